This is an optimization exercise on Yosys and OpenROAD, whose aim is small area, a short achievable clock period and few clock cycles, not a production implementation. At most, simulation tests tie the RTL to the original design; equivalence was not proved. Order is by start time. A run may have started before the one above it ended, and the first run may already hold edits. The series may have gaps, and a smaller design here may also do less where the tests do not look. Function not checked in runs 1 to 8, 15 and 19: the RTL went through the layout flow alone. Power figures rest on the tool's default switching activity, not on a simulated workload.

--- run.sh ---
#!/bin/bash
# synth_recipe.tcl (not shown) runs the flow's synth.tcl, then flattens the netlist and writes it again
# the make line also repeats each setting of config.mk as NAME=value (left out here)
make -C /OpenROAD-flow-scripts/flow DESIGN_CONFIG=/design/flow/config.mk WORK_HOME=/design/flow/orfs CLKGATE_MAP_FILE= SYNTH_SCRIPT=/design/flow/synth_recipe.tcl finish
--- config.mk ---
export PLATFORM = sky130hd
export DESIGN_NAME = fullyconnect_4
export DESIGN_NICKNAME = fullyconnect_4
export VERILOG_FILES = /design/flow/design.v
export SDC_FILE = /design/flow/constraint.sdc
export NUM_CORES = 4
export LEC_CHECK = 0
export CAP_MARGIN = 20
export CORE_MARGIN = 2
export CORE_UTILIZATION = 40
export PLACE_DENSITY = 0.6
export SLEW_MARGIN = 20
--- constraint.sdc ---
create_clock -name core_clock -period 10.0 [get_ports {Clk}]
set_input_delay 2.0000 -clock core_clock [delete_from_list [all_inputs] [get_ports {Clk}]]
set_output_delay 2.0000 -clock core_clock [all_outputs]
set_load 0.01 [all_outputs]
--- design.v ---
module Mult #(
	Bitwidth = 32
)(
    input signed [31:0] a, b,
    output signed [31:0] c
);
	 logic signed [63:0] ab;  
	 assign ab = a * b;
	 assign c = ab[55:24];
endmodule
module fullyconnect_4(
	input logic 				  Clk, Reset, start,
	input logic signed [31:0] curdata,
	input logic signed [31:0] curweight,
	input logic signed [31:0] curbias,
	output logic 		 [13:0] data_addr,
	output logic 		 [13:0] weight_addr,
	output logic 		 [9:0]  bias_addr,
	output logic 		 [13:0] temp_addr,
	output logic signed[31:0] temp_data,
	output logic     			  temp_wren,
	output logic 				  ready
);
	logic signed [31:0] data;  
	logic signed [31:0] weight;
	logic signed [31:0] bias;
	logic signed [31:0] result;
	logic signed [31:0] accumulator;
	logic 		 [13:0] data_base_addr;
	integer counter_step, counter_neuron;
	Mult kernel(.a(data), .b(weight), .c(result));  
	assign data_addr = counter_step;
	assign weight_addr = counter_neuron * 60 + counter_step;
	assign temp_addr = counter_neuron;
	assign temp_data = accumulator;  
	enum logic [4:0] {IDLE, CHECK_NEURON, LOAD_BIAS, LOAD, CHECK_STEP, 
							ACCUMULATE, RELU, SAVE_RESULT, DONE} state;
	always_ff@(posedge Clk)
	begin
		if(Reset)begin
			state 			<= IDLE;
			accumulator    <= 0;
			bias_addr 		<= 0;
			counter_step 	<= 0;
			counter_neuron <= 0;
		end else begin
			case(state)
				IDLE:
					if(start)
						state <= CHECK_NEURON;
				CHECK_NEURON:
					if(counter_neuron == 48)  
						state <= DONE;
					else begin
						state <= LOAD_BIAS;
					end
				LOAD_BIAS:begin
					bias 			<= curbias;
					bias_addr 	<= bias_addr + 1;
					state 		<= CHECK_STEP;
				end
				CHECK_STEP:
					if(counter_step == 60)begin
						counter_step <= 0;
						accumulator  <= accumulator + bias;  
						state 		 <= RELU;
					end else
						state <= LOAD;
				LOAD:begin
					state 			<= ACCUMULATE;
					counter_step 	<= counter_step + 1;
					data 				<= curdata;
					weight 			<= curweight;
				end
				ACCUMULATE:begin
					accumulator 	<= accumulator + result;
					state 			<= CHECK_STEP;
				end
				RELU:begin
					if(accumulator < 0)
						accumulator <= 0;
					state <= SAVE_RESULT;
				end
				SAVE_RESULT:begin
					accumulator 	<= 0;  
					counter_neuron <= counter_neuron + 1;
					state 			<= CHECK_NEURON;
				end
				DONE:begin
					counter_neuron <= 0;  
					bias_addr <= 0;  
					state <= IDLE;
				end
			endcase
		end
	end
	always_comb
	begin
		temp_wren = 1'b0;
		ready = 1'b0;
		case(state)
			SAVE_RESULT:
				temp_wren = 1'b1;
			DONE:
				ready = 1'b1;
			default:;
		endcase
	end
endmodule
==> results of run 1 <==
==> cells by family (layout without fill, tap and decap cells) <==
kind of cell	after synthesis	in the layout
AO/OA/AOI/OAI	354	354
buffers and inverters	1221	1443
adder cells (fa/ha/maj)	1239	1239
flip-flops	206	206
multiplexers	3	3
XOR/XNOR	148	148
AND/OR/NAND/NOR	1484	1484
==> placed cells by master (no fill, tap or decap), types with 10 or more instances in the layout <==
cell,synthesis,routed
a22oi_1,14,14
dfxtp_1,110,110
buf_4,30,184
clkbuf_16,0,35
ha_4,0,13
ha_1,239,222
inv_1,955,951
or3_1,19,19
nor4_1,17,15
buf_12,0,50
edfxtp_1,96,96
nand2_1,584,581
and2_1,499,496
a21o_1,43,43
nor2_1,154,153
o21ai_0,77,60
nor3_1,31,30
nand4_1,31,31
o21ai_1,2,13
a21oi_2,0,13
clkdlybuf4s50_1,0,183
nand3_1,44,43
a21oi_1,110,97
o21bai_1,11,10
nor2b_1,22,22
xor2_1,65,64
xnor2_1,83,81
fa_2,0,14
fa_1,1000,986
and3_1,21,21
nand2b_1,23,23
o21a_1,17,16
==> cell type report <==
type,count,area share
sequential,206,0.101
inverter,956,0.0712
clock buffer,33,0.0147
multi-input combinational,3228,0.685
clock inverter,21,0.00456
timing repair buffer,433,0.0887
tap,1414,0.0351
==> flip-flops by register name (all words and copies together) (netlist names) <==
| name | flops |
|---|---|
| accumulator | 32 |
| bias | 32 |
| counter_neuron | 32 |
| counter_step | 32 |
| data | 32 |
| weight | 32 |
| bias_addr | 10 |
| state | 4 |
==> metal layers <==
layer	routed length, um	vias up
met1	50300	16400
met3	5860	144
met5	12	-
met2	60800	732
met4	3250	2
li1	-	14300
==> per-stage QoR <==
step                hold slack (ns)  setup TNS, ns  utilization
floorplan                     0.465              0            -
global placement              0.475        -0.0749        0.446
detailed placement            0.487         -0.142        0.446
CTS                           0.496              0        0.455
global route                  0.542         -0.140        0.464
finish                        0.500              0        0.464
==> power groups by stage <==
stage	clock [mW]	sequential, mW	combinational [mW]
after floorplan	0	0.915	6.07
after global placement	0	0.919	9.73
after detailed placement	0	0.919	9.73
after CTS	1.14	0.901	9.91
after global routing	1.17	0.902	11.8
final	1.10	0.901	10.6
==> what timing repair did <==
item / CTS / global route
gates cloned: 0 / 6
endpoints found under the setup margin: 5 / 17
buffers inserted: 1 / 32
pin swaps: 4 / 91
gates resized for setup: 10 / 116
==> final timing paths <==
kind	slack, ns	start	end
min reg2reg	0.50	counter_neuron[15]	counter_neuron[15]
max reg2reg	0.27	data[15]	accumulator[31]
max	0.27	data[15]	accumulator[31]
min	0.50	counter_neuron[15]	counter_neuron[15]
==> critical path: cells and delay by family (launching register included) <==
kind | cells | cell delay (ns)
adders and majority gates | 10 | 4.73
AOI/OAI and AO/OA | 12 | 2.61
buffers and inverters | 7 | 0.77
and+or+nand+nor | 6 | 0.71
DFF | 1 | 0.43
xor gates and xnor gates | 1 | 0.29
==> results.json, run 1 <==
{
  "powerDensity_nw_per_um2": 250,
  "coreArea_um2": 109000,
  "p_sw_mw": 6.40,
  "pwr-share-comb": 0.841,
  "grt_use_met2": 0.383,
  "intPower_mw": 6.24,
  "clockRootBuffer": "clkbuf_16",
  "io_buffers": 184,
  "critPathMostFrequentCell": "fa_1",
  "finalSetupViolCount": 0,
  "rows": 121,
  "n_fill_cell": 10400,
  "rsz0062_at_grt": "true",
  "setup.worst_path.class": "register to register",
  "p_clk_frac": 0.087,
  "grt_util_met1": 0.289,
  "max_freq_mhz": 103,
  "clk_latency_ns": 0.65,
  "gp_congestion": 0.865,
  "diodes": 0,
  "wl_mm": 120,
  "slew_viol_final": 0,
  "hpwl_mm": 98.3,
  "max-slew-margin-rel": 0.326,
  "multiInputGateArea_um2": 34500,
  "grt_pass1_vias": 34000,
  "synth_commonest_cells": "fa_1, inv_1, nand2_1, and2_1, ha_1",
  "synth_xor_area_frac": 0.0296,
  "hold_viol": 0,
  "initial_core_util": 0.403,
  "ys.flop_type": "dfxtp_1",
  "io_pins": 185,
  "netlist_area_um2": 43800,
  "skew_ns": 0.0566,
  "synth.top_cell.area_share": 0.457,
  "fin_crit_sh": 0.973,
  "post-place-ws_ns": -0.142,
  "synth-compound-area-share": 0.0515,
  "drtIter0Drc": 1676,
  "antenna_found_initial": 5,
  "numCtsBuffers": 29,
  "synth_top_family_by_area": "adder cells",
  "holdPathStages": 2,
  "die-area_um2": 112000,
  "syn_avg_cell_area_um2": 9.41,
  "yosysSeqAreaShare": 0.116,
  "finalCriticalPeriod_ns": 9.73,
  "fin_cells": 6291,
  "holdBufCountCts": 0,
  "tightest_slew_ns": 1.01,
  "power_frac_seq": 0.071,
  "ys_types": 71,
  "sw_frac_of_total": 0.506,
  "dp_cells": 6198,
  "max_cap_viol_count": 0,
  "reg2regPathDepth": 36,
  "async_flop_share": 0,
  "grtUsageTotal": 0.218,
  "die_w_um": 335,
  "gr-usage-met3": 0.0269,
  "postRouteAntennaNets": 0,
  "top_usage_layer": "met2",
  "required_ns": 10.49,
  "synth_edf_count": 96,
  "viasPerCell": 5.02,
  "dpl_cell_area_um2": 48500,
  "synth_most_common_cell": "fa_1",
  "grt_max_degree": 65,
  "muxShareOfSynthArea": 0.000685,
  "p_leak_nw": 23.6,
  "fin_nets": 6192,
  "cts_buffer_depth": 3,
  "synth-simple-area-share": 0.170,
  "post-route-drc-count": 0,
  "dr_total_vias": 31600,
  "drt-wirelength-per-cell_um": 19.1,
  "start_kind": "register",
  "path_clk_slew_ns": 0.07,
  "syn_inst": 4655,
  "grt-ovfl-total": 0,
  "yosys-top-cells-area": "fa_1, inv_1, and2_1",
  "vdd_drop_max_uv": 513,
  "synth-warning-count": 1,
  "fin_area_um2": 50400,
  "dr.pass1.iters": 8,
  "cts_sinks": 206,
  "crit_slowest_cell": "fa_1",
  "status": "finished clean",
  "fin_ws_ns": 0.274,
  "cts_tree": "yes",
  "yosysTopAreaCell": "fa_1",
  "seqCellArea_um2": 5080,
  "cts_max_level": 1,
  "fin_total_pwr_mw": 12.6,
  "worst_setup_path_end_kind": "register",
  "hp-class": "register to register",
  "path_max_fanout": 6,
  "cpPeakStageDelay_ns": 0.60,
  "final_layout_size_suffix_gt1_frac": 0.0812,
  "grt_pass1_wl_mm": 191,
  "yosys_register_bits": 206,
  "synth-adder-area-share": 0.525,
  "die_y_um": 335,
  "critical_path_arrival_ns": 10.21,
  "syn2layout_area_growth_pct": 15.1
}
==> run 2: too many edits to list; what changed since run 1 <==
design.v: 109 -> 3140 lines; modules unchanged: 0
  Mult: edited, 10 -> 2489 lines, shown in part
  fullyconnect_4: edited, 99 -> 651 lines, not shown
==> module Mult, changes in run 2, first 84 of 2498 lines <==
@@ -1,10 +1,2489 @@
-module Mult #(
-	Bitwidth = 32
-)(
-    input signed [31:0] a, b,
-    output signed [31:0] c
+module Mult (
+    input  logic [31:0] d,
+    input  logic [31:0] w,
+    output logic [214:0] rows
 );
-	 logic signed [63:0] ab;  
-	 assign ab = a * b;
-	 assign c = ab[55:24];
+    logic [15:0] one, two, neg;
+    logic [32:0] wx;
+    assign wx = {w, 1'b0};
+    always_comb begin
+        for (int i = 0; i < 16; i++) begin
+            one[i] = wx[2*i+1] ^ wx[2*i];
+            two[i] = (wx[2*i+2] & ~wx[2*i+1] & ~wx[2*i]) | (~wx[2*i+2] & wx[2*i+1] & wx[2*i]);
+            neg[i] = wx[2*i+2] & ~(wx[2*i+1] & wx[2*i]);
+        end
+    end
+    logic pp0_0;
+    logic pp0_1;
+    logic pp0_2;
+    logic pp0_3;
+    logic pp0_4;
+    logic pp0_5;
+    logic pp0_6;
+    logic pp0_7;
+    logic pp0_8;
+    logic pp0_9;
+    logic pp0_10;
+    logic pp0_11;
+    logic pp0_12;
+    logic pp0_13;
+    logic pp0_14;
+    logic pp0_15;
+    logic pp0_16;
+    logic pp0_17;
+    logic pp0_18;
+    logic pp0_19;
+    logic pp0_20;
+    logic pp0_21;
+    logic pp0_22;
+    logic pp0_23;
+    logic pp0_24;
+    logic pp0_25;
+    logic pp0_26;
+    logic pp0_27;
+    logic pp0_28;
+    logic pp0_29;
+    logic pp0_30;
+    logic pp0_31;
+    logic pp0_32;
+    logic pp1_0;
+    logic pp1_1;
+    logic pp1_2;
+    logic pp1_3;
+    logic pp1_4;
+    logic pp1_5;
+    logic pp1_6;
+    logic pp1_7;
+    logic pp1_8;
+    logic pp1_9;
+    logic pp1_10;
+    logic pp1_11;
+    logic pp1_12;
+    logic pp1_13;
+    logic pp1_14;
+    logic pp1_15;
+    logic pp1_16;
+    logic pp1_17;
+    logic pp1_18;
+    logic pp1_19;
+    logic pp1_20;
+    logic pp1_21;
+    logic pp1_22;
+    logic pp1_23;
+    logic pp1_24;
+    logic pp1_25;
+    logic pp1_26;
==> run 2 against run 1 <==
Against the previous run:
- final cell count fell by 26%
- area after synthesis fell by 23%
- maximum frequency rose by 99%
- core utilization fell by 1.0 points
- highest routed layer unchanged
- global-route usage rose by 3.9 points
- non-clock buffer count fell by 208
- first-iteration DRC count rose by 78%
- flip-flop and latch count rose by 178
- via count fell by 19%
==> results.json, run 2 <==
{
  "yosysSeqAreaShare": 0.227,
  "fin_ws_ns": 5.10,
  "gp_congestion": 0.874,
  "fin_area_um2": 38000,
  "clockRootBuffer": "clkbuf_16",
  "grt_max_degree": 65,
  "synth_top_family_by_area": "adder cells",
  "synth-adder-area-share": 0.308,
  "dr.pass1.iters": 6,
  "synth-compound-area-share": 0.150,
  "finalSetupViolCount": 0,
  "cts_buffer_depth": 3,
  "start_kind": "register",
  "top_usage_layer": "met2",
  "cts_tree": "yes",
  "worst_setup_path_end_kind": "register",
  "fin_crit_sh": 0.490,
  "synth_commonest_cells": "inv_1, a22oi_1, fa_1, dfxtp_1, xnor2_1",
  "hp-start": "l0",
  "multiInputGateArea_um2": 22900,
  "final_common_cell": "inv_1",
  "rsz0062_at_grt": "false",
  "die-area_um2": 86900,
  "slew_viol_final": 0,
  "max_cap_viol_count": 0,
  "gr-usage-met3": 0.0779,
  "seqCellArea_um2": 7710,
  "r2r-start": "f1",
  "final_layout_size_suffix_gt1_frac": 0.0681,
  "hp-class": "register to register",
  "finalSetupTns_ns": 0,
  "diodes": 0,
  "yosys-top-cells-area": "fa_1, dfxtp_1, a22oi_1",
  "hold_viol": 0,
  "viasPerCell": 5.47,
  "required_ns": 10.51,
  "rows": 106,
  "initial_core_util": 0.404,
  "synth_edf_count": 0,
  "fin_nets": 4168,
  "io_buffers": 161,
  "numCtsBuffers": 47,
  "io_pins": 185,
  "path_clk_slew_ns": 0.06,
  "grt_use_met2": 0.376,
  "path_max_fanout": 32,
  "reg2regPathDepth": 14,
  "dr_total_vias": 25600,
  "wl_mm": 112,
  "grtUsageTotal": 0.257,
  "finalCriticalPeriod_ns": 4.90,
  "grt-ovfl-total": 0,
  "max_freq_mhz": 204,
  "async_flop_share": 0,
  "muxShareOfSynthArea": 0.0109,
  "dpl_cell_area_um2": 36400,
  "yosysTopAreaCell": "fa_1",
  "largest_reg_flops": 215,
  "coreArea_um2": 83700,
  "syn2layout_area_growth_pct": 12.2,
  "drtIter0Drc": 2987,
  "tightest_slew_ns": 1.15,
  "die_w_um": 295,
  "drt-wirelength-per-cell_um": 24.0,
  "synth_xor_area_frac": 0.148,
  "syn_avg_cell_area_um2": 9.61,
  "final_cell_mix": "inv_1, a22oi_1, fa_1",
  "skew_ns": 0.0356,
  "ys_types": 65,
  "holdPathStages": 0,
  "clk_latency_ns": 0.63,
  "post-place-ws_ns": 5.09,
  "ys.flop_type": "dfxtp_1",
  "postRouteAntennaNets": 0,
  "synth_most_common_cell": "inv_1",
  "cts_max_level": 2,
  "synth.top_cell.area_share": 0.263,
  "n_fill_cell": 7941,
  "cts_sinks": 384,
  "grt_util_met1": 0.359,
  "post-cts-setup-buffer-count": 0,
  "setup.worst_path.class": "register to register",
  "status": "finished clean",
  "holdBufCountCts": 0,
  "syn_inst": 3522,
  "netlist_area_um2": 33800,
  "die_y_um": 295,
  "regMostFlops": "r1",
  "antenna_found_initial": 1,
  "critical_path_arrival_ns": 5.41,
  "post-route-drc-count": 0,
  "synth-simple-area-share": 0.0521,
  "crit_start": "f1",
  "cts_resized": 0,
  "grt_pass1_vias": 26100,
  "max-slew-margin-rel": 0.232,
  "hpwl_mm": 72.8,
  "synth-warning-count": 2,
  "yosys_register_bits": 384,
  "grt_pass1_wl_mm": 167
}
[run 2: layer usage]
layer	wire length, um	up-vias
met5	10	-
met4	3950	2
met2	46700	1604
met1	47700	12500
met3	14000	306
li1	-	11200
[run 2: path summary, 6_finish.rpt]
path	to	slack, ns
max	acc[29]	5.10
min	l1	0.33
min reg2reg	l1	0.33
max reg2reg	acc[29]	5.10
[run 2: cells by family after synthesis]
family | after synthesis
mux | 34
simple gates | 352
buf+inv | 913
fa+ha+maj | 566
other cells | 1
compound gates | 702
xor+xnor | 570
flops | 384
[run 2: critical path, stage by stage, from the launching register on]
cell and delay (ns):
dfxtp_2 0.96, mux2i_1 0.32, fa_1 0.46, fa_1 0.48, inv_1 0.04, ha_1 0.36
a21oi_1 0.15, o21ai_1 0.11, a2111oi_2 0.39, nand3_2 0.16, a21oi_4 0.28, o22ai_1 0.15
o41ai_2 0.53, o31ai_1 0.16, xor2_1 0.16
[run 2: metrics by stage]
step           instances   util  hold slack (ns)
3_3_place_gp        4588  0.434            0.310
2_1_floorplan       3544      -            0.310
5_1_grt             4673  0.454            0.329
6_report            4673  0.454            0.325
4_1_cts             4673  0.454            0.327
3_5_place_dp        4588  0.434            0.313
[run 2: cell type report]
type / instances / area share
Tap cell: 1134 / 0.0374
Clock inverter: 27 / 0.00946
Sequential cell: 384 / 0.203
Multi-Input combinational cell: 2247 / 0.603
Clock buffer: 58 / 0.0331
Inverter: 598 / 0.0591
Timing Repair Buffer: 225 / 0.0551
Power of run 2 is left out: the tool's default activity adds up to more than one toggle a clock period on the data nets, which glitch-free logic cannot reach.
==> inputs of run 3 (changes only) <==
--- a/config.mk
+++ b/config.mk
@@ -7,2 +7,3 @@
 export LEC_CHECK = 0
+export ABC_CLOCK_PERIOD_IN_PS = 3000
 export CAP_MARGIN = 20
==> run 3 against run 2 <==
Against the previous run:
- still clean on timing, DRC and antenna
- worst setup slack did not move
- clock skew did not move
- hold slack did not move
- cell area stayed put
- area after synthesis did not move
- non-clock buffer count unchanged
- global-route usage unchanged
- wire length stayed put
- maximum frequency stayed put
- synthesized cell count stayed put
- count of clock-buffer cells in the layout stayed put
- critical endpoint unchanged
- highest routed layer unchanged
==> results.json, run 3 <==
{
  "status": "finished clean",
  "yosysTopAreaCell": "fa_1",
  "synth_most_common_cell": "inv_1",
  "post-cts-setup-buffer-count": 0,
  "start_kind": "register",
  "fin_nets": 4168,
  "die-area_um2": 86900,
  "cts_max_level": 2,
  "final_common_cell": "inv_1",
  "finalSetupViolCount": 0,
  "drtIter0Drc": 2987,
  "numCtsBuffers": 47,
  "drt-wirelength-per-cell_um": 24.0,
  "postRouteAntennaNets": 0,
  "yosysSeqAreaShare": 0.227,
  "finalSetupTns_ns": 0,
  "final_layout_size_suffix_gt1_frac": 0.0681,
  "die_y_um": 295,
  "io_buffers": 161,
  "synth-warning-count": 2,
  "crit_slowest_cell": "dfxtp_2",
  "regMostFlops": "r1",
  "coreArea_um2": 83700,
  "final_cell_mix": "inv_1, a22oi_1, fa_1",
  "clockRootBuffer": "clkbuf_16",
  "cts_sinks": 384,
  "diodes": 0,
  "holdBufCountCts": 0,
  "finalCriticalPeriod_ns": 4.90,
  "clk_latency_ns": 0.63,
  "fin_area_um2": 38000,
  "grtUsageTotal": 0.257,
  "dp_cells": 4588,
  "yosys_register_bits": 384,
  "dr.pass1.iters": 6,
  "ys.flop_type": "dfxtp_1",
  "wl_mm": 112,
  "critPathMostFrequentCell": "fa_1",
  "yosys-top-cells-area": "fa_1, dfxtp_1, a22oi_1",
  "antenna_found_initial": 1,
  "ys_types": 65,
  "cts_tree": "yes",
  "synth_edf_count": 0,
  "hold_viol": 0,
  "max_freq_mhz": 204,
  "netlist_area_um2": 33800,
  "worst_setup_path_end_kind": "register",
  "rows": 106,
  "hpwl_mm": 72.8,
  "tightest_slew_ns": 1.15,
  "max-slew-margin-rel": 0.232,
  "viasPerCell": 5.47,
  "gp_congestion": 0.874,
  "cpPeakStageDelay_ns": 0.96,
  "grt_pass1_vias": 26100,
  "grt_pass1_wl_mm": 167,
  "async_flop_share": 0,
  "max_cap_viol_count": 0,
  "dr_total_vias": 25600,
  "dpl_cell_area_um2": 36400,
  "slew_viol_final": 0,
  "synth_commonest_cells": "inv_1, a22oi_1, fa_1, dfxtp_1, xnor2_1",
  "grt-ovfl-total": 0,
  "critical_path_arrival_ns": 5.41,
  "syn_avg_cell_area_um2": 9.61,
  "fin_crit_sh": 0.490,
  "required_ns": 10.51,
  "setup.worst_path.class": "register to register",
  "io_pins": 185,
  "die_w_um": 295,
  "cts_buffer_depth": 3,
  "largest_reg_flops": 215,
  "path_max_fanout": 32,
  "initial_core_util": 0.404,
  "grt_max_degree": 65,
  "hp-class": "register to register",
  "synth.top_cell.area_share": 0.263,
  "fin_cells": 4673,
  "post-route-drc-count": 0,
  "cts_resized": 0,
  "skew_ns": 0.0356,
  "path_cells": "mux2i_1 -> fa_1 -> fa_1 -> inv_1 -> ha_1 -> a21oi_1 -> o21ai_1 -> a2111oi_2 -> nand3_2 -> a21oi_4 -> o22ai_1 -> o41ai_2 -> o31ai_1 -> xor2_1",
  "syn_inst": 3522,
  "syn2layout_area_growth_pct": 12.2,
  "rsz0062_at_grt": "false",
  "path_clk_slew_ns": 0.06
}
[run 3: cell counts in the layout (fill, tap and decap cells not counted)]
No cell type changed its count.
[run 3: critical path, delay by kind of cell, from the launching register on]
family | cells | cell delay [ns]
AO/OA/AOI/OAI | 7 | 1.77
XOR/XNOR | 1 | 0.16
adder cells (fa/ha/maj) | 3 | 1.30
buffers and inverters | 1 | 0.04
flip-flops | 1 | 0.96
multiplexers | 1 | 0.32
AND/OR/NAND/NOR | 1 | 0.16
[run 3: cell families after synthesis]
kind of cell	synth area share
multiplexers	0.0109
other	0.000111
AND/OR/NAND/NOR	0.0521
buffers and inverters	0.104
AO/OA/AOI/OAI	0.150
adder cells (fa/ha/maj)	0.308
flip-flops	0.227
XOR/XNOR	0.148
[run 3: worst paths after layout]
check	end	start	slack, ns	cells after the start
setup / recovery	acc[29]	f1	5.10	14
setup reg to reg	acc[29]	f1	5.10	14
hold reg to reg	l1	l0	0.33	0
hold / removal	l1	l0	0.33	0
[run 3: layer usage]
| layer | global-route usage | part of all wire |
|---|---|---|
| met5 | 0 | 0.000089 |
| met1 | 0.359 | 0.42 |
| met3 | 0.0779 | 0.12 |
| met2 | 0.376 | 0.42 |
| met4 | 0.0872 | 0.035 |
[run 3: final cells by class]
cell class	count	area, um^2
well taps	1134	1420
multi-input cells	2247	22900
repair buffers	225	2090
clock buffers	58	1260
fillers	7941	45700
clock inverters	27	359
flip-flops and latches	384	7710
inverters	598	2240
[run 3: stage by stage]
| step | setup WS (ns) | utilization | hold slack (ns) |
|---|---|---|---|
| global placement | 5.18 | 0.434 | 0.310 |
| finish | 5.10 | 0.454 | 0.325 |
| CTS | 5.09 | 0.454 | 0.327 |
| floorplan | 5.68 | - | 0.310 |
| global route | 4.88 | 0.454 | 0.329 |
| detailed placement | 5.09 | 0.434 | 0.313 |
Power of run 3 is left out for the same reason.
## Run 4: large edit since run 3, in outline
design.v: 3140 -> 3277 lines; modules unchanged: 0
  Mult: edited, 2489 -> 2571 lines, shown in part
  fullyconnect_4: edited, 651 -> 706 lines, not shown
==> module Mult as of run 4, first 100 of 2571 lines <==
module Mult (
    input  logic [31:0] d,
    input  logic [15:0] e_one, e_two, e_neg,
    output logic [152:0] rows
);
    logic pp0_0;
    logic pp0_1;
    logic pp0_2;
    logic pp0_3;
    logic pp0_4;
    logic pp0_5;
    logic pp0_6;
    logic pp0_7;
    logic pp0_8;
    logic pp0_9;
    logic pp0_10;
    logic pp0_11;
    logic pp0_12;
    logic pp0_13;
    logic pp0_14;
    logic pp0_15;
    logic pp0_16;
    logic pp0_17;
    logic pp0_18;
    logic pp0_19;
    logic pp0_20;
    logic pp0_21;
    logic pp0_22;
    logic pp0_23;
    logic pp0_24;
    logic pp0_25;
    logic pp0_26;
    logic pp0_27;
    logic pp0_28;
    logic pp0_29;
    logic pp0_30;
    logic pp0_31;
    logic pp0_32;
    logic pp1_0;
    logic pp1_1;
    logic pp1_2;
    logic pp1_3;
    logic pp1_4;
    logic pp1_5;
    logic pp1_6;
    logic pp1_7;
    logic pp1_8;
    logic pp1_9;
    logic pp1_10;
    logic pp1_11;
    logic pp1_12;
    logic pp1_13;
    logic pp1_14;
    logic pp1_15;
    logic pp1_16;
    logic pp1_17;
    logic pp1_18;
    logic pp1_19;
    logic pp1_20;
    logic pp1_21;
    logic pp1_22;
    logic pp1_23;
    logic pp1_24;
    logic pp1_25;
    logic pp1_26;
    logic pp1_27;
    logic pp1_28;
    logic pp1_29;
    logic pp1_30;
    logic pp1_31;
    logic pp1_32;
    logic pp2_0;
    logic pp2_1;
    logic pp2_2;
    logic pp2_3;
    logic pp2_4;
    logic pp2_5;
    logic pp2_6;
    logic pp2_7;
    logic pp2_8;
    logic pp2_9;
    logic pp2_10;
    logic pp2_11;
    logic pp2_12;
    logic pp2_13;
    logic pp2_14;
    logic pp2_15;
    logic pp2_16;
    logic pp2_17;
    logic pp2_18;
    logic pp2_19;
    logic pp2_20;
    logic pp2_21;
    logic pp2_22;
    logic pp2_23;
    logic pp2_24;
    logic pp2_25;
    logic pp2_26;
    logic pp2_27;
    logic pp2_28;
--- a/config.mk
+++ b/config.mk
@@ -7,3 +7,2 @@
 export LEC_CHECK = 0
-export ABC_CLOCK_PERIOD_IN_PS = 3000
 export CAP_MARGIN = 20
==> run 4 against run 3 <==
Against the previous run:
- die area fell by 0.35%
- non-clock buffer count fell by 26
- clock skew fell by 0.0016 ns
- global-route usage fell by 1.9 points
- sequential share of layout area rose by 1.4 points
- register-to-register slack improved by 1.0 ns
- highest routed layer is now met4
==> results.json, run 4 <==
{
  "postRouteAntennaNets": 0,
  "rsz0062_at_grt": "false",
  "hpwl_mm": 65.5,
  "coreArea_um2": 83600,
  "crit_slowest_cell": "dfxtp_1",
  "final_layout_size_suffix_gt1_frac": 0.0677,
  "die-area_um2": 86600,
  "critPathMostFrequentCell": "fa_1",
  "grt-ovfl-total": 0,
  "ys.flop_type": "dfxtp_1",
  "numCtsBuffers": 50,
  "syn2layout_area_growth_pct": 11.7,
  "fin_crit_sh": 0.388,
  "initial_core_util": 0.403,
  "dpl_cell_area_um2": 35900,
  "tightest_slew_ns": 1.11,
  "critical_path_arrival_ns": 4.36,
  "finalCriticalPeriod_ns": 3.88,
  "wl_met3_mm": 11.2,
  "holdBufCountCts": 0,
  "syn_avg_cell_area_um2": 10.1,
  "finalSetupTns_ns": 0,
  "grt_max_degree": 67,
  "die_w_um": 294,
  "yosysTopAreaCell": "fa_1",
  "ys_types": 70,
  "fin_area_um2": 37700,
  "synth_edf_count": 0,
  "path_max_fanout": 23,
  "finalSetupViolCount": 0,
  "critPathTopFamily": "adder cells",
  "fin_nets": 3993,
  "dr_total_vias": 24200,
  "async_flop_share": 0,
  "cpPeakStageDelay_ns": 0.85,
  "cts_buffer_depth": 3,
  "cts_sinks": 404,
  "grt_pass1_wl_mm": 157,
  "post-route-drc-count": 0,
  "viasPerCell": 5.49,
  "grt_pass1_vias": 25300,
  "start_kind": "register",
  "max_freq_mhz": 258,
  "io_buffers": 161,
  "cts_resized": 0,
  "drt-wirelength-per-cell_um": 23.1,
  "powerDensity_nw_per_um2": 317,
  "required_ns": 10.48,
  "syn_inst": 3333,
  "clk_latency_ns": 0.63,
  "cts_tree": "yes",
  "worst_setup_path_end_kind": "register",
  "hold_viol": 0,
  "p_leak_nw": 16.0,
  "skew_ns": 0.0339,
  "yosys_register_bits": 404,
  "cts_max_level": 2,
  "netlist_area_um2": 33700,
  "met1Wirelength_mm": 42.6,
  "max-slew-margin-rel": 0.259,
  "setup.worst_path.class": "register to register",
  "die_y_um": 294,
  "n_fill_cell": 7944,
  "crit_buf_inv": 2,
  "yosys-top-cells-area": "fa_1, dfxtp_1, a22oi_1",
  "wl_mm": 102,
  "io_pins": 185,
  "max_cap_viol_count": 0,
  "slew_viol_final": 0,
  "grtUsageTotal": 0.238,
  "final_common_cell": "a22oi_1",
  "yosysSeqAreaShare": 0.240,
  "synth_commonest_cells": "a22oi_1, fa_1, inv_1, dfxtp_1, xnor2_1",
  "gp_congestion": 0.840,
  "dr.pass1.iters": 6,
  "status": "finished clean",
  "vdd_drop_max_uv": 166,
  "drtIter0Drc": 2502,
  "post-cts-setup-buffer-count": 0,
  "synth_most_common_cell": "a22oi_1",
  "clockRootBuffer": "clkbuf_16",
  "rows": 106,
  "path_clk_slew_ns": 0.06,
  "fin_total_pwr_mw": 12.0,
  "synth-warning-count": 1,
  "hp-class": "register to register",
  "antenna_found_initial": 1,
  "synth.top_cell.area_share": 0.283,
  "diodes": 0,
  "highest_layer": "met4",
  "regMostFlops": "r1",
  "largest_reg_flops": 153,
  "met2_length_mm": 44.7,
  "final_cell_mix": "a22oi_1, fa_1, inv_1",
  "path_cells": "inv_2 -> xnor2_1 -> fa_1 -> fa_1 -> inv_1 -> fa_1 -> fa_1"
}
run 4: cell type report:
class,count,area (um^2),area share
clock inverter,26,385,0.0102
sequential,404,8160,0.217
tap,1080,1350,0.0359
inverter,462,1730,0.0461
clock buffer,66,1400,0.0372
timing repair buffer,199,1900,0.0504
multi-input combinational,2181,22700,0.604
run 4: kinds of logic after synthesis:
group / synth area share
AO/OA/AOI/OAI: 0.139
adder cells (fa/ha/maj): 0.327
flip-flops: 0.240
buffers and inverters: 0.0887
AND/OR/NAND/NOR: 0.0471
multiplexers: 0.0108
XOR/XNOR: 0.147
other: 0.000111
run 4: metrics by stage:
step,util,worst slack [ns],hold WS (ns),instances
6_report,0.451,6.12,0.328,4418
5_1_grt,0.451,6.00,0.330,4418
4_1_cts,0.451,6.18,0.330,4418
3_5_place_dp,0.429,6.20,0.312,4326
3_3_place_gp,0.429,6.28,0.313,4326
2_1_floorplan,-,6.49,0.310,3355
run 4: metal layers:
layer / vias up / GRT usage
met4: 0 / 0.0803
met1: 12000 / 0.328
met2: 1393 / 0.362
li1: 10600 / -
met3: 261 / 0.0623
met5: - / 0
run 4: path summary, 6_finish.rpt:
kind / startpoint / end / slack, ns / cells after the start
hold reg to reg: f0 / f1 / 0.33 / 0
setup reg to reg: e_neg[11] / r1[61] / 6.12 / 7
hold / removal: f0 / f1 / 0.33 / 0
setup / recovery: e_neg[11] / r1[61] / 6.12 / 7
run 4: report_power, final:
| group | switching, mW | total, mW | internal [mW] | leakage (nW) |
|---|---|---|---|---|
| Combinational | 4.10 | 7.17 | 3.07 | 11.7 |
| Sequential | 0.448 | 2.82 | 2.37 | 3.39 |
| Clock | 0.763 | 1.96 | 1.20 | 0.888 |
| Total | 5.31 | 12.0 | 6.64 | 16.0 |
==> run 5: too many edits to list; what changed since run 4 <==
design.v: 3277 -> 3373 lines; modules unchanged: 0
  Mult: edited, 2571 -> 2699 lines, shown in part
  fullyconnect_4: edited, 706 -> 674 lines, not shown
==> module Mult, changes in run 5, first 81 of 1645 lines <==
@@ -3,3 +3,3 @@
     input  logic [15:0] e_one, e_two, e_neg,
-    output logic [152:0] rows
+    output logic [119:0] rows
 );
@@ -1287,2 +1287,66 @@
     logic c770;
+    logic s771;
+    logic c772;
+    logic s773;
+    logic c774;
+    logic s775;
+    logic c776;
+    logic s777;
+    logic c778;
+    logic s779;
+    logic c780;
+    logic s781;
+    logic c782;
+    logic s783;
+    logic c784;
+    logic s785;
+    logic c786;
+    logic s787;
+    logic c788;
+    logic s789;
+    logic c790;
+    logic s791;
+    logic c792;
+    logic s793;
+    logic c794;
+    logic s795;
+    logic c796;
+    logic s797;
+    logic c798;
+    logic s799;
+    logic c800;
+    logic s801;
+    logic c802;
+    logic s803;
+    logic c804;
+    logic s805;
+    logic c806;
+    logic s807;
+    logic c808;
+    logic s809;
+    logic c810;
+    logic s811;
+    logic c812;
+    logic s813;
+    logic c814;
+    logic s815;
+    logic c816;
+    logic s817;
+    logic c818;
+    logic s819;
+    logic c820;
+    logic s821;
+    logic c822;
+    logic s823;
+    logic c824;
+    logic s825;
+    logic c826;
+    logic s827;
+    logic c828;
+    logic s829;
+    logic c830;
+    logic s831;
+    logic c832;
+    logic s833;
+    logic c834;
     assign pp0_0 = (e_one[0] & d[0]) ^ e_neg[0];
@@ -1815,757 +1879,821 @@
     assign c16 = (pp2_2 & pp3_0) | (pp2_2 & c10) | (pp3_0 & c10);
-    assign s17 = pp0_7 ^ pp1_5 ^ pp2_3;
-    assign c18 = (pp0_7 & pp1_5) | (pp0_7 & pp2_3) | (pp1_5 & pp2_3);
-    assign s19 = pp3_1 ^ c14 ^ s17;
-    assign c20 = (pp3_1 & c14) | (pp3_1 & s17) | (c14 & s17);
-    assign s21 = e_neg[4] ^ pp0_8 ^ pp1_6;
-    assign c22 = (e_neg[4] & pp0_8) | (e_neg[4] & pp1_6) | (pp0_8 & pp1_6);
-    assign s23 = pp2_4 ^ pp3_2 ^ pp4_0;
==> run 5 against run 4 <==
Against the previous run:
- core utilization barely moved
- global-route usage shrank 0.079 points
- register-to-register slack worse by 0.92 ns
- total power down 0.47%
- first-iteration DRC count is 4.4% higher
- critical endpoint is now r1[77]
- final cell count shrank 0.91%
- critical path type unchanged
- hold slack gained 0.00052 ns
- worst setup slack lost 0.92 ns
- clock power down 9%
==> results.json, run 5 <==
{
  "status": "finished clean",
  "grt-ovfl-total": 0,
  "r2r-start": "e_neg[11]",
  "die_w_um": 292,
  "final_layout_size_suffix_gt1_frac": 0.0680,
  "synth_commonest_cells": "a22oi_1, fa_1, inv_1, dfxtp_1, xnor2_1",
  "ys.flop_type": "dfxtp_1",
  "ys_types": 57,
  "io_pins": 185,
  "die-area_um2": 85100,
  "finalSetupViolCount": 0,
  "final_cell_mix": "a22oi_1, fa_1, inv_1",
  "path_clk_slew_ns": 0.08,
  "drtIter0Drc": 2612,
  "dr.pass1.iters": 9,
  "cts_sinks": 371,
  "diodes": 0,
  "largest_reg_flops": 120,
  "initial_core_util": 0.404,
  "syn_avg_cell_area_um2": 10.0,
  "gp_congestion": 0.887,
  "holdBufCountCts": 0,
  "clockRootBuffer": "clkbuf_16",
  "final_common_cell": "a22oi_1",
  "seqCellArea_um2": 7500,
  "final_util": 0.450,
  "r2r_end": "r1[77]",
  "syn_inst": 3303,
  "finalSetupTns_ns": 0,
  "vdd_drop_max_uv": 152,
  "netlist_area_um2": 33100,
  "regMostFlops": "r1",
  "fin_crit_sh": 0.481,
  "required_ns": 10.50,
  "critical_path_arrival_ns": 5.31,
  "yosys-top-cells-area": "fa_1, dfxtp_1, a22oi_1",
  "cts_max_level": 2,
  "reg2regPathDepth": 11,
  "synth_edf_count": 0,
  "coreArea_um2": 82000,
  "n_fill_cell": 7915,
  "setup.worst_path.class": "register to register",
  "grtUsageTotal": 0.237,
  "p_leak_nw": 15.7,
  "antenna_found_initial": 1,
  "tightest_slew_ns": 1.22,
  "holdPathStages": 0,
  "post-cts-setup-buffer-count": 0,
  "yosysSeqAreaShare": 0.224,
  "regToRegSetupSlack_ns": 5.19,
  "hold_viol": 0,
  "clk_latency_ns": 0.61,
  "multiInputGateArea_um2": 22700,
  "fin_nets": 3990,
  "grt_max_degree": 66,
  "yosys_register_bits": 371,
  "die_y_um": 292,
  "cts_tree": "yes",
  "viasPerCell": 5.54,
  "slew_viol_final": 0,
  "hold_slack_ns": 0.329,
  "max-slew-margin-rel": 0.184,
  "start_kind": "register",
  "syn2layout_area_growth_pct": 11.6,
  "numCtsBuffers": 45,
  "dr_total_vias": 24300,
  "cts_resized": 0,
  "cts_buffer_depth": 3,
  "async_flop_share": 0,
  "wl_mm": 101,
  "rows": 105,
  "hp-class": "register to register",
  "drt-wirelength-per-cell_um": 23.0,
  "grt_pass1_vias": 25100,
  "max_freq_mhz": 208,
  "hpwl_mm": 63.8,
  "grt_pass1_wl_mm": 155,
  "yosysTopAreaCell": "fa_1",
  "finalCriticalPeriod_ns": 4.81,
  "holdPathEnd": "f1",
  "rsz0062_at_grt": "false",
  "path_max_fanout": 13,
  "max_cap_viol_count": 0,
  "hp-start": "f0",
  "postRouteAntennaNets": 0,
  "skew_ns": 0.0380,
  "worst_setup_path_end_kind": "register",
  "io_buffers": 161,
  "synth-warning-count": 1,
  "powerDensity_nw_per_um2": 322,
  "post-route-drc-count": 0,
  "synth_most_common_cell": "a22oi_1",
  "synth.top_cell.area_share": 0.289
}
==> run 5: changes by cell type after synthesis, moves of 9 or more <==
cell / previous run / this run
a21oi_1: 37 / 47
dfxtp_1: 404 / 371
ha_1: 119 / 142
mux2_2: 18 / 28
mux2i_1: 16 / 5
o21ai_0: 45 / 54
xnor2_1: 361 / 328
xor2_1: 204 / 236
==> run 5: how the worst max path moves through the flow <==
| stage | from | end | slack [ns] | cells after the start |
|---|---|---|---|---|
| 3_3_place_gp | e_neg[11] | r1[77] | 5.36 | 11 |
| 2_1_floorplan | e_neg[13] | r1[50] | 6.01 | 11 |
| 3_5_place_dp | e_neg[11] | r1[77] | 5.28 | 11 |
| 5_1_grt | e_neg[11] | r1[77] | 5.02 | 11 |
| 6_report | e_neg[11] | r1[77] | 5.19 | 11 |
| 4_1_cts | e_neg[11] | r1[77] | 5.27 | 11 |
==> run 5: per-stage QoR <==
step / std cells / cell area, um^2 / total power, mW / setup slack, ns
floorplan: 3325 / 33200 / 7.88 / 6.01
global placement: 4295 / 35300 / 9.99 / 5.36
detailed placement: 4295 / 35300 / 10.2 / 5.28
CTS: 4378 / 36900 / 12.0 / 5.27
global route: 4378 / 36900 / 13.4 / 5.02
finish: 4378 / 36900 / 11.9 / 5.19
==> run 5: kinds of logic (layout without fill, tap and decap cells) <==
logic type      Yosys count  count (layout)  synth area share
fa+ha+maj               619             619             0.342
buf+inv                 775             758            0.0911
mux                      33              33            0.0110
compound gates          640             640             0.139
simple gates            300             300            0.0430
flops                   371             371             0.224
other cells               1              23          0.000113
xor+xnor                564             564             0.149
==> run 5: metal layers <==
metal | part of all wire | GRT usage
met5 | 0.00013 | 0
met3 | 0.12 | 0.0774
met1 | 0.41 | 0.322
met2 | 0.43 | 0.351
met4 | 0.040 | 0.0874
==> run 5: cell type report <==
cell class | count | area share
Multi-Input combinational cell | 2179 | 0.616
Tap cell | 1070 | 0.0363
Clock inverter | 21 | 0.00901
Clock buffer | 62 | 0.0352
Sequential cell | 371 | 0.203
Timing Repair Buffer | 207 | 0.0530
Inverter | 468 | 0.0476
==> run 5: critical path, cell delays in order, from the launching register on <==
cell      delay [ns]
dfxtp_1         0.82
clkinv_1        0.72
buf_4           0.46
xnor2_1         0.18
fa_1            0.51
inv_1           0.05
fa_1            0.41
inv_1           0.09
fa_1            0.42
fa_1            0.54
inv_1           0.05
fa_1            0.42
==> run 5: power by group <==
group / switching (mW) / leakage [nW] / total, mW / internal (mW)
clock: 0.688 / 0.799 / 1.78 / 1.10
combinational: 4.32 / 11.8 / 7.58 / 3.25
sequential: 0.349 / 3.11 / 2.53 / 2.18
total: 5.36 / 15.7 / 11.9 / 6.53
==> inputs of run 6 (changes only) <==
==> design.v: back to that of run 4 <==
==> flow/run.sh (new file) <==
#!/bin/bash
# Layout flow: the standard ORFS flow (standard.sh) with two changes:
#  - synthesis runs the standard script with yosys's early generic ABC pass
#    skipped (synth -noabc), so that extract_fa sees the adders as written;
#  - timing repair (floorplan, CTS, global route) aims for SETUP_MARGIN ns of
#    setup slack beyond the design's clock period.
# Every tool's output stays in ORFS's logs under orfs/logs; make's output is
# in standard.log.
set -euo pipefail
SETUP_MARGIN=6.5
NOABC=1
SYN=$PWD/synth_recipe.tcl
if [[ $NOABC == 1 ]]; then
  sed 's/yosys synth -nofsm -noshare /yosys synth -nofsm -noshare -noabc /' synth_recipe.tcl > synth_recipe_noabc.tcl
  grep -q -- '-noabc' synth_recipe_noabc.tcl
  SYN=$PWD/synth_recipe_noabc.tcl
fi
bash standard.sh SYNTH_SCRIPT=$SYN SETUP_SLACK_MARGIN=$SETUP_MARGIN finish > standard.log 2>&1
==> standard.sh (new file) <==
#!/bin/bash
# synth_recipe.tcl (not shown) runs the flow's synth.tcl, then flattens the netlist and writes it again
# the make line also repeats each setting of config.mk as NAME=value (left out here)
make -C /OpenROAD-flow-scripts/flow DESIGN_CONFIG=/design/flow/config.mk WORK_HOME=/design/flow/orfs CLKGATE_MAP_FILE= SYNTH_SCRIPT=/design/flow/synth_recipe.tcl "${@:-finish}"
removed: run.sh
==> run 6 against run 5 <==
Against the previous run:
- still clean
- worst setup slack better by 1.4 ns
- synthesized cell count is 12% lower
- sequential share of layout area is 2.3 points higher
- combinational power is 6.6% lower
- via count is 4.6% lower
- wire length is 1.3% lower
- critical path depth is 10 lower
- die area is 2.7% lower
- first-iteration DRC count is 11% lower
- clock skew is 0.017 ns lower
- global-route usage is 0.25 points higher
- non-clock buffer count is 18 higher
- largest cell class unchanged
- largest power group unchanged
==> results.json, run 6 <==
{
  "drtIter0Drc": 2333,
  "finalSetupTns_ns": 0,
  "async_flop_share": 0,
  "initial_core_util": 0.402,
  "die_y_um": 288,
  "finalCriticalPeriod_ns": 3.44,
  "path_max_fanout": 1,
  "final_cell_mix": "xnor2_1, a22oi_1, fa_1",
  "cts_tree": "yes",
  "wl_mm": 99.4,
  "diodes": 0,
  "final_layout_size_suffix_gt1_frac": 0.0887,
  "p_leak_nw": 13.9,
  "viasPerCell": 5.80,
  "hpwl_mm": 63.7,
  "sw_frac_of_total": 0.425,
  "grt_pass1_vias": 25000,
  "finalSetupViolCount": 0,
  "tightest_slew_ns": 0.914,
  "post-cts-setup-buffer-count": 0,
  "cpPeakStageDelay_ns": 0.53,
  "cts_max_level": 2,
  "regMostFlops": "r1",
  "slew_viol_final": 0,
  "fin_crit_sh": 0.344,
  "io_buffers": 161,
  "yosysTopAreaCell": "fa_1",
  "syn_avg_cell_area_um2": 11.1,
  "critPathTopFamily": "buffers and inverters",
  "max_cap_viol_count": 0,
  "path_cells": "clkdlybuf4s50_1",
  "largest_reg_flops": 153,
  "numCtsBuffers": 48,
  "dr_total_vias": 23100,
  "synth_edf_count": 0,
  "cts_buffer_depth": 3,
  "netlist_area_um2": 32200,
  "vdd_drop_max_uv": 160,
  "hold_viol": 0,
  "fin_total_pwr_mw": 11.7,
  "synth.top_cell.area_share": 0.297,
  "worst_setup_path_end_kind": "output port",
  "ys_types": 65,
  "p_sw_mw": 4.96,
  "gp_congestion": 0.872,
  "syn2layout_area_growth_pct": 12.5,
  "io_pins": 185,
  "cts_sinks": 404,
  "n_fill_cell": 7389,
  "max_freq_mhz": 291,
  "fin_nets": 3592,
  "p_clk_frac": 0.161,
  "status": "finished clean",
  "post-route-drc-count": 0,
  "final_common_cell": "xnor2_1",
  "intPower_mw": 6.71,
  "critical_path_arrival_ns": 1.44,
  "coreArea_um2": 80000,
  "crit_buf_inv": 1,
  "synth_most_common_cell": "xnor2_1",
  "grtUsageTotal": 0.240,
  "powerDensity_nw_per_um2": 322,
  "die_w_um": 288,
  "crit_slowest_cell": "clkdlybuf4s50_1",
  "die-area_um2": 82700,
  "syn_inst": 2909,
  "pwr-share-comb": 0.607,
  "clk_latency_ns": 0.60,
  "grt_pass1_wl_mm": 152,
  "yosys-top-cells-area": "fa_1, dfxtp_1, xnor2_1",
  "dr.pass1.iters": 6,
  "ys.flop_type": "dfxtp_1",
  "power_frac_seq": 0.232,
  "yosys_register_bits": 404,
  "clockRootBuffer": "clkbuf_16",
  "grt-ovfl-total": 0,
  "synth-warning-count": 1,
  "grt_max_degree": 66,
  "start_kind": "register",
  "required_ns": 8.00,
  "setup.worst_path.class": "register to output port",
  "skew_ns": 0.0209,
  "rows": 104,
  "antenna_found_initial": 2,
  "max-slew-margin-rel": 0.386,
  "synth_commonest_cells": "xnor2_1, a22oi_1, fa_1, dfxtp_1, clkbuf_1",
  "rsz0062_at_grt": "false",
  "postRouteAntennaNets": 0,
  "yosysSeqAreaShare": 0.251,
  "path_clk_slew_ns": 0.06,
  "hp-class": "register to register",
  "drt-wirelength-per-cell_um": 24.9
}
-- run 6: cell count changes after synthesis, sizes merged, moves of 11 or more --
cell / delta
xnor2: +163
inv: -404
buf: +11
nor2b: +19
ha: -20
xor2: -159
dfxtp: +33
-- run 6: worst paths after layout --
check	startpoint	endpoint	slack [ns]	cells after the start
hold reg to reg	l0	l1	0.33	0
setup reg to reg	e_neg[4]	r1[81]	6.57	6
hold / removal	l0	l1	0.33	0
setup / recovery	tdata[8]	temp_data[8]	6.56	1
-- run 6: worst register-to-register path: stages, from the launching register on --
cell and delay, ns:
dfxtp_2 0.31, buf_4 0.59, xnor2_1 0.24, fa_1 0.53
fa_1 0.61, fa_1 0.55, fa_1 0.48
-- run 6: area by class of cell --
type | instances | area, um^2 | share of cell area
clock buffers | 62 | 1370 | 0.0377
clock inverters | 25 | 362 | 0.00999
inverters | 61 | 229 | 0.00632
multi-input cells | 2153 | 22700 | 0.626
flip-flops and latches | 404 | 8180 | 0.226
well taps | 1060 | 1330 | 0.0366
repair buffers | 225 | 2080 | 0.0575
-- run 6: repair_timing --
item                       CTS  global route
gates resized for setup     74            15
pin swaps                    0             0
hold buffers                 0             0
setup endpoints to repair   95            13
-- run 6: power groups by stage --
stage	Sequential, mW	Clock [mW]	Combinational, mW
after floorplan	2.62	0	5.07
after global placement	2.73	0	6.88
after detailed placement	2.74	0	7.16
after CTS	2.71	1.94	7.19
after global routing	2.76	2.00	8.09
final	2.70	1.88	7.08
-- run 6: cells by family after synthesis --
logic type,after synthesis,share of synthesized area
compound gates,630,0.142
xor+xnor,568,0.155
fa+ha+maj,600,0.345
buf+inv,374,0.0473
flops,404,0.251
mux,34,0.0118
other cells,1,0.000117
simple gates,298,0.0472
-- run 6: metal layers --
metal | share of wire | routed length, um | vias up | global-route usage
met5 | 0.00026 | 26 | - | 0
met1 | 0.41 | 40300 | 11600 | 0.315
met3 | 0.10 | 10400 | 334 | 0.0572
li1 | - | - | 9781 | -
met2 | 0.45 | 44600 | 1435 | 0.378
met4 | 0.042 | 4180 | 4 | 0.0984
-- run 6: through the flow --
| stage | util | hold WS (ns) | setup slack [ns] | cells | area [um^2] |
|---|---|---|---|---|---|
| after floorplan | - | 0.310 | 6.52 | 2931 | 32300 |
| after global placement | 0.430 | 0.316 | 6.34 | 3903 | 34400 |
| after detailed placement | 0.430 | 0.316 | 6.27 | 3903 | 34400 |
| after CTS | 0.452 | 0.331 | 6.39 | 3990 | 36200 |
| after global routing | 0.453 | 0.339 | 6.50 | 3990 | 36200 |
| final | 0.453 | 0.326 | 6.56 | 3990 | 36200 |
==> inputs of run 7 (changes only) <==
--- a/flow/run.sh
+++ b/flow/run.sh
@@ -9,3 +9,3 @@
 set -euo pipefail
-SETUP_MARGIN=6.5
+SETUP_MARGIN=0
 NOABC=1
==> run 7 against run 6 <==
Against the previous run:
- cell area shrank 0.49%
- wire length grew 0.65%
- critical endpoint is now r1[81]
- flip-flop and latch count is the same
- via count grew 0.38%
- critical path type is now register to register
- critical path depth grew 5
- count of clock-buffer cells in the layout grew 1
- clock power shrank 5%
- non-clock buffer count grew 1
- core utilization shrank 0.22 points
- largest cell class unchanged
==> results.json, run 7 <==
{
  "cts_resized": 0,
  "synth_most_common_cell": "xnor2_1",
  "crit_start": "d[9]",
  "final_util": 0.450,
  "antenna_found_initial": 1,
  "regMostFlops": "r1",
  "p_clk_frac": 0.154,
  "fin_ws_ns": 6.24,
  "syn_inst": 2909,
  "path_cells": "a22oi_1 -> xnor2_1 -> fa_1 -> fa_1 -> fa_1 -> fa_1",
  "required_ns": 10.45,
  "synth_edf_count": 0,
  "n_fill_cell": 7410,
  "finalSetupViolCount": 0,
  "drtIter0Drc": 2394,
  "sw_frac_of_total": 0.428,
  "powerDensity_nw_per_um2": 323,
  "ys_types": 65,
  "pwr-share-comb": 0.614,
  "max_freq_mhz": 266,
  "cpPeakStageDelay_ns": 1.10,
  "synth-warning-count": 1,
  "drt-wirelength-per-cell_um": 25.1,
  "max_cap_viol_count": 0,
  "hold_viol": 0,
  "yosysTopAreaCell": "fa_1",
  "rows": 104,
  "power_frac_seq": 0.232,
  "syn2layout_area_growth_pct": 12.0,
  "viasPerCell": 5.82,
  "clockRootBuffer": "clkbuf_16",
  "vdd_drop_max_uv": 172,
  "grt-ovfl-total": 0,
  "cts_buffer_depth": 3,
  "max-slew-margin-rel": 0.219,
  "hp-start": "f0",
  "dpl_cell_area_um2": 34400,
  "skew_ns": 0.0526,
  "fin_total_pwr_mw": 11.6,
  "holdBufCountCts": 0,
  "start_kind": "register",
  "syn_avg_cell_area_um2": 11.1,
  "rsz0062_at_grt": "false",
  "io_pins": 185,
  "clk_latency_ns": 0.63,
  "synth_commonest_cells": "xnor2_1, a22oi_1, fa_1, dfxtp_1, clkbuf_1",
  "fin_nets": 3593,
  "dr_total_vias": 23200,
  "crit_slowest_cell": "dfxtp_2",
  "io_buffers": 161,
  "synth.top_cell.area_share": 0.297,
  "r2r-start": "d[9]",
  "post-cts-setup-buffer-count": 0,
  "tightest_slew_ns": 1.17,
  "setup.worst_path.class": "register to register",
  "grtUsageTotal": 0.243,
  "dr.pass1.iters": 6,
  "path_clk_slew_ns": 0.07,
  "worst_setup_path_end_kind": "register",
  "yosys_register_bits": 404,
  "ys.flop_type": "dfxtp_1",
  "grt_max_degree": 66,
  "die_w_um": 288,
  "slew_viol_final": 0,
  "cts_sinks": 404,
  "yosysSeqAreaShare": 0.251,
  "critPathMostFrequentCell": "fa_1",
  "postRouteAntennaNets": 0,
  "final_common_cell": "xnor2_1",
  "finalSetupTns_ns": 0,
  "grt_pass1_vias": 25100,
  "coreArea_um2": 80000,
  "die-area_um2": 82700,
  "dp_cells": 3904,
  "fin_cells": 3992,
  "fin_area_um2": 36000,
  "path_max_fanout": 32,
  "hpwl_mm": 63.7,
  "p_leak_nw": 13.6,
  "finalCriticalPeriod_ns": 3.76,
  "initial_core_util": 0.402,
  "die_y_um": 288,
  "status": "finished clean",
  "critical_path_arrival_ns": 4.21,
  "hp-class": "register to register",
  "cts_max_level": 2,
  "final_cell_mix": "xnor2_1, a22oi_1, fa_1",
  "hold_slack_ns": 0.330,
  "final_layout_size_suffix_gt1_frac": 0.0839,
  "yosys-top-cells-area": "fa_1, dfxtp_1, xnor2_1",
  "async_flop_share": 0,
  "largest_reg_flops": 153,
  "numCtsBuffers": 48,
  "wl_mm": 100,
  "grt_pass1_wl_mm": 154,
  "fin_crit_sh": 0.376,
  "netlist_area_um2": 32200,
  "diodes": 0,
  "cts_tree": "yes",
  "post-place-ws_ns": 6.31,
  "post-route-drc-count": 0,
  "p_sw_mw": 4.98,
  "intPower_mw": 6.65,
  "gp_congestion": 0.875
}
[run 7: cell counts after synthesis]
Identical to the previous run, type by type.
[run 7: worst paths after layout]
| kind | slack [ns] | end | depth (start not counted) |
|---|---|---|---|
| max | 6.24 | r1[81] | 6 |
| min | 0.33 | f1 | 0 |
| max reg2reg | 6.24 | r1[81] | 6 |
| min reg2reg | 0.33 | f1 | 0 |
[run 7: cells by family after synthesis]
kind of cell               Yosys count  synth area share
DFF                                404             0.251
AOI/OAI and AO/OA                  630             0.142
other                                1          0.000117
xor gates and xnor gates           568             0.155
muxes                               34            0.0118
and+or+nand+nor                    298            0.0472
buffers and inverters              374            0.0473
adders and majority gates          600             0.345
[run 7: worst max-delay path, delay by kind of cell, from the launching register on]
kind / cells / cell delay, ns
adders and majority gates: 4 / 2.07
DFF: 1 / 1.10
xor gates and xnor gates: 1 / 0.22
AOI/OAI and AO/OA: 1 / 0.19
[run 7: cell type report]
| class | count | area [um^2] | area share |
|---|---|---|---|
| multi-input cells | 2153 | 22700 | 0.629 |
| flip-flops and latches | 404 | 8130 | 0.225 |
| repair buffers | 226 | 2100 | 0.0583 |
| clock buffers | 63 | 1330 | 0.0369 |
| well taps | 1060 | 1330 | 0.0368 |
| clock inverters | 25 | 277 | 0.00767 |
| inverters | 61 | 229 | 0.00635 |
[run 7: layer usage]
layer,GRT usage,up-vias,share of wire,wire length [um]
met5,0,-,0.00012,12
met4,0.105,2,0.041,4140
met3,0.0544,310,0.099,9910
met2,0.381,1409,0.45,45200
met1,0.323,11700,0.41,40800
li1,-,9777,-,-
[run 7: power groups by stage]
| stage | registers [mW] | clock network, mW | logic, mW |
|---|---|---|---|
| floorplan | 2.62 | 0 | 5.07 |
| global placement | 2.73 | 0 | 6.91 |
| detailed placement | 2.74 | 0 | 7.18 |
| CTS | 2.71 | 1.85 | 7.24 |
| global route | 2.76 | 1.91 | 8.18 |
| finish | 2.70 | 1.79 | 7.14 |
==> inputs of run 8 (changes only) <==
--- a/design.v
+++ b/design.v
@@ -2592,3 +2592,3 @@
 	assign bias_addr   = {4'd0, neuron};
-	assign go = running | start;
+	assign go = running;
 	assign step_last  = (step == 6'd59);
@@ -2613,2 +2613,4 @@
 			end
+		end else if (start) begin
+			running <= 1'b1;
 		end
--- a/flow/run.sh
+++ b/flow/run.sh
@@ -9,3 +9,3 @@
 set -euo pipefail
-SETUP_MARGIN=0
+SETUP_MARGIN=7.0
 NOABC=1
==> run 8 against run 7 <==
Against the previous run:
- critical path type unchanged
- sequential power barely moved
- hold slack got worse by 0.0016 ns
- first-iteration DRC count rose by 62%
- via count rose by 14%
- still clean
==> results.json, run 8 <==
{
  "status": "finished clean",
  "io_pins": 185,
  "grt_pass1_wl_mm": 185,
  "n_fill_cell": 6626,
  "wl_mm": 133,
  "grt_max_degree": 66,
  "yosys-top-cells-area": "fa_1, dfxtp_1, xnor2_1",
  "viasPerCell": 6.24,
  "cpPeakStageDelay_ns": 0.58,
  "crit_buf_inv": 1,
  "numCtsBuffers": 50,
  "final_common_cell": "xnor2_1",
  "cts_sinks": 404,
  "ys.flop_type": "dfxtp_1",
  "regMostFlops": "r1",
  "rows": 104,
  "grt_pass1_vias": 27500,
  "yosysTopAreaCell": "fa_1",
  "die_w_um": 288,
  "io_buffers": 161,
  "cts_max_level": 2,
  "p_sw_mw": 5.51,
  "post-route-drc-count": 0,
  "dr.pass1.iters": 9,
  "final_cell_mix": "xnor2_1, fa_1, a22oi_1",
  "fin_nets": 3838,
  "start_kind": "register",
  "syn2layout_area_growth_pct": 32.2,
  "holdBufCountCts": 0,
  "fin_crit_sh": 0.311,
  "hp-class": "register to register",
  "antenna_found_initial": 2,
  "crit_slowest_cell": "fa_1",
  "drtIter0Drc": 3874,
  "power_frac_seq": 0.211,
  "final_util": 0.533,
  "cts_tree": "yes",
  "highest_layer": "met5",
  "synth_commonest_cells": "xnor2_1, a22oi_1, fa_1, dfxtp_1, clkbuf_1",
  "cts_buffer_depth": 3,
  "met2_length_mm": 54.6,
  "gp_congestion": 0.870,
  "largest_reg_flops": 153,
  "critPathMostFrequentCell": "fa_1",
  "clk_latency_ns": 0.63,
  "path_cells": "buf_12 -> a22oi_2 -> xnor2_2 -> fa_1 -> fa_1 -> fa_1 -> fa_1",
  "dr_total_vias": 26500,
  "synth.top_cell.area_share": 0.296,
  "p_leak_nw": 16.5,
  "ys_types": 54,
  "sw_frac_of_total": 0.427,
  "p_clk_frac": 0.159,
  "required_ns": 10.50,
  "rsz0062_at_grt": "true",
  "skew_ns": 0.0392,
  "async_flop_share": 0,
  "drt-wirelength-per-cell_um": 31.3,
  "powerDensity_nw_per_um2": 301,
  "grtUsageTotal": 0.305,
  "finalSetupTns_ns": 0,
  "postRouteAntennaNets": 0,
  "worst_setup_path_end_kind": "register",
  "syn_avg_cell_area_um2": 11.1,
  "yosysSeqAreaShare": 0.250,
  "wl_met3_mm": 20.6,
  "pwr-share-comb": 0.630,
  "max-slew-margin-rel": 0.426,
  "initial_core_util": 0.403,
  "intPower_mw": 7.38,
  "final_layout_size_suffix_gt1_frac": 0.305,
  "grt-ovfl-total": 0,
  "syn_inst": 2923,
  "max_cap_viol_count": 0,
  "hpwl_mm": 64.7,
  "finalSetupViolCount": 0,
  "synth_edf_count": 0,
  "die_y_um": 288,
  "synth-warning-count": 1,
  "yosys_register_bits": 404,
  "slew_viol_final": 0,
  "coreArea_um2": 80300,
  "critical_path_arrival_ns": 3.61,
  "hold_viol": 0,
  "clockRootBuffer": "clkbuf_16",
  "tightest_slew_ns": 0.856,
  "critPathTopFamily": "adder cells",
  "finalCriticalPeriod_ns": 3.11,
  "max_freq_mhz": 322,
  "vdd_drop_max_uv": 183,
  "path_clk_slew_ns": 0.06,
  "netlist_area_um2": 32400,
  "synth_most_common_cell": "xnor2_1",
  "path_max_fanout": 8,
  "die-area_um2": 83200,
  "setup.worst_path.class": "register to register",
  "met1Wirelength_mm": 46.2
}
## run 8: per-stage QoR
step | instances | power (mW) | hold WS, ns | setup WS, ns | area (um^2)
floorplan | 2945 | 7.73 | 0.310 | 6.96 | 32800
global placement | 3914 | 9.78 | 0.314 | 6.35 | 34600
detailed placement | 3914 | 10.0 | 0.317 | 6.30 | 34600
CTS | 4179 | 12.6 | 0.332 | 6.88 | 41000
global route | 4241 | 14.0 | 0.349 | 6.87 | 42800
finish | 4244 | 12.9 | 0.328 | 6.89 | 42800
## run 8: power groups by stage
stage                     logic, mW  clock network [mW]  registers [mW]
after floorplan                5.11                   0            2.62
after global placement         7.01                   0            2.76
after detailed placement       7.25                   0            2.77
after CTS                      7.79                2.08            2.71
after global routing           9.03                2.16            2.78
final                          8.12                2.05            2.73
## run 8: area by class of cell
type | instances | area [um^2] | share of cell area
Sequential cell | 404 | 8420 | 0.197
Tap cell | 1060 | 1330 | 0.0310
Clock inverter | 33 | 518 | 0.0121
Multi-Input combinational cell | 2167 | 24200 | 0.567
Clock buffer | 60 | 1370 | 0.0320
Inverter | 58 | 218 | 0.00509
Antenna cell | 4 | 10.0 | 0.000234
Timing Repair Buffer | 458 | 6690 | 0.156
## run 8: kinds of logic after synthesis
group | after synthesis | share of synthesized area
other cells | 1 | 0.000116
simple gates | 289 | 0.0486
flops | 404 | 0.250
fa+ha+maj | 600 | 0.343
compound gates | 648 | 0.145
buf+inv | 375 | 0.0474
mux | 35 | 0.0120
xor+xnor | 571 | 0.154
## run 8: repair_timing
item,CTS,global route
resized for setup,769,262
setup endpoints to repair,228,180
buffers inserted,123,47
pin swaps,112,174
cloned,49,14
## run 8: final timing paths
kind | from | to | cells past startpoint | slack (ns)
setup reg to reg | d[17] | r1[33] | 7 | 6.89
hold reg to reg | l0 | l1 | 0 | 0.33
hold / removal | l0 | l1 | 0 | 0.33
setup / recovery | d[17] | r1[33] | 7 | 6.89
## run 8: worst register-to-register path: cells and delay by family (launching register included)
kind / cells / cell delay [ns]
flops: 1 / 0.46
compound gates: 1 / 0.14
buf+inv: 1 / 0.23
xor+xnor: 1 / 0.17
fa+ha+maj: 4 / 1.97
## run 8: per-layer routing
metal | up-vias | track usage
met5 | - | 0.00966
met4 | 8 | 0.197
met3 | 831 | 0.127
met2 | 2323 | 0.446
met1 | 13000 | 0.370
li1 | 10400 | -
==> run 9: too many edits to list; what changed since run 8 <==
design.v: 3279 -> 3287 lines; modules unchanged: 0
  Mult: edited, 2571 -> 2391 lines, shown in part
  fullyconnect_4: edited, 708 -> 896 lines, not shown
==> module Mult as of run 9, first 100 of 2391 lines <==
module Mult (
    input  logic [31:0] d,
    input  logic [15:0] e_one, e_two, e_neg,
    output logic [197:0] rows
);
    logic pp0_0;
    logic pp0_1;
    logic pp0_2;
    logic pp0_3;
    logic pp0_4;
    logic pp0_5;
    logic pp0_6;
    logic pp0_7;
    logic pp0_8;
    logic pp0_9;
    logic pp0_10;
    logic pp0_11;
    logic pp0_12;
    logic pp0_13;
    logic pp0_14;
    logic pp0_15;
    logic pp0_16;
    logic pp0_17;
    logic pp0_18;
    logic pp0_19;
    logic pp0_20;
    logic pp0_21;
    logic pp0_22;
    logic pp0_23;
    logic pp0_24;
    logic pp0_25;
    logic pp0_26;
    logic pp0_27;
    logic pp0_28;
    logic pp0_29;
    logic pp0_30;
    logic pp0_31;
    logic pp0_32;
    logic pp1_0;
    logic pp1_1;
    logic pp1_2;
    logic pp1_3;
    logic pp1_4;
    logic pp1_5;
    logic pp1_6;
    logic pp1_7;
    logic pp1_8;
    logic pp1_9;
    logic pp1_10;
    logic pp1_11;
    logic pp1_12;
    logic pp1_13;
    logic pp1_14;
    logic pp1_15;
    logic pp1_16;
    logic pp1_17;
    logic pp1_18;
    logic pp1_19;
    logic pp1_20;
    logic pp1_21;
    logic pp1_22;
    logic pp1_23;
    logic pp1_24;
    logic pp1_25;
    logic pp1_26;
    logic pp1_27;
    logic pp1_28;
    logic pp1_29;
    logic pp1_30;
    logic pp1_31;
    logic pp1_32;
    logic pp2_0;
    logic pp2_1;
    logic pp2_2;
    logic pp2_3;
    logic pp2_4;
    logic pp2_5;
    logic pp2_6;
    logic pp2_7;
    logic pp2_8;
    logic pp2_9;
    logic pp2_10;
    logic pp2_11;
    logic pp2_12;
    logic pp2_13;
    logic pp2_14;
    logic pp2_15;
    logic pp2_16;
    logic pp2_17;
    logic pp2_18;
    logic pp2_19;
    logic pp2_20;
    logic pp2_21;
    logic pp2_22;
    logic pp2_23;
    logic pp2_24;
    logic pp2_25;
    logic pp2_26;
    logic pp2_27;
    logic pp2_28;
==> run 9 against run 8 <==
Against the previous run:
- still clean on timing, DRC and antenna
- clock skew fell by 0.025 ns
- wire length fell by 19%
- sequential power rose by 15%
- first-iteration DRC count fell by 32%
- global-route usage fell by 5.7 points
- non-clock buffer count fell by 207
- register-to-register slack improved by 0.13 ns
- critical path depth fell by 6
- worst setup slack improved by 0.027 ns
- cell area fell by 11%
- synthesized cell count rose by 3.3%
==> results.json, run 9 <==
{
  "fin_area_um2": 37900,
  "coreArea_um2": 82400,
  "path_clk_slew_ns": 0.06,
  "ys_types": 60,
  "rsz0062_at_grt": "true",
  "final_layout_size_suffix_gt1_frac": 0.127,
  "cts_buffer_depth": 3,
  "grtUsageTotal": 0.248,
  "dpl_cell_area_um2": 35500,
  "syn2layout_area_growth_pct": 13.7,
  "netlist_area_um2": 33400,
  "hold_viol": 0,
  "crit_buf_inv": 1,
  "largest_reg_flops": 198,
  "ys.flop_type": "dfxtp_1",
  "critPathTopFamily": "flip-flops",
  "crit_slowest_cell": "dfxtp_4",
  "yosys_register_bits": 449,
  "path_max_fanout": 2,
  "met1Wirelength_mm": 44.0,
  "holdBufCountCts": 0,
  "grt_pass1_wl_mm": 163,
  "wl_met3_mm": 12.9,
  "status": "finished clean",
  "antenna_found_initial": 2,
  "initial_core_util": 0.405,
  "diodes": 0,
  "numCtsBuffers": 52,
  "die_w_um": 293,
  "highest_layer": "met5",
  "yosys-top-cells-area": "fa_1, dfxtp_1, xnor2_1",
  "vdd_drop_max_uv": 189,
  "required_ns": 8.00,
  "syn_avg_cell_area_um2": 11.1,
  "holdPathStages": 0,
  "start_kind": "register",
  "synth_edf_count": 0,
  "die_y_um": 293,
  "final_cell_mix": "xnor2_1, a22oi_1, fa_1",
  "skew_ns": 0.0143,
  "synth.top_cell.area_share": 0.286,
  "hp-class": "register to register",
  "setup.worst_path.class": "register to output port",
  "fin_nets": 3728,
  "sw_frac_of_total": 0.431,
  "power_frac_seq": 0.239,
  "drt-wirelength-per-cell_um": 26.1,
  "drtIter0Drc": 2616,
  "regMostFlops": "r1",
  "tightest_slew_ns": 0.821,
  "p_leak_nw": 14.6,
  "async_flop_share": 0,
  "met2_length_mm": 45.8,
  "slew_viol_final": 0,
  "yosysTopAreaCell": "fa_1",
  "powerDensity_nw_per_um2": 346,
  "grt-ovfl-total": 0,
  "p_clk_frac": 0.154,
  "yosysSeqAreaShare": 0.269,
  "final_common_cell": "xnor2_1",
  "p_sw_mw": 5.65,
  "cpPeakStageDelay_ns": 0.36,
  "rows": 105,
  "cp.depth": 1,
  "finalSetupTns_ns": 0,
  "intPower_mw": 7.47,
  "synth_commonest_cells": "xnor2_1, a22oi_1, fa_1, dfxtp_1, clkbuf_1",
  "cts_tree": "yes",
  "max_freq_mhz": 325,
  "path_cells": "buf_6",
  "max-slew-margin-rel": 0.448,
  "dr.pass1.iters": 7,
  "reg2regPathDepth": 5,
  "gp_congestion": 0.863,
  "die-area_um2": 85800,
  "syn_inst": 3020,
  "worst_setup_path_end_kind": "output port",
  "pwr-share-comb": 0.607,
  "io_pins": 185,
  "cts_max_level": 2,
  "grt_pass1_vias": 26800,
  "synth_most_common_cell": "xnor2_1",
  "grt_max_degree": 66,
  "wl_mm": 108,
  "viasPerCell": 5.90,
  "io_buffers": 161,
  "finalSetupViolCount": 0,
  "fin_crit_sh": 0.308,
  "critical_path_arrival_ns": 1.08,
  "post-route-drc-count": 0,
  "dr_total_vias": 24400,
  "max_cap_viol_count": 0,
  "cts_sinks": 449,
  "postRouteAntennaNets": 0,
  "clockRootBuffer": "clkbuf_16",
  "hpwl_mm": 67.8,
  "clk_latency_ns": 0.61,
  "finalCriticalPeriod_ns": 3.08,
  "synth-warning-count": 1
}
## run 9: cell count changes after synthesis, moves of 9 or more
cell / previous run / this run
nor3_1: 4 / 32
buf_2: 0 / 14
nor2_1: 56 / 76
nand3_1: 12 / 22
nor3_2: 26 / 1
dfxtp_1: 404 / 449
o21ai_0: 42 / 51
## run 9: power by group through the flow
stage | clock network [mW] | logic (mW) | registers, mW
6_report | 2.02 | 7.97 | 3.13
5_1_grt | 2.14 | 9.04 | 3.20
4_1_cts | 2.08 | 7.94 | 3.13
3_5_place_dp | 0 | 7.91 | 3.16
3_3_place_gp | 0 | 7.73 | 3.14
2_1_floorplan | 0 | 5.42 | 2.95
## run 9: cell type report
| class | count | area [um^2] |
|---|---|---|
| Clock inverter | 29 | 379 |
| Timing Repair Buffer | 251 | 2340 |
| Inverter | 61 | 229 |
| Tap cell | 1070 | 1340 |
| Multi-Input combinational cell | 2211 | 23000 |
| Sequential cell | 449 | 9230 |
| Fill cell | 7435 | 44400 |
| Clock buffer | 66 | 1460 |
## run 9: kinds of logic (layout without fill, tap and decap cells)
logic type	after synthesis	after routing	share of synthesized area
compound gates	654	654	0.140
xor+xnor	560	560	0.147
fa+ha+maj	603	603	0.333
buf+inv	382	407	0.0465
flops	449	449	0.269
mux	36	36	0.0120
other cells	1	23	0.000112
simple gates	335	335	0.0515
## run 9: layer usage
layer,up-vias,global-route usage
met3,363,0.0834
met5,-,0
met4,4,0.113
met2,1660,0.371
li1,10200,-
met1,12200,0.326
## run 9: final timing paths
check | start | to | slack, ns
hold reg to reg | f0 | f1 | 0.33
setup / recovery | waddr[3] | weight_addr[3] | 6.92
hold / removal | f0 | f1 | 0.33
setup reg to reg | e_neg[11] | r1[70] | 7.02
## run 9: worst register-to-register path, cell delays in order, from the launching register on
cell     delay, ns
dfxtp_2       0.31
buf_4         0.62
xnor2_1       0.29
fa_1          0.56
fa_1          0.52
fa_1          0.54
## run 9: what timing repair did
item / CTS / global route
pin swaps: 0 / 1
resized for setup: 392 / 30
endpoints found under the setup margin: 181 / 97
setup buffers: 29 / 11
## run 9: through the flow
| stage | hold slack, ns | setup WS, ns | utilization | cells | power, mW |
|---|---|---|---|---|---|
| after floorplan | 0.310 | 7.01 | - | 3042 | 8.37 |
| after global placement | 0.312 | 6.50 | 0.431 | 4002 | 10.9 |
| after detailed placement | 0.324 | 6.42 | 0.431 | 4002 | 11.1 |
| after CTS | 0.338 | 6.88 | 0.458 | 4126 | 13.1 |
| after global routing | 0.339 | 6.89 | 0.461 | 4137 | 14.4 |
| final | 0.334 | 6.92 | 0.461 | 4137 | 13.1 |
Testbench counts for the RTL of run 9, summed over its fixed seeds: cycles 69,240.
==> inputs of run 10 (changes only) <==
==> flow/run.sh (replaced) <==
#!/bin/bash
# Layout flow: the standard ORFS flow (standard.sh) with these changes:
#  - synthesis runs the standard script with yosys's early generic ABC pass
#    skipped (synth -noabc), so that extract_fa sees the adders as written;
#  - timing repair (floorplan, CTS, global route) aims for SETUP_MARGIN ns of
#    setup slack beyond the design's clock period;
#  - every port still gets a buffer, but a plain buffer cell (PORT_BUF) rather
#    than the delay cell buffer_ports picks by default; repair may upsize it.
# Every tool's output stays in ORFS's logs under orfs/logs; make's output is
# in standard.log.
set -euo pipefail
SETUP_MARGIN=7.0
PORT_BUF=sky130_fd_sc_hd__buf_1
sed 's/yosys synth -nofsm -noshare /yosys synth -nofsm -noshare -noabc /' synth_recipe.tcl > synth_recipe_noabc.tcl
grep -q -- '-noabc' synth_recipe_noabc.tcl
bash standard.sh SYNTH_SCRIPT=$PWD/synth_recipe_noabc.tcl SETUP_SLACK_MARGIN=$SETUP_MARGIN \
  "BUFFER_PORTS_ARGS=-buffer_cell $PORT_BUF" finish > standard.log 2>&1
==> run 10 against run 9 <==
Against the previous run:
- still clean
- core utilization shrank 0.80 points
- flip-flop and latch count stayed put
- count of clock-buffer cells in the layout grew 5
- final cell count rose by 0.22%
- die area is the same
- clock skew is 0.014 ns higher
- worst setup slack worse by 0.0048 ns
- global-route usage decreased by 1.1 points
- sequential share of layout area rose by 0.32 points
- combinational power down 2.6%
- area after synthesis unchanged
==> results.json, run 10 <==
{
  "io_buffers": 161,
  "skew_ns": 0.0281,
  "synth-warning-count": 1,
  "slew_viol_final": 0,
  "clockRootBuffer": "clkbuf_16",
  "hold_slack_ns": 0.330,
  "pwr-share-comb": 0.600,
  "regMostFlops": "r1",
  "crit_buf_inv": 1,
  "highest_layer": "met5",
  "powerDensity_nw_per_um2": 347,
  "cts_sinks": 449,
  "wl_mm": 101,
  "yosys_register_bits": 449,
  "grt_pass1_vias": 24900,
  "antenna_found_initial": 3,
  "multiInputGateArea_um2": 23000,
  "fin_cells": 4146,
  "setup.worst_path.class": "register to output port",
  "synth_commonest_cells": "xnor2_1, a22oi_1, fa_1, dfxtp_1, clkbuf_1",
  "met1Wirelength_mm": 43.0,
  "syn2layout_area_growth_pct": 11.7,
  "grt_pass1_wl_mm": 156,
  "netlist_area_um2": 33400,
  "holdBufCountCts": 0,
  "grt-ovfl-total": 0,
  "io_pins": 185,
  "finalSetupViolCount": 0,
  "grt_max_degree": 66,
  "syn_inst": 3020,
  "max-slew-margin-rel": 0.449,
  "synth.top_cell.area_share": 0.286,
  "met2_length_mm": 43.7,
  "cts_max_level": 2,
  "yosys-top-cells-area": "fa_1, dfxtp_1, xnor2_1",
  "max_cap_viol_count": 0,
  "numCtsBuffers": 54,
  "async_flop_share": 0,
  "initial_core_util": 0.405,
  "postRouteAntennaNets": 0,
  "tightest_slew_ns": 0.827,
  "critical_path_arrival_ns": 1.08,
  "die_y_um": 293,
  "required_ns": 8.00,
  "ys.flop_type": "dfxtp_1",
  "die-area_um2": 85800,
  "grtUsageTotal": 0.237,
  "dr.pass1.iters": 6,
  "vdd_drop_max_uv": 207,
  "intPower_mw": 7.37,
  "sw_frac_of_total": 0.430,
  "start_kind": "register",
  "syn_avg_cell_area_um2": 11.1,
  "n_fill_cell": 7589,
  "p_leak_nw": 14.3,
  "hold_viol": 0,
  "power_frac_seq": 0.241,
  "p_clk_frac": 0.159,
  "final_cell_mix": "xnor2_1, a22oi_1, fa_1",
  "die_w_um": 293,
  "max_freq_mhz": 324,
  "fin_nets": 3732,
  "cts_tree": "yes",
  "seqCellArea_um2": 9190,
  "path_clk_slew_ns": 0.06,
  "cpPeakStageDelay_ns": 0.35,
  "synth_edf_count": 0,
  "synth_most_common_cell": "xnor2_1",
  "path_cells": "buf_6",
  "fin_crit_sh": 0.308,
  "rsz0062_at_grt": "true",
  "finalCriticalPeriod_ns": 3.08,
  "final_common_cell": "xnor2_1",
  "critPathTopFamily": "flip-flops",
  "yosysTopAreaCell": "fa_1",
  "crit_slowest_cell": "dfxtp_4",
  "clk_latency_ns": 0.62,
  "status": "finished clean",
  "dp_cells": 4007,
  "worst_setup_path_end_kind": "output port",
  "hpwl_mm": 64.8,
  "path_max_fanout": 2,
  "viasPerCell": 5.70,
  "gp_congestion": 0.887,
  "finalSetupTns_ns": 0,
  "largest_reg_flops": 198,
  "hp-class": "register to register",
  "wl_met3_mm": 11.1,
  "post-route-drc-count": 0,
  "rows": 105,
  "coreArea_um2": 82400,
  "yosysSeqAreaShare": 0.269,
  "drtIter0Drc": 2348,
  "final_layout_size_suffix_gt1_frac": 0.126,
  "final_util": 0.453,
  "drt-wirelength-per-cell_um": 24.4,
  "dr_total_vias": 23600,
  "p_sw_mw": 5.56,
  "ys_types": 60,
  "cts_buffer_depth": 3
}
-- run 10: per-stage QoR --
stage                     total power, mW  cell area [um^2]  setup WS (ns)
final                                12.9             37300           6.92
after global routing                 14.3             37300           6.89
after CTS                            13.0             37100           6.88
after detailed placement             10.8             34600           6.70
after global placement               10.7             34600           6.60
after floorplan                      8.37             33500           7.01
-- run 10: final cells by class --
class                      instances  share of cell area
multi-input combinational       2211               0.616
sequential                       449               0.247
timing repair buffer             253              0.0449
clock buffer                      71              0.0404
tap                             1070              0.0359
clock inverter                    30              0.0101
inverter                          61             0.00614
antenna                            1           0.0000671
-- run 10: per-layer routing --
metal | track usage | up-vias
li1 | - | 10300
met2 | 0.351 | 1382
met3 | 0.0648 | 247
met1 | 0.331 | 11700
met4 | 0.0863 | 4
met5 | 0 | -
-- run 10: kinds of logic after synthesis --
group,count (synthesis),share of synthesized area
mux,36,0.0120
simple gates,335,0.0515
buf+inv,382,0.0465
compound gates,654,0.140
fa+ha+maj,603,0.333
flops,449,0.269
xor+xnor,560,0.147
other cells,1,0.000112
-- run 10: power by group through the flow --
stage,logic (mW),clock network [mW],registers (mW)
floorplan,5.42,0,2.95
finish,7.76,2.06,3.11
global route,8.89,2.19,3.18
CTS,7.79,2.12,3.11
global placement,7.59,0,3.13
detailed placement,7.69,0,3.15
-- run 10: repair_timing --
action | in CTS | in global routing
resized for setup | 184 | 26
pin swaps | 0 | 1
setup endpoints to repair | 172 | 111
setup buffers | 29 | 8
-- run 10: final timing paths --
check                                 end  slack, ns     start  cells past startpoint
worst max-delay path            temp_wren       6.92       wr2                      1
worst min-delay path                   e1       0.33        e0                      0
worst max register to register    r1[159]       7.04  e_one[5]                      7
worst min register to register         e1       0.33        e0                      0
==> inputs of run 11 (changes only) <==
--- a/flow/run.sh
+++ b/flow/run.sh
@@ -7,3 +7,4 @@
 #  - every port still gets a buffer, but a plain buffer cell (PORT_BUF) rather
-#    than the delay cell buffer_ports picks by default; repair may upsize it.
+#    than the delay cell buffer_ports picks by default; repair may upsize it;
+#  - clock tree synthesis runs with ORFS's arguments plus CTS_EXTRA.
 # Every tool's output stays in ORFS's logs under orfs/logs; make's output is
@@ -13,2 +14,3 @@
 PORT_BUF=sky130_fd_sc_hd__buf_1
+CTS_EXTRA="-dont_use_dummy_load"
 sed 's/yosys synth -nofsm -noshare /yosys synth -nofsm -noshare -noabc /' synth_recipe.tcl > synth_recipe_noabc.tcl
@@ -16,2 +18,4 @@
 bash standard.sh SYNTH_SCRIPT=$PWD/synth_recipe_noabc.tcl SETUP_SLACK_MARGIN=$SETUP_MARGIN \
-  "BUFFER_PORTS_ARGS=-buffer_cell $PORT_BUF" finish > standard.log 2>&1
+  "BUFFER_PORTS_ARGS=-buffer_cell $PORT_BUF" \
+  "CTS_ARGS=-sink_clustering_enable -repair_clock_nets $CTS_EXTRA" \
+  finish > standard.log 2>&1
==> run 11 against run 10 <==
Against the previous run:
- die area stayed put
- flip-flop and latch count did not move
- still clean
- clock power decreased by about 20%
- wire length decreased by 0.23%
- sequential share of layout area up 0.35 points
- sequential power hardly changed
- hold slack worse by 0.00070 ns
- non-clock buffer count unchanged
- critical path type unchanged
- area after synthesis is the same
- critical path depth stayed put
- maximum frequency grew 0.67%
- largest cell class unchanged
==> results.json, run 11 <==
{
  "gp_congestion": 0.887,
  "cts_sinks": 449,
  "path_cells": "buf_6",
  "clk_latency_ns": 0.61,
  "yosysTopAreaCell": "fa_1",
  "rsz0062_at_grt": "true",
  "die_w_um": 293,
  "max_freq_mhz": 326,
  "cpPeakStageDelay_ns": 0.35,
  "grt_pass1_vias": 24900,
  "synth_commonest_cells": "xnor2_1, a22oi_1, fa_1, dfxtp_1, clkbuf_1",
  "syn_avg_cell_area_um2": 11.1,
  "antenna_found_initial": 3,
  "syn_inst": 3020,
  "fin_cells": 4099,
  "path_clk_slew_ns": 0.06,
  "numCtsBuffers": 54,
  "start_kind": "register",
  "skew_ns": 0.0459,
  "dp_cells": 4007,
  "fin_crit_sh": 0.306,
  "p_leak_nw": 14.0,
  "finalSetupTns_ns": 0,
  "critical_path_arrival_ns": 1.06,
  "crit_slowest_cell": "dfxtp_4",
  "netlist_area_um2": 33400,
  "post-route-drc-count": 0,
  "die_y_um": 293,
  "holdBufCountCts": 0,
  "cts_tree": "yes",
  "initial_core_util": 0.405,
  "drt-wirelength-per-cell_um": 24.7,
  "max_cap_viol_count": 0,
  "final_common_cell": "xnor2_1",
  "synth.top_cell.area_share": 0.286,
  "worst_setup_path_end_kind": "output port",
  "post-place-ws_ns": 6.70,
  "viasPerCell": 5.72,
  "synth_most_common_cell": "xnor2_1",
  "synth_edf_count": 0,
  "setup.worst_path.class": "register to output port",
  "grt-ovfl-total": 0,
  "final_cell_mix": "xnor2_1, a22oi_1, fa_1",
  "async_flop_share": 0,
  "critPathTopFamily": "flip-flops",
  "cts_max_level": 2,
  "synth-warning-count": 1,
  "path_max_fanout": 1,
  "die-area_um2": 85800,
  "ys_types": 60,
  "finalCriticalPeriod_ns": 3.06,
  "status": "finished clean",
  "final_layout_size_suffix_gt1_frac": 0.115,
  "yosysSeqAreaShare": 0.269,
  "regMostFlops": "r1",
  "hp-class": "register to register",
  "yosys_register_bits": 449,
  "syn2layout_area_growth_pct": 10.1,
  "hold_viol": 0,
  "required_ns": 8.00,
  "vdd_drop_max_uv": 204,
  "tightest_slew_ns": 0.826,
  "wl_mm": 101,
  "drtIter0Drc": 2411,
  "slew_viol_final": 0,
  "io_pins": 185,
  "postRouteAntennaNets": 0,
  "powerDensity_nw_per_um2": 341,
  "io_buffers": 161,
  "coreArea_um2": 82400,
  "cts_buffer_depth": 3,
  "grtUsageTotal": 0.237,
  "fin_nets": 3732,
  "n_fill_cell": 7631,
  "grt_pass1_wl_mm": 155,
  "hpwl_mm": 64.8,
  "dr_total_vias": 23400,
  "max-slew-margin-rel": 0.449,
  "grt_max_degree": 66,
  "fin_ws_ns": 6.94,
  "finalSetupViolCount": 0,
  "yosys-top-cells-area": "fa_1, dfxtp_1, xnor2_1",
  "clockRootBuffer": "clkbuf_16",
  "rows": 105,
  "dr.pass1.iters": 6,
  "crit_buf_inv": 1,
  "largest_reg_flops": 198,
  "ys.flop_type": "dfxtp_1"
}
## run 11: changes by cell type in the layout (fill, tap and decap cells not counted), sizes merged
| cell | previous run | this run |
|---|---|---|
| bufinv | 6 | 0 |
| clkbuf | 71 | 54 |
| clkinv | 11 | 0 |
| clkinvlp | 7 | 0 |
| inv | 67 | 61 |
## run 11: final timing paths
kind | startpoint | to | slack (ns) | cells past startpoint
min reg2reg | e0 | e1 | 0.33 | 0
max | tdata[11] | temp_data[11] | 6.94 | 1
min | e0 | e1 | 0.33 | 0
max reg2reg | e_neg[8] | r1[117] | 7.06 | 5
## run 11: logic make-up (layout without fill, tap and decap cells)
family	Yosys count	count (layout)	share of synthesized area
XOR/XNOR	560	560	0.147
flip-flops	449	449	0.269
buffers and inverters	382	368	0.0465
other	1	24	0.000112
AND/OR/NAND/NOR	335	335	0.0515
AO/OA/AOI/OAI	654	654	0.140
multiplexers	36	36	0.0120
adder cells (fa/ha/maj)	603	603	0.333
## run 11: what timing repair did
item / CTS / global route
resized for setup: 182 / 27
pin swaps: 0 / 1
buffers inserted: 29 / 8
setup endpoints to repair: 154 / 116
## run 11: routing by layer
| layer | GRT usage | wire length, um | vias up | part of all wire |
|---|---|---|---|---|
| li1 | - | - | 10200 | - |
| met2 | 0.351 | 43400 | 1342 | 0.43 |
| met3 | 0.0645 | 11000 | 253 | 0.11 |
| met5 | 0 | 30 | - | 0.00030 |
| met1 | 0.330 | 43300 | 11600 | 0.43 |
| met4 | 0.0847 | 3460 | 4 | 0.034 |
## run 11: per-stage QoR
stage / hold WS [ns] / util / instance area [um^2] / power [mW]
final: 0.329 / 0.446 / 36700 / 12.5
after global routing: 0.335 / 0.446 / 36700 / 13.8
after CTS: 0.332 / 0.444 / 36600 / 12.6
after detailed placement: 0.318 / 0.419 / 34600 / 10.8
after global placement: 0.310 / 0.419 / 34600 / 10.7
after floorplan: 0.310 / - / 33500 / 8.37
## run 11: final cells by class
class / instances / area, um^2 / share of cell area
diodes: 1 / 2.50 / 0.0000681
multi-input cells: 2211 / 23000 / 0.625
inverters: 61 / 229 / 0.00623
repair buffers: 253 / 1670 / 0.0455
well taps: 1070 / 1340 / 0.0364
flip-flops and latches: 449 / 9190 / 0.250
clock buffers: 54 / 1350 / 0.0368
## run 11: report_power, final
part           total, mW  internal, mW  switching (mW)
logic               7.78          3.50            4.28
registers           3.11          2.66           0.457
clock network       1.64         0.936           0.700
total               12.5          7.09            5.44
==> inputs of run 12 (changes only) <==
==> flow/run.sh (replaced) <==
#!/bin/bash
# Layout flow: the standard ORFS flow (standard.sh) with these changes:
#  - synthesis runs the standard script with yosys's early generic ABC pass
#    skipped (synth -noabc), so that extract_fa sees the adders as written;
#  - timing repair (floorplan, CTS, global route) aims for SETUP_MARGIN ns of
#    setup slack beyond the design's clock period;
#  - every port still gets a buffer, but a plain buffer cell (PORT_BUF) rather
#    than the delay cell buffer_ports picks by default; repair may upsize it.
# Every tool's output stays in ORFS's logs under orfs/logs; make's output is
# in standard.log.
set -euo pipefail
SETUP_MARGIN=7.3
PORT_BUF=sky130_fd_sc_hd__buf_1
sed 's/yosys synth -nofsm -noshare /yosys synth -nofsm -noshare -noabc /' synth_recipe.tcl > synth_recipe_noabc.tcl
grep -q -- '-noabc' synth_recipe_noabc.tcl
bash standard.sh SYNTH_SCRIPT=$PWD/synth_recipe_noabc.tcl SETUP_SLACK_MARGIN=$SETUP_MARGIN \
  "BUFFER_PORTS_ARGS=-buffer_cell $PORT_BUF" finish > standard.log 2>&1
==> run 12 against run 11 <==
Against the previous run:
- final cell count grew 4.7%
- global-route usage grew 2.9 points
- die area is the same
- core utilization grew 5.1 points
- register-to-register slack gained 0.17 ns
- critical path type unchanged
- largest power group unchanged
- critical endpoint is now ready
- largest cell class unchanged
==> results.json, run 12 <==
{
  "status": "finished clean",
  "hp-class": "register to register",
  "post-place-ws_ns": 6.74,
  "max_cap_viol_count": 0,
  "grtUsageTotal": 0.265,
  "syn_inst": 3020,
  "sw_frac_of_total": 0.426,
  "die_w_um": 293,
  "grt_pass1_wl_mm": 171,
  "finalSetupTns_ns": 0,
  "yosys_register_bits": 449,
  "synth_commonest_cells": "xnor2_1, a22oi_1, fa_1, dfxtp_1, clkbuf_1",
  "crit_slowest_cell": "dfxtp_4",
  "yosysSeqAreaShare": 0.269,
  "gp_congestion": 0.877,
  "postRouteAntennaNets": 0,
  "final_cell_mix": "xnor2_1, a22oi_1, fa_1",
  "n_fill_cell": 7227,
  "cts_buffer_depth": 3,
  "clk_latency_ns": 0.64,
  "crit_buf_inv": 1,
  "critPathTopFamily": "flip-flops",
  "vdd_drop_max_uv": 205,
  "hp-start": "f0",
  "p_sw_mw": 5.87,
  "drtIter0Drc": 3268,
  "wl_mm": 123,
  "synth_edf_count": 0,
  "syn_avg_cell_area_um2": 11.1,
  "io_buffers": 161,
  "finalCriticalPeriod_ns": 3.10,
  "coreArea_um2": 82400,
  "max-slew-margin-rel": 0.198,
  "max_freq_mhz": 323,
  "die_y_um": 293,
  "fin_crit_sh": 0.310,
  "fin_nets": 3882,
  "hold_viol": 0,
  "regMostFlops": "r1",
  "holdPathStages": 0,
  "r2r_end": "tdata[22]",
  "synth.top_cell.area_share": 0.286,
  "fin_area_um2": 41000,
  "skew_ns": 0.0282,
  "power_frac_seq": 0.225,
  "tightest_slew_ns": 1.20,
  "netlist_area_um2": 33400,
  "antenna_found_initial": 4,
  "cts_max_level": 2,
  "cts_sinks": 449,
  "worst_setup_path_end_kind": "output port",
  "io_pins": 185,
  "clockRootBuffer": "clkbuf_16",
  "grt_pass1_vias": 25900,
  "dr.pass1.iters": 10,
  "yosysTopAreaCell": "fa_1",
  "die-area_um2": 85800,
  "numCtsBuffers": 54,
  "syn2layout_area_growth_pct": 22.8,
  "p_clk_frac": 0.160,
  "p_leak_nw": 15.8,
  "path_cells": "buf_6",
  "finalSetupViolCount": 0,
  "fin_total_pwr_mw": 13.8,
  "drt-wirelength-per-cell_um": 28.6,
  "initial_core_util": 0.405,
  "r2r-start": "dc",
  "pwr-share-comb": 0.615,
  "synth-warning-count": 1,
  "final_layout_size_suffix_gt1_frac": 0.196,
  "regToRegSetupSlack_ns": 7.23,
  "final_common_cell": "xnor2_1",
  "async_flop_share": 0,
  "path_max_fanout": 4,
  "fin_ws_ns": 6.90,
  "powerDensity_nw_per_um2": 336,
  "viasPerCell": 6.05,
  "rows": 105,
  "intPower_mw": 7.90,
  "largest_reg_flops": 198,
  "start_kind": "register",
  "slew_viol_final": 0,
  "hold_slack_ns": 0.331,
  "rsz0062_at_grt": "true",
  "dr_total_vias": 26000,
  "diodes": 0,
  "ys_types": 60,
  "cts_tree": "yes",
  "hpwl_mm": 66.4,
  "required_ns": 8.00,
  "ys.flop_type": "dfxtp_1",
  "grt-ovfl-total": 0,
  "yosys-top-cells-area": "fa_1, dfxtp_1, xnor2_1",
  "holdPathEnd": "f1",
  "critical_path_arrival_ns": 1.10,
  "cpPeakStageDelay_ns": 0.36,
  "reg2regPathDepth": 10,
  "grt_max_degree": 35,
  "post-route-drc-count": 0,
  "path_clk_slew_ns": 0.06,
  "synth_most_common_cell": "xnor2_1",
  "setup.worst_path.class": "register to output port",
  "dpl_cell_area_um2": 34600
}
==> run 12: power by group through the flow <==
stage / logic (mW) / clock network, mW / registers (mW)
floorplan: 5.43 / 0 / 2.95
detailed placement: 7.52 / 0 / 3.16
finish: 8.46 / 2.20 / 3.10
CTS: 7.98 / 2.24 / 3.11
global route: 9.58 / 2.32 / 3.16
global placement: 7.34 / 0 / 3.16
==> run 12: how the worst max path moves through the flow <==
stage | depth (start not counted) | endpoint | slack (ns) | start
final | 1 | ready | 6.90 | rdy2
after global routing | 1 | temp_data[11] | 6.88 | tdata[11]
after CTS | 1 | temp_data[11] | 6.88 | tdata[11]
after detailed placement | 6 | r1[66] | 6.74 | d[16]
after global placement | 6 | r1[117] | 6.54 | e_two[1]
after floorplan | 7 | r1[95] | 7.30 | d[28]
==> run 12: cell families (layout without fill, tap and decap cells) <==
| family | after synthesis | count (layout) | synth area share |
|---|---|---|---|
| compound gates | 654 | 655 | 0.140 |
| fa+ha+maj | 603 | 603 | 0.333 |
| xor+xnor | 560 | 560 | 0.147 |
| flops | 449 | 449 | 0.269 |
| buf+inv | 382 | 562 | 0.0465 |
| simple gates | 335 | 335 | 0.0515 |
| mux | 36 | 36 | 0.0120 |
| other cells | 1 | 23 | 0.000112 |
==> run 12: timing repair <==
item | in CTS | in global routing
setup buffers | 79 | 78
pin swaps | 13 | 82
resized for setup | 327 | 190
endpoints found under the setup margin | 300 | 189
gates cloned | 4 | 23
hold buffers | 0 | 0
==> run 12: metrics by stage <==
step / cells / utilization
floorplan: 3042 / -
global placement: 4010 / 0.420
detailed placement: 4010 / 0.420
CTS: 4192 / 0.472
global route: 4293 / 0.498
finish: 4293 / 0.498
==> run 12: metal layers <==
metal	GRT usage	share of wire	vias up
li1	-	-	10600
met1	0.356	0.38	12700
met2	0.387	0.41	2114
met3	0.0942	0.14	581
met4	0.111	0.064	8
met5	0	0.00046	-
==> run 12: area by class of cell <==
type / count / area [um^2] / share of cell area
multi-input combinational: 2212 / 23400 / 0.570
sequential: 449 / 9260 / 0.226
timing repair buffer: 402 / 4800 / 0.117
clock buffer: 72 / 1550 / 0.0378
tap: 1070 / 1340 / 0.0327
clock inverter: 27 / 459 / 0.0112
inverter: 61 / 229 / 0.00559
==> inputs of run 13 (changes only) <==
--- a/flow/run.sh
+++ b/flow/run.sh
@@ -7,3 +7,4 @@
 #  - every port still gets a buffer, but a plain buffer cell (PORT_BUF) rather
-#    than the delay cell buffer_ports picks by default; repair may upsize it.
+#    than the delay cell buffer_ports picks by default; repair may upsize it;
+#  - clock tree synthesis runs with ORFS's arguments plus CTS_EXTRA.
 # Every tool's output stays in ORFS's logs under orfs/logs; make's output is
@@ -11,4 +12,5 @@
 set -euo pipefail
-SETUP_MARGIN=7.3
+SETUP_MARGIN=7.0
 PORT_BUF=sky130_fd_sc_hd__buf_1
+CTS_EXTRA="-dont_use_dummy_load -buf_list sky130_fd_sc_hd__clkbuf_8"
 sed 's/yosys synth -nofsm -noshare /yosys synth -nofsm -noshare -noabc /' synth_recipe.tcl > synth_recipe_noabc.tcl
@@ -16,2 +18,4 @@
 bash standard.sh SYNTH_SCRIPT=$PWD/synth_recipe_noabc.tcl SETUP_SLACK_MARGIN=$SETUP_MARGIN \
-  "BUFFER_PORTS_ARGS=-buffer_cell $PORT_BUF" finish > standard.log 2>&1
+  "BUFFER_PORTS_ARGS=-buffer_cell $PORT_BUF" \
+  "CTS_ARGS=-sink_clustering_enable -repair_clock_nets $CTS_EXTRA" \
+  finish > standard.log 2>&1
==> run 13 against run 12 <==
Against the previous run:
- still clean
- final cell count down 3.8%
- clock power down 36%
- critical path depth stayed put
- largest cell class unchanged
==> results.json, run 13 <==
{
  "regMostFlops": "r1",
  "clk_latency_ns": 0.68,
  "rows": 105,
  "reg2regPathDepth": 6,
  "max_cap_viol_count": 0,
  "fin_crit_sh": 0.314,
  "p_leak_nw": 14.0,
  "status": "finished clean",
  "synth.top_cell.area_share": 0.286,
  "gp_congestion": 0.887,
  "largest_reg_flops": 198,
  "yosysTopAreaCell": "fa_1",
  "final_cell_mix": "xnor2_1, a22oi_1, fa_1",
  "required_ns": 8.00,
  "critical_path_arrival_ns": 1.14,
  "post-route-drc-count": 0,
  "cpPeakStageDelay_ns": 0.35,
  "grtUsageTotal": 0.238,
  "finalCriticalPeriod_ns": 3.14,
  "powerDensity_nw_per_um2": 336,
  "postRouteAntennaNets": 0,
  "crit_slowest_cell": "dfxtp_4",
  "die_y_um": 293,
  "hpwl_mm": 64.8,
  "cts_sinks": 449,
  "start_kind": "register",
  "drt-wirelength-per-cell_um": 24.6,
  "fin_nets": 3759,
  "antenna_found_initial": 5,
  "synth_edf_count": 0,
  "die_w_um": 293,
  "max_freq_mhz": 319,
  "viasPerCell": 5.71,
  "path_clk_slew_ns": 0.06,
  "dr_total_vias": 23600,
  "hp-class": "register to register",
  "r2r_end": "r1[117]",
  "slew_viol_final": 0,
  "async_flop_share": 0,
  "rsz0062_at_grt": "true",
  "hp-start": "e0",
  "synth_most_common_cell": "xnor2_1",
  "regToRegSetupSlack_ns": 7.00,
  "ys_types": 60,
  "grt_pass1_wl_mm": 156,
  "cts_buffer_depth": 3,
  "dpl_cell_area_um2": 34600,
  "io_pins": 185,
  "grt_max_degree": 66,
  "yosys_register_bits": 449,
  "r2r-start": "d[18]",
  "grt-ovfl-total": 0,
  "final_layout_size_suffix_gt1_frac": 0.123,
  "path_cells": "buf_6",
  "crit_path_end": "weight_addr[2]",
  "synth_commonest_cells": "xnor2_1, a22oi_1, fa_1, dfxtp_1, clkbuf_1",
  "wl_mm": 101,
  "drtIter0Drc": 2493,
  "path_max_fanout": 2,
  "tightest_slew_ns": 0.815,
  "io_buffers": 161,
  "skew_ns": 0.0831,
  "dr.pass1.iters": 6,
  "synth-warning-count": 1,
  "setup.worst_path.class": "register to output port",
  "syn_inst": 3020,
  "numCtsBuffers": 80,
  "grt_pass1_vias": 25000,
  "yosys-top-cells-area": "fa_1, dfxtp_1, xnor2_1",
  "crit_start": "waddr[2]",
  "holdBufCountCts": 0,
  "cts_max_level": 3,
  "fin_total_pwr_mw": 12.3,
  "crit_buf_inv": 1,
  "max-slew-margin-rel": 0.456,
  "finalSetupTns_ns": 0,
  "ys.flop_type": "dfxtp_1",
  "initial_core_util": 0.405,
  "worst_setup_path_end_kind": "output port",
  "netlist_area_um2": 33400,
  "vdd_drop_max_uv": 218,
  "final_common_cell": "xnor2_1",
  "critPathTopFamily": "flip-flops",
  "yosysSeqAreaShare": 0.269,
  "cts_tree": "yes",
  "die-area_um2": 85800,
  "clockRootBuffer": "clkbuf_8",
  "coreArea_um2": 82400,
  "fin_area_um2": 36500,
  "syn2layout_area_growth_pct": 9.45,
  "syn_avg_cell_area_um2": 11.1,
  "hold_viol": 0,
  "cp.depth": 1,
  "finalSetupViolCount": 0
}
==> run 13: cell counts after synthesis <==
No cell type changed its count.
==> run 13: what timing repair did <==
action	CTS	global route
pin swaps	0	2
setup buffers	29	9
endpoints found under the setup margin	173	107
resized for setup	185	26
==> run 13: stage by stage <==
| stage | cells | util | setup WS (ns) | hold WS, ns |
|---|---|---|---|---|
| final | 4130 | 0.443 | 6.86 | 0.329 |
| after global routing | 4130 | 0.443 | 6.82 | 0.335 |
| after CTS | 4116 | 0.441 | 6.79 | 0.332 |
| after detailed placement | 4007 | 0.419 | 6.70 | 0.318 |
| after global placement | 4007 | 0.419 | 6.60 | 0.310 |
| after floorplan | 3042 | - | 7.01 | 0.310 |
==> run 13: cell type report <==
cell class                      count  area [um^2]
Fill cell                        7670        45800
Multi-Input combinational cell   2211        23000
Sequential cell                   449         9190
Timing Repair Buffer              254         1680
Tap cell                         1070         1340
Clock buffer                       80         1100
Inverter                           61          229
Antenna cell                        5         12.5
==> run 13: report_power, final <==
| group | internal (mW) | switching, mW |
|---|---|---|
| Combinational | 3.51 | 4.27 |
| Sequential | 2.66 | 0.456 |
| Clock | 0.701 | 0.702 |
| Total | 6.87 | 5.42 |
==> run 13: worst reg2reg max path, stage by stage (launching register included) <==
cell and delay [ns]:
dfxtp_1 0.50, buf_6 0.33, a22oi_1 0.16, xnor2_1 0.19, fa_1 0.46, fa_1 0.73
fa_1 0.46
==> run 13: logic make-up (layout without fill, tap and decap cells) <==
| family | after synthesis | in the layout | synth area share |
|---|---|---|---|
| other | 1 | 28 | 0.000112 |
| adder cells (fa/ha/maj) | 603 | 603 | 0.333 |
| AND/OR/NAND/NOR | 335 | 335 | 0.0515 |
| XOR/XNOR | 560 | 560 | 0.147 |
| multiplexers | 36 | 36 | 0.0120 |
| buffers and inverters | 382 | 395 | 0.0465 |
| AO/OA/AOI/OAI | 654 | 654 | 0.140 |
| flip-flops | 449 | 449 | 0.269 |
==> run 13: worst min-delay path by stage <==
stage                     endpoint  slack, ns  cells after the start
after detailed placement        e1       0.32                      0
final                           e1       0.33                      0
after CTS                       e1       0.33                      0
after floorplan                 e1       0.31                      0
after global placement          e1       0.31                      0
after global routing            e1       0.34                      0
==> run 13: per-layer routing <==
metal  up-vias  track usage  part of all wire
met5         -            0           0.00025
met4         4       0.0941             0.037
met3       283       0.0673              0.11
met2      1381        0.349              0.43
met1     11700        0.332              0.43
li1      10300            -                 -
==> inputs of run 14 (changes only) <==
--- a/flow/run.sh
+++ b/flow/run.sh
@@ -14,3 +14,3 @@
 PORT_BUF=sky130_fd_sc_hd__buf_1
-CTS_EXTRA="-dont_use_dummy_load -buf_list sky130_fd_sc_hd__clkbuf_8"
+CTS_EXTRA="-dont_use_dummy_load -buf_list {sky130_fd_sc_hd__clkbuf_4 sky130_fd_sc_hd__clkbuf_8} -sink_clustering_size 20"
 sed 's/yosys synth -nofsm -noshare /yosys synth -nofsm -noshare -noabc /' synth_recipe.tcl > synth_recipe_noabc.tcl
==> run 14 against run 13 <==
Against the previous run:
- still clean on timing, DRC and antenna
- register-to-register slack about the same
- critical path depth did not move
- via count up 0.25%
- die area did not move
- critical endpoint unchanged
- largest cell class unchanged
- largest power group unchanged
==> results.json, run 14 <==
{
  "coreArea_um2": 82400,
  "met2_length_mm": 43.2,
  "path_cells": "buf_6",
  "yosys-top-cells-area": "fa_1, dfxtp_1, xnor2_1",
  "gp_congestion": 0.887,
  "grt_max_degree": 66,
  "die_y_um": 293,
  "max_cap_viol_count": 0,
  "rows": 105,
  "ys_types": 60,
  "yosys_register_bits": 449,
  "n_fill_cell": 7672,
  "met1Wirelength_mm": 43.1,
  "hold_slack_ns": 0.329,
  "required_ns": 8.00,
  "dr_total_vias": 23600,
  "synth_most_common_cell": "xnor2_1",
  "hp-start": "e0",
  "hpwl_mm": 64.8,
  "netlist_area_um2": 33400,
  "syn2layout_area_growth_pct": 9.45,
  "holdPathStages": 0,
  "yosysSeqAreaShare": 0.269,
  "largest_reg_flops": 198,
  "numCtsBuffers": 80,
  "io_buffers": 161,
  "vdd_drop_max_uv": 217,
  "clk_latency_ns": 0.68,
  "finalSetupTns_ns": 0,
  "p_leak_nw": 14.0,
  "max_freq_mhz": 318,
  "cts_sinks": 449,
  "status": "finished clean",
  "synth_commonest_cells": "xnor2_1, a22oi_1, fa_1, dfxtp_1, clkbuf_1",
  "fin_crit_sh": 0.315,
  "drtIter0Drc": 2486,
  "yosysTopAreaCell": "fa_1",
  "crit_buf_inv": 1,
  "regToRegSetupSlack_ns": 7.01,
  "critPathTopFamily": "flip-flops",
  "holdPathEnd": "e1",
  "skew_ns": 0.0853,
  "final_layout_size_suffix_gt1_frac": 0.123,
  "finalCriticalPeriod_ns": 3.15,
  "synth_edf_count": 0,
  "highest_layer": "met5",
  "dr.pass1.iters": 7,
  "critical_path_arrival_ns": 1.15,
  "synth.top_cell.area_share": 0.286,
  "path_clk_slew_ns": 0.06,
  "finalSetupViolCount": 0,
  "viasPerCell": 5.72,
  "cts_max_level": 3,
  "ys.flop_type": "dfxtp_1",
  "die_w_um": 293,
  "regMostFlops": "r1",
  "die-area_um2": 85800,
  "cts_buffer_depth": 3,
  "grt_pass1_vias": 25000,
  "drt-wirelength-per-cell_um": 24.6,
  "final_cell_mix": "xnor2_1, a22oi_1, fa_1",
  "worst_setup_path_end_kind": "output port",
  "tightest_slew_ns": 0.817,
  "syn_inst": 3020,
  "path_max_fanout": 2,
  "start_kind": "register",
  "reg2regPathDepth": 5,
  "final_common_cell": "xnor2_1",
  "syn_avg_cell_area_um2": 11.1,
  "synth-warning-count": 1,
  "hold_viol": 0,
  "initial_core_util": 0.405,
  "wl_mm": 102,
  "post-route-drc-count": 0,
  "crit_slowest_cell": "dfxtp_4",
  "grt_pass1_wl_mm": 156,
  "slew_viol_final": 0,
  "wl_met3_mm": 11.1,
  "async_flop_share": 0,
  "cp.depth": 1,
  "powerDensity_nw_per_um2": 337,
  "cts_tree": "yes",
  "r2r-start": "e_one[8]",
  "holdBufCountCts": 0,
  "setup.worst_path.class": "register to output port",
  "clockRootBuffer": "clkbuf_8",
  "rsz0062_at_grt": "true",
  "dpl_cell_area_um2": 34600,
  "max-slew-margin-rel": 0.455,
  "fin_nets": 3759,
  "grt-ovfl-total": 0,
  "postRouteAntennaNets": 0,
  "final_util": 0.443,
  "grtUsageTotal": 0.238,
  "cpPeakStageDelay_ns": 0.35,
  "antenna_found_initial": 5,
  "fin_area_um2": 36500,
  "io_pins": 185,
  "hp-class": "register to register",
  "r2r_end": "r1[117]"
}
run 14: what timing repair did:
action,in CTS,in global routing
buffers inserted,29,9
gates cloned,0,0
gates resized for setup,184,27
pin swaps,0,2
endpoints found under the setup margin,173,107
run 14: worst max-delay path by stage:
stage | slack [ns] | to | startpoint
finish | 6.85 | weight_addr[2] | waddr[2]
global placement | 6.60 | r1[117] | e_two[1]
floorplan | 7.01 | r1[74] | e_neg[13]
global route | 6.81 | weight_addr[0] | waddr[0]
detailed placement | 6.70 | waddr[9] | Reset
CTS | 6.79 | temp_data[30] | tdata[30]
run 14: cell families after synthesis:
kind of cell / share of synthesized area
DFF: 0.269
adders and majority gates: 0.333
and+or+nand+nor: 0.0515
other: 0.000112
AOI/OAI and AO/OA: 0.140
xor gates and xnor gates: 0.147
muxes: 0.0120
buffers and inverters: 0.0465
run 14: area by class of cell:
| type | instances | area, um^2 | area share |
|---|---|---|---|
| timing repair buffer | 254 | 1680 | 0.0460 |
| sequential | 449 | 9190 | 0.252 |
| antenna | 5 | 12.5 | 0.000343 |
| inverter | 61 | 229 | 0.00627 |
| multi-input combinational | 2211 | 23000 | 0.629 |
| clock buffer | 80 | 1100 | 0.0301 |
| tap | 1070 | 1340 | 0.0367 |
run 14: report_power, final:
| part | internal, mW | switching [mW] |
|---|---|---|
| logic | 3.51 | 4.27 |
| registers | 2.66 | 0.456 |
| clock network | 0.701 | 0.703 |
run 14: through the flow:
step,instances,total power [mW],setup WS (ns)
final,4130,12.3,6.85
after global routing,4130,13.6,6.81
after CTS,4116,12.3,6.79
after detailed placement,4007,10.8,6.70
after global placement,4007,10.7,6.60
after floorplan,3042,8.37,7.01
run 14: per-layer routing:
layer  global-route usage  up-vias
met5                    0        -
met4               0.0942        4
met3               0.0674      314
met2                0.349     1395
met1                0.332    11700
li1                     -    10200
## Run 15: large edit since run 14, in outline
design.v: 3287 -> 3239 lines; modules unchanged: 0
  Mult: edited, 2391 -> 2447 lines, shown in part
  fullyconnect_4: edited, 896 -> 792 lines, not shown
==> module Mult, changes in run 15, first 56 of 1392 lines <==
@@ -3,3 +3,3 @@
     input  logic [15:0] e_one, e_two, e_neg,
-    output logic [197:0] rows
+    output logic [170:0] rows
 );
@@ -1197,2 +1197,30 @@
     logic c680;
+    logic s681;
+    logic c682;
+    logic s683;
+    logic c684;
+    logic s685;
+    logic c686;
+    logic s687;
+    logic c688;
+    logic s689;
+    logic c690;
+    logic s691;
+    logic c692;
+    logic s693;
+    logic c694;
+    logic s695;
+    logic c696;
+    logic s697;
+    logic c698;
+    logic s699;
+    logic c700;
+    logic s701;
+    logic c702;
+    logic s703;
+    logic c704;
+    logic s705;
+    logic c706;
+    logic s707;
+    logic c708;
     assign pp0_0 = (e_one[0] & d[0]) ^ e_neg[0];
@@ -1719,438 +1747,438 @@
     assign c10 = (pp0_5 & pp1_3) | (pp0_5 & pp2_1) | (pp1_3 & pp2_1);
-    assign s11 = e_neg[3] ^ pp0_6 ^ pp1_4;
-    assign c12 = (e_neg[3] & pp0_6) | (e_neg[3] & pp1_4) | (pp0_6 & pp1_4);
-    assign s13 = pp2_2 ^ pp3_0 ^ c10;
-    assign c14 = (pp2_2 & pp3_0) | (pp2_2 & c10) | (pp3_0 & c10);
-    assign s15 = pp0_7 ^ pp1_5 ^ pp2_3;
-    assign c16 = (pp0_7 & pp1_5) | (pp0_7 & pp2_3) | (pp1_5 & pp2_3);
-    assign s17 = pp3_1 ^ c12 ^ s15;
-    assign c18 = (pp3_1 & c12) | (pp3_1 & s15) | (c12 & s15);
-    assign s19 = e_neg[4] ^ pp0_8 ^ pp1_6;
-    assign c20 = (e_neg[4] & pp0_8) | (e_neg[4] & pp1_6) | (pp0_8 & pp1_6);
-    assign s21 = pp2_4 ^ pp3_2 ^ pp4_0;
-    assign c22 = (pp2_4 & pp3_2) | (pp2_4 & pp4_0) | (pp3_2 & pp4_0);
-    assign s23 = c16 ^ s19 ^ s21;
-    assign c24 = (c16 & s19) | (c16 & s21) | (s19 & s21);
-    assign s25 = pp0_9 ^ pp1_7 ^ pp2_5;
-    assign c26 = (pp0_9 & pp1_7) | (pp0_9 & pp2_5) | (pp1_7 & pp2_5);
-    assign s27 = pp3_3 ^ pp4_1 ^ c20;
-    assign c28 = (pp3_3 & pp4_1) | (pp3_3 & c20) | (pp4_1 & c20);
--- a/flow/run.sh
+++ b/flow/run.sh
@@ -14,3 +14,3 @@
 PORT_BUF=sky130_fd_sc_hd__buf_1
-CTS_EXTRA="-dont_use_dummy_load -buf_list {sky130_fd_sc_hd__clkbuf_4 sky130_fd_sc_hd__clkbuf_8} -sink_clustering_size 20"
+CTS_EXTRA="-dont_use_dummy_load"
 sed 's/yosys synth -nofsm -noshare /yosys synth -nofsm -noshare -noabc /' synth_recipe.tcl > synth_recipe_noabc.tcl
==> run 15 against run 14 <==
Against the previous run:
- first-iteration DRC count is 45% higher
- cell area increased by 6.3%
- clock skew is 0.045 ns lower
- total power shrank 3.3%
==> results.json, run 15 <==
{
  "ys_types": 53,
  "grt_pass1_vias": 25700,
  "die_w_um": 288,
  "status": "finished clean",
  "async_flop_share": 0,
  "die_y_um": 288,
  "regMostFlops": "r1",
  "fin_nets": 3726,
  "finalSetupViolCount": 0,
  "path_max_fanout": 16,
  "skew_ns": 0.0399,
  "p_leak_nw": 14.8,
  "finalCriticalPeriod_ns": 3.06,
  "grtUsageTotal": 0.255,
  "n_fill_cell": 7116,
  "critical_path_arrival_ns": 3.54,
  "syn_inst": 2894,
  "cpPeakStageDelay_ns": 0.63,
  "final_layout_size_suffix_gt1_frac": 0.193,
  "regToRegSetupSlack_ns": 6.94,
  "io_buffers": 161,
  "r2r-start": "d[20]",
  "grt-ovfl-total": 0,
  "die-area_um2": 82900,
  "hold_slack_ns": 0.327,
  "vdd_drop_max_uv": 193,
  "clk_latency_ns": 0.61,
  "antenna_found_initial": 3,
  "path_clk_slew_ns": 0.06,
  "multiInputGateArea_um2": 22800,
  "slew_viol_final": 0,
  "reg2regPathDepth": 7,
  "drt-wirelength-per-cell_um": 29.1,
  "syn_avg_cell_area_um2": 11.1,
  "largest_reg_flops": 171,
  "cts_buffer_depth": 3,
  "max_freq_mhz": 327,
  "worst_setup_path_end_kind": "register",
  "synth.top_cell.area_share": 0.297,
  "cts_max_level": 2,
  "clockRootBuffer": "clkbuf_16",
  "critPathMostFrequentCell": "fa_1",
  "diodes": 0,
  "r2r_end": "r1[125]",
  "wl_mm": 119,
  "required_ns": 10.48,
  "fin_cells": 4095,
  "gp_congestion": 0.862,
  "coreArea_um2": 80200,
  "seqCellArea_um2": 8730,
  "drtIter0Drc": 3604,
  "initial_core_util": 0.402,
  "netlist_area_um2": 32200,
  "setup.worst_path.class": "register to register",
  "io_pins": 185,
  "fin_crit_sh": 0.306,
  "rows": 104,
  "synth_most_common_cell": "xnor2_1",
  "hold_viol": 0,
  "holdPathStages": 0,
  "yosysSeqAreaShare": 0.262,
  "syn2layout_area_growth_pct": 20.5,
  "postRouteAntennaNets": 0,
  "grt_max_degree": 65,
  "grt_pass1_wl_mm": 159,
  "post-route-drc-count": 0,
  "powerDensity_nw_per_um2": 306,
  "start_kind": "register",
  "dr_total_vias": 25200,
  "final_cell_mix": "xnor2_1, a22oi_1, fa_1",
  "ys.flop_type": "dfxtp_1",
  "yosys-top-cells-area": "fa_1, dfxtp_1, xnor2_1",
  "max_cap_viol_count": 0,
  "synth_edf_count": 0,
  "dr.pass1.iters": 10,
  "final_common_cell": "xnor2_1",
  "hp-start": "l0",
  "viasPerCell": 6.14,
  "numCtsBuffers": 51,
  "cts_sinks": 422,
  "cts_tree": "yes",
  "rsz0062_at_grt": "true",
  "yosys_register_bits": 422,
  "hpwl_mm": 64.6,
  "yosysTopAreaCell": "fa_1",
  "max-slew-margin-rel": 0.302,
  "dp_cells": 3894,
  "tightest_slew_ns": 1.04,
  "synth-warning-count": 1,
  "finalSetupTns_ns": 0,
  "crit_slowest_cell": "fa_2",
  "hp-class": "register to register",
  "path_cells": "buf_12 -> a22oi_1 -> xnor2_1 -> fa_1 -> fa_1 -> fa_2 -> fa_1",
  "holdPathEnd": "l1",
  "synth_commonest_cells": "xnor2_1, a22oi_1, fa_1, dfxtp_1, clkbuf_1",
  "holdBufCountCts": 0
}
## run 15: changes by cell type in the layout (fill, tap and decap cells not counted), moves of 27 or more
cell       change
fa_1          -39
a22oi_2       +41
buf_12        +76
a22oi_1       -42
nor3_1        -27
clkbuf_16     +86
inv_1         -29
fa_2          +40
dfxtp_1       -56
clkbuf_8      -77
## run 15: report_power, final
group	switching (mW)	total [mW]	internal, mW
clock	0.669	1.55	0.885
sequential	0.351	2.82	2.47
combinational	4.10	7.52	3.42
## run 15: area by class of cell
type	count	share of cell area
Timing Repair Buffer	385	0.117
Multi-Input combinational cell	2145	0.588
Inverter	32	0.00309
Tap cell	1060	0.0341
Sequential cell	422	0.225
Clock buffer	51	0.0329
## run 15: what timing repair did
item                                    4_1_cts  5_1_grt
pin swaps                                     7       53
gates cloned                                  7       35
gates resized for setup                     365      215
endpoints found under the setup margin      198      125
buffers inserted                             69       39
## run 15: kinds of logic after synthesis
family / share of synthesized area
compound gates: 0.141
fa+ha+maj: 0.340
xor+xnor: 0.155
flops: 0.262
buf+inv: 0.0440
simple gates: 0.0454
mux: 0.0121
other cells: 0.000116
## run 15: how the worst max path moves through the flow
stage,startpoint,endpoint,slack [ns],depth (start not counted)
after floorplan,e_neg[13],r1[74],6.98,8
after global placement,d[29],r1[170],6.36,9
after detailed placement,d[29],r1[170],6.41,9
after CTS,e_one[13],r1[170],6.89,10
after global routing,d[11],r1[70],6.90,8
final,d[20],r1[125],6.94,7
## run 15: worst max-delay path, delay by kind of cell (launching register included)
family / cells / cell delay [ns]
DFF: 1 / 0.44
buffers and inverters: 1 / 0.23
adders and majority gates: 4 / 1.99
AOI/OAI and AO/OA: 1 / 0.10
xor gates and xnor gates: 1 / 0.17
## run 15: metal layers
metal / wire length [um] / track usage
met1: 43400 / 0.328
met2: 49100 / 0.383
met3: 18300 / 0.0888
met4: 8040 / 0.118
met5: 76 / 0
## run 15: stage by stage
| step | utilization | worst slack [ns] | cell area (um^2) | power, mW |
|---|---|---|---|---|
| floorplan | - | 6.98 | 32400 | 7.62 |
| global placement | 0.418 | 6.36 | 33500 | 9.66 |
| detailed placement | 0.418 | 6.41 | 33500 | 9.89 |
| CTS | 0.461 | 6.89 | 36900 | 11.7 |
| global route | 0.485 | 6.90 | 38800 | 13.0 |
| finish | 0.485 | 6.94 | 38800 | 11.9 |
==> inputs of run 16 (changes only) <==
==> design.v: back to that of run 9 <==
--- a/flow/run.sh
+++ b/flow/run.sh
@@ -14,2 +14,3 @@
 PORT_BUF=sky130_fd_sc_hd__buf_1
+PLACE_DENSITY=0.75
 CTS_EXTRA="-dont_use_dummy_load"
@@ -20,2 +21,2 @@
   "CTS_ARGS=-sink_clustering_enable -repair_clock_nets $CTS_EXTRA" \
-  finish > standard.log 2>&1
+  PLACE_DENSITY=$PLACE_DENSITY finish > standard.log 2>&1
==> run 16 against run 15 <==
Against the previous run:
- flip-flop and latch count rose by 27
- area after synthesis rose by 3.5%
- global-route usage fell by 2.0 points
- die area rose by 3.5%
- sequential share of layout area rose by 2.4 points
- combinational power rose by 3.6%
- largest cell class unchanged
- sequential power rose by 9.9%
==> results.json, run 16 <==
{
  "fin_cells": 4113,
  "synth_xor_area_frac": 0.147,
  "critPathTopFamily": "flip-flops",
  "cts_max_level": 2,
  "muxShareOfSynthArea": 0.0120,
  "synth-simple-area-share": 0.0515,
  "postRouteAntennaNets": 0,
  "syn_inst": 3020,
  "regMostFlops": "r1",
  "grt-ovfl-total": 0,
  "antenna_found_initial": 18,
  "coreArea_um2": 82400,
  "synth-compound-area-share": 0.140,
  "powerDensity_nw_per_um2": 338,
  "fin_ws_ns": 6.92,
  "post-route-drc-count": 0,
  "start_kind": "register",
  "holdBufCountCts": 0,
  "synth.top_cell.area_share": 0.286,
  "finalSetupTns_ns": 0,
  "path_max_fanout": 1,
  "post-place-ws_ns": 6.72,
  "gp_congestion": 0.910,
  "required_ns": 8.00,
  "slew_viol_final": 0,
  "status": "finished clean",
  "die_w_um": 293,
  "fin_crit_sh": 0.308,
  "crit_slowest_cell": "dfxtp_2",
  "rsz0062_at_grt": "true",
  "synth_top_family_by_area": "adder cells",
  "wl_met3_mm": 14.8,
  "ys_types": 60,
  "drtIter0Drc": 2973,
  "finalSetupViolCount": 0,
  "max-slew-margin-rel": 0.253,
  "skew_ns": 0.0973,
  "syn_avg_cell_area_um2": 11.1,
  "clk_latency_ns": 0.63,
  "die_y_um": 293,
  "n_fill_cell": 7429,
  "finalCriticalPeriod_ns": 3.08,
  "fin_nets": 3745,
  "io_buffers": 161,
  "cts_sinks": 449,
  "die-area_um2": 85800,
  "dr.pass1.iters": 9,
  "yosys-top-cells-area": "fa_1, dfxtp_1, xnor2_1",
  "synth_edf_count": 0,
  "hp-class": "register to register",
  "synth_commonest_cells": "xnor2_1, a22oi_1, fa_1, dfxtp_1, clkbuf_1",
  "met1Wirelength_mm": 38.4,
  "tightest_slew_ns": 1.12,
  "yosysTopAreaCell": "fa_1",
  "grt_pass1_vias": 25700,
  "fin_total_pwr_mw": 12.5,
  "final_layout_size_suffix_gt1_frac": 0.121,
  "grt_max_degree": 66,
  "highest_layer": "met5",
  "initial_core_util": 0.405,
  "cts_tree": "yes",
  "async_flop_share": 0,
  "numCtsBuffers": 51,
  "max_freq_mhz": 324,
  "final_util": 0.448,
  "final_common_cell": "xnor2_1",
  "cpPeakStageDelay_ns": 0.35,
  "path_cells": "buf_6",
  "largest_reg_flops": 198,
  "yosys_register_bits": 449,
  "grt_pass1_wl_mm": 156,
  "synth-warning-count": 1,
  "path_clk_slew_ns": 0.06,
  "vdd_drop_max_uv": 222,
  "cts_buffer_depth": 3,
  "dr_total_vias": 24700,
  "io_pins": 185,
  "critical_path_arrival_ns": 1.08,
  "drt-wirelength-per-cell_um": 24.8,
  "syn2layout_area_growth_pct": 10.6,
  "ys.flop_type": "dfxtp_1",
  "crit_buf_inv": 1,
  "yosysSeqAreaShare": 0.269,
  "worst_setup_path_end_kind": "output port",
  "wl_mm": 102,
  "hold_viol": 0,
  "viasPerCell": 6.00,
  "max_cap_viol_count": 0,
  "synth_most_common_cell": "xnor2_1",
  "synth-adder-area-share": 0.333,
  "setup.worst_path.class": "register to output port",
  "met2_length_mm": 43.4,
  "hpwl_mm": 64.4,
  "clockRootBuffer": "clkbuf_16",
  "grtUsageTotal": 0.235,
  "rows": 105,
  "p_leak_nw": 14.1,
  "netlist_area_um2": 33400,
  "final_cell_mix": "xnor2_1, a22oi_1, fa_1",
  "dp_cells": 4020
}
## run 16: final timing paths
kind              startpoint            end  slack, ns  depth (start not counted)
hold reg to reg           e0             e1       0.33                          0
setup / recovery   tdata[20]  temp_data[20]       6.92                          1
hold / removal            e0             e1       0.33                          0
setup reg to reg       d[13]         r1[64]       7.02                          6
## run 16: metrics by stage
stage	hold WS [ns]	cell area, um^2
2_1_floorplan	0.310	33500
3_3_place_gp	0.312	34600
3_5_place_dp	0.315	34600
4_1_cts	0.329	36700
5_1_grt	0.331	36900
6_report	0.328	36900
## run 16: cell type report
class                           count  area [um^2]  share of cell area
Inverter                           61          229             0.00620
Antenna cell                        2         5.00            0.000136
Tap cell                         1070         1340              0.0363
Timing Repair Buffer              268         1910              0.0518
Multi-Input combinational cell   2212        23000               0.623
Sequential cell                   449         9170               0.248
Clock buffer                       51         1280              0.0346
## run 16: report_power, final
group	internal, mW	switching (mW)
registers	2.66	0.441
clock network	0.886	0.713
logic	3.52	4.27
total	7.07	5.43
## run 16: logic make-up (layout without fill, tap and decap cells)
group	Yosys count	in the layout
AO/OA/AOI/OAI	654	655
XOR/XNOR	560	560
adder cells (fa/ha/maj)	603	603
buffers and inverters	382	380
flip-flops	449	449
multiplexers	36	36
other	1	25
AND/OR/NAND/NOR	335	335
## run 16: layer usage
layer / up-vias / track usage
met1: 12000 / 0.297
li1: 10200 / -
met5: - / 0.00567
met4: 34 / 0.0991
met3: 546 / 0.0974
met2: 1916 / 0.352
## run 16: what timing repair did
| item | 4_1_cts | 5_1_grt |
|---|---|---|
| setup endpoints to repair | 120 | 114 |
| gates resized for setup | 205 | 31 |
| hold endpoints to repair | 0 | 0 |
| setup buffers | 30 | 9 |
| pin swaps | 1 | 1 |
| gates cloned | 1 | 0 |
## run 16: worst register-to-register path, stage by stage, from the launching register on
cell,delay (ns)
dfxtp_1,0.31
buf_4,0.44
a22oi_1,0.22
xnor2_1,0.19
fa_1,0.54
fa_1,0.52
fa_1,0.54
Testbench counts for the RTL of run 16, summed over its fixed seeds: cycles 69,240.
==> inputs of run 17 (changes only) <==
--- a/flow/run.sh
+++ b/flow/run.sh
@@ -14,4 +14,3 @@
 PORT_BUF=sky130_fd_sc_hd__buf_1
-PLACE_DENSITY=0.75
-CTS_EXTRA="-dont_use_dummy_load"
+CTS_EXTRA="-dont_use_dummy_load -sink_clustering_size 28 -sink_clustering_max_diameter 120"
 sed 's/yosys synth -nofsm -noshare /yosys synth -nofsm -noshare -noabc /' synth_recipe.tcl > synth_recipe_noabc.tcl
@@ -21,2 +20,2 @@
   "CTS_ARGS=-sink_clustering_enable -repair_clock_nets $CTS_EXTRA" \
-  PLACE_DENSITY=$PLACE_DENSITY finish > standard.log 2>&1
+  finish > standard.log 2>&1
==> run 17 against run 16 <==
Against the previous run:
- count of clock-buffer cells in the layout shrank 28
- still clean
- maximum frequency increased by 0.60%
- critical path depth unchanged
- wire length fell by 2.2%
- hold slack worse by 0.029 ns
- critical path type unchanged
- die area unchanged
- clock skew fell by 0.044 ns
- first-iteration DRC count shrank 22%
- cell area down 2.6%
==> results.json, run 17 <==
{
  "status": "finished clean",
  "initial_core_util": 0.405,
  "cpPeakStageDelay_ns": 0.37,
  "yosysTopAreaCell": "fa_1",
  "io_pins": 185,
  "synth_most_common_cell": "xnor2_1",
  "reg2regPathDepth": 6,
  "yosys-top-cells-area": "fa_1, dfxtp_1, xnor2_1",
  "fin_crit_sh": 0.307,
  "numCtsBuffers": 23,
  "crit_buf_inv": 1,
  "grt_max_degree": 66,
  "gp_congestion": 0.887,
  "cts_buffer_depth": 3,
  "viasPerCell": 5.71,
  "max_freq_mhz": 326,
  "fin_area_um2": 35900,
  "final_cell_mix": "xnor2_1, a22oi_1, fa_1",
  "ys.flop_type": "dfxtp_1",
  "post-route-drc-count": 0,
  "synth.top_cell.area_share": 0.286,
  "synth_commonest_cells": "xnor2_1, a22oi_1, fa_1, dfxtp_1, clkbuf_1",
  "rsz0062_at_grt": "true",
  "wl_mm": 99.9,
  "hp-class": "register to register",
  "max-slew-margin-rel": 0.450,
  "crit_slowest_cell": "dfxtp_4",
  "cts_tree": "yes",
  "die_w_um": 293,
  "worst_setup_path_end_kind": "output port",
  "regMostFlops": "r1",
  "grt-ovfl-total": 0,
  "clockRootBuffer": "clkbuf_16",
  "io_buffers": 161,
  "start_kind": "register",
  "synth_edf_count": 0,
  "drt-wirelength-per-cell_um": 24.6,
  "r2r-start": "d[15]",
  "rows": 105,
  "cts_sinks": 449,
  "finalCriticalPeriod_ns": 3.07,
  "syn2layout_area_growth_pct": 7.70,
  "diodes": 0,
  "die_y_um": 293,
  "synth-warning-count": 1,
  "path_cells": "buf_6",
  "drtIter0Drc": 2328,
  "holdBufCountCts": 0,
  "critPathTopFamily": "flip-flops",
  "path_clk_slew_ns": 0.10,
  "antenna_found_initial": 2,
  "yosysSeqAreaShare": 0.269,
  "largest_reg_flops": 198,
  "grt_pass1_wl_mm": 154,
  "grt_pass1_vias": 24500,
  "postRouteAntennaNets": 0,
  "dr.pass1.iters": 6,
  "skew_ns": 0.0530,
  "yosys_register_bits": 449,
  "dpl_cell_area_um2": 34600,
  "finalSetupTns_ns": 0,
  "fin_nets": 3696,
  "cts_max_level": 1,
  "powerDensity_nw_per_um2": 331,
  "p_leak_nw": 13.6,
  "grtUsageTotal": 0.234,
  "final_common_cell": "xnor2_1",
  "hold_viol": 0,
  "finalSetupViolCount": 0,
  "ys_types": 60,
  "syn_inst": 3020,
  "clk_latency_ns": 0.59,
  "die-area_um2": 85800,
  "coreArea_um2": 82400,
  "regToRegSetupSlack_ns": 7.07,
  "required_ns": 8.00,
  "critical_path_arrival_ns": 1.06,
  "crit_path_end": "temp_wren",
  "hpwl_mm": 64.8,
  "netlist_area_um2": 33400,
  "r2r_end": "r1[174]",
  "tightest_slew_ns": 0.825,
  "setup.worst_path.class": "register to output port",
  "dr_total_vias": 23200,
  "slew_viol_final": 0,
  "crit_start": "wr2",
  "final_layout_size_suffix_gt1_frac": 0.104,
  "max_cap_viol_count": 0,
  "syn_avg_cell_area_um2": 11.1,
  "vdd_drop_max_uv": 205,
  "path_max_fanout": 2,
  "async_flop_share": 0,
  "cp.depth": 1
}
run 17: cell counts after synthesis:
No cell type changed its count.
run 17: worst min path at each step:
stage / startpoint / endpoint / slack [ns] / cells after the start
after global routing: l0 / l1 / 0.31 / 0
after detailed placement: e0 / e1 / 0.32 / 0
after CTS: l0 / l1 / 0.31 / 0
final: l0 / l1 / 0.30 / 0
after global placement: e0 / e1 / 0.31 / 0
after floorplan: e0 / e1 / 0.31 / 0
run 17: timing repair:
action                     CTS  global route
resized for setup          184            26
cloned                       0             0
pin swaps                    0             2
setup endpoints to repair  171           101
setup buffers               29             3
run 17: area by class of cell:
type	count	area, um^2
inverters	61	229
well taps	1070	1340
fillers	7702	46400
multi-input cells	2211	23000
repair buffers	248	1630
flip-flops and latches	449	9190
clock buffers	23	576
run 17: power by group:
part           internal [mW]  switching, mW
logic                   3.50           4.29
clock network          0.411          0.586
registers               2.65          0.456
run 17: kinds of logic (layout without fill, tap and decap cells):
| group | after synthesis | in the layout | share of synthesized area |
|---|---|---|---|
| other | 1 | 23 | 0.000112 |
| buffers and inverters | 382 | 332 | 0.0465 |
| muxes | 36 | 36 | 0.0120 |
| and+or+nand+nor | 335 | 335 | 0.0515 |
| xor gates and xnor gates | 560 | 560 | 0.147 |
| AOI/OAI and AO/OA | 654 | 654 | 0.140 |
| adders and majority gates | 603 | 603 | 0.333 |
| DFF | 449 | 449 | 0.269 |
run 17: metrics by stage:
stage                     cells  hold slack [ns]  power (mW)  setup slack, ns  utilization
after floorplan            3042            0.310        8.37             7.01            -
after global placement     4007            0.310        10.7             6.60        0.419
after detailed placement   4007            0.318        10.8             6.70        0.419
after CTS                  4059            0.306        11.9             6.89        0.435
after global routing       4062            0.311        13.2             6.89        0.436
final                      4062            0.299        11.9             6.94        0.436
run 17: routing by layer:
layer | global-route usage | vias to the layer above | part of all wire
li1 | - | 10100 | -
met1 | 0.330 | 11600 | 0.43
met2 | 0.351 | 1290 | 0.43
met3 | 0.0586 | 217 | 0.10
met4 | 0.0725 | 4 | 0.033
met5 | 0 | - | 0.00026
==> inputs of run 18 (changes only) <==
--- a/flow/run.sh
+++ b/flow/run.sh
@@ -14,3 +14,3 @@
 PORT_BUF=sky130_fd_sc_hd__buf_1
-CTS_EXTRA="-dont_use_dummy_load -sink_clustering_size 28 -sink_clustering_max_diameter 120"
+CTS_EXTRA="-dont_use_dummy_load -sink_clustering_size 24 -sink_clustering_max_diameter 100"
 sed 's/yosys synth -nofsm -noshare /yosys synth -nofsm -noshare -noabc /' synth_recipe.tcl > synth_recipe_noabc.tcl
==> run 18 against run 17 <==
Against the previous run:
- worst setup slack better by 0.0036 ns
- sequential power barely moved
- non-clock buffer count is 3 higher
- via count is 0.40% higher
- combinational power about the same
- critical path depth unchanged
- register-to-register slack better by 0.02 ns
- clock power is 6% higher
- sequential share of layout area fell by 0.069 points
- maximum frequency rose by 0.12%
- critical path type unchanged
- highest routed layer unchanged
==> results.json, run 18 <==
{
  "worst_setup_path_end_kind": "output port",
  "gp_congestion": 0.887,
  "synth_top_family_by_area": "adder cells",
  "start_kind": "register",
  "post-route-drc-count": 0,
  "path_cells": "buf_6",
  "synth.top_cell.area_share": 0.286,
  "synth_edf_count": 0,
  "critPathTopFamily": "flip-flops",
  "grtUsageTotal": 0.234,
  "coreArea_um2": 82400,
  "syn_avg_cell_area_um2": 11.1,
  "synth_xor_area_frac": 0.147,
  "fin_area_um2": 36000,
  "cts_sinks": 449,
  "diodes": 0,
  "clk_latency_ns": 0.62,
  "syn_inst": 3020,
  "slew_viol_final": 0,
  "synth-warning-count": 1,
  "cts_buffer_depth": 3,
  "rows": 105,
  "fin_crit_sh": 0.306,
  "clockRootBuffer": "clkbuf_16",
  "yosys-top-cells-area": "fa_1, dfxtp_1, xnor2_1",
  "critical_path_arrival_ns": 1.06,
  "postRouteAntennaNets": 0,
  "status": "finished clean",
  "hold_slack_ns": 0.335,
  "required_ns": 8.00,
  "tightest_slew_ns": 0.829,
  "die_y_um": 293,
  "final_layout_size_suffix_gt1_frac": 0.106,
  "finalSetupTns_ns": 0,
  "path_max_fanout": 2,
  "holdBufCountCts": 0,
  "synth-adder-area-share": 0.333,
  "max_freq_mhz": 327,
  "crit_slowest_cell": "dfxtp_4",
  "yosys_register_bits": 449,
  "regMostFlops": "r1",
  "synth-compound-area-share": 0.140,
  "drtIter0Drc": 2428,
  "setup.worst_path.class": "register to output port",
  "cpPeakStageDelay_ns": 0.36,
  "wl_mm": 101,
  "max-slew-margin-rel": 0.447,
  "grt_pass1_vias": 24600,
  "ys_types": 60,
  "max_cap_viol_count": 0,
  "cts_max_level": 1,
  "final_util": 0.438,
  "syn2layout_area_growth_pct": 8.00,
  "path_clk_slew_ns": 0.09,
  "hp-class": "register to register",
  "grt_pass1_wl_mm": 154,
  "skew_ns": 0.0684,
  "rsz0062_at_grt": "true",
  "crit_buf_inv": 1,
  "yosysSeqAreaShare": 0.269,
  "drt-wirelength-per-cell_um": 24.7,
  "io_pins": 185,
  "dr_total_vias": 23300,
  "grt-ovfl-total": 0,
  "grt_max_degree": 66,
  "numCtsBuffers": 26,
  "largest_reg_flops": 198,
  "finalSetupViolCount": 0,
  "antenna_found_initial": 2,
  "synth-simple-area-share": 0.0515,
  "vdd_drop_max_uv": 205,
  "ys.flop_type": "dfxtp_1",
  "async_flop_share": 0,
  "hpwl_mm": 64.8,
  "viasPerCell": 5.73,
  "final_cell_mix": "xnor2_1, a22oi_1, fa_1",
  "finalCriticalPeriod_ns": 3.06,
  "hold_viol": 0,
  "p_leak_nw": 13.7,
  "dr.pass1.iters": 6,
  "cts_tree": "yes",
  "initial_core_util": 0.405,
  "final_common_cell": "xnor2_1",
  "powerDensity_nw_per_um2": 332,
  "die-area_um2": 85800,
  "io_buffers": 161,
  "synth_most_common_cell": "xnor2_1",
  "fin_nets": 3702,
  "netlist_area_um2": 33400,
  "die_w_um": 293,
  "yosysTopAreaCell": "fa_1",
  "dpl_cell_area_um2": 34600,
  "muxShareOfSynthArea": 0.0120,
  "synth_commonest_cells": "xnor2_1, a22oi_1, fa_1, dfxtp_1, clkbuf_1"
}
[run 18: changes by cell type in the layout (fill, tap and decap cells not counted)]
cell and change:
clkbuf_16 +3, buf_4 +3
[run 18: per-stage QoR]
step           instances  worst slack, ns  total power [mW]
2_1_floorplan       3042             7.01              8.37
3_3_place_gp        4007             6.60              10.7
3_5_place_dp        4007             6.70              10.8
4_1_cts             4062             6.88              12.0
5_1_grt             4068             6.89              13.3
6_report            4068             6.94              12.0
[run 18: layer usage]
metal  up-vias  part of all wire  global-route usage
li1      10100                 -                   -
met1     11600              0.43               0.330
met2      1328              0.43               0.352
met3       246              0.11              0.0604
met4         4             0.034              0.0739
met5         -           0.00030                   0
[run 18: area by class of cell]
cell class | count | area [um^2]
fillers | 7699 | 46300
multi-input cells | 2211 | 23000
well taps | 1070 | 1340
inverters | 61 | 229
flip-flops and latches | 449 | 9190
clock buffers | 26 | 651
repair buffers | 251 | 1650
[run 18: power by group]
part / internal [mW] / switching [mW]
Clock: 0.460 / 0.597
Combinational: 3.50 / 4.29
Sequential: 2.65 / 0.458
Total: 6.61 / 5.34
[run 18: worst reg2reg max path: stages (launching register included)]
cell	delay (ns)
dfxtp_2	0.32
buf_4	0.64
xnor2_1	0.23
fa_1	0.49
fa_1	0.70
fa_1	0.45
[run 18: path summary, 6_finish.rpt]
path,endpoint,depth (start not counted),slack [ns],from
worst max-delay path,temp_wren,1,6.94,wr2
worst min-delay path,l1,0,0.33,l0
worst max register to register,r1[117],5,7.09,e_neg[8]
worst min register to register,l1,0,0.33,l0
[run 18: cell families after synthesis]
| family | after synthesis |
|---|---|
| buf+inv | 382 |
| mux | 36 |
| other cells | 1 |
| compound gates | 654 |
| flops | 449 |
| xor+xnor | 560 |
| fa+ha+maj | 603 |
| simple gates | 335 |
[run 18: timing repair]
action | in CTS | in global routing
pin swaps | 0 | 2
resized for setup | 181 | 29
setup buffers | 29 | 6
setup endpoints to repair | 158 | 125
--- run 19: outline of the changes from run 18 ---
design.v: 3287 -> 3287 lines; modules unchanged: 0
  Mult: edited, 2391 -> 2391 lines, shown in part
  fullyconnect_4: edited, 896 -> 896 lines
==> module Mult as of run 19, first 98 of 2391 lines <==
module Mult (
    input  logic [31:0] dn,                    
    input  logic [15:0] e_onen, e_twon, e_neg,  
    output logic [197:0] rows
);
    logic pp0_0;
    logic pp0_1;
    logic pp0_2;
    logic pp0_3;
    logic pp0_4;
    logic pp0_5;
    logic pp0_6;
    logic pp0_7;
    logic pp0_8;
    logic pp0_9;
    logic pp0_10;
    logic pp0_11;
    logic pp0_12;
    logic pp0_13;
    logic pp0_14;
    logic pp0_15;
    logic pp0_16;
    logic pp0_17;
    logic pp0_18;
    logic pp0_19;
    logic pp0_20;
    logic pp0_21;
    logic pp0_22;
    logic pp0_23;
    logic pp0_24;
    logic pp0_25;
    logic pp0_26;
    logic pp0_27;
    logic pp0_28;
    logic pp0_29;
    logic pp0_30;
    logic pp0_31;
    logic pp0_32;
    logic pp1_0;
    logic pp1_1;
    logic pp1_2;
    logic pp1_3;
    logic pp1_4;
    logic pp1_5;
    logic pp1_6;
    logic pp1_7;
    logic pp1_8;
    logic pp1_9;
    logic pp1_10;
    logic pp1_11;
    logic pp1_12;
    logic pp1_13;
    logic pp1_14;
    logic pp1_15;
    logic pp1_16;
    logic pp1_17;
    logic pp1_18;
    logic pp1_19;
    logic pp1_20;
    logic pp1_21;
    logic pp1_22;
    logic pp1_23;
    logic pp1_24;
    logic pp1_25;
    logic pp1_26;
    logic pp1_27;
    logic pp1_28;
    logic pp1_29;
    logic pp1_30;
    logic pp1_31;
    logic pp1_32;
    logic pp2_0;
    logic pp2_1;
    logic pp2_2;
    logic pp2_3;
    logic pp2_4;
    logic pp2_5;
    logic pp2_6;
    logic pp2_7;
    logic pp2_8;
    logic pp2_9;
    logic pp2_10;
    logic pp2_11;
    logic pp2_12;
    logic pp2_13;
    logic pp2_14;
    logic pp2_15;
    logic pp2_16;
    logic pp2_17;
    logic pp2_18;
    logic pp2_19;
    logic pp2_20;
    logic pp2_21;
    logic pp2_22;
    logic pp2_23;
    logic pp2_24;
    logic pp2_25;
    logic pp2_26;
==> module fullyconnect_4, changes in run 19 <==
@@ -70,4 +70,4 @@
 	end
-	logic [31:0] d;
-	logic [15:0] e_one, e_two, e_neg;
+	logic [31:0] dn;
+	logic [15:0] e_onen, e_twon, e_neg;
 	logic [32:0] wx;
@@ -75,7 +75,7 @@
 	always_ff @(posedge Clk) begin
-		d <= curdata;
+		dn <= ~curdata;
 		for (int i = 0; i < 16; i++) begin
-			e_one[i] <= wx[2*i+1] ^ wx[2*i];
-			e_two[i] <= (wx[2*i+2] & ~wx[2*i+1] & ~wx[2*i]) | (~wx[2*i+2] & wx[2*i+1] & wx[2*i]);
-			e_neg[i] <= wx[2*i+2] & ~(wx[2*i+1] & wx[2*i]);
+			e_onen[i] <= ~(wx[2*i+1] ^ wx[2*i]);
+			e_twon[i] <= ~((wx[2*i+2] & ~wx[2*i+1] & ~wx[2*i]) | (~wx[2*i+2] & wx[2*i+1] & wx[2*i]));
+			e_neg[i]  <= wx[2*i+2] & ~(wx[2*i+1] & wx[2*i]);
 		end
@@ -84,3 +84,3 @@
 	logic [31:0] bias;
-	Mult kernel(.d(d), .e_one(e_one), .e_two(e_two), .e_neg(e_neg), .rows(rows));
+	Mult kernel(.dn(dn), .e_onen(e_onen), .e_twon(e_twon), .e_neg(e_neg), .rows(rows));
 	always_ff @(posedge Clk) begin
==> run 19 against run 18 <==
Against the previous run:
- critical path depth increased by 12
- maximum frequency decreased by 1.8%
- cell area decreased by 1.3%
- via count decreased by 1.5%
- first-iteration DRC count decreased by 8.4%
- area after synthesis decreased by 2.7%
- non-clock buffer count unchanged
- largest cell class unchanged
- largest power group unchanged
- count of clock-buffer cells in the layout unchanged
- register-to-register slack got worse by 0.21 ns
- sequential power about the same
- global-route usage decreased by 0.67 points
- wire length decreased by 5.5%
==> results.json, run 19 <==
{
  "antenna_found_initial": 9,
  "synth_most_common_cell": "xor2_1",
  "reg2regPathDepth": 13,
  "max_cap_viol_count": 0,
  "critical_path_arrival_ns": 3.63,
  "cts_tree": "yes",
  "synth_edf_count": 0,
  "cts_max_level": 1,
  "syn2layout_area_growth_pct": 9.60,
  "synth-warning-count": 1,
  "synth_commonest_cells": "xor2_1, o22ai_1, fa_1, dfxtp_1, clkbuf_1",
  "vdd_drop_max_uv": 176,
  "required_ns": 10.51,
  "dr.pass1.iters": 5,
  "cts_buffer_depth": 3,
  "critPathTopFamily": "compound AO/OA/AOI/OAI gates",
  "holdPathStages": 0,
  "finalCriticalPeriod_ns": 3.12,
  "die_w_um": 289,
  "finalSetupViolCount": 0,
  "crit_buf_inv": 2,
  "numCtsBuffers": 26,
  "rsz0062_at_grt": "true",
  "syn_avg_cell_area_um2": 10.9,
  "die-area_um2": 83400,
  "powerDensity_nw_per_um2": 335,
  "largest_reg_flops": 198,
  "initial_core_util": 0.404,
  "fin_total_pwr_mw": 11.9,
  "worst_setup_path_end_kind": "register",
  "seqCellArea_um2": 9280,
  "max-slew-margin-rel": 0.445,
  "path_max_fanout": 6,
  "multiInputGateArea_um2": 22100,
  "skew_ns": 0.0530,
  "dr_total_vias": 22900,
  "io_buffers": 161,
  "ys.flop_type": "dfxtp_1",
  "yosys-top-cells-area": "fa_1, dfxtp_1, xor2_1",
  "max_freq_mhz": 321,
  "regMostFlops": "r1",
  "fin_nets": 3675,
  "finalSetupTns_ns": 0,
  "syn_inst": 2982,
  "grt_pass1_wl_mm": 147,
  "fin_crit_sh": 0.312,
  "gp_congestion": 0.843,
  "yosysTopAreaCell": "fa_1",
  "slew_viol_final": 0,
  "cp.depth": 13,
  "holdBufCountCts": 0,
  "synth.top_cell.area_share": 0.294,
  "hold_viol": 0,
  "die_y_um": 289,
  "path_cells": "fa_2 -> a21o_1 -> nand4_1 -> a31oi_2 -> o211a_1 -> or2_1 -> a41o_4 -> a31oi_4 -> nor4_2 -> a311o_2 -> buf_12 -> clkbuf_16 -> nor2_1",
  "io_pins": 185,
  "drtIter0Drc": 2223,
  "grtUsageTotal": 0.228,
  "cts_sinks": 449,
  "clk_latency_ns": 0.60,
  "tightest_slew_ns": 0.832,
  "cpPeakStageDelay_ns": 0.41,
  "crit_slowest_cell": "fa_2",
  "ys_types": 50,
  "clockRootBuffer": "clkbuf_16",
  "grt_pass1_vias": 24100,
  "setup.worst_path.class": "register to register",
  "start_kind": "register",
  "drt-wirelength-per-cell_um": 23.6,
  "rows": 104,
  "path_clk_slew_ns": 0.09,
  "post-route-drc-count": 0,
  "final_layout_size_suffix_gt1_frac": 0.123,
  "wl_mm": 95.0,
  "p_leak_nw": 14.8,
  "grt-ovfl-total": 0,
  "hp-class": "register to register",
  "final_common_cell": "xor2_1",
  "yosys_register_bits": 449,
  "final_cell_mix": "xor2_1, o22ai_1, fa_1",
  "coreArea_um2": 80400,
  "status": "finished clean",
  "viasPerCell": 5.69,
  "netlist_area_um2": 32500,
  "async_flop_share": 0,
  "postRouteAntennaNets": 0,
  "yosysSeqAreaShare": 0.277,
  "n_fill_cell": 7584,
  "grt_max_degree": 66,
  "hpwl_mm": 59.2
}
run 19: path summary, 6_finish.rpt:
| check | from | to | slack (ns) |
|---|---|---|---|
| max | acc_s[0] | tdata[12] | 6.88 |
| min | l0 | l1 | 0.33 |
| max reg2reg | acc_s[0] | tdata[12] | 6.88 |
| min reg2reg | l0 | l1 | 0.33 |
run 19: logic make-up after synthesis:
logic type | Yosys count | share of synthesized area
adders and majority gates | 603 | 0.343
DFF | 449 | 0.277
and+or+nand+nor | 288 | 0.0446
other | 1 | 0.000116
AOI/OAI and AO/OA | 622 | 0.119
xor gates and xnor gates | 567 | 0.153
buffers and inverters | 417 | 0.0511
muxes | 35 | 0.0120
run 19: layer usage:
metal / track usage / routed length (um)
met4: 0.0671 / 2850
met3: 0.0646 / 10600
met1: 0.319 / 40300
met5: 0 / 92
met2: 0.342 / 41100
run 19: worst register-to-register path, delay by kind of cell, from the launching register on:
kind	cells	cell delay, ns
AOI/OAI and AO/OA	6	1.45
and+or+nand+nor	4	0.51
adders and majority gates	1	0.41
buffers and inverters	2	0.34
DFF	1	0.33
run 19: layout make-up:
cell class | count | area share
timing repair buffer | 251 | 0.0512
antenna | 2 | 0.000141
sequential | 449 | 0.261
inverter | 107 | 0.0113
multi-input combinational | 2138 | 0.621
clock buffer | 26 | 0.0183
tap | 1060 | 0.0373
run 19: through the flow:
step	setup slack [ns]	util	hold slack (ns)	cell area [um^2]	std cells
2_1_floorplan	7.00	-	0.310	32500	3004
3_3_place_gp	6.51	0.418	0.310	33600	3956
3_5_place_dp	6.42	0.418	0.315	33600	3956
4_1_cts	6.88	0.440	0.330	35400	4024
5_1_grt	6.79	0.442	0.339	35600	4032
6_report	6.88	0.442	0.327	35600	4033
run 19: report_power, final:
part | total, mW | leakage (nW) | switching (mW) | internal [mW]
sequential | 3.13 | 3.81 | 0.493 | 2.64
clock | 1.05 | 0.320 | 0.588 | 0.461
combinational | 7.73 | 10.7 | 4.10 | 3.63
run 19: what timing repair did:
item / 4_1_cts / 5_1_grt
buffers inserted: 41 / 6
pin swaps: 17 / 9
cloned: 1 / 1
gates resized for setup: 264 / 34
setup endpoints to repair: 168 / 142
hold endpoints to repair: 0 / 0
==> inputs of run 20 (changes only) <==
--- a/design.v
+++ b/design.v
@@ -3270,4 +3270,6 @@
 	logic [31:0] tdata, res;
+	logic [32:0] rsum;
 	logic [5:0]  oaddr;
-	assign res = acc_s + acc_c + {31'd0, dc};
+	assign rsum = {acc_s, 1'b1} + {acc_c, dc};
+	assign res  = rsum[32:1];
 	always_ff @(posedge Clk) begin
==> run 20 against run 19 <==
Against the previous run:
- area after synthesis grew 0.90%
- core utilization shrank 0.43 points
- hold slack gained 0.0072 ns
- sequential share of layout area shrank 0.19 points
- largest power group unchanged
- register-to-register slack gained 0.18 ns
- count of clock-buffer cells in the layout shrank 1
- die area grew 0.89%
- critical path depth shrank 12
- synthesized cell count grew 1.2%
- critical endpoint is now bias_addr[0]
- cell area shrank 0.50%
- largest cell class unchanged
- non-clock buffer count grew 6
==> results.json, run 20 <==
{
  "status": "finished clean",
  "hp-class": "register to register",
  "coreArea_um2": 80800,
  "die_y_um": 290,
  "final_layout_size_suffix_gt1_frac": 0.108,
  "vdd_drop_max_uv": 222,
  "grt_pass1_vias": 24400,
  "required_ns": 8.00,
  "viasPerCell": 5.73,
  "worst_setup_path_end_kind": "output port",
  "multiInputGateArea_um2": 22200,
  "async_flop_share": 0,
  "path_cells": "buf_6",
  "syn_avg_cell_area_um2": 10.8,
  "largest_reg_flops": 198,
  "regMostFlops": "r1",
  "rsz0062_at_grt": "true",
  "post-route-drc-count": 0,
  "cpPeakStageDelay_ns": 0.37,
  "fin_crit_sh": 0.307,
  "io_buffers": 161,
  "path_clk_slew_ns": 0.09,
  "netlist_area_um2": 32800,
  "dr_total_vias": 23300,
  "cts_max_level": 1,
  "yosysSeqAreaShare": 0.274,
  "syn_inst": 3019,
  "synth_most_common_cell": "xor2_1",
  "drtIter0Drc": 2258,
  "critPathTopFamily": "flip-flops",
  "wl_mm": 97.6,
  "clockRootBuffer": "clkbuf_16",
  "skew_ns": 0.0511,
  "cts_tree": "yes",
  "holdBufCountCts": 0,
  "critical_path_arrival_ns": 1.07,
  "final_cell_mix": "xor2_1, o22ai_1, fa_1",
  "max_freq_mhz": 325,
  "grt_max_degree": 66,
  "cts_sinks": 449,
  "ys_types": 66,
  "path_max_fanout": 4,
  "antenna_found_initial": 7,
  "max_cap_viol_count": 0,
  "synth.top_cell.area_share": 0.291,
  "hpwl_mm": 63.0,
  "fin_nets": 3713,
  "hold_viol": 0,
  "synth-warning-count": 1,
  "crit_buf_inv": 1,
  "initial_core_util": 0.405,
  "setup.worst_path.class": "register to output port",
  "finalCriticalPeriod_ns": 3.07,
  "io_pins": 185,
  "gp_congestion": 0.889,
  "slew_viol_final": 0,
  "finalSetupViolCount": 0,
  "grt-ovfl-total": 0,
  "die_w_um": 290,
  "drt-wirelength-per-cell_um": 24.0,
  "clk_latency_ns": 0.59,
  "final_common_cell": "xor2_1",
  "yosys-top-cells-area": "fa_1, dfxtp_1, xor2_1",
  "dr.pass1.iters": 6,
  "synth_edf_count": 0,
  "postRouteAntennaNets": 0,
  "powerDensity_nw_per_um2": 325,
  "synth_commonest_cells": "xor2_1, o22ai_1, fa_1, dfxtp_1, clkbuf_1",
  "n_fill_cell": 7611,
  "yosys_register_bits": 449,
  "crit_slowest_cell": "dfxtp_4",
  "grt_pass1_wl_mm": 151,
  "syn2layout_area_growth_pct": 8.08,
  "die-area_um2": 84200,
  "p_leak_nw": 14.9,
  "grtUsageTotal": 0.228,
  "tightest_slew_ns": 0.833,
  "final_util": 0.438,
  "cts_buffer_depth": 3,
  "rows": 104,
  "start_kind": "register",
  "yosysTopAreaCell": "fa_1",
  "seqCellArea_um2": 9170,
  "finalSetupTns_ns": 0,
  "max-slew-margin-rel": 0.445,
  "numCtsBuffers": 25,
  "ys.flop_type": "dfxtp_1"
}
==> run 20: cell types whose count changed in the layout (fill, tap and decap cells not counted), moves of 9 or more <==
cell / before / now
xnor2_1: 72 / 81
dfxtp_4: 56 / 29
dfxtp_2: 64 / 54
buf_2: 3 / 16
buf_4: 79 / 92
dfxtp_1: 329 / 366
nand2_1: 42 / 59
nor3_1: 3 / 12
buf_6: 67 / 50
==> run 20: repair_timing <==
item	in CTS	in global routing
setup endpoints to repair	173	108
buffers inserted	26	4
resized for setup	167	36
==> run 20: kinds of logic after synthesis <==
kind of cell | count (synthesis) | share of synthesized area
other | 1 | 0.000114
XOR/XNOR | 568 | 0.152
AO/OA/AOI/OAI | 643 | 0.125
AND/OR/NAND/NOR | 300 | 0.0455
multiplexers | 34 | 0.0116
buffers and inverters | 421 | 0.0522
adder cells (fa/ha/maj) | 603 | 0.339
flip-flops | 449 | 0.274
==> run 20: path summary, 6_finish.rpt <==
path,from,to,slack (ns),cells after the start
min,l0,l1,0.33,0
max,neuron[0],bias_addr[0],6.93,1
min reg2reg,l0,l1,0.33,0
max reg2reg,dn[18],r1[174],7.06,6
==> run 20: per-stage QoR <==
| stage | instance area [um^2] | setup slack (ns) | hold slack, ns | cells | power, mW |
|---|---|---|---|---|---|
| 3_5_place_dp | 34000 | 6.74 | 0.316 | 4014 | 10.5 |
| 3_3_place_gp | 34000 | 6.48 | 0.312 | 4013 | 10.3 |
| 5_1_grt | 35400 | 6.90 | 0.341 | 4069 | 12.8 |
| 2_1_floorplan | 32800 | 7.00 | 0.310 | 3041 | 8.26 |
| 4_1_cts | 35200 | 6.90 | 0.338 | 4065 | 11.6 |
| 6_report | 35400 | 6.93 | 0.334 | 4070 | 11.5 |
==> run 20: area by class of cell <==
class / count / area share
multi-input cells: 2171 / 0.626
inverters: 107 / 0.0113
repair buffers: 257 / 0.0486
diodes: 1 / 0.0000707
well taps: 1060 / 0.0375
clock buffers: 25 / 0.0177
flip-flops and latches: 449 / 0.259
==> run 20: metal layers <==
metal / track usage / vias to the layer above / routed length, um
li1: - / 10100 / -
met5: 0 / - / 103
met2: 0.339 / 1487 / 41300
met3: 0.0665 / 285 / 10900
met4: 0.0775 / 13 / 3620
met1: 0.318 / 11500 / 41600
==> run 20: where the power goes <==
part           total, mW  switching (mW)  leakage, nW  internal, mW
Clock               1.04           0.595        0.308         0.444
Sequential          3.07           0.422         3.80          2.65
Combinational       7.41            4.07         10.8          3.34
Testbench counts for the RTL of run 20, summed over its fixed seeds: cycles 69,240.
==> inputs of run 21 (changes only) <==
--- a/flow/run.sh
+++ b/flow/run.sh
@@ -8,3 +8,4 @@
 #    than the delay cell buffer_ports picks by default; repair may upsize it;
-#  - clock tree synthesis runs with ORFS's arguments plus CTS_EXTRA.
+#  - clock tree synthesis runs with ORFS's arguments plus CTS_EXTRA;
+#  - the core is sized for CORE_UTIL percent utilisation, placed at PLACE_DENSITY.
 # Every tool's output stays in ORFS's logs under orfs/logs; make's output is
@@ -14,2 +15,4 @@
 PORT_BUF=sky130_fd_sc_hd__buf_1
+CORE_UTIL=65
+PLACE_DENSITY=0.75
 CTS_EXTRA="-dont_use_dummy_load -sink_clustering_size 24 -sink_clustering_max_diameter 100"
@@ -20,2 +23,2 @@
   "CTS_ARGS=-sink_clustering_enable -repair_clock_nets $CTS_EXTRA" \
-  finish > standard.log 2>&1
+  CORE_UTILIZATION=$CORE_UTIL PLACE_DENSITY=$PLACE_DENSITY finish > standard.log 2>&1
==> run 21 against run 20 <==
Against the previous run:
- worst setup slack got worse by 0.019 ns
- maximum frequency fell by 0.63%
- first-iteration DRC count rose by 37%
- critical path depth unchanged
- clock skew is 0.029 ns higher
- global-route usage rose by 15 points
- sequential power about the same
- critical endpoint is now weight_addr[4]
==> results.json, run 21 <==
{
  "drtIter0Drc": 3087,
  "ys_types": 66,
  "required_ns": 8.00,
  "highest_layer": "met4",
  "synth-warning-count": 1,
  "cts_tree": "yes",
  "hold_slack_ns": 0.343,
  "grtUsageTotal": 0.382,
  "coreArea_um2": 50000,
  "grt_max_degree": 66,
  "regToRegSetupSlack_ns": 6.99,
  "rows": 82,
  "start_kind": "register",
  "synth_edf_count": 0,
  "initial_core_util": 0.656,
  "met1Wirelength_mm": 37.2,
  "regMostFlops": "r1",
  "numCtsBuffers": 25,
  "die-area_um2": 52200,
  "grt-ovfl-total": 0,
  "finalCriticalPeriod_ns": 3.09,
  "post-route-drc-count": 0,
  "yosysTopAreaCell": "fa_1",
  "synth_most_common_cell": "xor2_1",
  "wl_met3_mm": 13.2,
  "async_flop_share": 0,
  "io_pins": 185,
  "path_clk_slew_ns": 0.09,
  "dp_cells": 3632,
  "reg2regPathDepth": 6,
  "syn_avg_cell_area_um2": 10.8,
  "p_clk_frac": 0.090,
  "vdd_drop_max_uv": 237,
  "io_buffers": 161,
  "final_layout_size_suffix_gt1_frac": 0.104,
  "grt_pass1_vias": 26800,
  "path_cells": "buf_6",
  "r2r-start": "dn[11]",
  "holdPathEnd": "f1",
  "skew_ns": 0.0797,
  "antenna_found_initial": 2,
  "pwr-share-comb": 0.646,
  "finalSetupTns_ns": 0,
  "path_max_fanout": 2,
  "cts_max_level": 1,
  "yosys-top-cells-area": "fa_1, dfxtp_1, xor2_1",
  "r2r_end": "r1[141]",
  "postRouteAntennaNets": 0,
  "crit_slowest_cell": "dfxtp_2",
  "powerDensity_nw_per_um2": 330,
  "worst_setup_path_end_kind": "output port",
  "critical_path_arrival_ns": 1.09,
  "p_sw_mw": 5.09,
  "netlist_area_um2": 32800,
  "critPathTopFamily": "flip-flops",
  "max_cap_viol_count": 0,
  "cpPeakStageDelay_ns": 0.38,
  "sw_frac_of_total": 0.442,
  "die_w_um": 228,
  "gp_congestion": 0.924,
  "final_common_cell": "xor2_1",
  "fin_crit_sh": 0.309,
  "hpwl_mm": 61.0,
  "clk_latency_ns": 0.61,
  "dr_total_vias": 24800,
  "n_fill_cell": 3646,
  "intPower_mw": 6.42,
  "max_freq_mhz": 323,
  "yosysSeqAreaShare": 0.274,
  "cts_sinks": 449,
  "rsz0062_at_grt": "true",
  "fin_cells": 3698,
  "clockRootBuffer": "clkbuf_16",
  "synth_commonest_cells": "xor2_1, o22ai_1, fa_1, dfxtp_1, clkbuf_1",
  "largest_reg_flops": 198,
  "hold_viol": 0,
  "yosys_register_bits": 449,
  "synth.top_cell.area_share": 0.291,
  "p_leak_nw": 15.0,
  "tightest_slew_ns": 0.843,
  "cts_buffer_depth": 3,
  "grt_pass1_wl_mm": 154,
  "fin_ws_ns": 6.91,
  "dr.pass1.iters": 6,
  "slew_viol_final": 0,
  "status": "finished clean",
  "die_y_um": 228,
  "crit_buf_inv": 1,
  "met2_length_mm": 43.5,
  "power_frac_seq": 0.264,
  "viasPerCell": 6.70,
  "fin_nets": 3728,
  "drt-wirelength-per-cell_um": 27.1,
  "syn2layout_area_growth_pct": 6.68,
  "syn_inst": 3019,
  "finalSetupViolCount": 0,
  "holdPathStages": 0,
  "hp-start": "f0",
  "final_cell_mix": "xor2_1, o22ai_1, fa_1",
  "post-place-ws_ns": 6.67,
  "wl_mm": 100,
  "ys.flop_type": "dfxtp_1",
  "hp-class": "register to register",
  "holdBufCountCts": 0,
  "max-slew-margin-rel": 0.438,
  "setup.worst_path.class": "register to output port"
}
## run 21: cell counts after synthesis
Identical to the previous run, type by type.
## run 21: worst reg2reg max path, stage by stage (launching register included)
cell,delay [ns]
dfxtp_1,0.32
buf_4,0.48
o22ai_1,0.22
xor2_1,0.20
fa_1,0.55
fa_1,0.52
fa_1,0.65
## run 21: worst max-delay path by stage
| stage | start | slack, ns | cells after the start | endpoint |
|---|---|---|---|---|
| finish | waddr[4] | 6.91 | 1 | weight_addr[4] |
| global route | wr2 | 6.88 | 1 | temp_wren |
| CTS | wr2 | 6.89 | 1 | temp_wren |
| detailed placement | dn[18] | 6.67 | 6 | r1[74] |
| global placement | dn[18] | 6.71 | 6 | r1[74] |
| floorplan | e_neg[14] | 7.00 | 6 | r1[137] |
## run 21: cells by family after synthesis
| kind of cell | after synthesis | synth area share |
|---|---|---|
| mux | 34 | 0.0116 |
| buf+inv | 421 | 0.0522 |
| fa+ha+maj | 603 | 0.339 |
| xor+xnor | 568 | 0.152 |
| flops | 449 | 0.274 |
| other cells | 1 | 0.000114 |
| compound gates | 643 | 0.125 |
| simple gates | 300 | 0.0455 |
## run 21: stage by stage
stage / power (mW) / area [um^2] / utilization
2_1_floorplan: 8.26 / 32800 / -
3_3_place_gp: 10.0 / 33500 / 0.671
3_5_place_dp: 10.4 / 33500 / 0.671
4_1_cts: 11.5 / 34800 / 0.696
5_1_grt: 12.7 / 34900 / 0.699
6_report: 11.5 / 34900 / 0.699
## run 21: final cells by class
class | count | area [um^2] | share of cell area
multi-input cells | 2171 | 22100 | 0.634
flip-flops and latches | 449 | 9110 | 0.261
repair buffers | 272 | 1810 | 0.0518
well taps | 672 | 841 | 0.0241
clock buffers | 25 | 626 | 0.0179
inverters | 107 | 402 | 0.0115
diodes | 2 | 5.00 | 0.000143
## run 21: routing by layer
layer	up-vias	GRT usage
met3	545	0.118
met2	2036	0.579
met5	-	0
met4	0	0.192
met1	12100	0.499
li1	10100	-
## run 21: timing repair
item / 4_1_cts / 5_1_grt
setup endpoints to repair: 170 / 114
endpoints found under the hold margin: 0 / 0
pin swaps: 0 / 1
gates resized for setup: 162 / 24
buffers inserted: 30 / 9
## run 21: power groups by stage
stage          logic (mW)  clock network (mW)  registers [mW]
2_1_floorplan        5.31                   0            2.95
3_3_place_gp         6.96                   0            3.06
3_5_place_dp         7.32                   0            3.08
4_1_cts              7.40                1.05            3.03
5_1_grt              8.44                1.12            3.10
6_report             7.43                1.04            3.04
==> inputs of run 22 (changes only) <==
--- a/flow/run.sh
+++ b/flow/run.sh
@@ -8,4 +8,3 @@
 #    than the delay cell buffer_ports picks by default; repair may upsize it;
-#  - clock tree synthesis runs with ORFS's arguments plus CTS_EXTRA;
-#  - the core is sized for CORE_UTIL percent utilisation, placed at PLACE_DENSITY.
+#  - clock tree synthesis runs with ORFS's arguments plus CTS_EXTRA.
 # Every tool's output stays in ORFS's logs under orfs/logs; make's output is
@@ -13,6 +12,4 @@
 set -euo pipefail
-SETUP_MARGIN=7.0
+SETUP_MARGIN=7.1
 PORT_BUF=sky130_fd_sc_hd__buf_1
-CORE_UTIL=65
-PLACE_DENSITY=0.75
 CTS_EXTRA="-dont_use_dummy_load -sink_clustering_size 24 -sink_clustering_max_diameter 100"
@@ -23,2 +20,2 @@
   "CTS_ARGS=-sink_clustering_enable -repair_clock_nets $CTS_EXTRA" \
-  CORE_UTILIZATION=$CORE_UTIL PLACE_DENSITY=$PLACE_DENSITY finish > standard.log 2>&1
+  finish > standard.log 2>&1
==> run 22 against run 21 <==
Against the previous run:
- global-route usage fell by 15 points
- total power rose by 0.93%
- register-to-register slack better by 0.15 ns
- maximum frequency is 0.55% higher
- sequential share of layout area decreased by 0.43 points
- count of clock-buffer cells in the layout up 1
- worst setup slack improved by 0.017 ns
- final cell count rose by 11%
- area after synthesis unchanged
- largest power group unchanged
- flip-flop and latch count unchanged
- core utilization down 26 points
- synthesized cell count is the same
==> results.json, run 22 <==
{
  "yosys-top-cells-area": "fa_1, dfxtp_1, xor2_1",
  "io_buffers": 161,
  "antenna_found_initial": 3,
  "die-area_um2": 84200,
  "r2r_end": "r1[18]",
  "gp_congestion": 0.864,
  "yosysTopAreaCell": "fa_1",
  "fin_crit_sh": 0.308,
  "hp-class": "register to register",
  "cpPeakStageDelay_ns": 0.37,
  "crit_path_end": "weight_addr[4]",
  "grt_pass1_wl_mm": 153,
  "crit_buf_inv": 1,
  "crit_start": "waddr[4]",
  "worst_setup_path_end_kind": "output port",
  "async_flop_share": 0,
  "cts_tree": "yes",
  "max-slew-margin-rel": 0.486,
  "yosys_register_bits": 449,
  "die_y_um": 290,
  "cts_buffer_depth": 3,
  "coreArea_um2": 80800,
  "cp.depth": 1,
  "largest_reg_flops": 198,
  "ys_types": 66,
  "path_max_fanout": 4,
  "initial_core_util": 0.405,
  "reg2regPathDepth": 6,
  "r2r-start": "dn[8]",
  "regToRegSetupSlack_ns": 7.14,
  "yosysSeqAreaShare": 0.274,
  "dr.pass1.iters": 5,
  "die_w_um": 290,
  "dr_total_vias": 23300,
  "crit_slowest_cell": "dfxtp_4",
  "synth_commonest_cells": "xor2_1, o22ai_1, fa_1, dfxtp_1, clkbuf_1",
  "clockRootBuffer": "clkbuf_16",
  "synth.top_cell.area_share": 0.291,
  "syn_inst": 3019,
  "status": "finished clean",
  "finalCriticalPeriod_ns": 3.08,
  "max_freq_mhz": 325,
  "ys.flop_type": "dfxtp_1",
  "drt-wirelength-per-cell_um": 24.4,
  "cts_sinks": 449,
  "final_common_cell": "xor2_1",
  "netlist_area_um2": 32800,
  "drtIter0Drc": 2383,
  "critPathTopFamily": "flip-flops",
  "max_cap_viol_count": 0,
  "skew_ns": 0.0679,
  "syn_avg_cell_area_um2": 10.8,
  "numCtsBuffers": 26,
  "synth-warning-count": 1,
  "rows": 104,
  "diodes": 0,
  "finalSetupViolCount": 0,
  "regMostFlops": "r1",
  "hold_viol": 0,
  "post-route-drc-count": 0,
  "final_cell_mix": "xor2_1, o22ai_1, fa_1",
  "viasPerCell": 5.71,
  "grtUsageTotal": 0.232,
  "required_ns": 8.00,
  "n_fill_cell": 7608,
  "fin_nets": 3732,
  "tightest_slew_ns": 0.768,
  "setup.worst_path.class": "register to output port",
  "path_cells": "buf_6",
  "synth_most_common_cell": "xor2_1",
  "holdBufCountCts": 0,
  "grt_pass1_vias": 24600,
  "synth_edf_count": 0,
  "postRouteAntennaNets": 0,
  "cts_max_level": 1,
  "fin_total_pwr_mw": 11.6,
  "grt-ovfl-total": 0,
  "grt_max_degree": 66,
  "path_clk_slew_ns": 0.09,
  "clk_latency_ns": 0.60,
  "p_leak_nw": 15.1,
  "final_layout_size_suffix_gt1_frac": 0.114,
  "rsz0062_at_grt": "true",
  "wl_mm": 99.6,
  "hpwl_mm": 63.8,
  "powerDensity_nw_per_um2": 325,
  "start_kind": "register",
  "io_pins": 185,
  "slew_viol_final": 0,
  "vdd_drop_max_uv": 236,
  "critical_path_arrival_ns": 1.08,
  "syn2layout_area_growth_pct": 9.23,
  "finalSetupTns_ns": 0
}
## run 22: repair_timing
item                                    4_1_cts  5_1_grt
pin swaps                                     0        0
buffers inserted                             25       21
gates resized for setup                     194       63
endpoints found under the setup margin      267      136
## run 22: worst min path at each step
stage                     from  to  depth (start not counted)
after floorplan             e0  e1                          0
after global placement      l0  l1                          0
after detailed placement    f0  f1                          0
after CTS                   f0  f1                          0
after global routing        f0  f1                          0
final                       f0  f1                          0
## run 22: cells by family after synthesis
family,share of synthesized area
multiplexers,0.0116
buffers and inverters,0.0522
AO/OA/AOI/OAI,0.125
XOR/XNOR,0.152
AND/OR/NAND/NOR,0.0455
other,0.000114
flip-flops,0.274
adder cells (fa/ha/maj),0.339
## run 22: cell type report
cell class	instances	area (um^2)	share of cell area
timing repair buffer	275	2060	0.0575
tap	1060	1330	0.0371
sequential	449	9180	0.256
multi-input combinational	2171	22200	0.620
inverter	107	402	0.0112
clock buffer	26	651	0.0182
## run 22: power breakdown
part	internal [mW]	leakage, nW	switching [mW]	total (mW)
clock	0.461	0.320	0.595	1.06
combinational	3.38	10.9	4.11	7.49
sequential	2.65	3.80	0.418	3.07
total	6.50	15.1	5.12	11.6
## run 22: metal layers
| metal | track usage | vias up | share of wire |
|---|---|---|---|
| met3 | 0.0650 | 263 | 0.11 |
| met2 | 0.344 | 1430 | 0.42 |
| met4 | 0.0799 | 4 | 0.038 |
| met5 | 0 | - | 0.00027 |
| li1 | - | 10100 | - |
| met1 | 0.326 | 11500 | 0.43 |
## run 22: stage by stage
step / setup WS [ns] / instance area, um^2 / cells / hold slack, ns / utilization
after detailed placement: 6.68 / 34000 / 4016 / 0.313 / 0.421
after floorplan: 7.10 / 32800 / 3041 / 0.310 / -
after CTS: 6.88 / 35400 / 4067 / 0.332 / 0.437
after global placement: 6.53 / 34000 / 4016 / 0.311 / 0.421
after global routing: 6.88 / 35800 / 4088 / 0.357 / 0.443
final: 6.92 / 35800 / 4088 / 0.331 / 0.443
==> inputs of run 23 (changes only) <==
--- a/flow/run.sh
+++ b/flow/run.sh
@@ -12,5 +12,5 @@
 set -euo pipefail
-SETUP_MARGIN=7.1
+SETUP_MARGIN=7.0
 PORT_BUF=sky130_fd_sc_hd__buf_1
-CTS_EXTRA="-dont_use_dummy_load -sink_clustering_size 24 -sink_clustering_max_diameter 100"
+CTS_EXTRA="-dont_use_dummy_load -sink_clustering_size 32 -sink_clustering_max_diameter 80"
 sed 's/yosys synth -nofsm -noshare /yosys synth -nofsm -noshare -noabc /' synth_recipe.tcl > synth_recipe_noabc.tcl
==> run 23 against run 22 <==
Against the previous run:
- clock skew fell by 0.0044 ns
- hold slack gained 0.0014 ns
- sequential share of layout area is 0.13 points higher
- synthesized cell count is the same
==> results.json, run 23 <==
{
  "hpwl_mm": 63.0,
  "max_cap_viol_count": 0,
  "rsz0062_at_grt": "true",
  "rows": 104,
  "dr_total_vias": 23300,
  "syn_avg_cell_area_um2": 10.8,
  "netlist_area_um2": 32800,
  "die_w_um": 290,
  "setup.worst_path.class": "register to output port",
  "postRouteAntennaNets": 0,
  "gp_congestion": 0.889,
  "final_cell_mix": "xor2_1, o22ai_1, fa_1",
  "regMostFlops": "r1",
  "holdBufCountCts": 0,
  "required_ns": 8.00,
  "synth-warning-count": 1,
  "path_clk_slew_ns": 0.10,
  "hp-class": "register to register",
  "cts_max_level": 1,
  "r2r-start": "dn[20]",
  "final_layout_size_suffix_gt1_frac": 0.109,
  "die_y_um": 290,
  "crit_buf_inv": 1,
  "fin_area_um2": 35600,
  "max-slew-margin-rel": 0.464,
  "synth_most_common_cell": "xor2_1",
  "yosys-top-cells-area": "fa_1, dfxtp_1, xor2_1",
  "slew_viol_final": 0,
  "critPathTopFamily": "flip-flops",
  "io_buffers": 161,
  "dpl_cell_area_um2": 34000,
  "yosysSeqAreaShare": 0.274,
  "n_fill_cell": 7586,
  "synth_edf_count": 0,
  "hold_viol": 0,
  "syn2layout_area_growth_pct": 8.54,
  "cts_tree": "yes",
  "grt_max_degree": 66,
  "synth.top_cell.area_share": 0.291,
  "viasPerCell": 5.72,
  "reg2regPathDepth": 6,
  "finalCriticalPeriod_ns": 3.11,
  "ys.flop_type": "dfxtp_1",
  "status": "finished clean",
  "finalSetupTns_ns": 0,
  "coreArea_um2": 80800,
  "numCtsBuffers": 31,
  "yosys_register_bits": 449,
  "grt_pass1_wl_mm": 151,
  "cpPeakStageDelay_ns": 0.37,
  "fin_nets": 3719,
  "path_cells": "buf_6",
  "finalSetupViolCount": 0,
  "drtIter0Drc": 2268,
  "post-route-drc-count": 0,
  "grtUsageTotal": 0.229,
  "die-area_um2": 84200,
  "wl_mm": 97.8,
  "drt-wirelength-per-cell_um": 24.0,
  "critical_path_arrival_ns": 1.11,
  "grt_pass1_vias": 24500,
  "crit_start": "waddr[4]",
  "synth_commonest_cells": "xor2_1, o22ai_1, fa_1, dfxtp_1, clkbuf_1",
  "crit_path_end": "weight_addr[4]",
  "seqCellArea_um2": 9160,
  "start_kind": "register",
  "final_util": 0.440,
  "fin_crit_sh": 0.311,
  "max_freq_mhz": 321,
  "final_common_cell": "xor2_1",
  "cts_buffer_depth": 3,
  "powerDensity_nw_per_um2": 327,
  "largest_reg_flops": 198,
  "path_max_fanout": 4,
  "cp.depth": 1,
  "regToRegSetupSlack_ns": 7.04,
  "ys_types": 66,
  "yosysTopAreaCell": "fa_1",
  "multiInputGateArea_um2": 22200,
  "crit_slowest_cell": "dfxtp_4",
  "cts_sinks": 449,
  "grt-ovfl-total": 0,
  "r2r_end": "r1[174]",
  "p_leak_nw": 15.0,
  "clk_latency_ns": 0.64,
  "worst_setup_path_end_kind": "output port",
  "io_pins": 185,
  "dr.pass1.iters": 5,
  "initial_core_util": 0.405,
  "vdd_drop_max_uv": 185,
  "clockRootBuffer": "clkbuf_16",
  "antenna_found_initial": 7,
  "async_flop_share": 0,
  "syn_inst": 3019,
  "tightest_slew_ns": 0.804,
  "skew_ns": 0.0635,
  "fin_total_pwr_mw": 11.6
}
## run 23: cell counts after synthesis
Identical to the previous run, type by type.
## run 23: cell families after synthesis
family / after synthesis / share of synthesized area
XOR/XNOR: 568 / 0.152
flip-flops: 449 / 0.274
other: 1 / 0.000114
AND/OR/NAND/NOR: 300 / 0.0455
adder cells (fa/ha/maj): 603 / 0.339
multiplexers: 34 / 0.0116
buffers and inverters: 421 / 0.0522
AO/OA/AOI/OAI: 643 / 0.125
## run 23: stage by stage
step,setup WS [ns],hold slack (ns),instances
floorplan,7.00,0.310,3041
global placement,6.48,0.312,4013
detailed placement,6.74,0.316,4014
CTS,6.85,0.335,4071
global route,6.84,0.337,4075
finish,6.89,0.333,4076
## run 23: timing repair
action | 4_1_cts | 5_1_grt
endpoints found under the setup margin | 180 | 109
gates resized for setup | 166 | 37
hold endpoints to repair | 0 | 0
buffers inserted | 26 | 4
## run 23: layer usage
layer,vias to the layer above,global-route usage,share of wire
li1,10100,-,-
met1,11400,0.318,0.42
met2,1489,0.339,0.43
met3,282,0.0678,0.11
met4,10,0.0796,0.036
met5,-,0,0.00071
## run 23: worst min-delay path by stage
stage | from | endpoint | slack, ns | depth (start not counted)
6_report | l0 | l1 | 0.33 | 0
4_1_cts | l0 | l1 | 0.34 | 0
3_5_place_dp | l0 | l1 | 0.32 | 0
3_3_place_gp | l0 | l1 | 0.31 | 0
2_1_floorplan | e0 | e1 | 0.31 | 0
5_1_grt | l0 | l1 | 0.34 | 0
## run 23: area by class of cell
| class | instances | share of cell area |
|---|---|---|
| Tap cell | 1060 | 0.0373 |
| Clock buffer | 31 | 0.0218 |
| Multi-Input combinational cell | 2171 | 0.623 |
| Inverter | 107 | 0.0113 |
| Timing Repair Buffer | 257 | 0.0485 |
| Sequential cell | 449 | 0.258 |
| Antenna cell | 1 | 0.0000704 |
## run 23: power breakdown
part / leakage, nW / internal, mW / switching [mW]
combinational: 10.8 / 3.34 / 4.06
clock: 0.382 / 0.544 / 0.621
sequential: 3.80 / 2.65 / 0.423
## run 23: worst register-to-register path: stages (launching register included)
cell     delay [ns]
dfxtp_2        0.55
buf_4          0.38
o22ai_1        0.16
xor2_1         0.18
fa_1           0.43
fa_1           0.59
fa_1           0.56
==> inputs of run 24 (changes only) <==
--- a/flow/run.sh
+++ b/flow/run.sh
@@ -14,3 +14,3 @@
 PORT_BUF=sky130_fd_sc_hd__buf_1
-CTS_EXTRA="-dont_use_dummy_load -sink_clustering_size 32 -sink_clustering_max_diameter 80"
+CTS_EXTRA="-dont_use_dummy_load -sink_clustering_size 24 -sink_clustering_max_diameter 100 -balance_levels"
 sed 's/yosys synth -nofsm -noshare /yosys synth -nofsm -noshare -noabc /' synth_recipe.tcl > synth_recipe_noabc.tcl
==> run 24 against run 23 <==
Against the previous run:
- register-to-register slack gained 0.02 ns
- critical path depth unchanged
- global-route usage down 0.072 points
- clock power down about 10%
- clock skew decreased by 0.012 ns
- count of clock-buffer cells in the layout is 6 lower
- still clean on timing, DRC and antenna
- hold slack better by 0.0018 ns
- non-clock buffer count unchanged
- die area stayed put
==> results.json, run 24 <==
{
  "die-area_um2": 84200,
  "dr.pass1.iters": 6,
  "cts_tree": "yes",
  "max_cap_viol_count": 0,
  "initial_core_util": 0.405,
  "path_cells": "buf_6",
  "reg2regPathDepth": 6,
  "r2r_end": "r1[174]",
  "tightest_slew_ns": 0.833,
  "grt_pass1_wl_mm": 151,
  "holdBufCountCts": 0,
  "clockRootBuffer": "clkbuf_16",
  "crit_slowest_cell": "dfxtp_4",
  "cpPeakStageDelay_ns": 0.37,
  "grt-ovfl-total": 0,
  "post-route-drc-count": 0,
  "cts_buffer_depth": 3,
  "synth-warning-count": 1,
  "regMostFlops": "r1",
  "yosysTopAreaCell": "fa_1",
  "netlist_area_um2": 32800,
  "final_common_cell": "xor2_1",
  "rows": 104,
  "powerDensity_nw_per_um2": 325,
  "io_buffers": 161,
  "hp-class": "register to register",
  "async_flop_share": 0,
  "synth.top_cell.area_share": 0.291,
  "fin_total_pwr_mw": 11.5,
  "fin_crit_sh": 0.307,
  "rsz0062_at_grt": "true",
  "coreArea_um2": 80800,
  "wl_mm": 97.6,
  "clk_latency_ns": 0.59,
  "holdPathEnd": "l1",
  "die_w_um": 290,
  "holdPathStages": 0,
  "r2r-start": "dn[18]",
  "ys.flop_type": "dfxtp_1",
  "finalSetupTns_ns": 0,
  "viasPerCell": 5.73,
  "max_freq_mhz": 325,
  "grtUsageTotal": 0.228,
  "max-slew-margin-rel": 0.445,
  "worst_setup_path_end_kind": "output port",
  "required_ns": 8.00,
  "synth_commonest_cells": "xor2_1, o22ai_1, fa_1, dfxtp_1, clkbuf_1",
  "skew_ns": 0.0511,
  "slew_viol_final": 0,
  "synth_most_common_cell": "xor2_1",
  "numCtsBuffers": 25,
  "die_y_um": 290,
  "ys_types": 66,
  "vdd_drop_max_uv": 222,
  "start_kind": "register",
  "yosys_register_bits": 449,
  "critPathTopFamily": "flip-flops",
  "io_pins": 185,
  "dr_total_vias": 23300,
  "synth_edf_count": 0,
  "drtIter0Drc": 2258,
  "path_max_fanout": 4,
  "fin_nets": 3713,
  "syn2layout_area_growth_pct": 8.08,
  "gp_congestion": 0.889,
  "grt_max_degree": 66,
  "critical_path_arrival_ns": 1.07,
  "grt_pass1_vias": 24400,
  "finalSetupViolCount": 0,
  "setup.worst_path.class": "register to output port",
  "postRouteAntennaNets": 0,
  "final_cell_mix": "xor2_1, o22ai_1, fa_1",
  "cts_max_level": 1,
  "crit_buf_inv": 1,
  "syn_inst": 3019,
  "path_clk_slew_ns": 0.09,
  "yosysSeqAreaShare": 0.274,
  "antenna_found_initial": 7,
  "p_leak_nw": 14.9,
  "cts_sinks": 449,
  "finalCriticalPeriod_ns": 3.07,
  "largest_reg_flops": 198,
  "status": "finished clean",
  "drt-wirelength-per-cell_um": 24.0,
  "syn_avg_cell_area_um2": 10.8,
  "yosys-top-cells-area": "fa_1, dfxtp_1, xor2_1",
  "regToRegSetupSlack_ns": 7.06,
  "hold_viol": 0,
  "final_layout_size_suffix_gt1_frac": 0.108,
  "hpwl_mm": 63.0,
  "hp-start": "l0"
}
run 24: cell counts after synthesis:
No cell type changed its count.
run 24: cells by family (layout without fill, tap and decap cells):
kind of cell,count (synthesis),count (layout),synth area share
compound gates,643,643,0.125
fa+ha+maj,603,603,0.339
xor+xnor,568,568,0.152
flops,449,449,0.274
buf+inv,421,389,0.0522
simple gates,300,300,0.0455
mux,34,34,0.0116
other cells,1,24,0.000114
run 24: routing by layer:
layer  routed length (um)  up-vias  GRT usage  part of all wire
met4                 3620       13     0.0775             0.037
met2                41300     1487      0.339              0.42
met1                41600    11500      0.318              0.43
met3                10900      285     0.0665              0.11
li1                     -    10100          -                 -
met5                  103        -          0            0.0011
run 24: cell type report:
class | count | area [um^2]
antenna | 1 | 2.50
clock buffer | 25 | 626
fill | 7611 | 45400
inverter | 107 | 402
multi-input combinational | 2171 | 22200
sequential | 449 | 9170
tap | 1060 | 1330
timing repair buffer | 257 | 1720
run 24: worst max path at each step:
stage          startpoint            to  slack, ns  cells past startpoint
6_report        neuron[0]  bias_addr[0]       6.93                      1
5_1_grt          tdata[1]  temp_data[1]       6.90                      1
4_1_cts          tdata[1]  temp_data[1]       6.90                      1
3_5_place_dp       dn[18]       r1[174]       6.74                      6
3_3_place_gp    e_twon[3]       r1[106]       6.48                      5
2_1_floorplan   e_neg[14]       r1[137]       7.00                      6
run 24: timing repair:
| action | 4_1_cts | 5_1_grt |
|---|---|---|
| endpoints found under the setup margin | 173 | 108 |
| resized for setup | 167 | 36 |
| buffers inserted | 26 | 4 |
| gates cloned | 0 | 0 |
run 24: metrics by stage:
stage | setup slack [ns] | cells | hold WS [ns] | area, um^2 | util
global placement | 6.48 | 4013 | 0.312 | 34000 | 0.421
global route | 6.90 | 4069 | 0.341 | 35400 | 0.438
finish | 6.93 | 4070 | 0.334 | 35400 | 0.438
detailed placement | 6.74 | 4014 | 0.316 | 34000 | 0.421
CTS | 6.90 | 4065 | 0.338 | 35200 | 0.436
floorplan | 7.00 | 3041 | 0.310 | 32800 | -
run 24: power by group:
part           switching, mW  total (mW)  internal, mW
Combinational           4.07        7.41          3.34
Clock                  0.595        1.04         0.444
Sequential             0.422        3.07          2.65
Total                   5.08        11.5          6.44

-- what the ideal ports hide --
The results above use ideal ports. As a check the final layouts listed here were re-extracted and re-timed, cells and wires unchanged.
Step 1 assumes that a clkbuf_16 drives the clock port and a buf_2 every other input.
Step 2 adds t to the input delays and takes it off the output delays; t is the mean of the earliest and latest rising clock arrival at the registers after step 1. Input paths then give back, and output paths get back, about the clock's delay inside the block.
Three values: ideal, step 1, step 2; two values: the first two.
| run | t (ns) | setup slack, ns | worst setup path at the end | slew at the worst register clock pin (ns) |
|---|---|---|---|---|
| run 1 | 0.695 | 0.274 / 0.274 / 0.274 | register to register | 0.07 / 0.07 |
| run 2 | 0.686 | 5.102 / 5.102 / 5.102 | register to register | 0.07 / 0.07 |
| run 3 | 0.686 | 5.102 / 5.102 / 5.102 | register to register | 0.07 / 0.07 |
| run 4 | 0.679 | 6.119 / 6.119 / 6.119 | register to register | 0.07 / 0.07 |
| run 5 | 0.656 | 5.195 / 5.195 / 5.195 | register to register | 0.08 / 0.08 |
| run 6 | 0.663 | 6.560 / 6.491 / 6.272 | input to register | 0.06 / 0.06 |
| run 7 | 0.672 | 6.239 / 6.239 / 6.239 | register to register | 0.08 / 0.08 |
| run 8 | 0.678 | 6.895 / 6.848 / 6.582 | input to register | 0.06 / 0.06 |
| run 9 | 0.670 | 6.921 / 6.852 / 6.814 | input to register | 0.07 / 0.07 |
| run 10 | 0.674 | 6.916 / 6.846 / 6.734 | input to register | 0.07 / 0.07 |
| run 11 | 0.658 | 6.937 / 6.867 / 6.713 | input to register | 0.07 / 0.07 |
| run 12 | 0.690 | 6.900 / 6.833 / 7.021 | input to register | 0.06 / 0.06 |
| run 13 | 0.703 | 6.863 / 6.795 / 6.748 | input to register | 0.07 / 0.07 |
| run 14 | 0.703 | 6.854 / 6.787 / 6.749 | input to register | 0.06 / 0.06 |
| run 15 | 0.655 | 6.944 / 6.887 / 6.759 | input to register | 0.06 / 0.06 |
| run 16 | 0.640 | 6.916 / 6.854 / 6.704 | input to register | 0.07 / 0.07 |
| run 17 | 0.633 | 6.935 / 6.867 / 6.723 | input to register | 0.11 / 0.11 |
| run 18 | 0.649 | 6.939 / 6.871 / 6.720 | input to register | 0.11 / 0.11 |
| run 19 | 0.639 | 6.884 / 6.858 / 6.763 | input to register | 0.10 / 0.10 |
| run 20 | 0.633 | 6.927 / 6.863 / 6.901 | input to register | 0.10 / 0.10 |
| run 21 | 0.635 | 6.908 / 6.845 / 6.757 | input to register | 0.11 / 0.11 |
| run 22 | 0.628 | 6.924 / 6.861 / 6.936 | input to register | 0.10 / 0.10 |
| run 23 | 0.670 | 6.887 / 6.824 / 6.884 | input to register | 0.11 / 0.11 |
| run 24 | 0.633 | 6.927 / 6.863 / 6.901 | input to register | 0.10 / 0.10 |
After both steps every run listed still meets setup and hold. The setup slack of run 8, which loses most, moves by -0.047 ns with the drivers and by -0.313 ns with both steps.
